From an optimization exercise on the open Yosys and OpenROAD flow, aimed at small area, a short achievable clock period and few clock cycles per item; shortcuts taken in it are not production practice. Where RTL was checked, it was by simulation tests only, not by an equivalence proof against the original. The runs stand in the order in which they began. Some may have run side by side, so a run need not build on the results above it, and the first need not be the original design. Some runs may be left out. An edit can pass the tests and still lose a function that they never use. No functional check of the RTL was part of runs 2 and 4 to 6. Power and IR drop assume default switching activity.

`flow/config.mk`:
```
export PLATFORM = sky130hd
export DESIGN_NAME = fmul
export DESIGN_NICKNAME = fmul
export VERILOG_FILES = /design/flow/design.v
export SDC_FILE = /design/flow/constraint.sdc
export NUM_CORES = 8
export LEC_CHECK = 0
export CAP_MARGIN = 20
export CORE_MARGIN = 2
export CORE_UTILIZATION = 40
export SLEW_MARGIN = 20
```
`flow/constraint.sdc`:
```
create_clock -name core_clock -period 10.0 [get_ports {clk}]
set_input_delay 2.0000 -clock core_clock [delete_from_list [all_inputs] [get_ports {clk}]]
set_output_delay 2.0000 -clock core_clock [all_outputs]
set_load 0.01 [all_outputs]
```
`flow/design.v`:
```
    module CLA_8(
        input  wire        Cin,
        input  wire [7:0]  A,
        input  wire [7:0]  B,
        output wire [8:0]  result
    );
        reg [7:0] G, P, S;
        reg [8:0] C;  
        integer i;
        assign result = {C[8], S};
        always @(*) begin
            C[1] = G[0] | (P[0] & C[0]);
            C[2] = G[1] | (P[1] & G[0]) | (P[1] & P[0] & C[0]);
            C[3] = G[2] | (P[2] & G[1]) | (P[2] & P[1] & G[0]) | (P[2] & P[1] & P[0] & C[0]);
            C[4] = G[3] | (P[3] & G[2]) | (P[3] & P[2] & G[1]) | (P[3] & P[2] & P[1] & G[0]) | (P[3] & P[2] & P[1] & P[0] & C[0]);
            C[5] = G[4] | (P[4] & G[3]) | (P[4] & P[3] & G[2]) | (P[4] & P[3] & P[2] & G[1]) | (P[4] & P[3] & P[2] & P[1] & G[0]) | (P[4] & P[3] & P[2] & P[1] & P[0] & C[0]);
            C[6] = G[5] | (P[5] & G[4]) | (P[5] & P[4] & G[3]) | (P[5] & P[4] & P[3] & G[2]) | (P[5] & P[4] & P[3] & P[2] & G[1]) | (P[5] & P[4] & P[3] & P[2] & P[1] & G[0]) | (P[5] & P[4] & P[3] & P[2] & P[1] & P[0] & C[0]);
            C[7] = G[6] | (P[6] & G[5]) | (P[6] & P[5] & G[4]) | (P[6] & P[5] & P[4] & G[3]) | (P[6] & P[5] & P[4] & P[3] & G[2]) | (P[6] & P[5] & P[4] & P[3] & P[2] & G[1]) | (P[6] & P[5] & P[4] & P[3] & P[2] & P[1] & G[0]) | (P[6] & P[5] & P[4] & P[3] & P[2] & P[1] & P[0] & C[0]);
            C[8] = G[7] | (P[7] & G[6]) | (P[7] & P[6] & G[5]) | (P[7] & P[6] & P[5] & G[4]) | (P[7] & P[6] & P[5] & P[4] & G[3]) | (P[7] & P[6] & P[5] & P[4] & P[3] & G[2]) | (P[7] & P[6] & P[5] & P[4] & P[3] & P[2] & G[1]) | (P[7] & P[6] & P[5] & P[4] & P[3] & P[2] & P[1] & G[0]) | (P[7] & P[6] & P[5] & P[4] & P[3] & P[2] & P[1] & P[0] & C[0]);
        end
        always @(*)begin
            C[0] = Cin;
        end
        always @(*) begin
            for (i = 0; i < 8; i = i + 1) begin
                G[i] = A[i] & B[i];
                P[i] = A[i] ^ B[i];
            end
        end
        always @(*) begin
            for (i = 0; i < 8; i = i + 1)begin
                S[i] = P[i] ^ C[i];
            end
        end
    endmodule
module LOD_64 #(
    parameter pDATA_WIDTH    = 64,
    parameter pCOUNTER_WIDTH = 12
)(
    input [(pDATA_WIDTH-1)   :0] A,
    output[(pCOUNTER_WIDTH-1):0] position
);
localparam pSECOND_WIDTH  = pDATA_WIDTH  /2;    
localparam pTHIRD_WIDTH   = pSECOND_WIDTH/2;    
localparam pFOURTH_WIDTH  = pTHIRD_WIDTH /2;    
localparam pFIFTH_WIDTH   = pFOURTH_WIDTH/2;    
localparam pSIXTH_WIDTH   = pFIFTH_WIDTH/2 ;    
wire [5:0]                  data_chk;
wire [(pSECOND_WIDTH-1):0]  part_1;
wire [(pTHIRD_WIDTH-1):0]   part_2;
wire [(pFOURTH_WIDTH-1):0]  part_3;
wire [(pFIFTH_WIDTH-1):0]   part_4;
wire [(pSIXTH_WIDTH-1):0]   part_5;
assign data_chk[5] = |A     [(pDATA_WIDTH-1):pSECOND_WIDTH];   
assign data_chk[4] = |part_1[(pSECOND_WIDTH-1): pTHIRD_WIDTH];
assign data_chk[3] = |part_2[(pTHIRD_WIDTH-1) : pFOURTH_WIDTH];
assign data_chk[2] = |part_3[(pFOURTH_WIDTH-1): pFIFTH_WIDTH ];
assign data_chk[1] = |part_4[(pFIFTH_WIDTH-1) : pSIXTH_WIDTH ];
assign data_chk[0] = |part_5[(pSIXTH_WIDTH-1) ];
assign	part_1	 = (data_chk[5]) ?      A[(pDATA_WIDTH-1):pSECOND_WIDTH]    :      A[(pSECOND_WIDTH-1):0]; 
assign	part_2 	 = (data_chk[4]) ? part_1[(pSECOND_WIDTH-1):pTHIRD_WIDTH]   : part_1[(pTHIRD_WIDTH-1):0];		
assign	part_3 	 = (data_chk[3]) ? part_2[(pTHIRD_WIDTH-1) :pFOURTH_WIDTH]  : part_2[(pFOURTH_WIDTH-1):0];		
assign	part_4 	 = (data_chk[2]) ? part_3[(pFOURTH_WIDTH-1):pFIFTH_WIDTH]   : part_3[(pFIFTH_WIDTH-1 ):0];		
assign  part_5   = (data_chk[1]) ? part_4[(pFIFTH_WIDTH-1 ):pSIXTH_WIDTH]   : part_4[(pSIXTH_WIDTH-1):0];		
assign 	position = (|A) ? {{(pCOUNTER_WIDTH-6){1'b0}}, ~data_chk} : {{(pCOUNTER_WIDTH-8){1'b0}} , 8'd64} ;
endmodule
    module add_11_overflow (
        input [10:0] in_A,
        input [10:0] in_B,
        output[11:0] result
    );
    wire[15:0]      result_expand;
    wire[15:0]      in_A_expand;
    wire[15:0]      in_B_expand;
    wire[7:0]       part_A[0:1];
    wire[7:0]       part_B[0:1];
    wire[8:0]       result_predict_zero[0:1];
    wire[8:0]       result_predict_one [0:1];
    wire            logic_one;
    wire            logic_zero;
    wire[8:0]       r[0:1];            
    assign logic_one   = 1'b1;
    assign logic_zero  = 1'b0;
    assign in_A_expand = {5'd0 ,in_A};
    assign in_B_expand = {5'd0 ,in_B};
    genvar i;
    generate
        for(i=0 ; i<2 ; i=i+1)begin : GEN_PART
            assign part_A[i] = in_A_expand[(8*i+7):(8*i)] ;
            assign part_B[i] = in_B_expand[(8*i+7):(8*i)] ;
        end
    endgenerate
        CLA_8 CLA8_zero(
            .Cin(logic_zero),
            .A( part_A[0] ),
            .B( part_B[0] ),
            .result(result_predict_zero[0])
        );
    genvar j;
    generate
        for(j=1 ; j<2 ; j=j+1)begin : GEN_CLA8
            CLA_8 CLA8_0(
                    .Cin(logic_zero),
                    .A( part_A[j] ),
                    .B( part_B[j] ),
                    .result(result_predict_zero[j])
            );
            CLA_8 CLA8_1(
                    .Cin(logic_one),
                    .A( part_A[j] ),
                    .B( part_B[j] ),
                    .result(result_predict_one[j])
            );
        end
    endgenerate
    assign r[0] = result_predict_zero[0];
    genvar k ;
    generate 
        for(k=1 ; k<2 ; k=k+1)begin : GEN_result
            assign r[k] = (r[k-1][8])? result_predict_one[k] : result_predict_zero[k];
        end
    endgenerate
    assign result_expand    = { r[1][7:0]  , r[0][7:0]  };
    assign result           = result_expand[11:0];
    endmodule
    module add_13 (
        input [12:0] in_A,
        input [12:0] in_B,
        output[12:0] result
    );
    wire[15:0]      result_expand;
    wire[15:0]      in_A_expand;
    wire[15:0]      in_B_expand;
    wire[7:0]       part_A[0:1];
    wire[7:0]       part_B[0:1];
    wire[8:0]       result_predict_zero[0:1];
    wire[8:0]       result_predict_one [0:1];
    wire            logic_one;
    wire            logic_zero;
    wire[8:0]       r[0:1];            
    assign logic_one   = 1'b1;
    assign logic_zero  = 1'b0;
    assign in_A_expand = {3'd0 ,in_A};
    assign in_B_expand = {3'd0 ,in_B};
    genvar i;
    generate
        for(i=0 ; i<2 ; i=i+1)begin : GEN_PART
            assign part_A[i] = in_A_expand[(8*i+7):(8*i)] ;
            assign part_B[i] = in_B_expand[(8*i+7):(8*i)] ;
        end
    endgenerate
        CLA_8 CLA8_zero(
            .Cin(logic_zero),
            .A( part_A[0] ),
            .B( part_B[0] ),
            .result(result_predict_zero[0])
        );
    genvar j;
    generate
        for(j=1 ; j<2 ; j=j+1)begin : GEN_CLA8
            CLA_8 CLA8_0(
                    .Cin(logic_zero),
                    .A( part_A[j] ),
                    .B( part_B[j] ),
                    .result(result_predict_zero[j])
            );
            CLA_8 CLA8_1(
                    .Cin(logic_one),
                    .A( part_A[j] ),
                    .B( part_B[j] ),
                    .result(result_predict_one[j])
            );
        end
    endgenerate
    assign r[0] = result_predict_zero[0];
    genvar k ;
    generate 
        for(k=1 ; k<2 ; k=k+1)begin : GEN_result
            assign r[k] = (r[k-1][8])? result_predict_one[k] : result_predict_zero[k];
        end
    endgenerate
    assign result_expand    = { r[1][7:0]  , r[0][7:0]  };
    assign result           = result_expand[12:0];
    endmodule
    module add_13_overflow (
        input [12:0] in_A,
        input [12:0] in_B,
        output[13:0] result
    );
    wire[15:0]      result_expand;
    wire[15:0]      in_A_expand;
    wire[15:0]      in_B_expand;
    wire[7:0]       part_A[0:1];
    wire[7:0]       part_B[0:1];
    wire[8:0]       result_predict_zero[0:1];
    wire[8:0]       result_predict_one [0:1];
    wire            logic_one;
    wire            logic_zero;
    wire[8:0]       r[0:1];            
    assign logic_one   = 1'b1;
    assign logic_zero  = 1'b0;
    assign in_A_expand = {3'd0 ,in_A};
    assign in_B_expand = {3'd0 ,in_B};
    genvar i;
    generate
        for(i=0 ; i<2 ; i=i+1)begin : GEN_PART
            assign part_A[i] = in_A_expand[(8*i+7):(8*i)] ;
            assign part_B[i] = in_B_expand[(8*i+7):(8*i)] ;
        end
    endgenerate
        CLA_8 CLA8_zero(
            .Cin(logic_zero),
            .A( part_A[0] ),
            .B( part_B[0] ),
            .result(result_predict_zero[0])
        );
    genvar j;
    generate
        for(j=1 ; j<2 ; j=j+1)begin : GEN_CLA8
            CLA_8 CLA8_0(
                    .Cin(logic_zero),
                    .A( part_A[j] ),
                    .B( part_B[j] ),
                    .result(result_predict_zero[j])
            );
            CLA_8 CLA8_1(
                    .Cin(logic_one),
                    .A( part_A[j] ),
                    .B( part_B[j] ),
                    .result(result_predict_one[j])
            );
        end
    endgenerate
    assign r[0] = result_predict_zero[0];
    genvar k ;
    generate 
        for(k=1 ; k<2 ; k=k+1)begin : GEN_result
            assign r[k] = (r[k-1][8])? result_predict_one[k] : result_predict_zero[k];
        end
    endgenerate
    assign result_expand    = { r[1][7:0]  , r[0][7:0]  };
    assign result           = result_expand[13:0];
    endmodule
    module add_53_overflow (
        input [52:0] in_A,
        input [52:0] in_B,
        output[53:0] result
    );
    wire[55:0]     result_expand;
    wire[55:0]     in_A_expand;
    wire[55:0]     in_B_expand;
    wire[7:0]       part_A[0:6];
    wire[7:0]       part_B[0:6];
    wire[8:0]       result_predict_zero[0:6];
    wire[8:0]       result_predict_one [0:6];
    wire            logic_one;
    wire            logic_zero;
    wire[8:0]       r[0:6];            
    assign logic_one   = 1'b1;
    assign logic_zero  = 1'b0;
    assign in_A_expand = {3'd0 ,in_A};
    assign in_B_expand = {3'd0 ,in_B};
    genvar i;
    generate
        for(i=0 ; i<7 ; i=i+1)begin : GEN_PART
            assign part_A[i] = in_A_expand[(8*i+7):(8*i)] ;
            assign part_B[i] = in_B_expand[(8*i+7):(8*i)] ;
        end
    endgenerate
        CLA_8 CLA8_zero(
            .Cin(logic_zero),
            .A( part_A[0] ),
            .B( part_B[0] ),
            .result(result_predict_zero[0])
        );
    genvar j;
    generate
        for(j=1 ; j<7 ; j=j+1)begin : GEN_CLA8
            CLA_8 CLA8_0(
                    .Cin(logic_zero),
                    .A( part_A[j] ),
                    .B( part_B[j] ),
                    .result(result_predict_zero[j])
            );
            CLA_8 CLA8_1(
                    .Cin(logic_one),
                    .A( part_A[j] ),
                    .B( part_B[j] ),
                    .result(result_predict_one[j])
            );
        end
    endgenerate
    assign r[0] = result_predict_zero[0];
    genvar k ;
    generate 
        for(k=1 ; k<7 ; k=k+1)begin : GEN_result
            assign r[k] = (r[k-1][8])? result_predict_one[k] : result_predict_zero[k];
        end
    endgenerate
    assign result_expand    = { r[6][7:0], r[5][7:0]  , r[4][7:0]  , r[3][7:0]  , r[2][7:0], r[1][7:0]  , r[0][7:0]  };
    assign result           = result_expand[53:0];
    endmodule
    module sub_13 (
        input [12:0] in_A,
        input [12:0] in_B,
        output[12:0] result
    );
    wire[12:0]      in_B_inv     ;
    wire[15:0]      result_expand;
    wire[15:0]      in_A_expand;
    wire[15:0]      in_B_expand;
    wire[7:0]       part_A[0:1];
    wire[7:0]       part_B[0:1];
    wire[8:0]       result_predict_zero[0:1];
    wire[8:0]       result_predict_one [0:1];
    wire            logic_one;
    wire            logic_zero;
    wire[8:0]       r[0:1];            
    assign in_B_inv    = ~in_B;
    assign logic_one   = 1'b1;
    assign logic_zero  = 1'b0;
    assign in_A_expand = {3'd0 ,in_A};
    assign in_B_expand = {3'd0 ,in_B_inv};
    genvar i;
    generate
        for(i=0 ; i<2 ; i=i+1)begin : GEN_PART
            assign part_A[i] = in_A_expand[(8*i+7):(8*i)] ;
            assign part_B[i] = in_B_expand[(8*i+7):(8*i)] ;
        end
    endgenerate
        CLA_8 CLA8_zero(
            .Cin(logic_one),
            .A( part_A[0] ),
            .B( part_B[0] ),
            .result(result_predict_zero[0])
        );
    genvar j;
    generate
        for(j=1 ; j<2 ; j=j+1)begin : GEN_CLA8
            CLA_8 CLA8_0(
                    .Cin(logic_zero),
                    .A( part_A[j] ),
                    .B( part_B[j] ),
                    .result(result_predict_zero[j])
            );
            CLA_8 CLA8_1(
                    .Cin(logic_one),
                    .A( part_A[j] ),
                    .B( part_B[j] ),
                    .result(result_predict_one[j])
            );
        end
    endgenerate
    assign r[0] = result_predict_zero[0];
    genvar k ;
    generate 
        for(k=1 ; k<2 ; k=k+1)begin : GEN_result
            assign r[k] = (r[k-1][8])? result_predict_one[k] : result_predict_zero[k];
        end
    endgenerate
    assign result_expand    = { r[1][7:0]  , r[0][7:0]  };
    assign result           = result_expand[12:0];
    endmodule
module fmul_exp #(
    parameter pEXP_WIDTH = 11
)(
    input                      clk,
    input                      rst_n,
    input                      in_valid,
    input  [(pEXP_WIDTH-1):0]  exp_A,
    input  [(pEXP_WIDTH-1):0]  exp_B,
    output [(pEXP_WIDTH+1):0]  exp_o,
    output                     out_inf,    
    output                     out_valid
);
    localparam LATENCY      = 7;     
    localparam  INF_EXP      = 11'b111_1111_1111 ;       
    localparam EXP_BIAS      = 13'd1023;                 
    localparam EXP_BIAS_sub  = 13'b1_1100_0000_0001;     
    localparam EXP_BIAS_sub2 = 13'b1_1000_0000_0010;
    reg                                     pip1_v;
    reg [(pEXP_WIDTH-1):0]                  pip1_exp_a;
    reg [(pEXP_WIDTH-1):0]                  pip1_exp_b;
    reg                                     pip2_v;
    reg                                     pip2_inf;
    reg [(pEXP_WIDTH):0]                    pip2_exp;
    reg [1:0]                               pip2_sub_norm ;
    wire                                    zero_a;
    wire                                    zero_b;
    wire                                    inf_a;
    wire                                    inf_b;
    wire[1:0]                               subnorm_add;
    wire[(pEXP_WIDTH):0]                    exp_add;
    wire[(pEXP_WIDTH):0]                    exp_result;
    wire[(pEXP_WIDTH+1):0]                  exp_real;
    wire[(pEXP_WIDTH+1):0]                  exp_expand;
    wire[(pEXP_WIDTH+1):0]                  exp_real_value;
    reg                                     pip3_v ;
    reg [1:0]                               pip3_sub_norm;  
    reg                                     pip3_inf;
    reg [(pEXP_WIDTH+1):0]                  pip3_exp;
    reg                                     pip_v  [0:LATENCY];
    reg                                     pip_inf[0:LATENCY];
    reg [(pEXP_WIDTH+1):0]                  pip_exp[0:LATENCY];
always @(posedge clk or negedge rst_n) begin
    if(!rst_n)begin
        pip1_v         <= 1'b0;
        pip1_exp_a     <= {(pEXP_WIDTH){1'b0}};
        pip1_exp_b     <= {(pEXP_WIDTH){1'b0}};
    end else begin
        pip1_v         <= in_valid;
        pip1_exp_a     <= exp_A;
        pip1_exp_b     <= exp_B;
    end
end
assign inf_a       = &(pip1_exp_a);
assign inf_b       = &(pip1_exp_b);
assign zero_a      = ~(|pip1_exp_a) ;
assign zero_b      = ~(|pip1_exp_b) ;
assign subnorm_add = zero_a + zero_b;
add_11_overflow add_11_0( .in_A( pip1_exp_a ) , .in_B( pip1_exp_b ) , .result( exp_add ));
always @(posedge clk or negedge rst_n) begin
    if(!rst_n)begin
        pip2_v          <= 1'b0;
        pip2_inf        <= 1'b0;
        pip2_exp        <= {(pEXP_WIDTH+1){1'b0}};
        pip2_sub_norm   <= 2'd0 ;
    end else begin
        pip2_v          <= pip1_v;
        pip2_inf        <= (inf_a | inf_b);
        pip2_exp        <= exp_add[(pEXP_WIDTH):0];
        pip2_sub_norm   <= subnorm_add ;
    end
end
assign exp_expand      = {1'b0 , pip2_exp};  
assign exp_real_value  =  exp_real[(pEXP_WIDTH+1): 0];
add_13 add_13_0( .in_A( exp_expand ) , .in_B( EXP_BIAS_sub ) , .result( exp_real ));
integer i;
always @(posedge clk or negedge rst_n) begin
    if(!rst_n)begin
        pip3_v          <= 1'b0 ;
        pip3_inf        <= 1'b0 ;
        pip3_exp        <= {(pEXP_WIDTH+2){1'b0}};
        pip3_sub_norm   <= 2'd0;
    end else begin 
        pip3_v          <= pip2_v ;
        pip3_inf        <= pip2_inf ;
        pip3_exp        <= exp_real_value ;
        pip3_sub_norm   <= pip2_sub_norm ;
    end
end
always @(posedge clk or negedge rst_n) begin
    if(!rst_n)begin
        for(i=4 ; i<=LATENCY ; i=i+1)begin
            pip_v[i]   <= 1'b0;
            pip_inf[i] <= 1'b0;
            pip_exp[i] <= {(pEXP_WIDTH+1){1'b0}};
        end
    end else begin
        pip_v  [4] <= pip3_v;
        pip_inf[4] <= pip3_inf;
        pip_exp[4] <= (pip3_exp + { {(pEXP_WIDTH){1'b0}} , pip3_sub_norm });
        for(i=5 ; i<=LATENCY ; i=i+1)begin
            pip_v[i]   <= pip_v[i-1];
            pip_inf[i] <= pip_inf[i-1];
            pip_exp[i] <= pip_exp[i-1];
        end
    end
end
assign exp_o     = pip_exp[LATENCY];
assign out_valid = pip_v  [LATENCY];
assign out_inf   = pip_inf[LATENCY];
endmodule
module fmul_rounder#(
    parameter pDIN_WIDTH   = 106 ,
    parameter pFRAC_WIDTH  = 52  ,
    parameter pEXP_WIDTH   = 11
)
(
    input [(pDIN_WIDTH-1) :0]    frac_i    ,
    input [(pEXP_WIDTH+1) :0]    exp_i     ,
    output[(pFRAC_WIDTH-1):0]    frac_o    ,
    output[(pEXP_WIDTH-1) :0]    exp_o     ,
    input                        inf_case  ,
    input                        in_valid  ,
    output                       out_valid ,
    input                        clk       ,
    input                        rst_n
);
localparam pLOD_WIDTH = 64 ;
wire [(pEXP_WIDTH+1) :0]                exp          ;
wire [(pFRAC_WIDTH)  :0]                frac         ;
wire [(pFRAC_WIDTH+1):0]                frac_add     ;
wire [(pFRAC_WIDTH+1):0]                frac_rounded ;
wire [(pDIN_WIDTH-1) :0]                logic_one ;
wire [(pEXP_WIDTH+2) :0]                exp_add   ;
wire                                    lsb       ;
wire                                    guard_bit ;
wire                                    round_bit ;
wire                                    sticky    ;
reg [(pFRAC_WIDTH+1):0]                 pip1_frac ;
reg [(pEXP_WIDTH+1) :0]                 pip1_exp  ;
reg                                     pip1_v    ;
reg                                     pip1_inf  ;
wire [(pFRAC_WIDTH) :0]                 frac_shift_0      ;
wire [(pFRAC_WIDTH) :0]                 frac_normalized_0 ;
wire [(pEXP_WIDTH+1):0]                 exp_norm          ;
wire [(pEXP_WIDTH+1):0]                 exp_abs           ;
wire [(pEXP_WIDTH+1):0]                 logic_norm_0      ;
wire [(pEXP_WIDTH  ):0]                 exp_normalized_0  ;
reg                                     pip2_v     ;
reg                                     pip2_inf   ;
reg  [(pFRAC_WIDTH) :0]                 pip2_frac  ;
reg  [(pEXP_WIDTH)  :0]                 pip2_exp   ;
wire [(pLOD_WIDTH-1):0]                 frac_expand       ;
wire [(pEXP_WIDTH+1):0]                 exp_expand        ;
wire [(pEXP_WIDTH  ):0]                 shift             ;
wire [(pEXP_WIDTH  ):0]                 shift_amount      ;
wire [(pEXP_WIDTH+1):0]                 shift_expand      ;
wire [(pEXP_WIDTH+1):0]                 exp_sub           ;
wire [(pEXP_WIDTH)  :0]                 exp_normalized_1  ;
wire [(pFRAC_WIDTH) :0]                 frac_normalized_1 ; 
reg                                     pip3_v      ;
reg                                     pip3_inf    ;
reg  [(pEXP_WIDTH) :0]                  pip3_exp    ;
reg  [(pFRAC_WIDTH):0]                  pip3_frac   ;
reg  [(pFRAC_WIDTH-1):0]                frac_result ;
reg  [(pEXP_WIDTH-1) :0]                exp_result  ;
reg                                     pip4_v      ;
reg [(pEXP_WIDTH-1): 0]                 pip4_exp    ;
reg [(pFRAC_WIDTH-1):0]                 pip4_frac   ;
assign exp          = ( frac_i[pDIN_WIDTH-1] )?   exp_add[(pEXP_WIDTH+1):0] : exp_i ;
assign frac         = ( frac_i[pDIN_WIDTH-1] )?   frac_i[(pDIN_WIDTH-1) : (pDIN_WIDTH-pFRAC_WIDTH-1)]  :  frac_i[(pDIN_WIDTH-2) : (pDIN_WIDTH-pFRAC_WIDTH-2)] ;
assign lsb          = ( frac_i[pDIN_WIDTH-1] )?   frac_i[pDIN_WIDTH-pFRAC_WIDTH-1]         : frac_i[pDIN_WIDTH-pFRAC_WIDTH-2] ;
assign guard_bit    = ( frac_i[pDIN_WIDTH-1] )?   frac_i[pDIN_WIDTH-pFRAC_WIDTH-2]         : frac_i[pDIN_WIDTH-pFRAC_WIDTH-3] ;
assign round_bit    = ( frac_i[pDIN_WIDTH-1] )?   frac_i[pDIN_WIDTH-pFRAC_WIDTH-3]         : frac_i[pDIN_WIDTH-pFRAC_WIDTH-4] ;
assign sticky       = ( frac_i[pDIN_WIDTH-1] )?   (|frac_i[(pDIN_WIDTH-pFRAC_WIDTH-4):0])  : (|frac_i[(pDIN_WIDTH-pFRAC_WIDTH-5):0] );
assign frac_rounded = (guard_bit && (lsb | round_bit | sticky))?  frac_add : {1'b0 , frac}  ;
assign logic_one    = {{(pDIN_WIDTH-1){1'b0}} , 1'b1};
add_13_overflow add_13_00 ( .in_A( exp_i ) , .in_B( logic_one[(pEXP_WIDTH+1):0] ) , .result( exp_add  ) ) ;
add_53_overflow add_53_00 ( .in_A( frac  ) , .in_B( logic_one[(pFRAC_WIDTH) :0] ) , .result( frac_add ) ) ;
always @(posedge clk or negedge rst_n) begin
    if(!rst_n)begin
        pip1_v     <= 1'b0;
        pip1_inf   <= 1'b0;
        pip1_frac  <= {(pFRAC_WIDTH+2){1'b0}};
        pip1_exp   <= {(pEXP_WIDTH+2){1'b0}};
    end else begin
        pip1_v     <= in_valid ;
        pip1_inf   <= inf_case ;
        pip1_frac  <= frac_rounded ;
        pip1_exp   <= exp          ;
    end
end
assign frac_shift_0      = ( pip1_frac[pFRAC_WIDTH+1] )? pip1_frac[(pFRAC_WIDTH+1):1] : pip1_frac[(pFRAC_WIDTH):0] ;
assign exp_normalized_0  = ( pip1_frac[pFRAC_WIDTH+1] )? (( exp_norm[pEXP_WIDTH+1] )? {(pEXP_WIDTH+1){1'b0}}   : exp_norm[(pEXP_WIDTH):0] ) : (( pip1_exp [pEXP_WIDTH+1]  )? {(pEXP_WIDTH+1){1'b0}} : pip1_exp[(pEXP_WIDTH):0]);
assign frac_normalized_0 = ( pip1_frac[pFRAC_WIDTH+1] )? (( exp_norm[pEXP_WIDTH+1] )? (frac_shift_0 >> exp_abs) : frac_shift_0 )            : (( pip1_exp [pEXP_WIDTH+1 ] )? ( frac_shift_0 >> exp_abs ) : frac_shift_0 );
assign logic_norm_0      = ( pip1_frac[pFRAC_WIDTH+1] )?  {(pEXP_WIDTH+2){1'b0}} : {{(pEXP_WIDTH+1){1'b0}} , 1'b1};   
add_13 add_13_01 ( .in_A( pip1_exp  ) , .in_B( logic_one   [(pEXP_WIDTH+1):0] ) , .result( exp_norm ) );
add_13 add_13_02 ( .in_A( ~pip1_exp ) , .in_B( logic_norm_0[(pEXP_WIDTH+1):0] ) , .result( exp_abs )  );
always @(posedge clk or negedge rst_n) begin
    if(!rst_n)begin
        pip2_v     <= 1'b0;
        pip2_inf   <= 1'b0;
        pip2_frac  <= {(pFRAC_WIDTH+1){1'b0}};
        pip2_exp   <= {(pEXP_WIDTH+1){1'b0}};
    end else begin
        pip2_v     <= pip1_v   ;
        pip2_inf   <= pip1_inf ;
        pip2_frac  <= frac_normalized_0 ;
        pip2_exp   <= exp_normalized_0  ;
    end
end
assign frac_expand       = { pip2_frac , {(pLOD_WIDTH-pFRAC_WIDTH-1){1'b1}} } ;
assign exp_expand        = { 1'b0      , pip2_exp } ;     
assign shift_expand      = { 1'b0      , shift    } ;     
assign shift_amount      = ( exp_sub[pEXP_WIDTH+1] )? pip2_exp : shift      ;
assign exp_normalized_1  = ( exp_sub[pEXP_WIDTH+1] )? {(pEXP_WIDTH+1){1'b0}} : exp_sub[(pEXP_WIDTH) : 0] ;
assign frac_normalized_1 = pip2_frac << shift_amount ;
LOD_64 LOD_00    ( .A( frac_expand   ) ,  .position( shift ));
sub_13 sub_13_00 ( .in_A( exp_expand ) ,  .in_B( shift_expand ) , .result( exp_sub )  );
always @(posedge clk or negedge rst_n) begin
    if(!rst_n)begin
        pip3_v     <= 1'b0;
        pip3_inf   <= 1'b0;
        pip3_frac  <= {(pFRAC_WIDTH+1){1'b0}};
        pip3_exp   <= {(pEXP_WIDTH+1 ){1'b0}};
    end else begin
        pip3_v     <= pip2_v   ;
        pip3_inf   <= pip2_inf ;
        pip3_frac  <= frac_normalized_1 ;
        pip3_exp   <= exp_normalized_1  ;
    end
end
localparam EXP_INF   = 11'd2047 ;
localparam FRAC_ZERO = 52'd0    ;
always @(*) begin
    if(pip3_exp[pEXP_WIDTH] || pip3_inf || (& pip3_exp[(pEXP_WIDTH-1):0]))begin
        frac_result = FRAC_ZERO ;
    end else if (|pip3_exp)  begin
        frac_result = pip3_frac[(pFRAC_WIDTH-1):0] ;
    end else begin
        frac_result = pip3_frac[(pFRAC_WIDTH) :1]  ;
    end
end
always @(*) begin
    if(pip3_exp[pEXP_WIDTH] || pip3_inf || (& pip3_exp[(pEXP_WIDTH-1):0]))begin
        exp_result = EXP_INF ;
    end else begin
        exp_result = pip3_exp[(pEXP_WIDTH-1):0] ;
    end
end
always @(posedge clk or negedge rst_n) begin
    if(!rst_n)begin
        pip4_v     <= 1'b0                  ;
        pip4_frac  <= {(pFRAC_WIDTH){1'b0}} ;
        pip4_exp   <= {(pEXP_WIDTH ){1'b0}} ;
    end else begin
        pip4_v     <= pip3_v      ;
        pip4_frac  <= frac_result ;
        pip4_exp   <= exp_result  ;
    end
end
assign exp_o     = pip4_exp  ;
assign frac_o    = pip4_frac ;
assign out_valid = pip4_v    ;   
endmodule
module mul_16 (      
    in_a,
    in_b,
    in_valid,
    out_valid,
    result,
    clk,
    rst_n
);
    localparam pDATA_WIDTH = 16;
    localparam zero = 0;
    input [15:0]                            in_a;
    input [15:0]                            in_b;
    input                                   in_valid;
    input                                   clk;
    input                                   rst_n;
    output                                  out_valid;
    output[31:0]                            result;
    reg [(pDATA_WIDTH-1) : 0]   product[0 : (pDATA_WIDTH-1)] ;
    wire[10:0]                  wallace_lv1[0 : (pDATA_WIDTH*2-2)];
    wire[7:0]                   wallace_lv2[0 : (pDATA_WIDTH*2-1)];
    wire[5:0]                   wallace_lv3[0 : (pDATA_WIDTH*2-1)];
    wire[3:0]                   wallace_lv4[0 : (pDATA_WIDTH*2)];
    wire[2:0]                   wallace_lv5[0 : (pDATA_WIDTH*2)];
    wire[1:0]                   wallace_lv6[0 : (pDATA_WIDTH*2 + 1)];
    wire[33:0]                  last_lv_A;
    wire[33:0]                  last_lv_B;
    wire                        logic_one;
    wire                        logic_zero;
    wire[8:0]                   result_15_7;
    wire[8:0]                   result_23_15_one;
    wire[8:0]                   result_23_15_zero;
    wire[8:0]                   result_31_23_one;
    wire[8:0]                   result_31_23_zero;
    wire[1:0]                   result_32_31_zero ;
    wire[1:0]                   result_32_31_one ; 
    wire[6:0]                   r0;
    wire[8:0]                   r1;
    wire[8:0]                   r2;
    wire[8:0]                   r3;
    wire[1:0]                   r4;
    reg                         stage_1_0;
    reg                         stage_1_1;
    reg                         stage_1_2;
    reg [1:0]                   stage_1_3;
    reg [1:0]                   stage_1_4;
    reg [2:0]                   stage_1_5;
    reg [2:0]                   stage_1_6;
    reg [3:0]                   stage_1_7;
    reg [3:0]                   stage_1_8;
    reg [4:0]                   stage_1_9;
    reg [4:0]                   stage_1_10;
    reg [4:0]                   stage_1_11;
    reg [5:0]                   stage_1_12;
    reg [5:0]                   stage_1_13;
    reg [6:0]                   stage_1_14;
    reg [6:0]                   stage_1_15;
    reg [7:0]                   stage_1_16;
    reg [6:0]                   stage_1_17;
    reg [6:0]                   stage_1_18;
    reg [5:0]                   stage_1_19;
    reg [5:0]                   stage_1_20;
    reg [5:0]                   stage_1_21;
    reg [4:0]                   stage_1_22;
    reg [3:0]                   stage_1_23;
    reg [3:0]                   stage_1_24;
    reg [3:0]                   stage_1_25;
    reg [2:0]                   stage_1_26;
    reg [2:0]                   stage_1_27;
    reg [1:0]                   stage_1_28;
    reg [1:0]                   stage_1_29;
    reg [1:0]                   stage_1_30;
    reg                         stage_1_31;
    reg                         stage_1_v;
    wire[7:0]                   stage_1_array[0:(pDATA_WIDTH*2 - 1)];
    reg                         stage_2_0;
    reg                         stage_2_1;
    reg                         stage_2_2;
    reg                         stage_2_3;
    reg                         stage_2_4;
    reg [1:0]                   stage_2_5;
    reg [1:0]                   stage_2_6;
    reg [1:0]                   stage_2_7;
    reg [1:0]                   stage_2_8;
    reg [1:0]                   stage_2_9;
    reg [2:0]                   stage_2_10;
    reg [2:0]                   stage_2_11;
    reg [2:0]                   stage_2_12;
    reg [2:0]                   stage_2_13;
    reg [2:0]                   stage_2_14;
    reg [3:0]                   stage_2_15;
    reg [3:0]                   stage_2_16;
    reg [3:0]                   stage_2_17;
    reg [3:0]                   stage_2_18;
    reg [3:0]                   stage_2_19;
    reg [2:0]                   stage_2_20;
    reg [2:0]                   stage_2_21;
    reg [2:0]                   stage_2_22;
    reg [2:0]                   stage_2_23;
    reg [1:0]                   stage_2_24;
    reg [1:0]                   stage_2_25;
    reg [1:0]                   stage_2_26;
    reg [1:0]                   stage_2_27;
    reg [1:0]                   stage_2_28;
    reg [1:0]                   stage_2_29;
    reg [1:0]                   stage_2_30;
    reg [1:0]                   stage_2_31;
    reg                         stage_2_32;
    reg                         stage_2_v; 
    wire[3:0]                   stage_2_array[0 : (pDATA_WIDTH*2)];
    reg                         stage_3_0 ;
    reg                         stage_3_1 ;
    reg                         stage_3_2 ;
    reg                         stage_3_3 ;
    reg                         stage_3_4 ;
    reg                         stage_3_5 ;
    reg                         stage_3_6 ;
    reg[1:0]                    stage_3_7 ;
    reg[1:0]                    stage_3_8 ;
    reg[1:0]                    stage_3_9 ;
    reg[1:0]                    stage_3_10 ;
    reg[1:0]                    stage_3_11 ;
    reg[1:0]                    stage_3_12 ;
    reg[1:0]                    stage_3_13 ;
    reg[1:0]                    stage_3_14 ;
    reg[1:0]                    stage_3_15 ;
    reg[1:0]                    stage_3_16 ;
    reg[1:0]                    stage_3_17 ;
    reg[1:0]                    stage_3_18 ;
    reg[1:0]                    stage_3_19 ;
    reg[1:0]                    stage_3_20 ;
    reg[1:0]                    stage_3_21 ;
    reg[1:0]                    stage_3_22 ;
    reg[1:0]                    stage_3_23 ;
    reg[1:0]                    stage_3_24 ;
    reg[1:0]                    stage_3_25 ;
    reg[1:0]                    stage_3_26 ;
    reg[1:0]                    stage_3_27 ;
    reg[1:0]                    stage_3_28 ;
    reg[1:0]                    stage_3_29 ;
    reg[1:0]                    stage_3_30 ;
    reg[1:0]                    stage_3_31 ;
    reg[1:0]                    stage_3_32 ;
    reg                         stage_3_33 ;
    reg                         stage_3_v;
    reg [6:0]                   stage_4_0      ;
    reg [8:0]                   stage_4_1      ;
    reg [8:0]                   stage_4_2_zero ;
    reg [8:0]                   stage_4_2_one  ;
    reg [8:0]                   stage_4_3_zero ;
    reg [8:0]                   stage_4_3_one  ;
    reg [1:0]                   stage_4_4_zero ;
    reg [1:0]                   stage_4_4_one  ;
    reg                         stage_4_v;
    integer i,j;
    always @(*) begin
        for(i=0 ; i<pDATA_WIDTH ; i=i+1)begin
            for(j=0 ; j<pDATA_WIDTH ; j=j+1)begin
                product[i][j] = (in_a[j] & in_b[i]) ;
            end
        end
    end
    genvar a ,b;
    generate
        for(a=0 ; a < 14 ; a=a+1)begin : gen_wallace_tree_lv1_FA_0
            if(a > 10)begin : gen_wallace_lv1_00
                FA FA_lv1_00 (.A(product[0][a+2]) , .B(product[1][a+1] )  , .Cin(product[2][a] ) , .Cout( wallace_lv1[a+3][0] ) , .Sum( wallace_lv1[a+2][1] ));            
            end else if(a > 7) begin : gen_wallace_lv1_01
                FA FA_lv1_01 (.A(product[0][a+2]) , .B(product[1][a+1] )  , .Cin(product[2][a] ) , .Cout( wallace_lv1[a+3][0] ) , .Sum( wallace_lv1[a+2][1] ));
                FA FA_lv1_03 (.A(product[3][a+2]) , .B(product[4][a+1] )  , .Cin(product[5][a] ) , .Cout( wallace_lv1[a+6][2] ) , .Sum( wallace_lv1[a+5][3] ));
            end else if(a > 4)begin : gen_wallace_lv1_02
                FA FA_lv1_02 (.A(product[0][a+2]) , .B(product[1][a+1] )  , .Cin(product[2][a] ) , .Cout( wallace_lv1[a+3][0] ) , .Sum( wallace_lv1[a+2][1] ));
                FA FA_lv1_1 (.A(product[3][a+2]) , .B(product[4][a+1] )  , .Cin(product[5][a] ) , .Cout( wallace_lv1[a+6][2] ) , .Sum( wallace_lv1[a+5][3] ));
                FA FA_lv1_2 (.A(product[6][a+2]) , .B(product[7][a+1] )  , .Cin(product[8][a] ) , .Cout( wallace_lv1[a+9][4] ) , .Sum( wallace_lv1[a+8][5] ));
            end else if(a > 1)begin : gen_wallace_lv1_03
                FA FA_lv1_3 (.A(product[0][a+2]) , .B(product[1][a+1] )  , .Cin(product[2][a] ) , .Cout( wallace_lv1[a+3][0] ) , .Sum( wallace_lv1[a+2][1] ));
                FA FA_lv1_4 (.A(product[3][a+2]) , .B(product[4][a+1] )  , .Cin(product[5][a] ) , .Cout( wallace_lv1[a+6][2] ) , .Sum( wallace_lv1[a+5][3] ));
                FA FA_lv1_5 (.A(product[6][a+2]) , .B(product[7][a+1] )  , .Cin(product[8][a] ) , .Cout( wallace_lv1[a+9][4] ) , .Sum( wallace_lv1[a+8][5] ));
                FA FA_lv1_6 (.A(product[9][a+2]) , .B(product[10][a+1] )  , .Cin(product[11][a] ) , .Cout( wallace_lv1[a+12][6] ) , .Sum( wallace_lv1[a+11][7] ));
            end else begin : gen_wallace_lv1_03
                FA FA_lv1_7 (.A(product[0][a+2]) , .B(product[1][a+1] )  , .Cin(product[2][a] ) , .Cout( wallace_lv1[a+3][0] ) , .Sum( wallace_lv1[a+2][1] ));
                FA FA_lv1_8 (.A(product[3][a+2]) , .B(product[4][a+1] )  , .Cin(product[5][a] ) , .Cout( wallace_lv1[a+6][2] ) , .Sum( wallace_lv1[a+5][3] ));
                FA FA_lv1_9 (.A(product[6][a+2]) , .B(product[7][a+1] )  , .Cin(product[8][a] ) , .Cout( wallace_lv1[a+9][4] ) , .Sum( wallace_lv1[a+8][5] ));
                FA FA_lv1_10 (.A(product[9][a+2]) , .B(product[10][a+1] )  , .Cin(product[11][a] ) , .Cout( wallace_lv1[a+12][6] ) , .Sum( wallace_lv1[a+11][7] ));
                FA FA_lv1_11 (.A(product[12][a+2]) , .B(product[13][a+1] ) , .Cin(product[14][a] ) , .Cout( wallace_lv1[a+15][8] ) , .Sum( wallace_lv1[a+14][9] ));
            end
        end
    endgenerate
    generate
        for(b=1 ; b <14  ; b=b+1)begin : gen_wallace_tree_lv1_FA_1
            if(b < 4)begin : gen_wallace_lv1_04
                FA FA_lv1_12 (.A(product[13][b+2]) , .B(product[14][b+1] )  , .Cin(product[15][b] ) , .Cout( wallace_lv1[b+16][0] ) , .Sum( wallace_lv1[b+15][1] ));
            end else if(b < 7) begin : gen_wallace_lv1_05
                FA FA_lv1_13 (.A(product[10][b+2]) , .B(product[11][b+1] )  , .Cin(product[12][b] ) , .Cout( wallace_lv1[b+13][2] ) , .Sum( wallace_lv1[b+12][3] ));
                FA FA_lv1_14 (.A(product[13][b+2]) , .B(product[14][b+1] )  , .Cin(product[15][b] ) , .Cout( wallace_lv1[b+16][0] ) , .Sum( wallace_lv1[b+15][1] ));
            end else if (b <10)begin : gen_wallace_lv1_06
                FA FA_lv1_15 (.A(product[7][b+2]) , .B(product[8][b+1] )  , .Cin(product[9][b] ) , .Cout( wallace_lv1[b+10][4] )    , .Sum( wallace_lv1[b+9][5] ));
                FA FA_lv1_16 (.A(product[10][b+2]) , .B(product[11][b+1] )  , .Cin(product[12][b] ) , .Cout( wallace_lv1[b+13][2] ) , .Sum( wallace_lv1[b+12][3] ));
                FA FA_lv1_17 (.A(product[13][b+2]) , .B(product[14][b+1] )  , .Cin(product[15][b] ) , .Cout( wallace_lv1[b+16][0] ) , .Sum( wallace_lv1[b+15][1] ));
            end else if(b < 13)begin : gen_wallace_lv1_07
                FA FA_lv1_18 (.A(product[4][b+2]) , .B(product[5][b+1] )  , .Cin(product[6][b] ) , .Cout( wallace_lv1[b+7][6] )    , .Sum( wallace_lv1[b+6][7] ));
                FA FA_lv1_19 (.A(product[7][b+2]) , .B(product[8][b+1] )  , .Cin(product[9][b] ) , .Cout( wallace_lv1[b+10][4] )    , .Sum( wallace_lv1[b+9][5] ));
                FA FA_lv1_20 (.A(product[10][b+2]) , .B(product[11][b+1] )  , .Cin(product[12][b] ) , .Cout( wallace_lv1[b+13][2] ) , .Sum( wallace_lv1[b+12][3] ));
                FA FA_lv1_21 (.A(product[13][b+2]) , .B(product[14][b+1] )  , .Cin(product[15][b] ) , .Cout( wallace_lv1[b+16][0] ) , .Sum( wallace_lv1[b+15][1] ));
            end else begin  : gen_wallace_lv1_08
                FA FA_lv1_22 (.A(product[1][b+2]) , .B(product[2][b+1] )  , .Cin(product[3][b] ) , .Cout( wallace_lv1[b+4][8] )    , .Sum( wallace_lv1[b+3][9] ));
                FA FA_lv1_23 (.A(product[4][b+2]) , .B(product[5][b+1] )  , .Cin(product[6][b] ) , .Cout( wallace_lv1[b+7][6] )    , .Sum( wallace_lv1[b+6][7] ));
                FA FA_lv1_24 (.A(product[7][b+2]) , .B(product[8][b+1] )  , .Cin(product[9][b] ) , .Cout( wallace_lv1[b+10][4] )    , .Sum( wallace_lv1[b+9][5] ));
                FA FA_lv1_25 (.A(product[10][b+2]) , .B(product[11][b+1] )  , .Cin(product[12][b] ) , .Cout( wallace_lv1[b+13][2] ) , .Sum( wallace_lv1[b+12][3] ));
                FA FA_lv1_26 (.A(product[13][b+2]) , .B(product[14][b+1] )  , .Cin(product[15][b] ) , .Cout( wallace_lv1[b+16][0] ) , .Sum( wallace_lv1[b+15][1] ));
            end
        end
    endgenerate
    HA HA_lv1_0 (.A(product[0][1] ) , .B( product[1][0] )  , .Cout( wallace_lv1[2][0] ) , .Sum( wallace_lv1[1][0] ));
    HA HA_lv1_1 (.A(product[3][1] ) , .B( product[4][0] )  , .Cout( wallace_lv1[5][2] ) , .Sum( wallace_lv1[4][2] ));
    HA HA_lv1_2 (.A(product[6][1] ) , .B( product[7][0] )  , .Cout( wallace_lv1[8][4] ) , .Sum( wallace_lv1[7][4] ));
    HA HA_lv1_3 (.A(product[9][1] ) , .B( product[10][0] ) , .Cout( wallace_lv1[11][6] ) , .Sum( wallace_lv1[10][6] ));
    HA HA_lv1_4 (.A(product[12][1] ) , .B( product[13][0] ) , .Cout( wallace_lv1[14][8] ) , .Sum( wallace_lv1[13][8] ));
    HA HA_lv1_5 (.A(product[2][15] ) , .B( product[3][14] ) , .Cout( wallace_lv1[18][8] ) , .Sum( wallace_lv1[17][9] ));
    HA HA_lv1_6 (.A(product[5][15] ) , .B( product[6][14] ) , .Cout( wallace_lv1[21][6] ) , .Sum( wallace_lv1[20][7] ));
    HA HA_lv1_7 (.A(product[8][15] ) , .B( product[9][14] ) , .Cout( wallace_lv1[24][4] ) , .Sum( wallace_lv1[23][5] ));
    HA HA_lv1_8 (.A(product[11][15] ) , .B( product[12][14] ) , .Cout( wallace_lv1[27][2] ) , .Sum( wallace_lv1[26][3] ));
    HA HA_lv1_9 (.A(product[14][15] ) , .B( product[15][14] ) , .Cout( wallace_lv1[30][0] ) , .Sum( wallace_lv1[29][1] ));
    assign wallace_lv1[0][0]   = product[0][0];
    assign wallace_lv1[3][2]   = product[3][0];
    assign wallace_lv1[6][4]   = product[6][0];
    assign wallace_lv1[9][6]   = product[9][0];
    assign wallace_lv1[12][8]  = product[12][0]; 
    assign wallace_lv1[15][10] = product[15][0];
    assign wallace_lv1[18][9]  = product[3][15];
    assign wallace_lv1[21][7]  = product[6][15];
    assign wallace_lv1[24][5]  = product[9][15];
    assign wallace_lv1[27][3]  = product[12][15];
    assign wallace_lv1[30][1]  = product[15][15];
    genvar c,d,e;
    generate
        for(c=3 ; c < 28 ; c = c+1)begin : gen_wallace_tree_lv2_FA_0
            FA FA_lv2_0(.A(wallace_lv1[c][0]) , .B(wallace_lv1[c][1] )  , .Cin(wallace_lv1[c][2] ) , .Cout( wallace_lv2[c+1][0] )    , .Sum( wallace_lv2[c][1] ));
        end
    endgenerate
    generate
        for(d=8 ; d < 25 ; d = d+1)begin : gen_wallace_tree_lv2_FA_1
            FA FA_lv2_1(.A(wallace_lv1[d][3]) , .B(wallace_lv1[d][4] )  , .Cin(wallace_lv1[d][5] ) , .Cout( wallace_lv2[d+1][2] )    , .Sum( wallace_lv2[d][3] ));
        end
    endgenerate
    generate
        for(e=12 ; e < 19 ; e = e+1)begin : gen_wallace_tree_lv2_FA_2
            FA FA_lv2_2(.A(wallace_lv1[e][6]) , .B(wallace_lv1[e][7] )  , .Cin(wallace_lv1[e][8] ) , .Cout( wallace_lv2[e+1][4] )    , .Sum( wallace_lv2[e][5] ));
        end
    endgenerate
    HA HA_lv2_0 (.A(wallace_lv1[2][0] ) , .B( wallace_lv1[2][1] )  , .Cout( wallace_lv2[3][0] ) , .Sum( wallace_lv2[2][0] ));
    HA HA_lv2_1 (.A(wallace_lv1[6][3] ) , .B( wallace_lv1[6][4] )  , .Cout( wallace_lv2[7][2] ) , .Sum( wallace_lv2[6][2] ));
    HA HA_lv2_2 (.A(wallace_lv1[7][3] ) , .B( wallace_lv1[7][4] )  , .Cout( wallace_lv2[8][2] ) , .Sum( wallace_lv2[7][3] ));
    HA HA_lv2_3 (.A(wallace_lv1[11][6] ) , .B( wallace_lv1[11][7] )  , .Cout( wallace_lv2[12][4] ) , .Sum( wallace_lv2[11][4] ));
    HA HA_lv2_4 (.A(wallace_lv1[15][9] ) , .B( wallace_lv1[15][10] )  , .Cout( wallace_lv2[16][6] ) , .Sum( wallace_lv2[15][6] ));
    HA HA_lv2_5 (.A(wallace_lv1[19][6] ) , .B( wallace_lv1[19][7] )  , .Cout( wallace_lv2[20][4] ) , .Sum( wallace_lv2[19][5] ));
    HA HA_lv2_6 (.A(wallace_lv1[20][6] ) , .B( wallace_lv1[20][7] )  , .Cout( wallace_lv2[21][4] ) , .Sum( wallace_lv2[20][5] ));
    HA HA_lv2_7 (.A(wallace_lv1[21][6] ) , .B( wallace_lv1[21][7] )  , .Cout( wallace_lv2[22][4] ) , .Sum( wallace_lv2[21][5] ));
    HA HA_lv2_8 (.A(wallace_lv1[28][0] ) , .B( wallace_lv1[28][1] )  , .Cout( wallace_lv2[29][0] ) , .Sum( wallace_lv2[28][1] ));
    HA HA_lv2_9 (.A(wallace_lv1[29][0] ) , .B( wallace_lv1[29][1] )  , .Cout( wallace_lv2[30][0] ) , .Sum( wallace_lv2[29][1] ));
    HA HA_lv2_10(.A(wallace_lv1[30][0] ) , .B( wallace_lv1[30][1] )  , .Cout( wallace_lv2[31][0] ) , .Sum( wallace_lv2[30][1] ));
    assign wallace_lv2[0][0]  = wallace_lv1[0][0];
    assign wallace_lv2[1][0]  = wallace_lv1[1][0];
    assign wallace_lv2[5][2]  = wallace_lv1[5][3];
    assign wallace_lv2[9][4]  = wallace_lv1[9][6];
    assign wallace_lv2[10][4] = wallace_lv1[10][6];
    assign wallace_lv2[14][6] = wallace_lv1[14][9];
    assign wallace_lv2[16][7] = wallace_lv1[16][9];
    assign wallace_lv2[17][6] = wallace_lv1[17][9];
    assign wallace_lv2[18][6] = wallace_lv1[18][9];
    assign wallace_lv2[25][3] = wallace_lv1[25][3];
    assign wallace_lv2[26][2] = wallace_lv1[26][3];
    assign wallace_lv2[27][2] = wallace_lv1[27][3];
    always @(posedge clk or negedge rst_n)begin
        if(!rst_n)begin
            stage_1_0  <=  zero;
            stage_1_1  <=  zero;
            stage_1_2  <=  zero;
            stage_1_3  <=  zero;
            stage_1_4  <=  zero;
            stage_1_5  <=  zero;
            stage_1_6  <=  zero;
            stage_1_7  <=  zero;
            stage_1_8  <=  zero;
            stage_1_9  <=  zero;
            stage_1_10  <=  zero;
            stage_1_11  <=  zero;
            stage_1_12  <=  zero;
            stage_1_13  <=  zero;
            stage_1_14  <=  zero;
            stage_1_15  <=  zero;
            stage_1_16  <=  zero;
            stage_1_17  <=  zero;
            stage_1_18  <=  zero;
            stage_1_19  <=  zero;
            stage_1_20  <=  zero;
            stage_1_21  <=  zero;
            stage_1_22  <=  zero;
            stage_1_23  <=  zero;
            stage_1_24  <=  zero;
            stage_1_25  <=  zero;
            stage_1_26  <=  zero;
            stage_1_27  <=  zero;
            stage_1_28  <=  zero;
            stage_1_29  <=  zero;
            stage_1_30  <=  zero;
            stage_1_31  <=  zero;
            stage_1_v   <=  zero;
        end else begin
            stage_1_0  <=  wallace_lv2[0][0];
            stage_1_1  <=  wallace_lv2[1][0];
            stage_1_2  <=  wallace_lv2[2][0];
            stage_1_3  <=  wallace_lv2[3][1:0];
            stage_1_4  <=  wallace_lv2[4][1:0];
            stage_1_5  <=  wallace_lv2[5][2:0];
            stage_1_6  <=  wallace_lv2[6][2:0];
            stage_1_7  <=  wallace_lv2[7][3:0];
            stage_1_8  <=  wallace_lv2[8][3:0];
            stage_1_9  <=  wallace_lv2[9][4:0];
            stage_1_10  <=  wallace_lv2[10][4:0];
            stage_1_11  <=  wallace_lv2[11][4:0];
            stage_1_12  <=  wallace_lv2[12][5:0];
            stage_1_13  <=  wallace_lv2[13][5:0];
            stage_1_14  <=  wallace_lv2[14][6:0];
            stage_1_15  <=  wallace_lv2[15][6:0];
            stage_1_16  <=  wallace_lv2[16][7:0];
            stage_1_17  <=  wallace_lv2[17][6:0];
            stage_1_18  <=  wallace_lv2[18][6:0];
            stage_1_19  <=  wallace_lv2[19][5:0];
            stage_1_20  <=  wallace_lv2[20][5:0];
            stage_1_21  <=  wallace_lv2[21][5:0];
            stage_1_22  <=  wallace_lv2[22][4:0];
            stage_1_23  <=  wallace_lv2[23][3:0];
            stage_1_24  <=  wallace_lv2[24][3:0];
            stage_1_25  <=  wallace_lv2[25][3:0];
            stage_1_26  <=  wallace_lv2[26][2:0];
            stage_1_27  <=  wallace_lv2[27][2:0];
            stage_1_28  <=  wallace_lv2[28][1:0];
            stage_1_29  <=  wallace_lv2[29][1:0];
            stage_1_30  <=  wallace_lv2[30][1:0];
            stage_1_31  <=  wallace_lv2[31][0];
            stage_1_v   <=  in_valid;
        end 
    end 
    assign stage_1_array[0][0]    = stage_1_0;
    assign stage_1_array[1][0]    = stage_1_1;
    assign stage_1_array[2][0]    = stage_1_2;
    assign stage_1_array[3][1:0]  = stage_1_3;
    assign stage_1_array[4][1:0]  = stage_1_4;
    assign stage_1_array[5][2:0]  = stage_1_5;
    assign stage_1_array[6][2:0]  = stage_1_6;
    assign stage_1_array[7][3:0]  = stage_1_7;
    assign stage_1_array[8][3:0]  = stage_1_8;
    assign stage_1_array[9][4:0]  = stage_1_9;
    assign stage_1_array[10][4:0] = stage_1_10;
    assign stage_1_array[11][4:0] = stage_1_11;
    assign stage_1_array[12][5:0] = stage_1_12;
    assign stage_1_array[13][5:0] = stage_1_13;
    assign stage_1_array[14][6:0] = stage_1_14;
    assign stage_1_array[15][6:0] = stage_1_15;
    assign stage_1_array[16][7:0] = stage_1_16;
    assign stage_1_array[17][6:0] = stage_1_17;
    assign stage_1_array[18][6:0] = stage_1_18;
    assign stage_1_array[19][5:0] = stage_1_19;
    assign stage_1_array[20][5:0] = stage_1_20;
    assign stage_1_array[21][5:0] = stage_1_21;
    assign stage_1_array[22][4:0] = stage_1_22;
    assign stage_1_array[23][3:0] = stage_1_23;
    assign stage_1_array[24][3:0] = stage_1_24;
    assign stage_1_array[25][3:0] = stage_1_25;
    assign stage_1_array[26][2:0] = stage_1_26;
    assign stage_1_array[27][2:0] = stage_1_27;
    assign stage_1_array[28][1:0] = stage_1_28;
    assign stage_1_array[29][1:0] = stage_1_29;
    assign stage_1_array[30][1:0] = stage_1_30;
    assign stage_1_array[31][0]   = stage_1_31;
    genvar f , g , h , k;    
    generate
        for(f = 5 ; f < 28 ; f = f+1)begin : gen_wallace_tree_lv3_FA_0
            FA FA_lv3_0(.A( stage_1_array[f][0] ) , .B( stage_1_array[f][1] ) , .Cin( stage_1_array[f][2] ) , .Cout( wallace_lv3[f+1][0] ) , .Sum( wallace_lv3[f][1]));
        end
    endgenerate
    generate
        for(g = 12 ; g < 22 ; g = g+1)begin : gen_wallace_tree_lv3_FA_1
            FA FA_lv3_1(.A( stage_1_array[g][3] ) , .B( stage_1_array[g][4] ) , .Cin( stage_1_array[g][5] ) , .Cout( wallace_lv3[g+1][2] ) , .Sum( wallace_lv3[g][3]));
        end
    endgenerate
    generate
        for(h = 10 ; h < 12 ; h = h+1)begin : gen_wallace_tree_lv3_HA_0
            HA HA_lv3_0(.A( stage_1_array[h][3] ) , .B( stage_1_array[h][4] ) , .Cout(wallace_lv3[h+1][2] ) , .Sum( wallace_lv3[h][3] ) );
        end
    endgenerate
    generate
        for(k = 28 ; k < 31 ; k = k+1)begin : gen_wallace_tree_lv3_HA_1
            HA HA_lv3_1(.A( stage_1_array[k][0] ) , .B( stage_1_array[k][1] ) , .Cout(wallace_lv3[k+1][0] ) , .Sum( wallace_lv3[k][1] ) );
        end
    endgenerate
    HA HA_lv3_2(.A( stage_1_array[9][3] ) , .B( stage_1_array[9][4] ) , .Cout(wallace_lv3[10][2]) , .Sum( wallace_lv3[9][2] ));
    HA HA_lv3_3(.A( stage_1_array[22][3]) , .B( stage_1_array[22][4]) , .Cout(wallace_lv3[23][2]) , .Sum( wallace_lv3[22][3] ));
    HA HA_lv3_4(.A( stage_1_array[4][0] ) , .B( stage_1_array[4][1] ) , .Cout(wallace_lv3[5][0] ) , .Sum( wallace_lv3[4][1] ));
    HA HA_lv3_5(.A( stage_1_array[3][0] ) , .B( stage_1_array[3][1] ) , .Cout(wallace_lv3[4][0] ) , .Sum( wallace_lv3[3][0] ));
    HA HA_lv3_6(.A( stage_1_array[16][6]) , .B( stage_1_array[16][7]) , .Cout(wallace_lv3[17][4] ) , .Sum( wallace_lv3[16][4] ));
    assign wallace_lv3[0][0] = stage_1_array[0][0];
    assign wallace_lv3[1][0] = stage_1_array[1][0];
    assign wallace_lv3[2][0] = stage_1_array[2][0];
    assign wallace_lv3[7][2]  = stage_1_array[7][3];
    assign wallace_lv3[8][2]  = stage_1_array[8][3];
    assign wallace_lv3[14][4] = stage_1_array[14][6];
    assign wallace_lv3[15][4] = stage_1_array[15][6];
    assign wallace_lv3[17][5] = stage_1_array[17][6];
    assign wallace_lv3[18][4] = stage_1_array[18][6];
    assign wallace_lv3[23][3] = stage_1_array[23][3];
    assign wallace_lv3[24][2] = stage_1_array[24][3];
    assign wallace_lv3[25][2] = stage_1_array[25][3];
    assign wallace_lv3[31][1] = stage_1_array[31][0];
    genvar L , m , n;
    generate
        for(L=7 ; L<26 ; L = L+1 )begin : gen_wallace_tree_lv4_FA_0
            FA FA_lv4_0(.A(wallace_lv3[L][0] ) , .B(wallace_lv3[L][1] ) , .Cin(wallace_lv3[L][2] ) , .Cout( wallace_lv4[L+1][0] ) , .Sum( wallace_lv4[L][1] ));
        end
    endgenerate
    generate
        for(m=26 ; m < 32 ; m = m+1)begin : gen_wallace_tree_lv4_HA_0
            HA HA_lv4_0(.A(wallace_lv3[m][0]) , .B(wallace_lv3[m][1] ) , .Cout(wallace_lv4[m+1][0] ) , .Sum(wallace_lv4[m][1]));
        end
    endgenerate
    FA FA_lv4_1(.A(wallace_lv3[17][3] ) , .B(wallace_lv3[17][4] ) , .Cin(wallace_lv3[17][5] ) , .Cout( wallace_lv4[18][2] ) , .Sum( wallace_lv4[17][3] ));
    HA HA_lv4_1(.A(wallace_lv3[4][0]) , .B(wallace_lv3[4][1] ) , .Cout(wallace_lv4[5][0] ) , .Sum(wallace_lv4[4][0]));
    HA HA_lv4_2(.A(wallace_lv3[5][0]) , .B(wallace_lv3[5][1] ) , .Cout(wallace_lv4[6][0] ) , .Sum(wallace_lv4[5][1]));
    HA HA_lv4_3(.A(wallace_lv3[6][0]) , .B(wallace_lv3[6][1] ) , .Cout(wallace_lv4[7][0] ) , .Sum(wallace_lv4[6][1]));
    HA HA_lv4_4(.A(wallace_lv3[14][3]) , .B(wallace_lv3[14][4] ) , .Cout(wallace_lv4[15][2] ) , .Sum(wallace_lv4[14][2]));
    HA HA_lv4_5(.A(wallace_lv3[15][3]) , .B(wallace_lv3[15][4] ) , .Cout(wallace_lv4[16][2] ) , .Sum(wallace_lv4[15][3]));
    HA HA_lv4_6(.A(wallace_lv3[16][3]) , .B(wallace_lv3[16][4] ) , .Cout(wallace_lv4[17][2] ) , .Sum(wallace_lv4[16][3]));
    HA HA_lv4_7(.A(wallace_lv3[18][3]) , .B(wallace_lv3[18][4] ) , .Cout(wallace_lv4[19][2] ) , .Sum(wallace_lv4[18][3]));
    assign wallace_lv4[0][0]  = wallace_lv3[0][0];
    assign wallace_lv4[1][0]  = wallace_lv3[1][0];
    assign wallace_lv4[2][0]  = wallace_lv3[2][0];
    assign wallace_lv4[3][0]  = wallace_lv3[3][0];
    assign wallace_lv4[10][2] = wallace_lv3[10][3];
    assign wallace_lv4[11][2] = wallace_lv3[11][3];
    assign wallace_lv4[12][2] = wallace_lv3[12][3];
    assign wallace_lv4[13][2] = wallace_lv3[13][3];
    assign wallace_lv4[19][3] = wallace_lv3[19][3];
    assign wallace_lv4[20][2] = wallace_lv3[20][3];
    assign wallace_lv4[21][2] = wallace_lv3[21][3];
    assign wallace_lv4[22][2] = wallace_lv3[22][3];
    assign wallace_lv4[23][2] = wallace_lv3[23][3];
    assign stage_2_array[0][0]    = stage_2_0 ;
    assign stage_2_array[1][0]    = stage_2_1 ;
    assign stage_2_array[2][0]    = stage_2_2 ;
    assign stage_2_array[3][0]    = stage_2_3 ;
    assign stage_2_array[4][0]    = stage_2_4 ;
    assign stage_2_array[5][1:0]  = stage_2_5[1:0] ;
    assign stage_2_array[6][1:0]  = stage_2_6[1:0] ;
    assign stage_2_array[7][1:0]  = stage_2_7[1:0] ;
    assign stage_2_array[8][1:0]  = stage_2_8[1:0] ;
    assign stage_2_array[9][1:0]  = stage_2_9[1:0] ;
    assign stage_2_array[10][2:0] = stage_2_10[2:0] ;
    assign stage_2_array[11][2:0] = stage_2_11[2:0] ;
    assign stage_2_array[12][2:0] = stage_2_12[2:0] ;
    assign stage_2_array[13][2:0] = stage_2_13[2:0] ;
    assign stage_2_array[14][2:0] = stage_2_14[2:0] ;
    assign stage_2_array[15][3:0] = stage_2_15[3:0] ;
    assign stage_2_array[16][3:0] = stage_2_16[3:0] ;
    assign stage_2_array[17][3:0] = stage_2_17[3:0] ;
    assign stage_2_array[18][3:0] = stage_2_18[3:0] ;
    assign stage_2_array[19][3:0] = stage_2_19[3:0] ;
    assign stage_2_array[20][2:0] = stage_2_20[2:0] ;
    assign stage_2_array[21][2:0] = stage_2_21[2:0] ;
    assign stage_2_array[22][2:0] = stage_2_22[2:0] ;
    assign stage_2_array[23][2:0] = stage_2_23[2:0] ;
    assign stage_2_array[24][1:0] = stage_2_24[1:0] ;
    assign stage_2_array[25][1:0] = stage_2_25[1:0] ;
    assign stage_2_array[26][1:0] = stage_2_26[1:0] ;
    assign stage_2_array[27][1:0] = stage_2_27[1:0] ;
    assign stage_2_array[28][1:0] = stage_2_28[1:0] ;
    assign stage_2_array[29][1:0] = stage_2_29[1:0] ;
    assign stage_2_array[30][1:0] = stage_2_30[1:0] ;
    assign stage_2_array[31][1:0] = stage_2_31[1:0] ;
    assign stage_2_array[32][0]   = stage_2_32 ;
    always @(posedge clk or negedge rst_n)begin
        if(!rst_n)begin
            stage_2_0    <=  zero;
            stage_2_1    <=  zero;
            stage_2_2    <=  zero;
            stage_2_3    <=  zero;
            stage_2_4    <=  zero;
            stage_2_5    <=  zero;
            stage_2_6    <=  zero;
            stage_2_7    <=  zero;
            stage_2_8    <=  zero;
            stage_2_9    <=  zero;
            stage_2_10   <=  zero;
            stage_2_11   <=  zero;
            stage_2_12   <=  zero;
            stage_2_13   <=  zero;
            stage_2_14   <=  zero;
            stage_2_15   <=  zero;
            stage_2_16   <=  zero;
            stage_2_17   <=  zero;
            stage_2_18   <=  zero;
            stage_2_19   <=  zero;
            stage_2_20   <=  zero;
            stage_2_21   <=  zero;
            stage_2_22   <=  zero;
            stage_2_23   <=  zero;
            stage_2_24   <=  zero;
            stage_2_25   <=  zero;
            stage_2_26   <=  zero;
            stage_2_27   <=  zero;
            stage_2_28   <=  zero;
            stage_2_29   <=  zero;
            stage_2_30   <=  zero;
            stage_2_31   <=  zero;
            stage_2_32   <=  zero;
            stage_2_v    <=  zero;
        end else begin
            stage_2_0    <=  wallace_lv4[0][0];
            stage_2_1    <=  wallace_lv4[1][0];
            stage_2_2    <=  wallace_lv4[2][0];
            stage_2_3    <=  wallace_lv4[3][0];
            stage_2_4    <=  wallace_lv4[4][0];
            stage_2_5    <=  wallace_lv4[5][1:0];
            stage_2_6    <=  wallace_lv4[6][1:0];
            stage_2_7    <=  wallace_lv4[7][1:0];
            stage_2_8    <=  wallace_lv4[8][1:0];
            stage_2_9    <=  wallace_lv4[9][1:0];
            stage_2_10   <=  wallace_lv4[10][2:0];
            stage_2_11   <=  wallace_lv4[11][2:0];
            stage_2_12   <=  wallace_lv4[12][2:0];
            stage_2_13   <=  wallace_lv4[13][2:0];
            stage_2_14   <=  wallace_lv4[14][2:0];
            stage_2_15   <=  wallace_lv4[15][3:0];
            stage_2_16   <=  wallace_lv4[16][3:0];
            stage_2_17   <=  wallace_lv4[17][3:0];
            stage_2_18   <=  wallace_lv4[18][3:0];
            stage_2_19   <=  wallace_lv4[19][3:0];
            stage_2_20   <=  wallace_lv4[20][2:0];
            stage_2_21   <=  wallace_lv4[21][2:0];
            stage_2_22   <=  wallace_lv4[22][2:0];
            stage_2_23   <=  wallace_lv4[23][2:0];
            stage_2_24   <=  wallace_lv4[24][1:0];
            stage_2_25   <=  wallace_lv4[25][1:0];
            stage_2_26   <=  wallace_lv4[26][1:0];
            stage_2_27   <=  wallace_lv4[27][1:0];
            stage_2_28   <=  wallace_lv4[28][1:0];
            stage_2_29   <=  wallace_lv4[29][1:0];
            stage_2_30   <=  wallace_lv4[30][1:0];
            stage_2_31   <=  wallace_lv4[31][1:0];
            stage_2_32   <=  wallace_lv4[32][0];
            stage_2_v    <=  stage_1_v;
        end
    end
    genvar x , y , z;
    generate
        for(x=10 ; x < 24 ; x=x+1)begin : gen_wallace_tree_lv5_FA_0
            FA FA_lv5(.A(stage_2_array[x][0]) , .B(stage_2_array[x][1]) , .Cin(stage_2_array[x][2]) , .Cout(wallace_lv5[x+1][0]) , .Sum(wallace_lv5[x][1]));
        end
    endgenerate
    generate
        for(y=6 ; y<10 ; y=y+1)begin : gen_wallace_tree_lv5_HA_0
            HA HA_lv5_0(.A(stage_2_array[y][0]) , .B(stage_2_array[y][1]) , .Cout(wallace_lv5[y+1][0] ) , .Sum(wallace_lv5[y][1]));
        end
    endgenerate
    generate
        for(z=24 ; z<32 ; z=z+1)begin : gen_wallace_tree_lv5_HA_1
            HA HA_lv5_1(.A(stage_2_array[z][0]) , .B(stage_2_array[z][1]) , .Cout(wallace_lv5[z+1][0] ) , .Sum(wallace_lv5[z][1]));
        end
    endgenerate
    HA HA_lv5_2(.A(stage_2_array[5][0]) , .B(stage_2_array[5][1]) , .Cout(wallace_lv5[6][0] ) , .Sum(wallace_lv5[5][0]));
    assign wallace_lv5[32][1] = stage_2_array[32][0];
    assign wallace_lv5[19][2] = stage_2_array[19][3];
    assign wallace_lv5[18][2] = stage_2_array[18][3];
    assign wallace_lv5[17][2] = stage_2_array[17][3];
    assign wallace_lv5[16][2] = stage_2_array[16][3];
    assign wallace_lv5[15][2] = stage_2_array[15][3];
    assign wallace_lv5[0][0] = stage_2_array[0][0];
    assign wallace_lv5[1][0] = stage_2_array[1][0];
    assign wallace_lv5[2][0] = stage_2_array[2][0];
    assign wallace_lv5[3][0] = stage_2_array[3][0];
    assign wallace_lv5[4][0] = stage_2_array[4][0];
    genvar  Q , P ,T;    
    generate
        for(Q=6 ; Q <15 ; Q = Q+1)begin : gen_wallace_tree_lv6_HA_0
            HA HA_lv6_0( .A(wallace_lv5[Q][0] ) , .B(wallace_lv5[Q][1] ) , .Cout( wallace_lv6[Q+1][0]) , .Sum( wallace_lv6[Q][1]));
        end
    endgenerate
    generate
        for(P=15 ; P<20 ; P=P+1)begin : gen_wallace_tree_lv6_FA_0
            FA FA_lv6_0(.A(wallace_lv5[P][0]) , .B(wallace_lv5[P][1]) , .Cin(wallace_lv5[P][2]) , .Cout(wallace_lv6[P+1][0]) , .Sum(wallace_lv6[P][1]));
        end
    endgenerate
    generate
        for(T=20 ; T<33 ; T=T+1)begin : gen_wallace_tree_lv6_HA_1
            HA HA_lv6_1(.A(wallace_lv5[T][0]) , .B(wallace_lv5[T][1]) ,  .Cout(wallace_lv6[T+1][0]) , .Sum(wallace_lv6[T][1]));
        end
    endgenerate
    assign wallace_lv6[0][0] = wallace_lv5[0][0] ;
    assign wallace_lv6[1][0] = wallace_lv5[1][0] ;
    assign wallace_lv6[2][0] = wallace_lv5[2][0] ;
    assign wallace_lv6[3][0] = wallace_lv5[3][0] ;
    assign wallace_lv6[4][0] = wallace_lv5[4][0] ;
    assign wallace_lv6[5][0] = wallace_lv5[5][0] ;
    assign wallace_lv6[6][0] = wallace_lv6[6][1];
    always @(posedge clk or negedge rst_n)begin
        if(!rst_n)begin
            stage_3_0   <=  zero;
            stage_3_1   <=  zero;
            stage_3_2   <=  zero;
            stage_3_3   <=  zero;
            stage_3_4   <=  zero;
            stage_3_5   <=  zero;
            stage_3_6   <=  zero;
            stage_3_7   <=  zero;
            stage_3_8   <=  zero;
            stage_3_9   <=  zero;
            stage_3_10  <=  zero;
            stage_3_11  <=  zero;
            stage_3_12  <=  zero;
            stage_3_13  <=  zero;
            stage_3_14  <=  zero;
            stage_3_15  <=  zero;
            stage_3_16  <=  zero;
            stage_3_17  <=  zero;
            stage_3_18  <=  zero;
            stage_3_19  <=  zero;
            stage_3_20  <=  zero;
            stage_3_21  <=  zero;
            stage_3_22  <=  zero;
            stage_3_23  <=  zero;
            stage_3_24  <=  zero;
            stage_3_25  <=  zero;
            stage_3_26  <=  zero;
            stage_3_27  <=  zero;
            stage_3_28  <=  zero;
            stage_3_29  <=  zero;
            stage_3_30  <=  zero;
            stage_3_31  <=  zero;
            stage_3_32  <=  zero;
            stage_3_33  <=  zero;
            stage_3_v   <=  zero;
        end else begin
            stage_3_0   <=  wallace_lv6[0][0];
            stage_3_1   <=  wallace_lv6[1][0];
            stage_3_2   <=  wallace_lv6[2][0];
            stage_3_3   <=  wallace_lv6[3][0];
            stage_3_4   <=  wallace_lv6[4][0];
            stage_3_5   <=  wallace_lv6[5][0];
            stage_3_6   <=  wallace_lv6[6][1];
            stage_3_7   <=  wallace_lv6[7][1:0];
            stage_3_8   <=  wallace_lv6[8][1:0];
            stage_3_9   <=  wallace_lv6[9][1:0];
            stage_3_10  <=  wallace_lv6[10][1:0];
            stage_3_11  <=  wallace_lv6[11][1:0];
            stage_3_12  <=  wallace_lv6[12][1:0];
            stage_3_13  <=  wallace_lv6[13][1:0];
            stage_3_14  <=  wallace_lv6[14][1:0];
            stage_3_15  <=  wallace_lv6[15][1:0];
            stage_3_16  <=  wallace_lv6[16][1:0];
            stage_3_17  <=  wallace_lv6[17][1:0];
            stage_3_18  <=  wallace_lv6[18][1:0];
            stage_3_19  <=  wallace_lv6[19][1:0];
            stage_3_20  <=  wallace_lv6[20][1:0];
            stage_3_21  <=  wallace_lv6[21][1:0];
            stage_3_22  <=  wallace_lv6[22][1:0];
            stage_3_23  <=  wallace_lv6[23][1:0];
            stage_3_24  <=  wallace_lv6[24][1:0];
            stage_3_25  <=  wallace_lv6[25][1:0];
            stage_3_26  <=  wallace_lv6[26][1:0];
            stage_3_27  <=  wallace_lv6[27][1:0];
            stage_3_28  <=  wallace_lv6[28][1:0];
            stage_3_29  <=  wallace_lv6[29][1:0];
            stage_3_30  <=  wallace_lv6[30][1:0];
            stage_3_31  <=  wallace_lv6[31][1:0];
            stage_3_32  <=  wallace_lv6[32][1:0];
            stage_3_33  <=  wallace_lv6[33][0];
            stage_3_v   <=  stage_2_v;
        end
    end
    assign logic_one       = 1'b1;
    assign logic_zero      = 1'b0;
    assign last_lv_A = { stage_3_33,
                stage_3_32[0],
                stage_3_31[0],
                stage_3_30[0],
                stage_3_29[0],
                stage_3_28[0],
                stage_3_27[0],
                stage_3_26[0],
                stage_3_25[0],
                stage_3_24[0],
                stage_3_23[0],
                stage_3_22[0],
                stage_3_21[0],
                stage_3_20[0],
                stage_3_19[0],
                stage_3_18[0],
                stage_3_17[0],
                stage_3_16[0],
                stage_3_15[0],
                stage_3_14[0],
                stage_3_13[0],
                stage_3_12[0],
                stage_3_11[0],
                stage_3_10[0],
                stage_3_9[0],
                stage_3_8[0],
                stage_3_7[0],
                stage_3_6,
                stage_3_5,
                stage_3_4,
                stage_3_3,
                stage_3_2,
                stage_3_1,
                stage_3_0
                };
    assign last_lv_B ={ 1'b0,
                stage_3_32[1],
                stage_3_31[1],
                stage_3_30[1],
                stage_3_29[1],
                stage_3_28[1],
                stage_3_27[1],
                stage_3_26[1],
                stage_3_25[1],
                stage_3_24[1],
                stage_3_23[1],
                stage_3_22[1],
                stage_3_21[1],
                stage_3_20[1],
                stage_3_19[1],
                stage_3_18[1],
                stage_3_17[1],
                stage_3_16[1],
                stage_3_15[1],
                stage_3_14[1],
                stage_3_13[1],
                stage_3_12[1],
                stage_3_11[1],
                stage_3_10[1],
                stage_3_9[1],
                stage_3_8[1],
                stage_3_7[1],
                7'd0
                };
        CLA_8 CLA1(
                    .Cin(logic_zero),
                    .A  (last_lv_A[14:7]),
                    .B  (last_lv_B[14:7]),
                    .result(result_15_7));
        CLA_8 CLA2(
                    .Cin(logic_zero),
                    .A  (last_lv_A[22:15]),
                    .B  (last_lv_B[22:15]),
                    .result(result_23_15_zero));
        CLA_8 CLA3(
                    .Cin(logic_one),
                    .A  (last_lv_A[22:15]),
                    .B  (last_lv_B[22:15]),
                    .result(result_23_15_one));
        CLA_8 CLA4(
                    .Cin(logic_zero),
                    .A  (last_lv_A[30:23]),
                    .B  (last_lv_B[30:23]),
                    .result(result_31_23_zero));
        CLA_8 CLA5(
                    .Cin(logic_one),
                    .A  (last_lv_A[30:23]),
                    .B  (last_lv_B[30:23]),
                    .result(result_31_23_one));
        assign result_32_31_one  = last_lv_A[32:31] + last_lv_B[32:31] + 2'd1;
        assign result_32_31_zero = last_lv_A[32:31] + last_lv_B[32:31] + 2'd0;
        always @(posedge clk or negedge rst_n) begin
            if(!rst_n)begin
                stage_4_0       <= 7'd0;
                stage_4_1       <= 9'd0;
                stage_4_2_zero  <= 9'd0;
                stage_4_2_one   <= 9'd0;
                stage_4_3_zero  <= 9'd0;
                stage_4_3_one   <= 9'd0;
                stage_4_4_zero  <= 2'd0;
                stage_4_4_one   <= 2'd0;
                stage_4_v       <= zero;
            end else begin
                stage_4_0       <= last_lv_A[6:0];
                stage_4_1       <= result_15_7;
                stage_4_2_zero  <= result_23_15_zero;
                stage_4_2_one   <= result_23_15_one;
                stage_4_3_zero  <= result_31_23_zero;
                stage_4_3_one   <= result_31_23_one;
                stage_4_4_zero  <= result_32_31_zero;
                stage_4_4_one   <= result_32_31_one;
                stage_4_v       <= stage_3_v;
            end
        end                                      
        assign r0         = stage_4_0[6:0];                                      
        assign r1         = stage_4_1[8:0];                                      
        assign r2         = (r1[8])?          stage_4_2_one : stage_4_2_zero;    
        assign r3         = (r2[8])?          stage_4_3_one : stage_4_3_zero;    
        assign r4         = (r3[8])?          stage_4_4_one : stage_4_4_zero;    
        assign result     = {r4[1:0] , r3[7:0] , r2[7:0] , r1[7:0] , r0[6:0]};
        assign out_valid  = stage_4_v;
endmodule
module FA  (
    input  wire A,    
    input  wire B,     
    input  wire Cin,   
    output wire Sum,  
    output wire Cout   
);
    assign {Cout ,Sum } = A + B + Cin;
endmodule
module HA  (
    input  wire A,    
    input  wire B,        
    output wire Sum,  
    output wire Cout   
);
    assign {Cout ,Sum } = A + B ;
endmodule
module mul16_array #(
    parameter pDi_WIDTH = 64 ,
    parameter pDo_WIDTH = 32 
)
( 
    input[(pDi_WIDTH-1):0]    in_A,   
    input[(pDi_WIDTH-1):0]    in_B,   
    input                     clk,
    input                     rst_n,
    input                     in_valid,
    output                    out_valid,
    output[(pDo_WIDTH-1):0]     result_00,
    output[(pDo_WIDTH-1):0]     result_01,
    output[(pDo_WIDTH-1):0]     result_02,
    output[(pDo_WIDTH-1):0]     result_03,
    output[(pDo_WIDTH-1):0]     result_10,
    output[(pDo_WIDTH-1):0]     result_11,
    output[(pDo_WIDTH-1):0]     result_12,
    output[(pDo_WIDTH-1):0]     result_13,
    output[(pDo_WIDTH-1):0]     result_20,
    output[(pDo_WIDTH-1):0]     result_21,
    output[(pDo_WIDTH-1):0]     result_22,
    output[(pDo_WIDTH-1):0]     result_23,
    output[(pDo_WIDTH-1):0]     result_30,
    output[(pDo_WIDTH-1):0]     result_31,
    output[(pDo_WIDTH-1):0]     result_32,
    output[(pDo_WIDTH-1):0]     result_33
);
localparam pMUL_WIDTH = 16;
    wire [(pMUL_WIDTH-1):0]  partA[0:3];
    wire [(pMUL_WIDTH-1):0]  partB[0:3];
    wire                     o_valid[0:15];
    wire [(pDo_WIDTH-1):0]   result_0[0:3];
    wire [(pDo_WIDTH-1):0]   result_1[0:3];
    wire [(pDo_WIDTH-1):0]   result_2[0:3];
    wire [(pDo_WIDTH-1):0]   result_3[0:3];
genvar a;
generate
    for(a=0 ; a<4 ; a=a+1)begin : GEN_PART_DAT
        assign partA[a] = in_A[(a*pMUL_WIDTH + 15) :(a*pMUL_WIDTH)];
        assign partB[a] = in_B[(a*pMUL_WIDTH + 15) :(a*pMUL_WIDTH)];
    end
endgenerate
generate
    for(a=0 ; a<4 ; a=a+1)begin : GEN_MUL16
        mul_16 u_mul16_0 (.in_a( partA[a] ), .in_b( partB[0] ), .in_valid( in_valid ), .out_valid( o_valid[a] ),    .result( result_0[a] ), .clk(clk), .rst_n(rst_n));
        mul_16 u_mul16_1 (.in_a( partA[a] ), .in_b( partB[1] ), .in_valid( in_valid ), .out_valid( o_valid[a+4] ),  .result( result_1[a] ), .clk(clk), .rst_n(rst_n));
        mul_16 u_mul16_2 (.in_a( partA[a] ), .in_b( partB[2] ), .in_valid( in_valid ), .out_valid( o_valid[a+8] ),  .result( result_2[a] ), .clk(clk), .rst_n(rst_n));
        mul_16 u_mul16_3 (.in_a( partA[a] ), .in_b( partB[3] ), .in_valid( in_valid ), .out_valid( o_valid[a+12] ), .result( result_3[a] ), .clk(clk), .rst_n(rst_n));
    end
endgenerate
assign result_00 = result_0[0];
assign result_01 = result_0[1];
assign result_02 = result_0[2];
assign result_03 = result_0[3];
assign result_10 = result_1[0];
assign result_11 = result_1[1];
assign result_12 = result_1[2];
assign result_13 = result_1[3];
assign result_20 = result_2[0];
assign result_21 = result_2[1];
assign result_22 = result_2[2];
assign result_23 = result_2[3];
assign result_30 = result_3[0];
assign result_31 = result_3[1];
assign result_32 = result_3[2];
assign result_33 = result_3[3];
assign out_valid = o_valid[0];
endmodule
module wallace_131 
(
    input                       clk,
    input                       rst_n,
    input                       mode ,      
    input                       in_valid,
    output                      out_valid,
    output[130:0]               result,  
    input[31 : 0]  mul_result_00 ,
    input[31 : 0]  mul_result_01 ,
    input[31 : 0]  mul_result_10 ,
    input[31 : 0]  mul_result_02 ,
    input[31 : 0]  mul_result_20 ,
    input[31 : 0]  mul_result_11 ,
    input[31 : 0]  mul_result_03 ,
    input[31 : 0]  mul_result_30 ,
    input[31 : 0]  mul_result_21 ,
    input[31 : 0]  mul_result_12 ,
    input[31 : 0]  mul_result_31 ,
    input[31 : 0]  mul_result_22 ,
    input[31 : 0]  mul_result_13 ,
    input[31 : 0]  mul_result_32 ,
    input[31 : 0]  mul_result_23 ,  
    input[31 : 0]  mul_result_33 ,  
    input[130 : 0]  in_A,            
    input[130 : 0]  in_B           
);
    localparam pMUL_WIDTH = 32 ;
    localparam pADD_WIDTH = 131;
    wire[(pADD_WIDTH-1):0]      wallace_lv0[0:6];    
    reg                         stage_0_v;
    reg [(pADD_WIDTH-1):0]      stage_0_0 ;
    reg [(pADD_WIDTH-1):0]      stage_0_1 ;
    reg [95:0]                  stage_0_2 ;
    reg [63:0]                  stage_0_3 ;
    reg [63:0]                  stage_0_4 ;
    reg [31:0]                  stage_0_5 ;
    reg [31:0]                  stage_0_6 ;
    wire[(pADD_WIDTH-1): 0]     stage_0[0:6];
    reg                         stage_1_v;
    reg                         stage_1_0;
    reg                         stage_1_1;
    reg                         stage_1_2;
    reg                         stage_1_3;
    reg [1:0]                   stage_1[4:(pADD_WIDTH-1)];    
    wire[4:0]                   wallace_lv1[0 : pADD_WIDTH];
    wire[3:0]                   wallace_lv2[0 : pADD_WIDTH];
    wire[2:0]                   wallace_lv3[0 : pADD_WIDTH];
    wire[1:0]                   wallace_lv4[0 : pADD_WIDTH];
    wire[(pADD_WIDTH):0]        last_lv_A;
    wire[(pADD_WIDTH):0]        last_lv_B;
    wire[15:0]                  logic_one;
    wire[15:0]                  logic_zero;
    wire[8:0]                   CLA_result_one [0:15];
    wire[8:0]                   CLA_result_zero[0:15];
    wire[8:0]                   sel_result[0:15];
    wire[pADD_WIDTH:0]          last_result;
    reg                         stage_2_v;
    reg [(pADD_WIDTH-1):0]      stage_2;
    assign wallace_lv0[0]  = (!mode)? {3'd0 , mul_result_33 , mul_result_31 , mul_result_02 , mul_result_00}          : in_A ;
    assign wallace_lv0[1]  = (!mode)? {3'd0 , 16'd0         , mul_result_32 , mul_result_03 , mul_result_01 , 16'd0 } : in_B ;
    assign wallace_lv0[2]  = (!mode)? {3'd0 , 16'd0         , mul_result_23 , mul_result_30 , mul_result_10 , 16'd0 } : 131'd0;
    assign wallace_lv0[3]  = (!mode)? {3'd0 , 32'd0         , mul_result_22 , mul_result_20 ,  32'd0 }                : 131'd0 ;
    assign wallace_lv0[4]  = (!mode)? {3'd0 , 32'd0         , mul_result_13 , mul_result_11 ,  32'd0 }                : 131'd0 ;
    assign wallace_lv0[5]  = (!mode)? {3'd0 , 48'd0         , mul_result_21 ,  48'd0 }                                : 131'd0;
    assign wallace_lv0[6]  = (!mode)? {3'd0 , 48'd0         , mul_result_12 ,  48'd0 }                                : 131'd0;
    always @(posedge clk or negedge rst_n) begin
        if(!rst_n)begin
            stage_0_v  <= 1'b0;
            stage_0_0  <= {(pADD_WIDTH){1'b0}};
            stage_0_1  <= {(pADD_WIDTH){1'b0}};
            stage_0_2  <= 96'd0;
            stage_0_3  <= 64'd0;
            stage_0_4  <= 64'd0;
            stage_0_5  <= 32'd0;
            stage_0_6  <= 32'd0;
        end else begin
            stage_0_v  <= in_valid;
            stage_0_0  <= wallace_lv0[0];
            stage_0_1  <= wallace_lv0[1];
            stage_0_2  <= wallace_lv0[2][111:16];
            stage_0_3  <= wallace_lv0[3][95:32] ;
            stage_0_4  <= wallace_lv0[4][95:32] ;
            stage_0_5  <= wallace_lv0[5][79:48] ;
            stage_0_6  <= wallace_lv0[6][79:48] ;
        end
    end
    assign stage_0[0]           = stage_0_0;
    assign stage_0[1]           = stage_0_1;
    assign stage_0[2][111: 16]  = stage_0_2;
    assign stage_0[3][95 : 32]  = stage_0_3;
    assign stage_0[4][95 : 32]  = stage_0_4;
    assign stage_0[5][79 : 48]  = stage_0_5;
    assign stage_0[6][79 : 48]  = stage_0_6;
genvar a;
generate
    for(a=1 ; a < 16 ; a = a+1)begin : GEN_WALLACE_LV1_HA0
        HA HA_lv1_0( .A(stage_0[0][a] ) , .B( stage_0[1][a] ) , .Cout( wallace_lv1[a+1][0] ) , .Sum( wallace_lv1[a][1]));
    end
endgenerate
generate
    for(a=16 ; a < 112 ; a = a+1)begin : GEN_WALLACE_LV1_FA0
        FA FA_lv1_0( .A( stage_0[0][a] ) , .B( stage_0[1][a] ) , .Cin( stage_0[2][a] ) , .Cout( wallace_lv1[a+1][0] ) , .Sum( wallace_lv1[a][1] ));
    end
endgenerate
generate
    for (a =112 ; a < 131 ; a = a+1) begin : GEN_WALLACE_LV1_HA1
        HA HA_lv1_1 ( .A(stage_0[0][a] ) , .B( stage_0[1][a] ) , .Cout( wallace_lv1[a+1][0] ) , .Sum( wallace_lv1[a][1]));
    end
endgenerate
generate
    for (a =33 ; a < 48 ; a = a+1) begin : GEN_WALLACE_LV1_HA2
        HA HA_lv1_2 ( .A(stage_0[3][a] ) , .B( stage_0[4][a] ) , .Cout( wallace_lv1[a+1][2] ) , .Sum( wallace_lv1[a][3]));
    end
endgenerate
generate
    for (a =80 ; a < 96 ; a = a+1) begin : GEN_WALLACE_LV1_HA3
        HA HA_lv1_3 ( .A(stage_0[3][a] ) , .B( stage_0[4][a] ) , .Cout( wallace_lv1[a+1][2] ) , .Sum( wallace_lv1[a][3]));
    end
endgenerate
generate
    for(a=48 ; a < 80 ; a = a+1)begin : GEN_WALLACE_LV1_FA1
        FA FA_lv1_1( .A( stage_0[3][a] ) , .B( stage_0[4][a] ) , .Cin( stage_0[5][a] ) , .Cout( wallace_lv1[a+1][2] ) , .Sum( wallace_lv1[a][3] ));
        assign wallace_lv1[a][4] = stage_0[6][a] ;
    end
endgenerate
HA HA_lv1_4( .A(stage_0[0][0] ) , .B( stage_0[1][0] ) , .Cout( wallace_lv1[1][0] ) , .Sum( wallace_lv1[0][0] ));
HA HA_lv1_5( .A(stage_0[3][32] ) , .B( stage_0[4][32] ) , .Cout( wallace_lv1[33][2] ) , .Sum( wallace_lv1[32][2]));
generate
    for(a=2 ; a < 32 ; a = a+1)begin : GEN_WALLACE_LV2_HA0
        HA HA_lv2_0( .A( wallace_lv1[a][0] ) , .B( wallace_lv1[a][1] ) , .Cout( wallace_lv2[a+1][0] ) , .Sum( wallace_lv2[a][1] ));
    end
endgenerate
generate
    for(a=32 ; a < 97 ; a = a+1)begin : GEN_WALLACE_LV2_FA0
        FA FA_lv2_0( .A( wallace_lv1[a][0] ) , .B( wallace_lv1[a][1] ) , .Cin( wallace_lv1[a][2] ) , .Cout( wallace_lv2[a+1][0] ) , .Sum( wallace_lv2[a][1] ));
    end
endgenerate
generate
    for(a=97 ; a < 131 ; a = a+1)begin : GEN_WALLACE_LV2_HA1
        HA HA_lv2_1( .A( wallace_lv1[a][0] ) , .B( wallace_lv1[a][1] ) , .Cout( wallace_lv2[a+1][0] ) , .Sum( wallace_lv2[a][1] ));
    end
endgenerate
generate
    for(a=49 ; a < 80 ; a = a+1)begin : GEN_WALLACE_LV2_HA2
        HA HA_lv2_2( .A( wallace_lv1[a][3] ) , .B( wallace_lv1[a][4] ) , .Cout( wallace_lv2[a+1][2] ) , .Sum( wallace_lv2[a][3] ));
    end
endgenerate
HA HA_lv2_3( .A( wallace_lv1[1][0] )  , .B( wallace_lv1[1][1] )  , .Cout( wallace_lv2[2][0] )  , .Sum( wallace_lv2[1][0] ));
HA HA_lv2_4( .A( wallace_lv1[48][3] ) , .B( wallace_lv1[48][4] ) , .Cout( wallace_lv2[49][2] ) , .Sum( wallace_lv2[48][2] ));
generate
    for (a = 81 ; a<96 ; a=a+1) begin : GEN_WALLACE_LV2_PASS0
        assign wallace_lv2[a][2] = wallace_lv1[a][3];
    end
endgenerate
generate
    for(a=33 ; a<48 ; a=a+1)begin : GEN_WALLACE_LV2_PASS1
        assign wallace_lv2[a][2] = wallace_lv1[a][3];
    end
endgenerate
assign wallace_lv2[0][0]  =  wallace_lv1[0][0];
assign wallace_lv2[80][3] =  wallace_lv1[80][3];
generate
    for(a=3 ; a<33 ; a=a+1)begin : GEN_WALLACE_LV3_HA0
        HA HA_lv3_0( .A( wallace_lv2[a][0] ) , .B( wallace_lv2[a][1] ) , .Cout( wallace_lv3[a+1][0] ) , .Sum( wallace_lv3[a][1] ));
    end
endgenerate
generate
    for(a=33 ; a<96 ; a=a+1)begin : GEN_WALLACE_LV3_FA0
        FA FA_lv3_0( .A( wallace_lv2[a][0] ) , .B( wallace_lv2[a][1] ) , .Cin( wallace_lv2[a][2] ) , .Cout( wallace_lv3[a+1][0] ) , .Sum( wallace_lv3[a][1] ));
    end
endgenerate
generate
    for(a=96 ; a<131 ; a=a+1)begin: GEN_WALLACE_LV3_HA1
        HA HA_lv3_0( .A( wallace_lv2[a][0] ) , .B( wallace_lv2[a][1] ) , .Cout( wallace_lv3[a+1][0] ) , .Sum( wallace_lv3[a][1] ));
    end
endgenerate
HA HA_lv3_2( .A( wallace_lv2[2][0] ) , .B( wallace_lv2[2][1] ) , .Cout( wallace_lv3[3][0] ) , .Sum( wallace_lv3[2][0] ));
generate
    for(a=49 ; a<81 ; a=a+1)begin : GEN_WALLACE_LV3_PASS
        assign wallace_lv3[a][2] = wallace_lv2[a][3];
    end
endgenerate
assign wallace_lv3[0][0] = wallace_lv2[0][0];
assign wallace_lv3[1][0] = wallace_lv2[1][0];
generate
    for(a=4 ; a<49 ; a=a+1)begin : GEN_WALLACE_LV4_HA0
        HA HA_lv4_0( .A( wallace_lv3[a][0] ) , .B( wallace_lv3[a][1] ) , .Cout( wallace_lv4[a+1][0] ) , .Sum( wallace_lv4[a][1] ));
    end
endgenerate
generate
    for(a=81 ; a<131 ; a=a+1)begin : GEN_WALLACE_LV4_HA1
        HA HA_lv4_1( .A( wallace_lv3[a][0] ) , .B( wallace_lv3[a][1] ) , .Cout( wallace_lv4[a+1][0] ) , .Sum( wallace_lv4[a][1] ));
    end
endgenerate
generate
    for(a=49 ; a<81 ; a=a+1)begin : GEN_WALLACE_LV4_FA0
        FA FA_lv4_0( .A( wallace_lv3[a][0] ) , .B( wallace_lv3[a][1] ) , .Cin( wallace_lv3[a][2] ) , .Cout( wallace_lv4[a+1][0] ) , .Sum( wallace_lv4[a][1] ));
    end
endgenerate
HA HA_lv4_2( .A( wallace_lv3[3][0] ) , .B( wallace_lv3[3][1] ) , .Cout( wallace_lv4[4][0] ) , .Sum( wallace_lv4[3][0] ));
assign wallace_lv4[0][0] = wallace_lv3[0][0];
assign wallace_lv4[1][0] = wallace_lv3[1][0];
assign wallace_lv4[2][0] = wallace_lv3[2][0];
integer i;
always @(posedge clk or negedge rst_n)begin
    if(!rst_n)begin
        stage_1_v  <= 1'b0;
        stage_1_0  <= 1'b0;
        stage_1_1  <= 1'b0;
        stage_1_2  <= 1'b0;
        stage_1_3  <= 1'b0;
        for(i=4 ; i<pADD_WIDTH ; i=i+1)begin
            stage_1[i] <= 2'd0;
        end
    end else begin
        stage_1_v  <= stage_0_v ;
        stage_1_0  <= wallace_lv4[0][0];
        stage_1_1  <= wallace_lv4[1][0];
        stage_1_2  <= wallace_lv4[2][0];
        stage_1_3  <= wallace_lv4[3][0];
        for(i=4 ; i<pADD_WIDTH ; i=i+1)begin
            stage_1[i] <= wallace_lv4[i][1:0];
        end
    end
end
assign last_lv_A[3:0]        = {stage_1_3 , stage_1_2 , stage_1_1 , stage_1_0}; 
assign last_lv_A[pADD_WIDTH] = 1'b0;
assign last_lv_B[3:0]        = 3'd0; 
assign last_lv_B[pADD_WIDTH] = 1'b0;
assign logic_one             = 16'b1111_1111_1111_1111;      
assign logic_zero            = 16'd0;
generate
    for(a=4 ; a<pADD_WIDTH ; a=a+1)begin : GEN_LAST_LV
       assign last_lv_A[a] = stage_1[a][0];
       assign last_lv_B[a] = stage_1[a][1];
    end
endgenerate
generate
    for(a=1 ; a<16 ; a=a+1)begin : GEN_CLA8
        CLA_8 CLA_one  (.A( last_lv_A[ a*8+11 : a*8+4 ] ) , .B( last_lv_B[a*8+11 : a*8+4] ) , .Cin( logic_one [a]  ) , .result( CLA_result_one [a] ));
        CLA_8 CLA_zero (.A( last_lv_A[ a*8+11 : a*8+4 ] ) , .B( last_lv_B[a*8+11 : a*8+4] ) , .Cin( logic_zero[a]  ) , .result( CLA_result_zero[a] ));
    end
endgenerate
CLA_8 CLA_0 (.A( last_lv_A[ 11 : 4 ] ) , .B( last_lv_B[ 11 : 4] ) , .Cin( logic_zero[0]  ) , .result( CLA_result_zero[0] ));
assign sel_result[0]      = CLA_result_zero[0];
assign last_result[3:0]   = last_lv_A[3:0];
generate
    for(a=1 ; a<16 ; a=a+1)begin : GEN_RESULT_SEL
        assign sel_result[a] = (sel_result[a-1][8])? CLA_result_one[a] : CLA_result_zero[a] ;
    end
endgenerate
generate
    for(a=0 ; a<16 ; a=a+1)begin : GEN_RESULT_LAST
        assign last_result[a*8+11 : a*8+4] = sel_result[a][7:0];
    end
endgenerate
always @(posedge clk or negedge rst_n) begin
    if(!rst_n)begin
        stage_2_v <= 1'b0;
        stage_2   <= 131'd0;
    end else begin
        stage_2_v <= stage_1_v;
        stage_2   <= last_result[(pADD_WIDTH-1):0];
    end
end
assign result       = stage_2;
assign out_valid    = stage_2_v;
endmodule
module fmul #(
    parameter pDATA_WIDTH = 64
) (
    input  [(pDATA_WIDTH-1):0]  in_A,
    input  [(pDATA_WIDTH-1):0]  in_B,
    input                       clk,
    input                       rst_n,
    input                       in_valid,
    output [(pDATA_WIDTH-1):0]  result,
    output                      out_valid
);
localparam NaN_num              = 64'h7FF0_0000_0000_0001;
localparam pFP_WIDTH            = 64 ;
localparam pMANTISSA_WIDTH      = 52 ;
localparam pEXP_WIDTH           = 11 ;
localparam pNTT_WIDTH           = 16 ;
localparam pWALLACE_WIDTH       = 131;
localparam pROUNDER_FRAC_WIDTH  = 106 ;
localparam pROUNDER_EXP_WIDTH   = 13  ;
localparam EXP_OP_LATENCY       = 7 ;
localparam ROUNDER_LATENCY      = 4 ;
wire [(pNTT_WIDTH*2-1):0]           mul_16_result_0[0:3];
wire [(pNTT_WIDTH*2-1):0]           mul_16_result_1[0:3];
wire [(pNTT_WIDTH*2-1):0]           mul_16_result_2[0:3];
wire [(pNTT_WIDTH*2-1):0]           mul_16_result_3[0:3];
wire                                array_out_valid;
wire                                wallace_out_valid;
wire [(pWALLACE_WIDTH-1):0]         wallace_out;
wire [(pWALLACE_WIDTH-1):0]         wallace_in;
wire [(pFP_WIDTH-1):0]              array_in_0;
wire [(pFP_WIDTH-1):0]              array_in_1;
wire                                hidden_a;
wire                                hidden_b;
wire [(pEXP_WIDTH-1):0]             exp_a;
wire [(pEXP_WIDTH-1):0]             exp_b;
wire [(pROUNDER_EXP_WIDTH-1):0]     exp_out;
wire                                inf_flag;
wire                                exp_ready;
wire [(pMANTISSA_WIDTH-1):0]        frac_rounded;
wire [(pEXP_WIDTH-1):0]             exp_rounded;
wire                                rounder_ready;
wire                                sign_ab;
wire                                NaN_ab;
reg                                 sign_reg [0:(EXP_OP_LATENCY + ROUNDER_LATENCY-1)];
reg                                 NaN_reg  [0:(EXP_OP_LATENCY + ROUNDER_LATENCY-1)];
integer i;
assign exp_a      = in_A[(pFP_WIDTH-2) : pMANTISSA_WIDTH];
assign exp_b      = in_B[(pFP_WIDTH-2) : pMANTISSA_WIDTH];
assign hidden_a   = |exp_a;
assign hidden_b   = |exp_b;
assign array_in_0 = {{(pFP_WIDTH - pMANTISSA_WIDTH -1 ){1'b0}} , hidden_a , in_A[(pMANTISSA_WIDTH-1):0]};
assign array_in_1 = {{(pFP_WIDTH - pMANTISSA_WIDTH -1 ){1'b0}} , hidden_b , in_B[(pMANTISSA_WIDTH-1):0]};
mul16_array mul16_array_0(
    .in_A( array_in_0 ),  .in_B( array_in_1 ),  .clk( clk ),  .rst_n( rst_n ),  .in_valid( in_valid ),  .out_valid( array_out_valid ),
    .result_00( mul_16_result_0[0] ) , .result_01( mul_16_result_0[1] ) , .result_02( mul_16_result_0[2] ) , .result_03( mul_16_result_0[3] ),
    .result_10( mul_16_result_1[0] ) , .result_11( mul_16_result_1[1] ) , .result_12( mul_16_result_1[2] ) , .result_13( mul_16_result_1[3] ),
    .result_20( mul_16_result_2[0] ) , .result_21( mul_16_result_2[1] ) , .result_22( mul_16_result_2[2] ) , .result_23( mul_16_result_2[3] ),
    .result_30( mul_16_result_3[0] ) , .result_31( mul_16_result_3[1] ) , .result_32( mul_16_result_3[2] ) , .result_33( mul_16_result_3[3] ));
assign wallace_in = {(pWALLACE_WIDTH){1'b0}};
wallace_131 wallace_tree_0(
    .clk( clk ) , .rst_n( rst_n ) , .mode( 1'b0 ) ,
    .in_valid( array_out_valid ) , .out_valid( wallace_out_valid ) , .result( wallace_out ),
    .mul_result_00( mul_16_result_0[0] ) , .mul_result_01( mul_16_result_0[1] ) , .mul_result_02( mul_16_result_0[2] ) , .mul_result_03( mul_16_result_0[3] ) ,
    .mul_result_10( mul_16_result_1[0] ) , .mul_result_11( mul_16_result_1[1] ) , .mul_result_12( mul_16_result_1[2] ) , .mul_result_13( mul_16_result_1[3] ) ,
    .mul_result_20( mul_16_result_2[0] ) , .mul_result_21( mul_16_result_2[1] ) , .mul_result_22( mul_16_result_2[2] ) , .mul_result_23( mul_16_result_2[3] ) ,
    .mul_result_30( mul_16_result_3[0] ) , .mul_result_31( mul_16_result_3[1] ) , .mul_result_32( mul_16_result_3[2] ) , .mul_result_33( mul_16_result_3[3] ) ,
    .in_A( wallace_in ) , .in_B( wallace_in )
);
fmul_exp exponent_op( .clk( clk ) , .rst_n( rst_n ), .in_valid( in_valid ), .exp_A( exp_a ), .exp_B( exp_b ), .exp_o( exp_out ), .out_inf( inf_flag ) , .out_valid( exp_ready ));
assign sign_ab = in_A[pFP_WIDTH-1] ^ in_B[pFP_WIDTH-1];
assign NaN_ab  = ((& exp_a) & (|in_A[(pMANTISSA_WIDTH-1):0])) | ((& exp_b) & (|in_B[(pMANTISSA_WIDTH-1):0]));
always @(posedge clk or negedge rst_n) begin
    if(!rst_n)begin
        for(i=0 ; i< (EXP_OP_LATENCY + ROUNDER_LATENCY) ; i=i+1)begin
            sign_reg[i] <= 1'b0;
            NaN_reg [i] <= 1'b0;
        end
    end else begin
        sign_reg[0] <= sign_ab;
        NaN_reg [0] <= NaN_ab;
        for(i=1 ; i< (EXP_OP_LATENCY + ROUNDER_LATENCY) ; i=i+1)begin
            sign_reg[i] <= sign_reg[i-1];
            NaN_reg [i] <= NaN_reg [i-1];
        end
    end
end
fmul_rounder rounder_0 ( .frac_i( wallace_out[(pROUNDER_FRAC_WIDTH-1):0] ) , .exp_i( exp_out ) , .frac_o( frac_rounded ) , .exp_o( exp_rounded ) , .inf_case( inf_flag ) , .in_valid( exp_ready ) , .out_valid( rounder_ready ) , .clk( clk ) , .rst_n( rst_n ));
assign result    = (NaN_reg[EXP_OP_LATENCY + ROUNDER_LATENCY -1])? NaN_num : {sign_reg[EXP_OP_LATENCY + ROUNDER_LATENCY -1] , exp_rounded , frac_rounded };
assign out_valid = rounder_ready;
endmodule
```
`flow/run.sh`:
```
#!/bin/bash
# synth_recipe.tcl (not shown) runs the flow's synth.tcl, then flattens the netlist and writes it again
# the make line also repeats each setting of config.mk as NAME=value (left out here)
make -C /OpenROAD-flow-scripts/flow DESIGN_CONFIG=/design/flow/config.mk WORK_HOME=/design/flow/orfs CLKGATE_MAP_FILE= SYNTH_SCRIPT=/design/flow/synth_recipe.tcl finish
```
==> results of run 1 <==
==> synthesized netlist by cell type (all sizes together), types with 24 or more instances <==
library cell	count
and2	2139
inv	2807
o21ai	153
nor4	64
fa	2324
nand3	131
o211ai	93
mux2i	206
buf	59
a21oi	414
a22o	24
and3	39
ha	1737
o21a	108
xor2	160
dfrtp	5098
nor2	413
or2	30
nor3	185
nor2b	150
o221ai	29
a21o	87
nand2	1297
nand4	40
a211oi	34
a31oi	37
clkbuf	768
mux2	257
nand2b	40
o21bai	25
a221o	30
xnor2	373
==> worst max path at each step <==
stage / end / slack (ns)
after floorplan: rounder_0.pip3_frac[49]$_DFF_PN0_ / 3.39
after global placement: rounder_0.pip3_frac[49]$_DFF_PN0_ / 1.56
after detailed placement: rounder_0.pip3_frac[49]$_DFF_PN0_ / 1.81
after CTS: rounder_0.pip3_frac[49]$_DFF_PN0_ / 1.77
after global routing: rounder_0.pip3_frac[52]$_DFF_PN0_ / 1.30
final: rounder_0.pip3_frac[48]$_DFF_PN0_ / 1.72
==> logic make-up (layout without fill, tap and decap cells) <==
family          Yosys count  in the layout  share of synthesized area, %
compound gates         1182           1182                          3.10
xor+xnor                533            533                          1.86
fa+ha+maj              4061           4061                          27.2
buf+inv                3636           4222                          5.47
flops                  5098           5098                          50.8
mux                     475            475                          2.08
other cells               1             67                       0.00149
simple gates           4566           4566                          9.54
==> through the flow <==
stage / setup slack [ns] / power, W
floorplan: 3.39 / 0.0510
global placement: 1.56 / 0.0617
detailed placement: 1.81 / 0.0623
CTS: 1.77 / 0.0835
global route: 1.30 / 0.0894
finish: 1.72 / 0.0822
==> worst max-delay path, cell delays in order (launching register included) <==
cell and delay [ns]:
dfrtp_1 0.45, or4_1 0.54, nor3_2 0.24, nand3_1 0.19, o21ai_2 0.65, o21ai_0 0.32
a2111oi_0 0.70, a21boi_2 0.29, nand3b_1 0.26, ha_1 0.34, o21a_1 0.13, o21ai_1 0.16
nand2b_1 0.11, a21o_1 0.23, a221oi_2 0.40, nor4b_2 0.31, buf_4 0.28, nand3b_1 0.36
o21a_1 0.55, buf_4 0.32, nor2_1 0.18, buf_4 0.19, a22o_1 0.20, a211oi_1 0.42
buf_4 0.21, a221oi_1 0.08
==> routing by layer <==
layer | vias to the layer above | wire length, um
li1 | 60793 | -
met4 | 14 | 17400
met3 | 951 | 33600
met1 | 73089 | 268000
met5 | - | 85
met2 | 3221 | 272000
==> power by group <==
part / leakage (nW) / internal [W] / total, W / switching, W
Clock: 9.05 / 0.0121 / 0.0206 / 0.00848
Sequential: 62.7 / 0.0279 / 0.0316 / 0.00368
Combinational: 67.4 / 0.0126 / 0.0300 / 0.0174
==> cell usage in the layout, fill, tap and decap left out, types with 129 or more instances in the layout <==
cell	instances
dfrtp_1	5094
inv_1	2807
fa_1	2324
and2_1	2136
ha_1	1736
nand2_1	1297
clkbuf_16	561
a21oi_1	413
nor2_1	412
xnor2_1	370
mux2_2	257
buf_4	244
mux2i_1	204
nor3_1	183
xor2_1	156
nor2b_1	150
o21ai_0	145
nand3_1	129
==> layout make-up <==
cell class / count / area share [%]
Multi-Input combinational cell: 10818 / 39.2
Clock inverter: 177 / 0.832
Timing Repair Buffer: 446 / 1.36
Clock buffer: 790 / 5.72
Inverter: 2809 / 3.75
Sequential cell: 5098 / 45.4
Antenna cell: 66 / 0.0587
Tap cell: 8350 / 3.72
==> flow_metrics.tcl, run 1 <==
set metrics [dict create \
    finish.utilization_pct 44.8 \
    worstSetupPathType "flip-flop to flip-flop" \
    critPathLaunch "rounder_0.pip2_frac[24]$_DFF_PN0_" \
    cp-start-kind "flip-flop" \
    clock_skew_ns 0.0552 \
    fp.dieW_um 796 \
    synth_cell_types 90 \
    r2r_setup_slack_ns 1.72 \
    drive_gt1_share_pct 7.78 \
    rr_startpoint "rounder_0.pip2_frac[24]$_DFF_PN0_" \
    worstReg2RegEnd "rounder_0.pip3_frac[48]$_DFF_PN0_" \
    synth_edf_count 0 \
    grtUsageMet3_pct 3.42 \
    synth_seq_cells 5098 \
    synthesis.nets 23744 \
    holdPathStages 0 \
    layout.cells.non_filler 28554 \
    r2r_cells 25 \
    syn_area_sq_mm 0.251 \
    period_needed_ns 8.28 \
    leakagePower_nw 139 \
    first_pass_iters 7 \
    hold_class "flip-flop to flip-flop" \
    hold_ws_ns 0.329 \
    drc 0 \
    area_growth_pct 11.9 \
    pin_count 196 \
    grt_pass1_vias 149658 \
    post-cts-setup-buffers 0 \
    report.final.hold_viol_count 0 \
    synth_top_cell_by_area "dfrtp_1" \
    slew_headroom_pct 24.0 \
    largest_reg_flops 188 \
    place.gp.congestion 0.829 \
    rows 291 \
    grtUsageMet2_pct 30.1 \
    grt_util_all_layers_pct 19.0 \
    ctsHoldBuffers 0 \
    fin_tns_setup_ns 0 \
    drv_slew 0 \
    clk_latency_ns 1.08 \
    ant_nets 0 \
    ys_seq_area_share_pct 50.8 \
    synth_warnings 23 \
    grt_max_degree 191 \
    maxCapViolCount 0 \
    overflow 0 \
    postLayoutCellArea_sq_mm 0.281 \
    crit_path_end_kind "flip-flop" \
    fillCellCount 56505 \
    crit_path_max_fanout 15 \
    syn_inst 19552 \
    core_area_sq_mm 0.627 \
    fp.dieH_um 796 \
    vias 138068 \
    worstPathArrival_ns 9.19 \
    cts_root_buf "clkbuf_16" \
    hold_end "wallace_tree_0.stage_0_1[28]$_DFF_PN0_" \
    multiInputGateArea_sq_mm 0.110 \
    fmax_ghz 0.121 \
    die-area_sq_mm 0.634 \
    async_flop_share_pct 100 \
    grt_setup_unrepaired "false" \
    clk_pin_slew_ns 0.06 \
    synth_area_leaders "dfrtp_1 (51%), fa_1 (19%), ha_1 (8.7%)" \
    nets 23917 \
    hp-start "mul16_array_0.GEN_MUL16[1].u_mul16_0.stage_4_1[5]$_DFF_PN0_" \
    tightest_slew_ns 1.13 \
    use_met1_pct 27.1 \
    dp_cells 27520 \
    routed_wl_um 591000 \
    grt_pass1_wl_um 921000 \
    avgRoutedWirePerCell_um 20.7 \
    drt-initial-drc-count 9523 \
    status "timing/DRC/antenna clean" \
    clkSinkCount 5098 \
    h-tree-depth 6 \
    synth_top_flop_cell "dfrtp_1" \
    busiest_layer "met2" \
    dp_hpwl_um 412000 \
    reg_top3 "wallace_tree_0.stage_1 (188), wallace_tree_0.stage_2 (106), wallace_tree_0.stage_0_0 (97)" \
    place_area_sq_mm 0.263 \
    seqCellArea_sq_mm 0.128 \
    powerDensity_mw_per_mm2 292 \
    period_share_pct 82.8 \
    setup_viol 0 \
    synth.avg_cell_area_sq_um 12.8 \
    port_buffers 195 \
    cts_tree "done" \
    cts_resized 0 \
    antenna_found_initial 100 \
    clk_path_buf_depth 4 \
    cts_buffers 552 \
    cp.required_ns 10.90 \
    ir_worst_vdd_mv 0.223 \
    initial_utilization_pct 40.1 \
    avgViaCountPerCell 4.84 \
    yosysTopAreaCellShare_pct 50.8 \
    regMostFlops "wallace_tree_0.stage_1" \
]
Testbench counts, summed over its fixed seeds: cycles 36,066, items 36,000.
--- run 2: outline of the changes from run 1 ---
flow/design.v: 1875 -> 7440 lines; modules unchanged: 0
  fmul: edited, 90 -> 7429 lines, shown in part
  bpp: new, 3 lines
  fa3: new, 4 lines
  ha2: new, 4 lines
  removed: CLA_8, LOD_64, add_11_overflow, add_13, add_13_overflow, add_53_overflow, sub_13, fmul_exp, fmul_rounder, mul_16, FA, HA, mul16_array, wallace_131
==> module fmul as of run 2, first 116 of 7429 lines <==
module fmul #(
    parameter pDATA_WIDTH = 64
) (
    input  [(pDATA_WIDTH-1):0]  in_A,
    input  [(pDATA_WIDTH-1):0]  in_B,
    input                       clk,
    input                       rst_n,
    input                       in_valid,
    output [(pDATA_WIDTH-1):0]  result,
    output                      out_valid
);
reg [5:0] vld;
always @(posedge clk or negedge rst_n) begin
    if (!rst_n) vld <= 6'd0;
    else        vld <= {vld[4:0], in_valid};
end
assign out_valid = vld[5];
wire bone0, btwo0, bneg0;
wire pp0_0;
wire pp0_1;
wire pp0_2;
wire pp0_3;
wire pp0_4;
wire pp0_5;
wire pp0_6;
wire pp0_7;
wire pp0_8;
wire pp0_9;
wire pp0_10;
wire pp0_11;
wire pp0_12;
wire pp0_13;
wire pp0_14;
wire pp0_15;
wire pp0_16;
wire pp0_17;
wire pp0_18;
wire pp0_19;
wire pp0_20;
wire pp0_21;
wire pp0_22;
wire pp0_23;
wire pp0_24;
wire pp0_25;
wire pp0_26;
wire pp0_27;
wire pp0_28;
wire pp0_29;
wire pp0_30;
wire pp0_31;
wire pp0_32;
wire pp0_33;
wire pp0_34;
wire pp0_35;
wire pp0_36;
wire pp0_37;
wire pp0_38;
wire pp0_39;
wire pp0_40;
wire pp0_41;
wire pp0_42;
wire pp0_43;
wire pp0_44;
wire pp0_45;
wire pp0_46;
wire pp0_47;
wire pp0_48;
wire pp0_49;
wire pp0_50;
wire pp0_51;
wire pp0_52;
wire pp0_53;
wire bnneg0;
wire bone1, btwo1, bneg1;
wire pp1_0;
wire pp1_1;
wire pp1_2;
wire pp1_3;
wire pp1_4;
wire pp1_5;
wire pp1_6;
wire pp1_7;
wire pp1_8;
wire pp1_9;
wire pp1_10;
wire pp1_11;
wire pp1_12;
wire pp1_13;
wire pp1_14;
wire pp1_15;
wire pp1_16;
wire pp1_17;
wire pp1_18;
wire pp1_19;
wire pp1_20;
wire pp1_21;
wire pp1_22;
wire pp1_23;
wire pp1_24;
wire pp1_25;
wire pp1_26;
wire pp1_27;
wire pp1_28;
wire pp1_29;
wire pp1_30;
wire pp1_31;
wire pp1_32;
wire pp1_33;
wire pp1_34;
wire pp1_35;
wire pp1_36;
wire pp1_37;
wire pp1_38;
wire pp1_39;
wire pp1_40;
wire pp1_41;
==> module bpp as of run 2 <==
module bpp (input one, input two, input neg, input x1, input x0, output pp);
assign pp = ((one & x1) | (two & x0)) ^ neg;
endmodule
==> module fa3 as of run 2 <==
module fa3 (input a, input b, input ci, output s, output co);
assign s  = a ^ b ^ ci;
assign co = (a & b) | (a & ci) | (b & ci);
endmodule
==> module ha2 as of run 2 <==
module ha2 (input a, input b, output s, output co);
assign s  = a ^ b;
assign co = a & b;
endmodule
--- a/flow/config.mk
+++ b/flow/config.mk
@@ -5,7 +5,9 @@
 export SDC_FILE = /design/flow/constraint.sdc
 export NUM_CORES = 8
 export LEC_CHECK = 0
+export ABC_AREA = 1
 export CAP_MARGIN = 20
 export CORE_MARGIN = 2
-export CORE_UTILIZATION = 40
+export CORE_UTILIZATION = 50
 export SLEW_MARGIN = 20
+export SYNTH_HIERARCHICAL = 1
==> flow_metrics.tcl, run 2 <==
set metrics [dict create \
    crit_path_end_kind "flip-flop" \
    rows 150 \
    cp-start-kind "flip-flop" \
    fmax_ghz 0.146 \
    period_share_pct 68.4 \
    synth_warnings 7 \
    r2r_cells 33 \
    synth_cell_types 71 \
    synth.avg_cell_area_sq_um 9.48 \
    rr_startpoint "q2[23]$_DFF_P_" \
    fp.dieW_um 414 \
    fin_tns_setup_ns 0 \
    synth_edf_count 0 \
    cp.required_ns 10.65 \
    cts_buffers 100 \
    grt_pass1_wl_um 512000 \
    worstSetupPathType "flip-flop to flip-flop" \
    post-cts-setup-buffers 0 \
    async_flop_share_pct 0.714 \
    place.gp.congestion 1.01 \
    grt_util_all_layers_pct 41.3 \
    fillCellCount 14958 \
    clk_latency_ns 0.80 \
    core_area_sq_mm 0.167 \
    cts_resized 0 \
    holdPathStages 0 \
    slew_headroom_pct 14.0 \
    routed_wl_um 359000 \
    clkSinkCount 840 \
    syn_area_sq_mm 0.0840 \
    initial_utilization_pct 50.3 \
    syn_inst 8869 \
    worstPathArrival_ns 7.49 \
    cts_root_buf "clkbuf_16" \
    drive_gt1_share_pct 6.84 \
    antenna_found_initial 18 \
    maxCapViolCount 0 \
    setup_viol 0 \
    first_pass_iters 11 \
    yosysMostFrequentCell "xor2_1" \
    hold_ws_ns 0.325 \
    ctsHoldBuffers 0 \
    port_buffers 195 \
    status "timing/DRC/antenna clean" \
    die-area_sq_mm 0.171 \
    hold_class "flip-flop to flip-flop" \
    avgRoutedWirePerCell_um 33.0 \
    synth_area_leaders "fa_1 (31%), dfxtp_1 (20%), xor2_1 (15%)" \
    drt-initial-drc-count 10455 \
    pin_count 196 \
    worstReg2RegEnd "p3[45]$_DFF_P_" \
    period_needed_ns 6.84 \
    grt_max_degree 68 \
    clk_pin_slew_ns 0.06 \
    tightest_slew_ns 1.26 \
    avgViaCountPerCell 6.83 \
    largest_reg_flops 408 \
    multiInputGateArea_sq_mm 0.0626 \
    cp_slowest_cell "a21boi_1" \
    mostFrequentLayoutCell "xor2_1" \
    seqCellArea_sq_mm 0.0169 \
    drv_slew 0 \
    synth_common_cells "xor2_1 (1,475), o22ai_1 (1,406), fa_1 (1,308)" \
    overflow 0 \
    crit_path_max_fanout 4 \
    place_area_sq_mm 0.0877 \
    vias 74255 \
    r2r_setup_slack_ns 3.16 \
    regMostFlops "q2" \
    synth_seq_cells 840 \
    h-tree-depth 3 \
    postLayoutCellArea_sq_mm 0.0914 \
    report.final.hold_viol_count 0 \
    synth_top_cell_by_area "fa_1" \
    fp.dieH_um 414 \
    clk_path_buf_depth 3 \
    cp_common_cell "nand2_1" \
    clock_skew_ns 0.0524 \
    nets 10257 \
    ys_seq_area_share_pct 20.0 \
    yosysTopAreaCellShare_pct 31.2 \
    synthesis.nets 10555 \
    area_growth_pct 8.72 \
    dp_hpwl_um 236000 \
    drc 0 \
    hp-start "sgn2$_DFF_P_" \
    cts_tree "done" \
    synth_top_flop_cell "dfxtp_1" \
    grt_setup_unrepaired "false" \
    final_cell_mix "xor2_1 (1,475), o22ai_1 (1,406), fa_1 (1,308)" \
    grt_pass1_vias 75996 \
    finish.utilization_pct 54.7 \
    hold_end "sgn3$_DFF_P_" \
    cpPeakStageDelay_ns 0.65 \
    ant_nets 0 \
]
-- run 2: cell types whose count changed in the layout (fill, tap and decap cells not counted), sizes merged, moves of 661 or more --
cell and change:
and2 -2137, clkbuf -661, dfrtp -5092, dfxtp +834
fa -1016, ha -1490, inv -2314, o22ai +1393
xor2 +1315
-- run 2: cell type report --
type                    count  share of cell area [%]
multi-input cells        6705                    68.5
inverters                 544                    2.25
clock buffers             129                    3.06
repair buffers            380                    3.67
diodes                     12                  0.0329
well taps                2204                    3.02
flip-flops and latches    840                    18.5
clock inverters            60                   0.939
-- run 2: logic make-up after synthesis --
group / share of synthesized area [%]
AOI/OAI and AO/OA: 15.4
adders and majority gates: 34.8
buffers and inverters: 5.95
xor gates and xnor gates: 15.8
DFF: 20.0
and+or+nand+nor: 7.43
muxes: 0.500
-- run 2: layer usage --
metal | share of wire (%) | global-route usage [%]
met5 | 0.063 | 0.862
met4 | 7.8 | 26.4
met3 | 15 | 17.3
met2 | 42 | 61.0
met1 | 35 | 49.3
-- run 2: stage by stage --
step / cells / setup slack [ns]
6_report: 10874 / 3.16
5_1_grt: 10864 / 2.65
4_1_cts: 10862 / 3.32
3_5_place_dp: 10673 / 3.36
3_3_place_gp: 10673 / 3.34
2_1_floorplan: 8869 / 4.67
-- run 2: worst max path at each step --
stage	depth (start not counted)	endpoint	from	slack [ns]
after CTS	33	p3[45]$_DFF_P_	q2[23]$_DFF_P_	3.32
after global placement	33	p3[45]$_DFF_P_	q2[23]$_DFF_P_	3.34
after global routing	40	e4[12]$_DFF_P_	p3[55]$_DFF_P_	2.65
after detailed placement	33	p3[45]$_DFF_P_	q2[23]$_DFF_P_	3.36
final	33	p3[45]$_DFF_P_	q2[23]$_DFF_P_	3.16
after floorplan	74	big5$_DFF_P_	f4[1]$_DFF_P_	4.67
-- run 2: Yosys stat by module, one instance, submodules excluded --
| module | area [sq um] | copies in the design |
|---|---|---|
| fmul | 57000 | 1 |
| fa3 | 20.0 | 1305 |
| ha2 | 12.5 | 70 |
-- run 2: worst max-delay path, delay by kind of cell (launching register included) --
family	cells	cell delay, ns
buf+inv	1	0.07
compound gates	18	3.88
xor+xnor	1	0.14
flops	1	0.31
fa+ha+maj	3	1.32
simple gates	10	0.96
Power of run 2 is not shown: the default activity estimate is doubtful for this run.
==> run 3, diff against run 2 <==
--- a/flow/design.v
+++ b/flow/design.v
@@ -7393,10 +7393,10 @@
     for (k = 0; k <= 52; k = k + 1)
         if (f4[k]) lz = 6'd52 - k[5:0];
 end
-wire signed [13:0] t_a = 14'sd52 - $signed({8'd0, lz});
-wire signed [13:0] t_b = 14'sd53 - $signed({e4[12], e4});
-wire signed [13:0] t_s = (t_a > t_b) ? t_a : t_b;
-wire        t_big = (t_s > 14'sd104);
+wire [13:0] t_a   = 14'd8244 - {8'd0, lz};                  
+wire [13:0] t_b   = 14'd8245 - {e4[12], e4};                
+wire [13:0] t_s   = (t_a > t_b) ? t_a : t_b;
+wire        t_big = (t_s > 14'd8296);                        
 wire [6:0]  t7    = t_s[6:0];
 wire        e_pos = ~e4[12] & (|e4);
 wire [12:0] e_sub = e4 - {7'd0, lz};
==> flow_metrics.tcl, run 3 <==
set metrics [dict create \
    cp.required_ns 10.65 \
    post-cts-setup-buffers 0 \
    cp_top_family "simple AND/OR/NAND/NOR gates" \
    fp.dieW_um 415 \
    hold_class "flip-flop to flip-flop" \
    cts_resized 0 \
    clk_path_buf_depth 3 \
    core_area_sq_mm 0.167 \
    rows 150 \
    nets 10349 \
    synth_area_leaders "fa_1 (31%), dfxtp_1 (20%), xor2_1 (15%)" \
    dp_hpwl_um 239000 \
    routed_wl_um 360000 \
    drt-initial-drc-count 11257 \
    port_buffers 195 \
    clock_skew_ns 0.0536 \
    async_flop_share_pct 0.714 \
    antenna_found_initial 11 \
    cp_slowest_cell "inv_1" \
    h-tree-depth 3 \
    hp-start "nan4$_DFF_P_" \
    synthesis.nets 10636 \
    drive_gt1_share_pct 6.57 \
    setup_viol 0 \
    synth_cell_types 64 \
    synth_edf_count 0 \
    hold_ws_ns 0.317 \
    grt_pass1_vias 77190 \
    critPathLaunch "p3[55]$_DFF_P_" \
    fin_tns_setup_ns 0 \
    synth_seq_cells 840 \
    synth_top_cell_by_area "fa_1" \
    ctsHoldBuffers 0 \
    area_growth_pct 8.67 \
    fp.dieH_um 415 \
    ant_nets 0 \
    grt_pass1_wl_um 516000 \
    place.gp.congestion 1.04 \
    postLayoutCellArea_sq_mm 0.0916 \
    crit_path_max_fanout 56 \
    largest_reg_flops 408 \
    drc 0 \
    tightest_slew_ns 1.37 \
    grt_max_degree 66 \
    avgRoutedWirePerCell_um 32.9 \
    period_share_pct 72.9 \
    status "timing/DRC/antenna clean" \
    cp_common_cell "nor2_1" \
    grt_util_all_layers_pct 40.8 \
    first_pass_iters 12 \
    die-area_sq_mm 0.172 \
    yosysMostFrequentCell "xor2_1" \
    cts_tree "done" \
    regMostFlops "q2" \
    clk_latency_ns 0.80 \
    period_needed_ns 7.29 \
    synth_common_cells "xor2_1 (1,485), o22ai_1 (1,409), fa_1 (1,308)" \
    worstSetupPathType "flip-flop to flip-flop" \
    avgViaCountPerCell 6.83 \
    slew_headroom_pct 8.35 \
    pin_count 196 \
    initial_utilization_pct 50.4 \
    final_cell_mix "xor2_1 (1,485), o22ai_1 (1,409), fa_1 (1,308)" \
    syn_inst 8949 \
    mostFrequentLayoutCell "xor2_1" \
    cp-start-kind "flip-flop" \
    maxCapViolCount 0 \
    grt_setup_unrepaired "false" \
    cpPeakStageDelay_ns 0.57 \
    cts_root_buf "clkbuf_16" \
    critPathBufInv 9 \
    vias 74784 \
    worstPathArrival_ns 7.94 \
    syn_area_sq_mm 0.0843 \
    yosysTopAreaCellShare_pct 31.1 \
    dp_cells 10764 \
    fmax_ghz 0.137 \
    clkSinkCount 840 \
    layout.cells.non_filler 10955 \
    ys_seq_area_share_pct 20.0 \
    rr_startpoint "p3[55]$_DFF_P_" \
    drv_slew 0 \
    overflow 0 \
    report.final.hold_viol_count 0 \
    clk_pin_slew_ns 0.06 \
    synth.avg_cell_area_sq_um 9.42 \
    synth_top_flop_cell "dfxtp_1" \
    cts_buffers 100 \
    place_area_sq_mm 0.0879 \
    synth_warnings 7 \
    crit_path_end_kind "flip-flop" \
]
[run 3: cell count changes in the layout (fill, tap and decap cells not counted), moves of 13 or more]
cell	before	now
inv_1	460	485
o21ai_1	30	6
inv_2	57	32
o21ai_0	272	292
nor2_1	356	400
nand2_1	748	803
clkinv_2	28	41
a21oi_1	239	256
[run 3: layout make-up]
cell class / count / area, sq um
diodes: 4 / 10.0
clock buffers: 132 / 2840
clock inverters: 55 / 781
fillers: 14938 / 75700
inverters: 557 / 2120
multi-input cells: 6775 / 62700
flip-flops and latches: 840 / 16900
well taps: 2204 / 2760
repair buffers: 388 / 3400
[run 3: final timing paths]
check / end / slack [ns] / depth (start not counted)
max in group asynchronous: vld[5]$_DFF_PN0_ / 8.33 / 1
hold reg to reg: nan5$_DFF_P_ / 0.32 / 0
hold / removal: nan5$_DFF_P_ / 0.32 / 0
setup / recovery: e4[12]$_DFF_P_ / 2.71 / 43
setup reg to reg: e4[12]$_DFF_P_ / 2.71 / 43
min in group asynchronous: vld[1]$_DFF_PN0_ / 1.47 / 1
[run 3: logic make-up after synthesis]
group | share of synthesized area [%]
xor+xnor | 16.0
simple gates | 7.66
compound gates | 15.1
flops | 20.0
fa+ha+maj | 34.8
mux | 0.515
buf+inv | 6.03
[run 3: stage by stage]
stage	utilization [%]	setup WS, ns
2_1_floorplan	-	4.32
3_3_place_gp	52.6	2.80
3_5_place_dp	52.6	2.74
4_1_cts	54.7	2.72
5_1_grt	54.8	1.69
6_report	54.8	2.71
[run 3: per-layer routing]
| metal | vias up | track usage, % | part of all wire, % |
|---|---|---|---|
| li1 | 29514 | - | - |
| met1 | 36543 | 47.9 | 35 |
| met2 | 6707 | 59.9 | 42 |
| met3 | 1996 | 18.5 | 16 |
| met4 | 24 | 26.7 | 8.0 |
| met5 | - | 1.22 | 0.11 |
[run 3: Yosys stat by module, one instance, submodules excluded]
| module | cells | cell area, sq um | copies in the design |
|---|---|---|---|
| fmul | 7574 | 57300 | 1 |
| ha2 | 1 | 12.5 | 70 |
| fa3 | 1 | 20.0 | 1305 |
Testbench counts for the RTL of run 3, summed over its fixed seeds: cycles 36,036, items 36,000.
Power of run 3 is not shown: the default activity estimate is doubtful for this run.
## Run 4: large edit since run 3, in outline
flow/design.v: 7440 -> 9383 lines; modules unchanged: 2
  fmul: edited, 7429 -> 9375 lines, shown in part
  removed: bpp
==> module fmul, changes in run 4, first 103 of 8411 lines <==
@@ -9,13 +9,12 @@
     output [(pDATA_WIDTH-1):0]  result,
     output                      out_valid
 );
-reg [5:0] vld;
+reg [6:0] vld;
 always @(posedge clk or negedge rst_n) begin
-    if (!rst_n) vld <= 6'd0;
-    else        vld <= {vld[4:0], in_valid};
+    if (!rst_n) vld <= 7'd0;
+    else        vld <= {vld[5:0], in_valid};
 end
-assign out_valid = vld[5];
-wire bone0, btwo0, bneg0;
+assign out_valid = vld[6];
 wire pp0_0;
 wire pp0_1;
 wire pp0_2;
@@ -70,8 +69,7 @@
 wire pp0_51;
 wire pp0_52;
 wire pp0_53;
-wire bnneg0;
-wire bone1, btwo1, bneg1;
+wire nneg0;
 wire pp1_0;
 wire pp1_1;
 wire pp1_2;
@@ -126,8 +124,7 @@
 wire pp1_51;
 wire pp1_52;
 wire pp1_53;
-wire bnneg1;
-wire bone2, btwo2, bneg2;
+wire nneg1;
 wire pp2_0;
 wire pp2_1;
 wire pp2_2;
@@ -182,8 +179,7 @@
 wire pp2_51;
 wire pp2_52;
 wire pp2_53;
-wire bnneg2;
-wire bone3, btwo3, bneg3;
+wire nneg2;
 wire pp3_0;
 wire pp3_1;
 wire pp3_2;
@@ -238,8 +234,7 @@
 wire pp3_51;
 wire pp3_52;
 wire pp3_53;
-wire bnneg3;
-wire bone4, btwo4, bneg4;
+wire nneg3;
 wire pp4_0;
 wire pp4_1;
 wire pp4_2;
@@ -294,8 +289,7 @@
 wire pp4_51;
 wire pp4_52;
 wire pp4_53;
-wire bnneg4;
-wire bone5, btwo5, bneg5;
+wire nneg4;
 wire pp5_0;
 wire pp5_1;
 wire pp5_2;
@@ -350,8 +344,7 @@
 wire pp5_51;
 wire pp5_52;
 wire pp5_53;
-wire bnneg5;
-wire bone6, btwo6, bneg6;
+wire nneg5;
 wire pp6_0;
 wire pp6_1;
 wire pp6_2;
@@ -406,8 +399,7 @@
 wire pp6_51;
 wire pp6_52;
 wire pp6_53;
-wire bnneg6;
-wire bone7, btwo7, bneg7;
+wire nneg6;
 wire pp7_0;
 wire pp7_1;
 wire pp7_2;
@@ -462,8 +454,7 @@
 wire pp7_51;
 wire pp7_52;
 wire pp7_53;
-wire bnneg7;
-wire bone8, btwo8, bneg8;
+wire nneg7;
 wire pp8_0;
 wire pp8_1;
 wire pp8_2;
@@ -518,8 +509,7 @@
 wire pp8_51;
 wire pp8_52;
 wire pp8_53;
-wire bnneg8;
--- a/flow/config.mk
+++ b/flow/config.mk
@@ -5,7 +5,6 @@
 export SDC_FILE = /design/flow/constraint.sdc
 export NUM_CORES = 8
 export LEC_CHECK = 0
-export ABC_AREA = 1
 export CAP_MARGIN = 20
 export CORE_MARGIN = 2
 export CORE_UTILIZATION = 50
==> flow_metrics.tcl, run 4 <==
set metrics [dict create \
    setup_viol 0 \
    synth_area_leaders "fa_1 (28%), dfxtp_1 (26%), xnor2_1 (14%)" \
    clk_latency_ns 0.82 \
    cpPeakStageDelay_ns 0.83 \
    finish.utilization_pct 54.8 \
    overflow 0 \
    avgViaCountPerCell 6.87 \
    synth_warnings 7 \
    leakagePower_nw 38.0 \
    seqPwrFrac_pct 25.3 \
    fmax_ghz 0.185 \
    grt_pass1_wl_um 539000 \
    cp-start-kind "flip-flop" \
    grt_util_all_layers_pct 39.2 \
    cts_root_buf "clkbuf_16" \
    ys_seq_area_share_pct 26.2 \
    worstSetupPathType "flip-flop to flip-flop" \
    cp.required_ns 10.70 \
    initial_utilization_pct 50.3 \
    setup_slack_ns 4.60 \
    synth_cell_types 83 \
    dpl_worst_slack_ns 4.61 \
    async_flop_share_pct 0.575 \
    slew_headroom_pct 7.84 \
    mostFrequentLayoutCell "xnor2_1" \
    area_growth_pct 8.92 \
    reg_top3 "q2 (531), rs (106), rc (101)" \
    ir_worst_vdd_mv 0.366 \
    worstPathArrival_ns 6.11 \
    critPathBufInv 2 \
    antenna_found_initial 14 \
    clk_pin_slew_ns 0.06 \
    h-tree-depth 4 \
    ant_nets 0 \
    crit_path_max_fanout 12 \
    grt_pass1_vias 76311 \
    syn_area_sq_mm 0.0932 \
    largest_reg_flops 531 \
    crit_path_end_kind "flip-flop" \
    avgRoutedWirePerCell_um 35.4 \
    clk_path_buf_depth 3 \
    layout.cells.non_filler 10699 \
    switchingPower_w 0.0168 \
    drc 0 \
    cell_internal_pwr_w 0.0206 \
    status "timing/DRC/antenna clean" \
    synth_common_cells "xnor2_1 (1,510), a22oi_1 (1,373), fa_1 (1,306)" \
    comb_power_share_pct 60.1 \
    synth_edf_count 0 \
    syn_inst 8507 \
    tightest_slew_ns 1.38 \
    synth_top_flop_cell "dfxtp_1" \
    regMostFlops "q2" \
    fp.dieW_um 436 \
    drive_gt1_share_pct 7.55 \
    dp_cells 10417 \
    ctsHoldBuffers 0 \
    routed_wl_um 379000 \
    clockPowerShare_pct 14.6 \
    port_buffers 195 \
    core_area_sq_mm 0.185 \
    synth.avg_cell_area_sq_um 11.0 \
    period_share_pct 54.0 \
    cp_slowest_cell "a21boi_0" \
    synthesis.nets 10241 \
    first_pass_iters 13 \
    pin_count 196 \
    yosysTopAreaCellShare_pct 28.0 \
    synth_seq_cells 1217 \
    drt-initial-drc-count 10733 \
    clkSinkCount 1217 \
    yosysMostFrequentCell "xnor2_1" \
    hold_class "flip-flop to flip-flop" \
    maxCapViolCount 0 \
    post-cts-setup-buffers 0 \
    crit_path_cell_trace "nor4_1 -> o21ai_0 -> a31oi_1 -> o2111ai_1 -> a21o_1 -> a21boi_0 -> a21boi_2 -> o21a_1 -> ha_1 -> inv_1 -> ha_1 -> nand4_1 -> o211ai_1 -> a21oi_1 -> a21oi_1 -> inv_1 -> o31a_1" \
    grt_max_degree 69 \
    period_needed_ns 5.40 \
    final_cell_mix "xnor2_1 (1,510), a22oi_1 (1,373), fa_1 (1,306)" \
    nets 9823 \
    fp.dieH_um 436 \
    rows 158 \
    report.final.hold_viol_count 0 \
    fillCellCount 15948 \
    drv_slew 0 \
    clock_skew_ns 0.0373 \
    vias 73521 \
    grt_setup_unrepaired "false" \
    cts_resized 0 \
    place.gp.congestion 0.966 \
    die-area_sq_mm 0.190 \
    synth_top_cell_by_area "fa_1" \
    total_power_w 0.0374 \
    powerDensity_mw_per_mm2 368 \
    fin_tns_setup_ns 0 \
    swShare_pct 44.9 \
    cts_tree "done" \
    dp_hpwl_um 220000 \
    cp_top_family "compound AO/OA/AOI/OAI gates" \
    cts_buffers 142 \
]
[run 4: cell types whose count changed after synthesis, sizes merged, moves of 180 or more]
cell,change
a22oi,+1370
dfxtp,+376
inv,-283
nand2,-604
nor2,-219
o21ai,-180
o22ai,-1383
xnor2,+1459
xor2,-1364
[run 4: final cells by class]
| cell class | instances | area (sq um) | area share (%) |
|---|---|---|---|
| repair buffers | 326 | 3100 | 3.06 |
| multi-input cells | 6144 | 64600 | 63.6 |
| inverters | 258 | 968 | 0.954 |
| diodes | 11 | 27.5 | 0.0271 |
| clock inverters | 54 | 678 | 0.668 |
| clock buffers | 209 | 4240 | 4.18 |
| flip-flops and latches | 1217 | 24800 | 24.5 |
| well taps | 2480 | 3100 | 3.06 |
[run 4: cells by family (layout without fill, tap and decap cells)]
logic type	Yosys count	after routing	share of synthesized area [%]
and+or+nand+nor	809	809	4.35
DFF	1217	1217	26.2
adders and majority gates	1603	1603	32.0
muxes	188	188	2.64
other	0	11	0
AOI/OAI and AO/OA	1913	1913	14.9
xor gates and xnor gates	1631	1631	15.3
buffers and inverters	1146	847	4.62
[run 4: worst paths after layout]
path                          startpoint               end  slack, ns  cells past startpoint
max                        f5[9]$_DFF_P_     t6[4]$_DFF_P_       4.60                     17
min                        e3[5]$_DFF_P_     e4[5]$_DFF_P_       0.31                      0
max reg2reg                f5[9]$_DFF_P_     t6[4]$_DFF_P_       4.60                     17
min reg2reg                e3[5]$_DFF_P_     e4[5]$_DFF_P_       0.31                      0
max in group asynchronous          rst_n  vld[3]$_DFF_PN0_       8.34                      1
min in group asynchronous          rst_n  vld[5]$_DFF_PN0_       1.44                      1
[run 4: modules after synthesis, one instance, submodules excluded]
module | cells | cell area [sq um] | flops+latches
fa3 | 1 | 20.0 | 0
fmul | 7132 | 66200 | 1217
ha2 | 1 | 12.5 | 0
[run 4: through the flow]
step	hold WS (ns)	instance area [sq um]
floorplan	0.310	93200
global placement	0.312	96300
detailed placement	0.312	96300
CTS	0.314	101000
global route	0.319	102000
finish	0.311	102000
[run 4: per-layer routing]
layer | vias to the layer above | GRT usage (%) | wire length (um)
li1 | 28308 | - | -
met1 | 36561 | 47.6 | 135000
met2 | 6565 | 57.0 | 157000
met3 | 2060 | 17.9 | 57700
met4 | 27 | 23.3 | 28700
met5 | - | 0.781 | 449
[run 4: power groups by stage]
stage / clock network [W] / logic [W] / registers (W)
CTS: 0.00553 / 0.0219 / 0.00943
global placement: 0 / 0.0214 / 0.00947
detailed placement: 0 / 0.0219 / 0.00952
global route: 0.00573 / 0.0246 / 0.00965
finish: 0.00547 / 0.0225 / 0.00947
floorplan: 0 / 0.0148 / 0.00855
## Run 5: large edit since run 4, in outline
flow/design.v: 9383 -> 9411 lines; modules unchanged: 2
  fmul: edited, 9375 -> 9403 lines, shown in part
==> module fmul as of run 5, first 119 of 9403 lines <==
module fmul #(
    parameter pDATA_WIDTH = 64
) (
    input  [(pDATA_WIDTH-1):0]  in_A,
    input  [(pDATA_WIDTH-1):0]  in_B,
    input                       clk,
    input                       rst_n,
    input                       in_valid,
    output [(pDATA_WIDTH-1):0]  result,
    output                      out_valid
);
reg [6:0] vld;
always @(posedge clk or negedge rst_n) begin
    if (!rst_n) vld <= 7'd0;
    else        vld <= {vld[5:0], in_valid};
end
assign out_valid = vld[6];
wire pp0_0;
wire pp0_1;
wire pp0_2;
wire pp0_3;
wire pp0_4;
wire pp0_5;
wire pp0_6;
wire pp0_7;
wire pp0_8;
wire pp0_9;
wire pp0_10;
wire pp0_11;
wire pp0_12;
wire pp0_13;
wire pp0_14;
wire pp0_15;
wire pp0_16;
wire pp0_17;
wire pp0_18;
wire pp0_19;
wire pp0_20;
wire pp0_21;
wire pp0_22;
wire pp0_23;
wire pp0_24;
wire pp0_25;
wire pp0_26;
wire pp0_27;
wire pp0_28;
wire pp0_29;
wire pp0_30;
wire pp0_31;
wire pp0_32;
wire pp0_33;
wire pp0_34;
wire pp0_35;
wire pp0_36;
wire pp0_37;
wire pp0_38;
wire pp0_39;
wire pp0_40;
wire pp0_41;
wire pp0_42;
wire pp0_43;
wire pp0_44;
wire pp0_45;
wire pp0_46;
wire pp0_47;
wire pp0_48;
wire pp0_49;
wire pp0_50;
wire pp0_51;
wire pp0_52;
wire pp0_53;
wire nneg0;
wire pp1_0;
wire pp1_1;
wire pp1_2;
wire pp1_3;
wire pp1_4;
wire pp1_5;
wire pp1_6;
wire pp1_7;
wire pp1_8;
wire pp1_9;
wire pp1_10;
wire pp1_11;
wire pp1_12;
wire pp1_13;
wire pp1_14;
wire pp1_15;
wire pp1_16;
wire pp1_17;
wire pp1_18;
wire pp1_19;
wire pp1_20;
wire pp1_21;
wire pp1_22;
wire pp1_23;
wire pp1_24;
wire pp1_25;
wire pp1_26;
wire pp1_27;
wire pp1_28;
wire pp1_29;
wire pp1_30;
wire pp1_31;
wire pp1_32;
wire pp1_33;
wire pp1_34;
wire pp1_35;
wire pp1_36;
wire pp1_37;
wire pp1_38;
wire pp1_39;
wire pp1_40;
wire pp1_41;
wire pp1_42;
wire pp1_43;
wire pp1_44;
wire pp1_45;
wire pp1_46;
==> flow_metrics.tcl, run 5 <==
set metrics [dict create \
    met1_length_um 140000 \
    yosys.area_share.simple_pct 5.46 \
    core_area_sq_mm 0.199 \
    h-tree-depth 4 \
    routed_wl_um 380000 \
    fp.dieW_um 451 \
    nets 10776 \
    top_layer "met5" \
    syn_area_sq_mm 0.100 \
    port_buffers 195 \
    cp_slowest_cell "buf_4" \
    synthesis.nets 11189 \
    crit_path_cell_trace "buf_4 -> o31a_1 -> o22ai_4 -> or4_4 -> nor3_4 -> nor3b_4 -> buf_4 -> o21ai_2 -> a211oi_2 -> nand2_1 -> xnor2_1 -> ha_1 -> nor2_1 -> o32ai_1 -> a32oi_1 -> xnor2_1" \
    async_flop_share_pct 0.489 \
    mostFrequentLayoutCell "xnor2_1" \
    vias 78429 \
    worstReg2RegEnd "exh5[4]$_DFF_P_" \
    largest_reg_flops 531 \
    holdPathStages 0 \
    grt_pass1_vias 80032 \
    hp-start "f5[10]$_DFF_P_" \
    final_cell_mix "xnor2_1 (1,499), fa_1 (1,304), dfxtp_1 (1,295)" \
    cts_root_buf "clkbuf_16" \
    cp.required_ns 10.70 \
    avgRoutedWirePerCell_um 31.9 \
    rr_startpoint "p4[55]$_DFF_P_" \
    fmax_ghz 0.186 \
    slew_headroom_pct 16.8 \
    synth_top_cell_by_area "dfxtp_1" \
    synth_seq_cells 1431 \
    ctsHoldBuffers 0 \
    crit_path_end_kind "flip-flop" \
    synth_warnings 7 \
    muxShareOfSynthArea_pct 3.62 \
    pin_count 196 \
    clkSinkCount 1431 \
    cp-start-kind "flip-flop" \
    grt_max_degree 84 \
    synth_common_cells "xnor2_1 (1,499), dfxtp_1 (1,424), fa_1 (1,304)" \
    ant_nets 0 \
    synth_cell_types 95 \
    dp_hpwl_um 255000 \
    cts_tree "done" \
    drv_slew 0 \
    status "timing/DRC/antenna clean" \
    initial_utilization_pct 50.2 \
    dr_wl_met3_um 61100 \
    clock_skew_ns 0.0514 \
    synth_area_leaders "dfxtp_1 (29%), fa_1 (26%), xnor2_1 (13%)" \
    synth.avg_cell_area_sq_um 10.5 \
    grt_util_all_layers_pct 36.5 \
    r2r_cells 16 \
    clk_path_buf_depth 3 \
    post-cts-setup-buffers 0 \
    met2_length_um 156000 \
    hold_class "flip-flop to flip-flop" \
    maxCapViolCount 0 \
    avgViaCountPerCell 6.59 \
    period_share_pct 53.6 \
    grt_pass1_wl_um 547000 \
    place.gp.congestion 0.987 \
    first_pass_iters 8 \
    drc 0 \
    synth_edf_count 0 \
    synth_adder_area_share_pct 29.2 \
    hold_end "f6[10]$_DFF_P_" \
    fp.dieH_um 451 \
    ys_seq_area_share_pct 28.7 \
    worstSetupPathType "flip-flop to flip-flop" \
    overflow 0 \
    yosysMostFrequentCell "xnor2_1" \
    area_growth_pct 9.07 \
    yosysTopAreaCellShare_pct 28.5 \
    cts_resized 0 \
    tightest_slew_ns 1.25 \
    setup_viol 0 \
    antenna_found_initial 20 \
    drive_gt1_share_pct 7.83 \
    crit_path_max_fanout 83 \
    drt-initial-drc-count 10242 \
    cp_top_family "simple AND/OR/NAND/NOR gates" \
    die-area_sq_mm 0.204 \
    regMostFlops "q2" \
    worstPathArrival_ns 6.06 \
    synth_top_flop_cell "dfxtp_1" \
    clk_pin_slew_ns 0.06 \
    synth_top_family_by_area "adder cells" \
    cpPeakStageDelay_ns 0.77 \
    fin_tns_setup_ns 0 \
    synth_xor_area_share_pct 14.2 \
    syn_inst 9505 \
    grt_setup_unrepaired "false" \
    period_needed_ns 5.36 \
    reg_top3 "q2 (531), pp3 (106), gg3 (100)" \
    rows 164 \
    clk_latency_ns 0.86 \
    critPathBufInv 2 \
    synth-compound-area-share_pct 13.9 \
    report.final.hold_viol_count 0 \
    cts_buffers 163 \
    r2r_setup_slack_ns 4.64 \
]
## run 5: cell types whose count changed in the layout (fill, tap and decap cells not counted), sizes merged, moves of 51 or more
cell / change
o22ai: +1061
a22o: -52
dfxtp: +214
nand2: +229
a22oi: -971
mux2i: +64
inv: +73
o21ai: +51
nor2: +118
a21oi: +105
## run 5: cells by family after synthesis
| kind of cell | after synthesis |
|---|---|
| and+or+nand+nor | 1185 |
| adders and majority gates | 1553 |
| DFF | 1431 |
| AOI/OAI and AO/OA | 2153 |
| xor gates and xnor gates | 1623 |
| buffers and inverters | 1285 |
| muxes | 275 |
## run 5: worst max-delay path by stage
stage,startpoint,endpoint,slack (ns),cells past startpoint
final,p4[55]$_DFF_P_,exh5[4]$_DFF_P_,4.64,16
after global routing,p4[55]$_DFF_P_,exh5[4]$_DFF_P_,4.27,16
after CTS,p4[55]$_DFF_P_,exh5[4]$_DFF_P_,4.64,16
after detailed placement,p4[55]$_DFF_P_,exh5[4]$_DFF_P_,4.66,16
after global placement,p4[55]$_DFF_P_,exh5[4]$_DFF_P_,4.69,16
after floorplan,p4[55]$_DFF_P_,exh5[4]$_DFF_P_,6.64,15
## run 5: through the flow
stage / util (%) / instances / setup WS [ns] / cell area (sq um) / hold WS, ns
floorplan: - / 9505 / 6.64 / 100000 / 0.310
global placement: 51.7 / 11581 / 4.69 / 103000 / 0.310
detailed placement: 51.7 / 11583 / 4.66 / 103000 / 0.312
CTS: 54.7 / 11881 / 4.64 / 109000 / 0.286
global route: 54.7 / 11902 / 4.27 / 109000 / 0.288
finish: 54.7 / 11908 / 4.64 / 109000 / 0.293
## run 5: cell type report
class	instances	area [sq um]
clock inverters	80	1280
well taps	2656	3320
fillers	17294	90200
inverters	357	1340
multi-input cells	6789	66500
flip-flops and latches	1431	28900
clock buffers	218	4570
diodes	27	67.6
repair buffers	350	3140
## run 5: per-module statistics from Yosys (local to each module, per instance)
module | flops+latches | cells | cell area (sq um)
fa3 | 0 | 1 | 20.0
fmul | 1431 | 8029 | 71700
ha2 | 0 | 1 | 12.5
## run 5: routing by layer
metal  vias up  track usage [%]
met5         -            0.545
met4        30             18.0
met3      1567             18.0
met2      6484             52.1
met1     38653             45.7
li1      31695                -
Power of run 5 is not shown: the default activity estimate is doubtful for this run.
==> run 6, diff against run 5 <==
--- a/flow/design.v
+++ b/flow/design.v
@@ -4902,6 +4902,7 @@
 wire inc_a1_47;
 wire inc_a1_49;
 wire inc_a1_51;
+wire inc_a1_53;
 wire inc_a2_2;
 wire inc_a2_3;
 wire inc_a2_6;
@@ -4953,6 +4954,7 @@
 wire inc_a3_46;
 wire inc_a3_47;
 wire inc_a3_52;
+wire inc_a3_53;
 wire inc_a4_8;
 wire inc_a4_9;
 wire inc_a4_10;
@@ -4998,6 +5000,7 @@
 wire inc_a5_50;
 wire inc_a5_51;
 wire inc_a5_52;
+wire inc_a5_53;
 wire inc_a6_32;
 wire inc_a6_33;
 wire inc_a6_34;
@@ -5019,6 +5022,7 @@
 wire inc_a6_50;
 wire inc_a6_51;
 wire inc_a6_52;
+wire inc_a6_53;
 wire lzz1_0, lzv1_0;
 wire lzz1_2, lzv1_2;
 wire lzz1_4, lzv1_4;
@@ -8922,8 +8926,8 @@
 wire [12:0] kk2 = 13'd62 - e3;
 wire [12:0] kk3 = 13'd61 - e3;
 wire [6:0]  dk0 = (kk0[12] | (kk0[11:0] < 12'd10)) ? 7'd10 : ((|kk0[11:7]) ? 7'd127 : kk0[6:0]);
-wire [6:0]  dk1 = (kk1[12] | (kk1[11:0] < 12'd10)) ? 7'd10 : ((|kk1[11:7]) ? 7'd127 : kk1[6:0]);
-wire [6:0]  dk2 = (kk2[12] | (kk2[11:0] < 12'd10)) ? 7'd10 : ((|kk2[11:7]) ? 7'd127 : kk2[6:0]);
+wire [6:0]  dk1 = (kk1[12] | (kk1[11:0] < 12'd10)) ? 7'd11 : ((kk1[11:0] > 12'd126) ? 7'd127 : kk1[6:0] + 7'd1);
+wire [6:0]  dk2 = (kk2[12] | (kk2[11:0] < 12'd10)) ? 7'd12 : ((kk2[11:0] > 12'd125) ? 7'd127 : kk2[6:0] + 7'd2);
 wire        bk0 = ~kk0[12] & (kk0[11:0] > 12'd115);
 wire        bk1 = ~kk1[12] & (kk1[11:0] > 12'd115);
 wire        bk2 = ~kk2[12] & (kk2[11:0] > 12'd115);
@@ -8957,90 +8961,92 @@
     sgn4  <= sgn3;
 end
 wire        h     = p4[55];                        
-wire [52:0] frac  = h ? p4[55:3] : p4[54:2];
+wire [53:0] qm    = {p4[55:3], p4[2] | h};
 wire        lsb   = h ? p4[3] : p4[2];
 wire        guard = h ? p4[2] : p4[1];
 wire        stk   = h ? (p4[1] | p4[0] | nz4) : (p4[0] | nz4);
 wire        rnd   = guard & (lsb | stk);
-wire [53:0] cy;                                     
-assign inc_a1_1 = frac[1] & frac[0];
-assign inc_a1_3 = frac[3] & frac[2];
-assign inc_a1_5 = frac[5] & frac[4];
-assign inc_a1_7 = frac[7] & frac[6];
-assign inc_a1_9 = frac[9] & frac[8];
-assign inc_a1_11 = frac[11] & frac[10];
-assign inc_a1_13 = frac[13] & frac[12];
-assign inc_a1_15 = frac[15] & frac[14];
-assign inc_a1_17 = frac[17] & frac[16];
-assign inc_a1_19 = frac[19] & frac[18];
-assign inc_a1_21 = frac[21] & frac[20];
-assign inc_a1_23 = frac[23] & frac[22];
-assign inc_a1_25 = frac[25] & frac[24];
-assign inc_a1_27 = frac[27] & frac[26];
-assign inc_a1_29 = frac[29] & frac[28];
-assign inc_a1_31 = frac[31] & frac[30];
-assign inc_a1_33 = frac[33] & frac[32];
-assign inc_a1_35 = frac[35] & frac[34];
-assign inc_a1_37 = frac[37] & frac[36];
-assign inc_a1_39 = frac[39] & frac[38];
-assign inc_a1_41 = frac[41] & frac[40];
-assign inc_a1_43 = frac[43] & frac[42];
-assign inc_a1_45 = frac[45] & frac[44];
-assign inc_a1_47 = frac[47] & frac[46];
-assign inc_a1_49 = frac[49] & frac[48];
-assign inc_a1_51 = frac[51] & frac[50];
-assign inc_a2_2 = frac[2] & inc_a1_1;
+wire [54:0] cy;                                     
+assign inc_a1_1 = qm[1] & qm[0];
+assign inc_a1_3 = qm[3] & qm[2];
+assign inc_a1_5 = qm[5] & qm[4];
+assign inc_a1_7 = qm[7] & qm[6];
+assign inc_a1_9 = qm[9] & qm[8];
+assign inc_a1_11 = qm[11] & qm[10];
+assign inc_a1_13 = qm[13] & qm[12];
+assign inc_a1_15 = qm[15] & qm[14];
+assign inc_a1_17 = qm[17] & qm[16];
+assign inc_a1_19 = qm[19] & qm[18];
+assign inc_a1_21 = qm[21] & qm[20];
+assign inc_a1_23 = qm[23] & qm[22];
+assign inc_a1_25 = qm[25] & qm[24];
+assign inc_a1_27 = qm[27] & qm[26];
+assign inc_a1_29 = qm[29] & qm[28];
+assign inc_a1_31 = qm[31] & qm[30];
+assign inc_a1_33 = qm[33] & qm[32];
+assign inc_a1_35 = qm[35] & qm[34];
+assign inc_a1_37 = qm[37] & qm[36];
+assign inc_a1_39 = qm[39] & qm[38];
+assign inc_a1_41 = qm[41] & qm[40];
+assign inc_a1_43 = qm[43] & qm[42];
+assign inc_a1_45 = qm[45] & qm[44];
+assign inc_a1_47 = qm[47] & qm[46];
+assign inc_a1_49 = qm[49] & qm[48];
+assign inc_a1_51 = qm[51] & qm[50];
+assign inc_a1_53 = qm[53] & qm[52];
+assign inc_a2_2 = qm[2] & inc_a1_1;
 assign inc_a2_3 = inc_a1_3 & inc_a1_1;
-assign inc_a2_6 = frac[6] & inc_a1_5;
+assign inc_a2_6 = qm[6] & inc_a1_5;
 assign inc_a2_7 = inc_a1_7 & inc_a1_5;
-assign inc_a2_10 = frac[10] & inc_a1_9;
+assign inc_a2_10 = qm[10] & inc_a1_9;
 assign inc_a2_11 = inc_a1_11 & inc_a1_9;
-assign inc_a2_14 = frac[14] & inc_a1_13;
+assign inc_a2_14 = qm[14] & inc_a1_13;
 assign inc_a2_15 = inc_a1_15 & inc_a1_13;
-assign inc_a2_18 = frac[18] & inc_a1_17;
+assign inc_a2_18 = qm[18] & inc_a1_17;
 assign inc_a2_19 = inc_a1_19 & inc_a1_17;
-assign inc_a2_22 = frac[22] & inc_a1_21;
+assign inc_a2_22 = qm[22] & inc_a1_21;
 assign inc_a2_23 = inc_a1_23 & inc_a1_21;
-assign inc_a2_26 = frac[26] & inc_a1_25;
+assign inc_a2_26 = qm[26] & inc_a1_25;
 assign inc_a2_27 = inc_a1_27 & inc_a1_25;
-assign inc_a2_30 = frac[30] & inc_a1_29;
+assign inc_a2_30 = qm[30] & inc_a1_29;
 assign inc_a2_31 = inc_a1_31 & inc_a1_29;
-assign inc_a2_34 = frac[34] & inc_a1_33;
+assign inc_a2_34 = qm[34] & inc_a1_33;
 assign inc_a2_35 = inc_a1_35 & inc_a1_33;
-assign inc_a2_38 = frac[38] & inc_a1_37;
+assign inc_a2_38 = qm[38] & inc_a1_37;
 assign inc_a2_39 = inc_a1_39 & inc_a1_37;
-assign inc_a2_42 = frac[42] & inc_a1_41;
+assign inc_a2_42 = qm[42] & inc_a1_41;
 assign inc_a2_43 = inc_a1_43 & inc_a1_41;
-assign inc_a2_46 = frac[46] & inc_a1_45;
+assign inc_a2_46 = qm[46] & inc_a1_45;
 assign inc_a2_47 = inc_a1_47 & inc_a1_45;
-assign inc_a2_50 = frac[50] & inc_a1_49;
+assign inc_a2_50 = qm[50] & inc_a1_49;
 assign inc_a2_51 = inc_a1_51 & inc_a1_49;
-assign inc_a3_4 = frac[4] & inc_a2_3;
+assign inc_a3_4 = qm[4] & inc_a2_3;
 assign inc_a3_5 = inc_a1_5 & inc_a2_3;
 assign inc_a3_6 = inc_a2_6 & inc_a2_3;
 assign inc_a3_7 = inc_a2_7 & inc_a2_3;
-assign inc_a3_12 = frac[12] & inc_a2_11;
+assign inc_a3_12 = qm[12] & inc_a2_11;
 assign inc_a3_13 = inc_a1_13 & inc_a2_11;
 assign inc_a3_14 = inc_a2_14 & inc_a2_11;
 assign inc_a3_15 = inc_a2_15 & inc_a2_11;
-assign inc_a3_20 = frac[20] & inc_a2_19;
+assign inc_a3_20 = qm[20] & inc_a2_19;
 assign inc_a3_21 = inc_a1_21 & inc_a2_19;
 assign inc_a3_22 = inc_a2_22 & inc_a2_19;
 assign inc_a3_23 = inc_a2_23 & inc_a2_19;
-assign inc_a3_28 = frac[28] & inc_a2_27;
+assign inc_a3_28 = qm[28] & inc_a2_27;
 assign inc_a3_29 = inc_a1_29 & inc_a2_27;
 assign inc_a3_30 = inc_a2_30 & inc_a2_27;
 assign inc_a3_31 = inc_a2_31 & inc_a2_27;
-assign inc_a3_36 = frac[36] & inc_a2_35;
+assign inc_a3_36 = qm[36] & inc_a2_35;
 assign inc_a3_37 = inc_a1_37 & inc_a2_35;
 assign inc_a3_38 = inc_a2_38 & inc_a2_35;
 assign inc_a3_39 = inc_a2_39 & inc_a2_35;
-assign inc_a3_44 = frac[44] & inc_a2_43;
+assign inc_a3_44 = qm[44] & inc_a2_43;
 assign inc_a3_45 = inc_a1_45 & inc_a2_43;
 assign inc_a3_46 = inc_a2_46 & inc_a2_43;
 assign inc_a3_47 = inc_a2_47 & inc_a2_43;
-assign inc_a3_52 = frac[52] & inc_a2_51;
-assign inc_a4_8 = frac[8] & inc_a3_7;
+assign inc_a3_52 = qm[52] & inc_a2_51;
+assign inc_a3_53 = inc_a1_53 & inc_a2_51;
+assign inc_a4_8 = qm[8] & inc_a3_7;
 assign inc_a4_9 = inc_a1_9 & inc_a3_7;
 assign inc_a4_10 = inc_a2_10 & inc_a3_7;
 assign inc_a4_11 = inc_a2_11 & inc_a3_7;
@@ -9048,7 +9054,7 @@
 assign inc_a4_13 = inc_a3_13 & inc_a3_7;
 assign inc_a4_14 = inc_a3_14 & inc_a3_7;
 assign inc_a4_15 = inc_a3_15 & inc_a3_7;
-assign inc_a4_24 = frac[24] & inc_a3_23;
+assign inc_a4_24 = qm[24] & inc_a3_23;
 assign inc_a4_25 = inc_a1_25 & inc_a3_23;
 assign inc_a4_26 = inc_a2_26 & inc_a3_23;
 assign inc_a4_27 = inc_a2_27 & inc_a3_23;
@@ -9056,7 +9062,7 @@
 assign inc_a4_29 = inc_a3_29 & inc_a3_23;
 assign inc_a4_30 = inc_a3_30 & inc_a3_23;
 assign inc_a4_31 = inc_a3_31 & inc_a3_23;
-assign inc_a4_40 = frac[40] & inc_a3_39;
+assign inc_a4_40 = qm[40] & inc_a3_39;
 assign inc_a4_41 = inc_a1_41 & inc_a3_39;
 assign inc_a4_42 = inc_a2_42 & inc_a3_39;
 assign inc_a4_43 = inc_a2_43 & inc_a3_39;
@@ -9064,7 +9070,7 @@
 assign inc_a4_45 = inc_a3_45 & inc_a3_39;
 assign inc_a4_46 = inc_a3_46 & inc_a3_39;
 assign inc_a4_47 = inc_a3_47 & inc_a3_39;
-assign inc_a5_16 = frac[16] & inc_a4_15;
+assign inc_a5_16 = qm[16] & inc_a4_15;
 assign inc_a5_17 = inc_a1_17 & inc_a4_15;
 assign inc_a5_18 = inc_a2_18 & inc_a4_15;
 assign inc_a5_19 = inc_a2_19 & inc_a4_15;
@@ -9080,12 +9086,13 @@
 assign inc_a5_29 = inc_a4_29 & inc_a4_15;
 assign inc_a5_30 = inc_a4_30 & inc_a4_15;
 assign inc_a5_31 = inc_a4_31 & inc_a4_15;
-assign inc_a5_48 = frac[48] & inc_a4_47;
+assign inc_a5_48 = qm[48] & inc_a4_47;
 assign inc_a5_49 = inc_a1_49 & inc_a4_47;
 assign inc_a5_50 = inc_a2_50 & inc_a4_47;
 assign inc_a5_51 = inc_a2_51 & inc_a4_47;
 assign inc_a5_52 = inc_a3_52 & inc_a4_47;
-assign inc_a6_32 = frac[32] & inc_a5_31;
+assign inc_a5_53 = inc_a3_53 & inc_a4_47;
+assign inc_a6_32 = qm[32] & inc_a5_31;
 assign inc_a6_33 = inc_a1_33 & inc_a5_31;
 assign inc_a6_34 = inc_a2_34 & inc_a5_31;
 assign inc_a6_35 = inc_a2_35 & inc_a5_31;
@@ -9106,8 +9113,9 @@
 assign inc_a6_50 = inc_a5_50 & inc_a5_31;
 assign inc_a6_51 = inc_a5_51 & inc_a5_31;
 assign inc_a6_52 = inc_a5_52 & inc_a5_31;
+assign inc_a6_53 = inc_a5_53 & inc_a5_31;
 assign cy[0] = rnd;
-assign cy[1] = rnd & frac[0];
+assign cy[1] = rnd & qm[0];
 assign cy[2] = rnd & inc_a1_1;
 assign cy[3] = rnd & inc_a2_2;
 assign cy[4] = rnd & inc_a2_3;
@@ -9160,6 +9168,7 @@
 assign cy[51] = rnd & inc_a6_50;
 assign cy[52] = rnd & inc_a6_51;
 assign cy[53] = rnd & inc_a6_52;
+assign cy[54] = rnd & inc_a6_53;
 assign lzz1_0 = ~(p4[54] | p4[53]);
 assign lzv1_0 = ~p4[54];
 assign lzz1_2 = ~(p4[52] | p4[51]);
@@ -9313,9 +9322,9 @@
 assign lzv6_0_3 = lzz5_0 ? lzv5_2_3 : lzv5_0_3;
 assign lzv6_0_4 = lzz5_0 ? lzz4_4 : lzz4_0;
 assign lzl = {lzz5_0, lzv6_0_4, lzv6_0_3, lzv6_0_2, lzv6_0_1, lzv6_0_0};
-wire [53:0] f54   = {cy[53], frac ^ cy[52:0]};
-wire        ovf1  = f54[53];
-wire [52:0] f1_s4 = ovf1 ? f54[53:1] : f54[52:0];
+wire [54:0] r55   = {cy[54], qm ^ cy[53:0]};
+wire        ovf1  = rnd & (h ? (&p4[54:3]) : (&p4[54:2]));
+wire [54:0] f1_s4 = {r55[54:1], r55[0] & ~h};
 wire [5:0]  lzl;
 wire        mono  = ~|(p4[54:3] & ~p4[53:2]);
 wire        lzdec = ~h & rnd & mono & ~p4[54];
@@ -9336,9 +9345,9 @@
 wire [6:0]  oc1   = ot1[12] ? 7'd0 : ((|ot1[11:6]) ? 7'd64 : {1'b0, ot1[5:0]});
 wire [6:0]  oc2   = ot2[12] ? 7'd0 : ((|ot2[11:6]) ? 7'd64 : {1'b0, ot2[5:0]});
 wire [6:0]  oc_s4 = j2 ? oc2 : (j1 ? oc1 : oc0);
-reg [52:0] f5;
+reg [54:0] f5;
 reg [5:0]  lz5;
-reg        dec5;
+reg        dec5, k1_5, k2_5;
 reg [6:0]  dk5, kc5;
 reg        big5;
 reg [11:0] exs5;
@@ -9349,6 +9358,8 @@
     f5    <= f1_s4;
     lz5   <= lz0;
     dec5  <= lzdec;
+    k1_5  <= h | ovf1;                    
+    k2_5  <= h & ovf1;                    
     dk5   <= dk_s4;
     kc5   <= kc_s4;
     big5  <= bk_s4;
@@ -9368,14 +9379,15 @@
 assign n1[4] = nz5[4] ^ (dec5 & nz5[0] & nz5[1] & nz5[2] & nz5[3]);
 assign n1[5] = nz5[5] ^ (dec5 & nz5[0] & nz5[1] & nz5[2] & nz5[3] & nz5[4]);
 wire        nrm   = ({1'b0, nz5} >= kc5);
-wire [6:0]  ush_s5 = nrm ? {1'b0, n1} : dk5;
+wire [6:0]  nk    = k1_5 ? {6'b100000, k2_5} : {1'b0, n1};
+wire [6:0]  ush_s5 = nrm ? nk : dk5;
 wire [6:0]  xlo   = {1'b0, exs5[5:0]} + {1'b0, nz5};
 wire [11:0] x5    = nrm ? {(xlo[6] ? exh5 : exs5[11:6]), xlo[5:0]} : 12'd0;
 wire        ovfx  = nrm & ({1'b0, nz5} >= oc5);
 wire        spec  = inf5 | ovfx;                     
 wire [10:0] xf_s5 = (nan5 | spec) ? 11'h7FF : x5[10:0];
 wire        mz_s5 = nan5 | spec | (big5 & ~nrm);    
-reg [52:0] f6;
+reg [54:0] f6;
 reg [6:0] u6_0, u6_1;
 always @(posedge clk) begin
     u6_0 <= ush_s5;
@@ -9390,11 +9402,11 @@
     sgn6 <= sgn5 & ~nan5;
     xf6  <= xf_s5;
 end
-wire [115:0] y = {f6, 63'd0};
+wire [117:0] y = {f6, 63'd0};
 wire [51:0] mant;
-wire [115:0] ysh0 = y >> u6_0;
+wire [117:0] ysh0 = y >> u6_0;
 assign mant[25:0] = ysh0[25:0];
-wire [115:0] ysh1 = y >> ~u6_1;
+wire [117:0] ysh1 = y >> ~u6_1;
 assign mant[51:26] = ysh1[51:26];
 wire [63:0]  res_s6 = {sgn6, xf6, mant[51:1] & {51{~mz6}}, (mant[0] & ~mz6) | nan6};
 reg [63:0] res7;
==> flow_metrics.tcl, run 6 <==
set metrics [dict create \
    worstPathArrival_ns 4.89 \
    fp.dieH_um 450 \
    setup_viol 0 \
    h-tree-depth 4 \
    die-area_sq_mm 0.203 \
    clk_latency_ns 0.84 \
    cp.required_ns 10.66 \
    worstSetupPathType "input port to flip-flop" \
    syn_area_sq_mm 0.0995 \
    yosysMostFrequentCell "xnor2_1" \
    synth_edf_count 0 \
    status "timing/DRC/antenna clean" \
    tightest_slew_ns 1.21 \
    period_share_pct 42.3 \
    post-cts-setup-buffers 0 \
    grt_util_all_layers_pct 36.7 \
    antenna_found_initial 11 \
    syn_inst 9400 \
    finish.utilization_pct 54.9 \
    synth_common_cells "xnor2_1 (1,475), dfxtp_1 (1,430), fa_1 (1,304)" \
    critPathBufInv 1 \
    cts_buffers 159 \
    ant_nets 0 \
    rows 163 \
    grt_pass1_vias 80473 \
    clk_pin_slew_ns 0.06 \
    crit_path_max_fanout 7 \
    synth_cell_types 94 \
    grt_max_degree 75 \
    vias 78205 \
    synth_top_cell_by_area "dfxtp_1" \
    synth_area_leaders "dfxtp_1 (29%), fa_1 (26%), xnor2_1 (13%)" \
    ctsHoldBuffers 0 \
    largest_reg_flops 531 \
    regMostFlops "q2" \
    pin_count 196 \
    routed_wl_um 380000 \
    crit_path_cell_trace "clkdlybuf4s50_1 -> nor2_1 -> nand4_1 -> or4_1 -> nor4_4 -> o22ai_1" \
    setup_slack_ns 5.77 \
    drt-initial-drc-count 10839 \
    ys_seq_area_share_pct 28.9 \
    cts_resized 0 \
    synth_seq_cells 1437 \
    first_pass_iters 10 \
    place.gp.congestion 0.976 \
    cts_tree "done" \
    clkSinkCount 1437 \
    final_cell_mix "xnor2_1 (1,475), dfxtp_1 (1,314), fa_1 (1,304)" \
    mostFrequentLayoutCell "xnor2_1" \
    seqCellArea_sq_mm 0.0290 \
    dp_hpwl_um 255000 \
    multiInputGateArea_sq_mm 0.0660 \
    reg_top3 "q2 (531), pp3 (106), gg3 (100)" \
    yosysTopAreaCellShare_pct 28.8 \
    synthesis.nets 11087 \
    async_flop_share_pct 0.487 \
    synth_warnings 7 \
    drv_slew 0 \
    crit_path_end_kind "flip-flop" \
    synth_top_flop_cell "dfxtp_1" \
    avgViaCountPerCell 6.62 \
    cp-start-kind "input port" \
    period_needed_ns 4.23 \
    dpl_worst_slack_ns 5.01 \
    fillCellCount 17103 \
    clk_path_buf_depth 3 \
    core_area_sq_mm 0.198 \
    slew_headroom_pct 19.6 \
    grt_pass1_wl_um 548000 \
    hold_class "flip-flop to flip-flop" \
    fmax_ghz 0.236 \
    cp_slowest_cell "nor4_4" \
    clock_skew_ns 0.0450 \
    fin_tns_setup_ns 0 \
    area_growth_pct 9.03 \
    cpPeakStageDelay_ns 0.90 \
    drc 0 \
    port_buffers 195 \
    maxCapViolCount 0 \
    initial_utilization_pct 50.4 \
    nets 10716 \
    avgRoutedWirePerCell_um 32.2 \
    cp_top_family "simple AND/OR/NAND/NOR gates" \
    grt_setup_unrepaired "false" \
    report.final.hold_viol_count 0 \
    drive_gt1_share_pct 8.17 \
    overflow 0 \
    cts_root_buf "clkbuf_16" \
    synth.avg_cell_area_sq_um 10.6 \
    fp.dieW_um 450 \
]
[run 6: per-module statistics from Yosys, one instance, submodules excluded]
module	times used	flip-flops and latches	cells	cell area, sq um
fa3	1302	0	1	20.0
ha2	174	0	1	12.5
fmul	1	1437	7924	71300
[run 6: final timing paths]
| path | startpoint | endpoint | slack (ns) | cells past startpoint |
|---|---|---|---|---|
| worst min register to register | f5[0]$_DFF_P_ | f6[0]$_DFF_P_ | 0.32 | 0 |
| max in group asynchronous | rst_n | vld[6]$_DFF_PN0_ | 8.35 | 1 |
| worst min-delay path | f5[0]$_DFF_P_ | f6[0]$_DFF_P_ | 0.32 | 0 |
| worst max register to register | pp3[57]$_DFF_P_ | p4[27]$_DFF_P_ | 6.23 | 11 |
| min in group asynchronous | rst_n | vld[0]$_DFF_PN0_ | 1.43 | 1 |
| worst max-delay path | in_B[5] | nan1$_DFF_P_ | 5.77 | 6 |
[run 6: cell families after synthesis]
| logic type | after synthesis | share of synthesized area, % |
|---|---|---|
| simple gates | 1211 | 5.58 |
| flops | 1437 | 28.9 |
| mux | 230 | 3.36 |
| xor+xnor | 1606 | 14.1 |
| fa+ha+maj | 1556 | 29.4 |
| buf+inv | 1243 | 4.72 |
| compound gates | 2117 | 13.8 |
[run 6: metal layers]
metal | global-route usage, % | vias up | share of wire [%]
li1 | - | 31461 | -
met1 | 46.6 | 38626 | 37
met2 | 53.0 | 6552 | 42
met3 | 17.6 | 1554 | 16
met4 | 15.8 | 12 | 5.2
met5 | 0.355 | - | 0.041
[run 6: per-stage QoR]
step                      hold slack [ns]  std cells  area [sq um]
final                               0.319      11806        108000
after global routing                0.329      11798        108000
after CTS                           0.320      11795        108000
after detailed placement            0.312      11506        103000
after global placement              0.310      11504        103000
after floorplan                     0.310       9400         99500
[run 6: layout make-up]
| cell class | count | share of cell area (%) |
|---|---|---|
| multi-input combinational | 6720 | 60.9 |
| tap | 2640 | 3.04 |
| timing repair buffer | 355 | 2.97 |
| inverter | 356 | 1.23 |
| clock inverter | 72 | 1.02 |
| clock buffer | 217 | 4.15 |
| antenna | 9 | 0.0208 |
| sequential | 1437 | 26.7 |
Power of run 6 is not shown: the default activity estimate is doubtful for this run.
## Run 7: large edit since run 6, in outline
flow/design.v: 9423 -> 8929 lines; modules unchanged: 2
  fmul: edited, 9415 -> 8921 lines, shown in part
==> module fmul, changes in run 7, first 106 of 2064 lines <==
@@ -4303,579 +4303,254 @@
 wire c2802;
 wire s2803;
 wire c2804;
-wire cpa_g1_1;
-wire cpa_g1_3;
-wire cpa_p1_3;
-wire cpa_g1_5;
-wire cpa_p1_5;
-wire cpa_g1_7;
-wire cpa_p1_7;
-wire cpa_g1_9;
-wire cpa_p1_9;
-wire cpa_g1_11;
-wire cpa_p1_11;
-wire cpa_g1_13;
-wire cpa_p1_13;
-wire cpa_g1_15;
-wire cpa_p1_15;
-wire cpa_g1_17;
-wire cpa_p1_17;
-wire cpa_g1_19;
-wire cpa_p1_19;
-wire cpa_g1_21;
-wire cpa_p1_21;
-wire cpa_g1_23;
-wire cpa_p1_23;
-wire cpa_g1_25;
-wire cpa_p1_25;
-wire cpa_g1_27;
-wire cpa_p1_27;
-wire cpa_g1_29;
-wire cpa_p1_29;
-wire cpa_g1_31;
-wire cpa_p1_31;
-wire cpa_g1_33;
-wire cpa_p1_33;
-wire cpa_g1_35;
-wire cpa_p1_35;
-wire cpa_g1_37;
-wire cpa_p1_37;
-wire cpa_g1_39;
-wire cpa_p1_39;
-wire cpa_g1_41;
-wire cpa_p1_41;
-wire cpa_g1_43;
-wire cpa_p1_43;
-wire cpa_g1_45;
-wire cpa_p1_45;
-wire cpa_g1_47;
-wire cpa_p1_47;
-wire cpa_g1_49;
-wire cpa_p1_49;
-wire cpa_g1_51;
-wire cpa_p1_51;
-wire cpa_g1_53;
-wire cpa_p1_53;
-wire cpa_g1_55;
-wire cpa_p1_55;
-wire cpa_g1_57;
-wire cpa_p1_57;
-wire cpa_g1_59;
-wire cpa_p1_59;
-wire cpa_g1_61;
-wire cpa_p1_61;
-wire cpa_g1_63;
-wire cpa_p1_63;
-wire cpa_g1_65;
-wire cpa_p1_65;
-wire cpa_g1_67;
-wire cpa_p1_67;
-wire cpa_g1_69;
-wire cpa_p1_69;
-wire cpa_g1_71;
-wire cpa_p1_71;
-wire cpa_g1_73;
-wire cpa_p1_73;
-wire cpa_g1_75;
-wire cpa_p1_75;
-wire cpa_g1_77;
-wire cpa_p1_77;
-wire cpa_g1_79;
-wire cpa_p1_79;
-wire cpa_g1_81;
-wire cpa_p1_81;
-wire cpa_g1_83;
-wire cpa_p1_83;
-wire cpa_g1_85;
-wire cpa_p1_85;
-wire cpa_g1_87;
-wire cpa_p1_87;
-wire cpa_g1_89;
-wire cpa_p1_89;
-wire cpa_g1_91;
-wire cpa_p1_91;
-wire cpa_g1_93;
-wire cpa_p1_93;
-wire cpa_g1_95;
-wire cpa_p1_95;
-wire cpa_g1_97;
-wire cpa_p1_97;
-wire cpa_g1_99;
-wire cpa_p1_99;
-wire cpa_g1_101;
-wire cpa_p1_101;
-wire cpa_g1_103;
removed: flow/run.sh
==> flow/flow/run.sh (new file) <==
#!/bin/bash
set -euo pipefail
export SETUP_SLACK_MARGIN=6.8
export BUFFER_PORTS_ARGS="-buffer_cell sky130_fd_sc_hd__buf_4"
bash standard.sh > standard.log 2>&1
==> flow/standard.sh (new file) <==
#!/bin/bash
# synth_recipe.tcl (not shown) runs the flow's synth.tcl, then flattens the netlist and writes it again
# the make line also repeats each setting of config.mk as NAME=value (left out here)
make -C /OpenROAD-flow-scripts/flow DESIGN_CONFIG=/design/flow/config.mk WORK_HOME=/design/flow/orfs CLKGATE_MAP_FILE= SYNTH_SCRIPT=/design/flow/synth_recipe.tcl "${@:-finish}"
--- a/flow/config.mk
+++ b/flow/config.mk
@@ -8,5 +8,7 @@
 export CAP_MARGIN = 20
 export CORE_MARGIN = 2
 export CORE_UTILIZATION = 50
+export CTS_CLUSTER_DIAMETER = 100
+export CTS_CLUSTER_SIZE = 24
 export SLEW_MARGIN = 20
 export SYNTH_HIERARCHICAL = 1
==> flow_metrics.tcl, run 7 <==
set metrics [dict create \
    yosysTopAreaCellShare_pct 28.9 \
    ant_nets 0 \
    rr_startpoint "r_two0[13]$_DFF_P_" \
    pin_count 196 \
    routed_wl_um 387000 \
    overflow 0 \
    vias 77447 \
    maxCapViolCount 0 \
    avgViaCountPerCell 6.68 \
    period_needed_ns 3.32 \
    worstReg2RegEnd "q2[241]$_DFF_P_" \
    avgRoutedWirePerCell_um 33.4 \
    critPathLaunch "r_two0[13]$_DFF_P_" \
    clk_latency_ns 0.81 \
    synth_warnings 7 \
    crit_path_end_kind "flip-flop" \
    first_pass_iters 12 \
    cp.required_ns 10.64 \
    synth_cell_types 81 \
    syn_inst 9344 \
    ys_seq_area_share_pct 29.1 \
    grt_pass1_wl_um 552000 \
    yosysMostFrequentCell "xnor2_1" \
    largest_reg_flops 531 \
    area_growth_pct 6.70 \
    tightest_slew_ns 1.21 \
    crit_path_cell_trace "a22oi_1 -> xnor2_1 -> fa_1 -> fa_1 -> fa_1" \
    nets 10599 \
    core_area_sq_mm 0.197 \
    setup_slack_ns 6.68 \
    reg_top3 "q2 (531), pp3 (106), gg3 (101)" \
    fillCellCount 17297 \
    layout.cells.non_filler 11601 \
    worstSetupEndpoint "q2[241]$_DFF_P_" \
    regMostFlops "q2" \
    ctsHoldBuffers 0 \
    grt_util_all_layers_pct 37.3 \
    fin_tns_setup_ns 0 \
    hold_class "flip-flop to flip-flop" \
    drt-initial-drc-count 10752 \
    syn_area_sq_mm 0.0989 \
    synth_top_cell_by_area "dfxtp_1" \
    fp.dieH_um 449 \
    port_buffers 195 \
    place.gp.congestion 0.992 \
    grt_setup_unrepaired "true" \
    cp_common_cell "fa_1" \
    report.final.hold_viol_count 0 \
    cts_tree "done" \
    clk_pin_slew_ns 0.10 \
    cp_slowest_cell "dfxtp_2" \
    cpPeakStageDelay_ns 1.04 \
    grt_pass1_vias 78712 \
    synth_edf_count 0 \
    r2r_setup_slack_ns 6.68 \
    grt_max_degree 77 \
    rows 163 \
    cts_buffers 79 \
    synth_area_leaders "dfxtp_1 (29%), fa_1 (26%), xnor2_1 (13%)" \
    dpl_worst_slack_ns 5.88 \
    cp-start-kind "flip-flop" \
    mostFrequentLayoutCell "xnor2_1" \
    dp_hpwl_um 259000 \
    drc 0 \
    h-tree-depth 3 \
    period_share_pct 33.2 \
    dp_cells 11444 \
    drv_slew 0 \
    synth.avg_cell_area_sq_um 10.6 \
    worstSetupPathType "flip-flop to flip-flop" \
    async_flop_share_pct 0.488 \
    worstPathArrival_ns 3.96 \
    status "timing/DRC/antenna clean" \
    clk_path_buf_depth 3 \
    initial_utilization_pct 50.2 \
    synth_top_flop_cell "dfxtp_1" \
    antenna_found_initial 11 \
    drive_gt1_share_pct 10.9 \
    final_cell_mix "xnor2_1 (1,484), fa_1 (1,299), dfxtp_1 (1,181)" \
    synth_common_cells "xnor2_1 (1,486), dfxtp_1 (1,428), fa_1 (1,304)" \
    fp.dieW_um 449 \
    fmax_ghz 0.302 \
    clock_skew_ns 0.0551 \
    slew_headroom_pct 19.2 \
    setup_viol 0 \
    crit_path_max_fanout 27 \
    clkSinkCount 1435 \
    cts_root_buf "clkbuf_16" \
    r2r_cells 5 \
    hold_ws_ns 0.311 \
    die-area_sq_mm 0.201 \
    synthesis.nets 11032 \
    synth_seq_cells 1435 \
]
==> run 7: cell types whose count changed in the layout (fill, tap and decap cells not counted), moves of 25 or more <==
cell,delta
buf_6,+71
buf_4,+139
clkbuf_16,-81
dfxtp_1,-133
nand2_1,-44
inv_4,+29
clkdlybuf4s50_1,-195
dfxtp_4,+69
or3_1,+25
dfxtp_2,+62
==> run 7: area by class of cell <==
class | count | area (sq um) | area share, %
sequential | 1435 | 29300 | 27.7
antenna | 8 | 20.0 | 0.0190
multi-input combinational | 6665 | 65900 | 62.4
inverter | 359 | 1440 | 1.37
clock buffer | 89 | 2060 | 1.96
timing repair buffer | 371 | 3110 | 2.95
tap | 2640 | 3300 | 3.13
clock inverter | 34 | 509 | 0.482
==> run 7: kinds of logic after synthesis <==
family                   share of synthesized area, %
AO/OA/AOI/OAI                                    13.7
AND/OR/NAND/NOR                                  5.47
adder cells (fa/ha/maj)                          29.6
flip-flops                                       29.1
buffers and inverters                            4.75
XOR/XNOR                                         14.3
multiplexers                                     3.11
==> run 7: how the worst min path moves through the flow <==
| stage | to | slack [ns] | cells after the start | start |
|---|---|---|---|---|
| 3_3_place_gp | pp3[1]$_DFF_P_ | 0.31 | 0 | q2[2]$_DFF_P_ |
| 5_1_grt | f6[22]$_DFF_P_ | 0.32 | 0 | f5[22]$_DFF_P_ |
| 6_report | f6[22]$_DFF_P_ | 0.31 | 0 | f5[22]$_DFF_P_ |
| 3_5_place_dp | f6[20]$_DFF_P_ | 0.31 | 0 | f5[20]$_DFF_P_ |
| 2_1_floorplan | f6[0]$_DFF_P_ | 0.31 | 0 | f5[0]$_DFF_P_ |
| 4_1_cts | f6[22]$_DFF_P_ | 0.32 | 0 | f5[22]$_DFF_P_ |
==> run 7: per-stage QoR <==
step,instance area (sq um),util (%)
2_1_floorplan,98900,-
3_3_place_gp,102000,51.6
3_5_place_dp,102000,51.6
4_1_cts,105000,53.3
5_1_grt,106000,53.6
6_report,106000,53.6
==> run 7: worst max-delay path, delay by kind of cell, from the launching register on <==
kind	cells	cell delay (ns)
xor gates and xnor gates	1	0.27
DFF	1	1.04
adders and majority gates	3	1.65
AOI/OAI and AO/OA	1	0.20
==> run 7: repair_timing <==
| item | CTS | global route |
|---|---|---|
| pin swaps | 7 | 8 |
| endpoints found under the setup margin | 339 | 235 |
| setup buffers | 15 | 11 |
| gates resized for setup | 185 | 190 |
==> run 7: modules after synthesis, one instance, submodules excluded <==
module	area [sq um]	times used	flip-flops and latches
fa3	20.0	1302	0
fmul	70700	1	1435
ha2	12.5	174	0
==> run 7: routing by layer <==
layer / track usage [%] / share of wire, % / up-vias / wire [um]
li1: - / - / 31024 / -
met1: 47.2 / 37 / 38391 / 142000
met2: 53.7 / 41 / 6516 / 160000
met3: 17.5 / 16 / 1502 / 61500
met4: 17.6 / 6.0 / 14 / 23300
met5: 1.33 / 0.11 / - / 440
Testbench counts for the RTL of run 7, summed over its fixed seeds: cycles 36,042, items 36,000.
Power of run 7 is not shown: the default activity estimate is doubtful for this run.
## Run 8: large edit since run 7, in outline
flow/design.v: 8929 -> 9014 lines; modules unchanged: 2
  fmul: edited, 8921 -> 9006 lines, shown in part
==> module fmul, changes in run 8, first 105 of 1466 lines <==
@@ -4303,6 +4303,77 @@
 wire c2802;
 wire s2803;
 wire c2804;
+wire lw_g0, lw_p0;
+wire lw_g1, lw_p1;
+wire lw_g2, lw_p2;
+wire lw_g3, lw_p3;
+wire lw_g4, lw_p4;
+wire lw_g5, lw_p5;
+wire lw_g6, lw_p6;
+wire lw_g7, lw_p7;
+wire lw_g8, lw_p8;
+wire lw_g9, lw_p9;
+wire lw_g10, lw_p10;
+wire lw_g11, lw_p11;
+wire lw_g12, lw_p12;
+wire lw_g13, lw_p13;
+wire lw_g14, lw_p14;
+wire lw_g15, lw_p15;
+wire lw_g16, lw_p16;
+wire lw_g17, lw_p17;
+wire lw_g18, lw_p18;
+wire lw_g19, lw_p19;
+wire lw_g20, lw_p20;
+wire lw_g21, lw_p21;
+wire lw_g22, lw_p22;
+wire lw_g23, lw_p23;
+wire lw_g24, lw_p24;
+wire lw_g25, lw_p25;
+wire lw_g1_0;
+wire lw_g1_2;
+wire lw_p1_2;
+wire lw_g1_4;
+wire lw_p1_4;
+wire lw_g1_6;
+wire lw_p1_6;
+wire lw_g1_8;
+wire lw_p1_8;
+wire lw_g1_10;
+wire lw_p1_10;
+wire lw_g1_12;
+wire lw_p1_12;
+wire lw_g1_14;
+wire lw_p1_14;
+wire lw_g1_16;
+wire lw_p1_16;
+wire lw_g1_18;
+wire lw_p1_18;
+wire lw_g1_20;
+wire lw_p1_20;
+wire lw_g1_22;
+wire lw_p1_22;
+wire lw_g1_24;
+wire lw_p1_24;
+wire lw_g2_0;
+wire lw_g2_2;
+wire lw_p2_2;
+wire lw_g2_4;
+wire lw_p2_4;
+wire lw_g2_6;
+wire lw_p2_6;
+wire lw_g2_8;
+wire lw_p2_8;
+wire lw_g2_10;
+wire lw_p2_10;
+wire lw_g3_0;
+wire lw_g3_2;
+wire lw_p3_2;
+wire lw_g3_4;
+wire lw_p3_4;
+wire lw_g4_0;
+wire lw_g4_2;
+wire lw_p4_2;
+wire lw_g5_0;
 wire lo_g1_0;
 wire lo_g1_2;
 wire lo_p1_2;
@@ -4326,32 +4397,6 @@
 wire lo_p1_20;
 wire lo_g1_22;
 wire lo_p1_22;
-wire lo_g1_24;
-wire lo_p1_24;
-wire lo_g1_26;
-wire lo_p1_26;
-wire lo_g1_28;
-wire lo_p1_28;
-wire lo_g1_30;
-wire lo_p1_30;
-wire lo_g1_32;
-wire lo_p1_32;
-wire lo_g1_34;
-wire lo_p1_34;
-wire lo_g1_36;
-wire lo_p1_36;
-wire lo_g1_38;
-wire lo_p1_38;
-wire lo_g1_40;
-wire lo_p1_40;
-wire lo_g1_42;
-wire lo_p1_42;
-wire lo_g1_44;
-wire lo_p1_44;
-wire lo_g1_46;
--- a/flow/config.mk
+++ b/flow/config.mk
@@ -7,7 +7,7 @@
 export LEC_CHECK = 0
 export CAP_MARGIN = 20
 export CORE_MARGIN = 2
-export CORE_UTILIZATION = 50
+export CORE_UTILIZATION = 55
 export CTS_CLUSTER_DIAMETER = 100
 export CTS_CLUSTER_SIZE = 24
 export SLEW_MARGIN = 20
==> flow_metrics.tcl, run 8 <==
set metrics [dict create \
    rows 152 \
    grt_setup_unrepaired "true" \
    postLayoutCellArea_sq_mm 0.101 \
    h-tree-depth 3 \
    synth_area_leaders "dfxtp_1 (28%), fa_1 (28%), xnor2_1 (14%)" \
    clkSinkCount 1345 \
    pin_count 196 \
    cp-start-kind "flip-flop" \
    grt_util_all_layers_pct 40.1 \
    syn_area_sq_mm 0.0947 \
    dp_hpwl_um 242000 \
    synth_common_cells "xnor2_1 (1,492), dfxtp_1 (1,338), fa_1 (1,307)" \
    drc 0 \
    drv_slew 0 \
    tightest_slew_ns 1.14 \
    largest_reg_flops 531 \
    synth_top_flop_cell "dfxtp_1" \
    cts_buffers 72 \
    cp_top_family "compound AO/OA/AOI/OAI gates" \
    cpPeakStageDelay_ns 0.45 \
    regMostFlops "q2" \
    grt_pass1_vias 74707 \
    slew_headroom_pct 24.0 \
    fmax_ghz 0.292 \
    syn_inst 8854 \
    fin_tns_setup_ns 0 \
    vias 72911 \
    hold_class "flip-flop to flip-flop" \
    r2r_setup_slack_ns 6.58 \
    ys_seq_area_share_pct 28.5 \
    antenna_found_initial 17 \
    cts_tree "done" \
    yosysTopAreaCellShare_pct 28.3 \
    fillCellCount 14491 \
    clk_latency_ns 0.79 \
    drive_gt1_share_pct 10.7 \
    crit_path_cell_trace "ha_4 -> o211ai_1 -> a211oi_2 -> o41ai_2 -> a2111oi_2 -> buf_4 -> o2111ai_4 -> buf_6 -> buf_6 -> a21oi_4 -> a21boi_2 -> o21bai_2 -> a21oi_2 -> o211a_1 -> o21bai_2 -> xor2_1" \
    report.final.hold_viol_count 0 \
    port_buffers 195 \
    critPathBufInv 3 \
    cp_slowest_cell "dfxtp_4" \
    synth_warnings 7 \
    synth_top_cell_by_area "dfxtp_1" \
    mostFrequentLayoutCell "xnor2_1" \
    crit_path_max_fanout 3 \
    ant_nets 0 \
    reg_top3 "q2 (531), pp3 (80), gg3 (79)" \
    setup_viol 0 \
    place_area_sq_mm 0.0972 \
    avgRoutedWirePerCell_um 32.9 \
    crit_path_end_kind "flip-flop" \
    clk_pin_slew_ns 0.10 \
    synth.avg_cell_area_sq_um 10.7 \
    overflow 0 \
    grt_max_degree 71 \
    drt-initial-drc-count 9862 \
    period_needed_ns 3.42 \
    clock_skew_ns 0.0533 \
    first_pass_iters 7 \
    cts_root_buf "clkbuf_16" \
    place.gp.congestion 0.977 \
    period_share_pct 34.2 \
    final_cell_mix "xnor2_1 (1,484), fa_1 (1,306), dfxtp_1 (1,135)" \
    avgViaCountPerCell 6.75 \
    die-area_sq_mm 0.176 \
    cp.required_ns 10.69 \
    worstPathArrival_ns 4.11 \
    fp.dieH_um 419 \
    maxCapViolCount 0 \
    nets 10163 \
    yosysMostFrequentCell "xnor2_1" \
    fp.dieW_um 419 \
    synthesis.nets 10559 \
    async_flop_share_pct 0.520 \
    clk_path_buf_depth 3 \
    routed_wl_um 355000 \
    synth_edf_count 0 \
    ctsHoldBuffers 0 \
    synth_seq_cells 1345 \
    area_growth_pct 6.46 \
    synth_cell_types 81 \
    status "timing/DRC/antenna clean" \
    initial_utilization_pct 55.3 \
    grt_pass1_wl_um 513000 \
    worstSetupPathType "flip-flop to flip-flop" \
    core_area_sq_mm 0.171 \
]
run 8: cell count changes after synthesis, moves of 26 or more:
cell,previous run,this run
inv_1,287,325
o21ai_0,168,142
mux4_2,70,41
nor2_1,342,301
clkbuf_1,655,619
a21oi_1,218,168
a211oi_1,45,13
dfxtp_1,1428,1338
mux2i_1,114,83
o22ai_1,1102,1061
nand2_1,400,251
run 8: layer usage:
layer | track usage (%) | wire length (um) | vias to the layer above | share of wire (%)
li1 | - | - | 29261 | -
met3 | 14.5 | 48400 | 1541 | 14
met5 | 0.306 | 153 | - | 0.043
met2 | 58.3 | 149000 | 5896 | 42
met4 | 21.7 | 23300 | 20 | 6.6
met1 | 52.0 | 134000 | 36193 | 38
run 8: path summary, 6_finish.rpt:
path,start,endpoint,cells after the start
setup / recovery,cl3$_DFF_P_,p4[29]$_DFF_P_,16
hold / removal,xf6[2]$_SDFF_PP1_,res7[54]$_DFF_P_,0
setup reg to reg,cl3$_DFF_P_,p4[29]$_DFF_P_,16
hold reg to reg,xf6[2]$_SDFF_PP1_,res7[54]$_DFF_P_,0
max in group asynchronous,rst_n,vld[0]$_DFF_PN0_,1
min in group asynchronous,rst_n,vld[6]$_DFF_PN0_,1
run 8: repair_timing:
item | 4_1_cts | 5_1_grt
gates resized for setup | 187 | 192
pin swaps | 28 | 25
buffers inserted | 17 | 11
setup endpoints to repair | 263 | 274
cloned | 1 | 0
run 8: area by class of cell:
type / instances / area, sq um / area share [%]
flip-flops and latches: 1345 / 27400 / 27.1
multi-input cells: 6262 / 63500 / 63.0
clock inverters: 20 / 279 / 0.277
clock buffers: 82 / 1930 / 1.92
diodes: 11 / 27.5 / 0.0273
well taps: 2310 / 2890 / 2.87
repair buffers: 387 / 3250 / 3.22
inverters: 390 / 1560 / 1.54
run 8: kinds of logic after synthesis:
logic type,Yosys count,synth area share [%]
compound gates,1969,13.5
xor+xnor,1622,15.0
fa+ha+maj,1574,31.2
flops,1345,28.5
buf+inv,1248,4.97
simple gates,945,4.72
mux,151,2.17
run 8: metrics by stage:
| step | instances | setup WS [ns] | util [%] | hold slack [ns] |
|---|---|---|---|---|
| finish | 10807 | 6.58 | 58.8 | 0.318 |
| global placement | 10665 | 6.03 | 56.7 | 0.311 |
| detailed placement | 10665 | 6.01 | 56.7 | 0.312 |
| global route | 10801 | 6.45 | 58.8 | 0.323 |
| floorplan | 8854 | 6.97 | - | 0.310 |
| CTS | 10785 | 6.54 | 58.5 | 0.329 |
run 8: Yosys stat by module (local to each module, per instance):
module,cell area [sq um],cells
fa3,20.0,1
ha2,12.5,1
fmul,66700,7400
run 8: worst register-to-register path: stages (launching register included):
cell,delay [ns]
dfxtp_4,0.45
ha_4,0.16
o211ai_1,0.13
a211oi_2,0.28
o41ai_2,0.12
a2111oi_2,0.32
buf_4,0.25
o2111ai_4,0.25
buf_6,0.23
buf_6,0.11
a21oi_4,0.13
a21boi_2,0.09
o21bai_2,0.19
a21oi_2,0.10
o211a_1,0.26
o21bai_2,0.12
xor2_1,0.15
Testbench counts for the RTL of run 8, summed over its fixed seeds: cycles 36,042, items 36,000.
Power of run 8 is not shown: the default activity estimate is doubtful for this run.
==> run 9, diff against run 8 <==
--- a/flow/design.v
+++ b/flow/design.v
@@ -4375,6 +4375,7 @@
 wire lw_p4_2;
 wire lw_g5_0;
 wire lo_g1_0;
+wire lo_p1_0;
 wire lo_g1_2;
 wire lo_p1_2;
 wire lo_g1_4;
@@ -4398,6 +4399,7 @@
 wire lo_g1_22;
 wire lo_p1_22;
 wire lo_g2_0;
+wire lo_p2_0;
 wire lo_g2_2;
 wire lo_p2_2;
 wire lo_g2_4;
@@ -4409,14 +4411,16 @@
 wire lo_g2_10;
 wire lo_p2_10;
 wire lo_g3_0;
+wire lo_p3_0;
 wire lo_g3_2;
 wire lo_p3_2;
 wire lo_g3_4;
 wire lo_p3_4;
 wire lo_g4_0;
-wire lo_g4_2;
-wire lo_p4_2;
+wire lo_p4_0;
 wire lo_g5_0;
+wire lo_p5_0;
+wire cin50;
 wire cph_g1_1, cph_p1_1;
 wire cph_g1_3, cph_p1_3;
 wire cph_g1_5, cph_p1_5;
@@ -8062,30 +8066,32 @@
     sgn3 <= sgn2;
 end
 wire [105:0] prod;
-assign lo_g1_0 = gg3[26] | (pp3[26] & cl3);
-assign lo_g1_2 = gg3[28] | (pp3[28] & gg3[27]);
-assign lo_p1_2 = pp3[28] & pp3[27];
-assign lo_g1_4 = gg3[30] | (pp3[30] & gg3[29]);
-assign lo_p1_4 = pp3[30] & pp3[29];
-assign lo_g1_6 = gg3[32] | (pp3[32] & gg3[31]);
-assign lo_p1_6 = pp3[32] & pp3[31];
-assign lo_g1_8 = gg3[34] | (pp3[34] & gg3[33]);
-assign lo_p1_8 = pp3[34] & pp3[33];
-assign lo_g1_10 = gg3[36] | (pp3[36] & gg3[35]);
-assign lo_p1_10 = pp3[36] & pp3[35];
-assign lo_g1_12 = gg3[38] | (pp3[38] & gg3[37]);
-assign lo_p1_12 = pp3[38] & pp3[37];
-assign lo_g1_14 = gg3[40] | (pp3[40] & gg3[39]);
-assign lo_p1_14 = pp3[40] & pp3[39];
-assign lo_g1_16 = gg3[42] | (pp3[42] & gg3[41]);
-assign lo_p1_16 = pp3[42] & pp3[41];
-assign lo_g1_18 = gg3[44] | (pp3[44] & gg3[43]);
-assign lo_p1_18 = pp3[44] & pp3[43];
-assign lo_g1_20 = gg3[46] | (pp3[46] & gg3[45]);
-assign lo_p1_20 = pp3[46] & pp3[45];
-assign lo_g1_22 = gg3[48] | (pp3[48] & gg3[47]);
-assign lo_p1_22 = pp3[48] & pp3[47];
+assign lo_g1_0 = gg3[27] | (pp3[27] & gg3[26]);
+assign lo_p1_0 = pp3[27] & pp3[26];
+assign lo_g1_2 = gg3[29] | (pp3[29] & gg3[28]);
+assign lo_p1_2 = pp3[29] & pp3[28];
+assign lo_g1_4 = gg3[31] | (pp3[31] & gg3[30]);
+assign lo_p1_4 = pp3[31] & pp3[30];
+assign lo_g1_6 = gg3[33] | (pp3[33] & gg3[32]);
+assign lo_p1_6 = pp3[33] & pp3[32];
+assign lo_g1_8 = gg3[35] | (pp3[35] & gg3[34]);
+assign lo_p1_8 = pp3[35] & pp3[34];
+assign lo_g1_10 = gg3[37] | (pp3[37] & gg3[36]);
+assign lo_p1_10 = pp3[37] & pp3[36];
+assign lo_g1_12 = gg3[39] | (pp3[39] & gg3[38]);
+assign lo_p1_12 = pp3[39] & pp3[38];
+assign lo_g1_14 = gg3[41] | (pp3[41] & gg3[40]);
+assign lo_p1_14 = pp3[41] & pp3[40];
+assign lo_g1_16 = gg3[43] | (pp3[43] & gg3[42]);
+assign lo_p1_16 = pp3[43] & pp3[42];
+assign lo_g1_18 = gg3[45] | (pp3[45] & gg3[44]);
+assign lo_p1_18 = pp3[45] & pp3[44];
+assign lo_g1_20 = gg3[47] | (pp3[47] & gg3[46]);
+assign lo_p1_20 = pp3[47] & pp3[46];
+assign lo_g1_22 = gg3[49] | (pp3[49] & gg3[48]);
+assign lo_p1_22 = pp3[49] & pp3[48];
 assign lo_g2_0 = lo_g1_2 | (lo_p1_2 & lo_g1_0);
+assign lo_p2_0 = lo_p1_2 & lo_p1_0;
 assign lo_g2_2 = lo_g1_6 | (lo_p1_6 & lo_g1_4);
 assign lo_p2_2 = lo_p1_6 & lo_p1_4;
 assign lo_g2_4 = lo_g1_10 | (lo_p1_10 & lo_g1_8);
@@ -8097,14 +8103,16 @@
 assign lo_g2_10 = lo_g1_22 | (lo_p1_22 & lo_g1_20);
 assign lo_p2_10 = lo_p1_22 & lo_p1_20;
 assign lo_g3_0 = lo_g2_2 | (lo_p2_2 & lo_g2_0);
+assign lo_p3_0 = lo_p2_2 & lo_p2_0;
 assign lo_g3_2 = lo_g2_6 | (lo_p2_6 & lo_g2_4);
 assign lo_p3_2 = lo_p2_6 & lo_p2_4;
 assign lo_g3_4 = lo_g2_10 | (lo_p2_10 & lo_g2_8);
 assign lo_p3_4 = lo_p2_10 & lo_p2_8;
 assign lo_g4_0 = lo_g3_2 | (lo_p3_2 & lo_g3_0);
-assign lo_g4_2 = gg3[49] | (pp3[49] & lo_g3_4);
-assign lo_p4_2 = pp3[49] & lo_p3_4;
-assign lo_g5_0 = lo_g4_2 | (lo_p4_2 & lo_g4_0);
+assign lo_p4_0 = lo_p3_2 & lo_p3_0;
+assign lo_g5_0 = lo_g3_4 | (lo_p3_4 & lo_g4_0);
+assign lo_p5_0 = lo_p3_4 & lo_p4_0;
+assign cin50 = lo_g5_0 | (lo_p5_0 & cl3);
 assign cph_g1_1 = gg3[51] | (pp3[51] & gg3[50]);
 assign cph_p1_1 = pp3[51] & pp3[50];
 assign cph_g1_3 = gg3[53] | (pp3[53] & gg3[52]);
@@ -8417,62 +8425,62 @@
 assign cph_p6_54 = cph_p5_54 & cph_p5_31;
 assign cph_g6_55 = cph_g5_55 | (cph_p5_55 & cph_g5_31);
 assign cph_p6_55 = cph_p5_55 & cph_p5_31;
-assign prod[50] = pp3[50] ^ lo_g5_0;
-assign prod[51] = pp3[51] ^ (gg3[50] | (pp3[50] & lo_g5_0));
-assign prod[52] = pp3[52] ^ (cph_g1_1 | (cph_p1_1 & lo_g5_0));
-assign prod[53] = pp3[53] ^ (cph_g2_2 | (cph_p2_2 & lo_g5_0));
-assign prod[54] = pp3[54] ^ (cph_g2_3 | (cph_p2_3 & lo_g5_0));
-assign prod[55] = pp3[55] ^ (cph_g3_4 | (cph_p3_4 & lo_g5_0));
-assign prod[56] = pp3[56] ^ (cph_g3_5 | (cph_p3_5 & lo_g5_0));
-assign prod[57] = pp3[57] ^ (cph_g3_6 | (cph_p3_6 & lo_g5_0));
-assign prod[58] = pp3[58] ^ (cph_g3_7 | (cph_p3_7 & lo_g5_0));
-assign prod[59] = pp3[59] ^ (cph_g4_8 | (cph_p4_8 & lo_g5_0));
-assign prod[60] = pp3[60] ^ (cph_g4_9 | (cph_p4_9 & lo_g5_0));
-assign prod[61] = pp3[61] ^ (cph_g4_10 | (cph_p4_10 & lo_g5_0));
-assign prod[62] = pp3[62] ^ (cph_g4_11 | (cph_p4_11 & lo_g5_0));
-assign prod[63] = pp3[63] ^ (cph_g4_12 | (cph_p4_12 & lo_g5_0));
-assign prod[64] = pp3[64] ^ (cph_g4_13 | (cph_p4_13 & lo_g5_0));
-assign prod[65] = pp3[65] ^ (cph_g4_14 | (cph_p4_14 & lo_g5_0));
-assign prod[66] = pp3[66] ^ (cph_g4_15 | (cph_p4_15 & lo_g5_0));
-assign prod[67] = pp3[67] ^ (cph_g5_16 | (cph_p5_16 & lo_g5_0));
-assign prod[68] = pp3[68] ^ (cph_g5_17 | (cph_p5_17 & lo_g5_0));
-assign prod[69] = pp3[69] ^ (cph_g5_18 | (cph_p5_18 & lo_g5_0));
-assign prod[70] = pp3[70] ^ (cph_g5_19 | (cph_p5_19 & lo_g5_0));
-assign prod[71] = pp3[71] ^ (cph_g5_20 | (cph_p5_20 & lo_g5_0));
-assign prod[72] = pp3[72] ^ (cph_g5_21 | (cph_p5_21 & lo_g5_0));
-assign prod[73] = pp3[73] ^ (cph_g5_22 | (cph_p5_22 & lo_g5_0));
-assign prod[74] = pp3[74] ^ (cph_g5_23 | (cph_p5_23 & lo_g5_0));
-assign prod[75] = pp3[75] ^ (cph_g5_24 | (cph_p5_24 & lo_g5_0));
-assign prod[76] = pp3[76] ^ (cph_g5_25 | (cph_p5_25 & lo_g5_0));
-assign prod[77] = pp3[77] ^ (cph_g5_26 | (cph_p5_26 & lo_g5_0));
-assign prod[78] = pp3[78] ^ (cph_g5_27 | (cph_p5_27 & lo_g5_0));
-assign prod[79] = pp3[79] ^ (cph_g5_28 | (cph_p5_28 & lo_g5_0));
-assign prod[80] = pp3[80] ^ (cph_g5_29 | (cph_p5_29 & lo_g5_0));
-assign prod[81] = pp3[81] ^ (cph_g5_30 | (cph_p5_30 & lo_g5_0));
-assign prod[82] = pp3[82] ^ (cph_g5_31 | (cph_p5_31 & lo_g5_0));
-assign prod[83] = pp3[83] ^ (cph_g6_32 | (cph_p6_32 & lo_g5_0));
-assign prod[84] = pp3[84] ^ (cph_g6_33 | (cph_p6_33 & lo_g5_0));
-assign prod[85] = pp3[85] ^ (cph_g6_34 | (cph_p6_34 & lo_g5_0));
-assign prod[86] = pp3[86] ^ (cph_g6_35 | (cph_p6_35 & lo_g5_0));
-assign prod[87] = pp3[87] ^ (cph_g6_36 | (cph_p6_36 & lo_g5_0));
-assign prod[88] = pp3[88] ^ (cph_g6_37 | (cph_p6_37 & lo_g5_0));
-assign prod[89] = pp3[89] ^ (cph_g6_38 | (cph_p6_38 & lo_g5_0));
-assign prod[90] = pp3[90] ^ (cph_g6_39 | (cph_p6_39 & lo_g5_0));
-assign prod[91] = pp3[91] ^ (cph_g6_40 | (cph_p6_40 & lo_g5_0));
-assign prod[92] = pp3[92] ^ (cph_g6_41 | (cph_p6_41 & lo_g5_0));
-assign prod[93] = pp3[93] ^ (cph_g6_42 | (cph_p6_42 & lo_g5_0));
-assign prod[94] = pp3[94] ^ (cph_g6_43 | (cph_p6_43 & lo_g5_0));
-assign prod[95] = pp3[95] ^ (cph_g6_44 | (cph_p6_44 & lo_g5_0));
-assign prod[96] = pp3[96] ^ (cph_g6_45 | (cph_p6_45 & lo_g5_0));
-assign prod[97] = pp3[97] ^ (cph_g6_46 | (cph_p6_46 & lo_g5_0));
-assign prod[98] = pp3[98] ^ (cph_g6_47 | (cph_p6_47 & lo_g5_0));
-assign prod[99] = pp3[99] ^ (cph_g6_48 | (cph_p6_48 & lo_g5_0));
-assign prod[100] = pp3[100] ^ (cph_g6_49 | (cph_p6_49 & lo_g5_0));
-assign prod[101] = pp3[101] ^ (cph_g6_50 | (cph_p6_50 & lo_g5_0));
-assign prod[102] = pp3[102] ^ (cph_g6_51 | (cph_p6_51 & lo_g5_0));
-assign prod[103] = pp3[103] ^ (cph_g6_52 | (cph_p6_52 & lo_g5_0));
-assign prod[104] = pp3[104] ^ (cph_g6_53 | (cph_p6_53 & lo_g5_0));
-assign prod[105] = pp3[105] ^ (cph_g6_54 | (cph_p6_54 & lo_g5_0));
+assign prod[50] = pp3[50] ^ cin50;
+assign prod[51] = pp3[51] ^ (gg3[50] | (pp3[50] & cin50));
+assign prod[52] = pp3[52] ^ (cph_g1_1 | (cph_p1_1 & cin50));
+assign prod[53] = pp3[53] ^ (cph_g2_2 | (cph_p2_2 & cin50));
+assign prod[54] = pp3[54] ^ (cph_g2_3 | (cph_p2_3 & cin50));
+assign prod[55] = pp3[55] ^ (cph_g3_4 | (cph_p3_4 & cin50));
+assign prod[56] = pp3[56] ^ (cph_g3_5 | (cph_p3_5 & cin50));
+assign prod[57] = pp3[57] ^ (cph_g3_6 | (cph_p3_6 & cin50));
+assign prod[58] = pp3[58] ^ (cph_g3_7 | (cph_p3_7 & cin50));
+assign prod[59] = pp3[59] ^ (cph_g4_8 | (cph_p4_8 & cin50));
+assign prod[60] = pp3[60] ^ (cph_g4_9 | (cph_p4_9 & cin50));
+assign prod[61] = pp3[61] ^ (cph_g4_10 | (cph_p4_10 & cin50));
+assign prod[62] = pp3[62] ^ (cph_g4_11 | (cph_p4_11 & cin50));
+assign prod[63] = pp3[63] ^ (cph_g4_12 | (cph_p4_12 & cin50));
+assign prod[64] = pp3[64] ^ (cph_g4_13 | (cph_p4_13 & cin50));
+assign prod[65] = pp3[65] ^ (cph_g4_14 | (cph_p4_14 & cin50));
+assign prod[66] = pp3[66] ^ (cph_g4_15 | (cph_p4_15 & cin50));
+assign prod[67] = pp3[67] ^ (cph_g5_16 | (cph_p5_16 & cin50));
+assign prod[68] = pp3[68] ^ (cph_g5_17 | (cph_p5_17 & cin50));
+assign prod[69] = pp3[69] ^ (cph_g5_18 | (cph_p5_18 & cin50));
+assign prod[70] = pp3[70] ^ (cph_g5_19 | (cph_p5_19 & cin50));
+assign prod[71] = pp3[71] ^ (cph_g5_20 | (cph_p5_20 & cin50));
+assign prod[72] = pp3[72] ^ (cph_g5_21 | (cph_p5_21 & cin50));
+assign prod[73] = pp3[73] ^ (cph_g5_22 | (cph_p5_22 & cin50));
+assign prod[74] = pp3[74] ^ (cph_g5_23 | (cph_p5_23 & cin50));
+assign prod[75] = pp3[75] ^ (cph_g5_24 | (cph_p5_24 & cin50));
+assign prod[76] = pp3[76] ^ (cph_g5_25 | (cph_p5_25 & cin50));
+assign prod[77] = pp3[77] ^ (cph_g5_26 | (cph_p5_26 & cin50));
+assign prod[78] = pp3[78] ^ (cph_g5_27 | (cph_p5_27 & cin50));
+assign prod[79] = pp3[79] ^ (cph_g5_28 | (cph_p5_28 & cin50));
+assign prod[80] = pp3[80] ^ (cph_g5_29 | (cph_p5_29 & cin50));
+assign prod[81] = pp3[81] ^ (cph_g5_30 | (cph_p5_30 & cin50));
+assign prod[82] = pp3[82] ^ (cph_g5_31 | (cph_p5_31 & cin50));
+assign prod[83] = pp3[83] ^ (cph_g6_32 | (cph_p6_32 & cin50));
+assign prod[84] = pp3[84] ^ (cph_g6_33 | (cph_p6_33 & cin50));
+assign prod[85] = pp3[85] ^ (cph_g6_34 | (cph_p6_34 & cin50));
+assign prod[86] = pp3[86] ^ (cph_g6_35 | (cph_p6_35 & cin50));
+assign prod[87] = pp3[87] ^ (cph_g6_36 | (cph_p6_36 & cin50));
+assign prod[88] = pp3[88] ^ (cph_g6_37 | (cph_p6_37 & cin50));
+assign prod[89] = pp3[89] ^ (cph_g6_38 | (cph_p6_38 & cin50));
+assign prod[90] = pp3[90] ^ (cph_g6_39 | (cph_p6_39 & cin50));
+assign prod[91] = pp3[91] ^ (cph_g6_40 | (cph_p6_40 & cin50));
+assign prod[92] = pp3[92] ^ (cph_g6_41 | (cph_p6_41 & cin50));
+assign prod[93] = pp3[93] ^ (cph_g6_42 | (cph_p6_42 & cin50));
+assign prod[94] = pp3[94] ^ (cph_g6_43 | (cph_p6_43 & cin50));
+assign prod[95] = pp3[95] ^ (cph_g6_44 | (cph_p6_44 & cin50));
+assign prod[96] = pp3[96] ^ (cph_g6_45 | (cph_p6_45 & cin50));
+assign prod[97] = pp3[97] ^ (cph_g6_46 | (cph_p6_46 & cin50));
+assign prod[98] = pp3[98] ^ (cph_g6_47 | (cph_p6_47 & cin50));
+assign prod[99] = pp3[99] ^ (cph_g6_48 | (cph_p6_48 & cin50));
+assign prod[100] = pp3[100] ^ (cph_g6_49 | (cph_p6_49 & cin50));
+assign prod[101] = pp3[101] ^ (cph_g6_50 | (cph_p6_50 & cin50));
+assign prod[102] = pp3[102] ^ (cph_g6_51 | (cph_p6_51 & cin50));
+assign prod[103] = pp3[103] ^ (cph_g6_52 | (cph_p6_52 & cin50));
+assign prod[104] = pp3[104] ^ (cph_g6_53 | (cph_p6_53 & cin50));
+assign prod[105] = pp3[105] ^ (cph_g6_54 | (cph_p6_54 & cin50));
 assign prod[0] = 1'b0;
 assign prod[1] = 1'b0;
 assign prod[2] = 1'b0;
==> flow/flow/run.sh (replaced) <==
#!/bin/bash
set -euo pipefail
export SETUP_SLACK_MARGIN=7.0
export BUFFER_PORTS_ARGS="-buffer_cell sky130_fd_sc_hd__buf_4"
bash standard.sh > standard.log 2>&1
--- a/flow/config.mk
+++ b/flow/config.mk
@@ -10,5 +10,6 @@
 export CORE_UTILIZATION = 55
 export CTS_CLUSTER_DIAMETER = 100
 export CTS_CLUSTER_SIZE = 24
+export PLACE_DENSITY = 0.7
 export SLEW_MARGIN = 20
 export SYNTH_HIERARCHICAL = 1
==> flow_metrics.tcl, run 9 <==
set metrics [dict create \
    synth_area_leaders "dfxtp_1 (28%), fa_1 (28%), xnor2_1 (14%)" \
    worstPathArrival_ns 1.21 \
    cts_buffers 73 \
    cp.required_ns 8.00 \
    async_flop_share_pct 0.520 \
    setup_viol 0 \
    port_buffers 195 \
    crit_path_end_kind "primary output" \
    maxCapViolCount 0 \
    fmax_ghz 0.312 \
    period_share_pct 32.1 \
    seqCellArea_sq_mm 0.0275 \
    synth.avg_cell_area_sq_um 10.7 \
    critPathBufInv 1 \
    grt_util_all_layers_pct 41.1 \
    routed_wl_um 369000 \
    synth_top_cell_by_area "dfxtp_1" \
    fp.dieH_um 420 \
    area_growth_pct 7.51 \
    tightest_slew_ns 1.14 \
    h-tree-depth 3 \
    grt_pass1_vias 77064 \
    crit_path_cell_trace "buf_6" \
    hp-start "vld[2]$_DFF_PN0_" \
    crit_path_max_fanout 1 \
    worstSetupPathType "flip-flop to primary output" \
    fillCellCount 14115 \
    ctsHoldBuffers 0 \
    clk_pin_slew_ns 0.09 \
    hold_ws_ns 0.319 \
    hold_class "flip-flop to flip-flop" \
    drc 0 \
    busiest_layer "met2" \
    nets 10206 \
    first_pass_iters 15 \
    core_area_sq_mm 0.172 \
    pin_count 196 \
    regMostFlops "q2" \
    clk_path_buf_depth 3 \
    synth_warnings 7 \
    hold_end "vld[3]$_DFF_PN0_" \
    largest_reg_flops 531 \
    syn_area_sq_mm 0.0950 \
    rows 152 \
    cts_root_buf "clkbuf_16" \
    clock_skew_ns 0.0510 \
    report.final.hold_viol_count 0 \
    status "timing/DRC/antenna clean" \
    grt_setup_unrepaired "true" \
    ys_seq_area_share_pct 28.4 \
    cp_slowest_cell "dfrtp_1" \
    grtUsageMet2_pct 55.8 \
    synth_top_flop_cell "dfxtp_1" \
    vias 76183 \
    r2r_cells 11 \
    clk_latency_ns 0.78 \
    overflow 0 \
    holdPathStages 0 \
    grtUsageMet3_pct 21.0 \
    ant_nets 0 \
    mostFrequentLayoutCell "xnor2_1" \
    fp.dieW_um 420 \
    drt-initial-drc-count 12671 \
    synthesis.nets 10574 \
    synth_cell_types 85 \
    synth_edf_count 0 \
    yosysTopAreaCellShare_pct 28.2 \
    synth_common_cells "xnor2_1 (1,483), dfxtp_1 (1,338), fa_1 (1,307)" \
    drv_slew 0 \
    cp-start-kind "flip-flop" \
    die-area_sq_mm 0.176 \
    fin_tns_setup_ns 0 \
    period_needed_ns 3.21 \
    slew_headroom_pct 23.5 \
    reg_top3 "q2 (531), pp3 (80), gg3 (79)" \
    avgRoutedWirePerCell_um 33.9 \
    dp_hpwl_um 240000 \
    use_met1_pct 50.5 \
    yosysMostFrequentCell "xnor2_1" \
    rr_startpoint "pp3[37]$_DFF_P_" \
    synth_seq_cells 1345 \
    syn_inst 8870 \
    initial_utilization_pct 55.4 \
    worstReg2RegEnd "p4[46]$_DFF_P_" \
    r2r_setup_slack_ns 6.81 \
    cts_tree "done" \
    clkSinkCount 1345 \
    avgViaCountPerCell 7.01 \
    final_cell_mix "xnor2_1 (1,472), fa_1 (1,299), dfxtp_1 (1,115)" \
    antenna_found_initial 24 \
    grt_pass1_wl_um 527000 \
    cp_top_family "flip-flops" \
    multiInputGateArea_sq_mm 0.0641 \
    cpPeakStageDelay_ns 0.37 \
    grt_max_degree 71 \
    drive_gt1_share_pct 11.8 \
    place.gp.congestion 1.03 \
]
==> run 9: cell count changes in the layout (fill, tap and decap cells not counted), moves of 19 or more <==
| cell | delta |
|---|---|
| inv_4 | -22 |
| inv_6 | +23 |
| nor2_1 | -27 |
| inv_1 | -24 |
| dfxtp_1 | -20 |
| buf_6 | +19 |
| dfxtp_4 | +36 |
| a21oi_1 | -27 |
==> run 9: logic make-up (layout without fill, tap and decap cells) <==
kind of cell | count (synthesis) | in the layout | share of synthesized area, %
AO/OA/AOI/OAI | 1999 | 1999 | 13.7
XOR/XNOR | 1624 | 1624 | 15.0
adder cells (fa/ha/maj) | 1573 | 1573 | 31.1
flip-flops | 1345 | 1345 | 28.4
buffers and inverters | 1230 | 894 | 4.87
AND/OR/NAND/NOR | 944 | 944 | 4.73
multiplexers | 155 | 155 | 2.24
other | 0 | 28 | 0
==> run 9: worst max path at each step <==
stage / startpoint / to / slack [ns] / cells after the start
floorplan: r_neg0[7]$_DFF_P_ / q2[66]$_DFF_P_ / 7.00 / 6
global placement: pp3[42]$_DFF_P_ / p4[43]$_DFF_P_ / 6.12 / 10
detailed placement: pp3[42]$_DFF_P_ / p4[43]$_DFF_P_ / 6.05 / 10
CTS: vld[6]$_DFF_PN0_ / out_valid / 6.74 / 1
global route: pp3[35]$_DFF_P_ / p4[43]$_DFF_P_ / 6.72 / 11
finish: vld[6]$_DFF_PN0_ / out_valid / 6.79 / 1
==> run 9: timing repair <==
item / in CTS / in global routing
resized for setup: 357 / 200
setup buffers: 25 / 28
pin swaps: 36 / 43
setup endpoints to repair: 545 / 278
==> run 9: final cells by class <==
type / instances / area share (%)
Clock buffer: 84 / 1.93
Inverter: 371 / 1.52
Multi-Input combinational cell: 6295 / 62.8
Clock inverter: 23 / 0.289
Tap cell: 2310 / 2.83
Timing Repair Buffer: 416 / 3.62
Sequential cell: 1345 / 26.9
Antenna cell: 28 / 0.0686
==> run 9: through the flow <==
stage / cell area (sq um) / instances / utilization, % / setup WS, ns
after floorplan: 95000 / 8870 / - / 7.00
after global placement: 97500 / 10684 / 56.8 / 6.12
after detailed placement: 97500 / 10684 / 56.8 / 6.05
after CTS: 101000 / 10816 / 58.9 / 6.74
after global routing: 102000 / 10859 / 59.5 / 6.72
final: 102000 / 10872 / 59.5 / 6.79
==> run 9: per-module statistics from Yosys, one instance, submodules excluded <==
module | area (sq um) | flip-flops and latches | cells
ha2 | 12.5 | 0 | 1
fa3 | 20.0 | 0 | 1
fmul | 67000 | 1345 | 7416
==> run 9: routing by layer <==
metal	vias to the layer above	share of wire, %
li1	29499	-
met1	37172	35
met2	7150	39
met3	2304	16
met4	58	8.6
met5	-	0.56
Testbench counts for the RTL of run 9, summed over its fixed seeds: cycles 36,042, items 36,000.
Power of run 9 is not shown: the default activity estimate is doubtful for this run.

## separate check: timing with driven ports
The flow's constraints put no driver on any port. The routed layouts listed below were extracted and timed again, unchanged, in two steps.
Step 1, drivers: a clkbuf_16 drives clk and a buf_2 each remaining input, both assumed.
Step 2, shift: input delay + t, output delay - t, t = (earliest + latest rising clock arrival at the registers) / 2. This alone moves slack from input paths to output paths.
Three values: ideal, step 1, step 2; two values: the first two.
run	shift t [ns]	setup slack, ns	hold slack, ns
run 1	1.188	1.717 / 1.717 / 1.717	0.329 / 0.329 / 0.329
run 2	0.872	3.165 / 3.165 / 3.165	0.325 / 0.325 / 0.325
run 3	0.859	2.715 / 2.715 / 2.715	0.317 / 0.317 / 0.317
run 4	0.894	4.597 / 4.597 / 4.597	0.311 / 0.311 / 0.311
run 5	0.933	4.635 / 4.635 / 4.507	0.293 / 0.293 / 0.293
run 6	0.919	5.769 / 5.847 / 4.928	0.319 / 0.319 / 0.319
run 7	0.875	6.684 / 6.623 / 6.413	0.311 / 0.311 / 0.311
run 8	0.855	6.576 / 6.576 / 6.576	0.318 / 0.318 / 0.318
run 9	0.841	6.791 / 6.699 / 6.669	0.319 / 0.319 / 0.319
After both steps setup and hold are still met in every run listed. For run 6, which loses most, drivers alone change the setup slack by +0.078 ns; drivers and shift together by -0.841 ns.
